This design comes from an exercise in tuning for small area and a short achievable clock period on the open sky130 flow, not from production work.
RTL that was checked went through simulation tests only; none was proved equivalent to the original.
The runs stand in the order in which they began. Some may have run side by side, so a run need not build on the results above it, and the first need not be the original design.
Some runs may be left out. An edit can pass the tests and still lose a function that they never use.
Only the layout flow was run in runs 2, 3, 10, 11, 20, 21 and 23; the RTL was not checked for function there.
No activity file was given, so power comes from the tool's default toggle rates.

## flow/run.sh

```bash
#!/bin/bash
# synth_recipe.tcl (not shown) runs the flow's synth.tcl, then flattens the netlist and writes it again
# the make line also repeats each setting of config.mk as NAME=value (left out here)
make -C /OpenROAD-flow-scripts/flow DESIGN_CONFIG=/design/flow/config.mk WORK_HOME=/design/flow/orfs CLKGATE_MAP_FILE= SYNTH_SCRIPT=/design/flow/synth_recipe.tcl finish
```

## flow/config.mk

```make
export PLATFORM = sky130hd
export DESIGN_NAME = CPU
export DESIGN_NICKNAME = CPU
export VERILOG_FILES = /design/flow/design.v
export SDC_FILE = /design/flow/constraint.sdc
export NUM_CORES = 4
export LEC_CHECK = 0
export CAP_MARGIN = 20
export CORE_MARGIN = 2
export CORE_UTILIZATION = 40
export SLEW_MARGIN = 20
```

## flow/constraint.sdc

```tcl
create_clock -name core_clock -period 6.2 [get_ports {clock}]
set_input_delay 1.2400 -clock core_clock [delete_from_list [all_inputs] [get_ports {clock}]]
set_output_delay 1.2400 -clock core_clock [all_outputs]
set_load 0.01 [all_outputs]
```

## flow/design.v

```verilog
`timescale 1ns / 1ps
module Adder_8bit(
    input [7:0] inA,
    input [7:0] inB,
    output [7:0] total
    );
    wire [7:0] carry;
    wire carry_out;
    assign {carry[0], total[0]} = inA[0] + inB[0];
    assign {carry[1], total[1]} = inA[1] + inB[1] + carry[0];
    assign {carry[2], total[2]} = inA[2] + inB[2] + carry[1];
    assign {carry[3], total[3]} = inA[3] + inB[3] + carry[2];
    assign {carry[4], total[4]} = inA[4] + inB[4] + carry[3];
    assign {carry[5], total[5]} = inA[5] + inB[5] + carry[4];
    assign {carry[6], total[6]} = inA[6] + inB[6] + carry[5];
    assign {carry_out, total[7]} = inA[7] + inB[7] + carry[6];
endmodule
`timescale 1ns / 1ps
module ALU(
    input [7:0] inA,
    input [7:0] inB,
    input [2:0] alu_op,
    output [7:0] alu_out,
    output SKZ_cmp
    );
    reg [7:0] alu_result;
    reg SKZ_source;
    wire [7:0] adder_result;
    Adder_8bit ad8(inA, inB, adder_result);
    always @(*)
    begin
        case(alu_op)
        3'b110:  
            alu_result = inA;
        3'b101:  
            alu_result = inB;
        3'b011:  
            alu_result = inA & inB;
        3'b100:  
            alu_result = inA ^ inB;
        3'b010:  
            alu_result = adder_result;
        default:
            alu_result = inA;
        endcase
        case (alu_op)
            3'b000, 3'b001, 3'b110, 3'b111:  
                SKZ_source = ~(inA[7] | inA[6] | inA[5] | inA[4] |
                               inA[3] | inA[2] | inA[1] | inA[0]);
            default:  
                SKZ_source = ~(alu_result[7] | alu_result[6] | alu_result[5] | alu_result[4] |
                               alu_result[3] | alu_result[2] | alu_result[1] | alu_result[0]);
        endcase
    end
    assign alu_out = alu_result;
    assign SKZ_cmp = SKZ_source;
endmodule
`timescale 1ns / 1ps
module Accumulator(
    input clock,
    input reset,
    input en_acc_in,
    input [7:0] alu_result,
    output reg [7:0] acc_out
);
    always @(posedge clock or posedge reset) begin
        if (reset)
            acc_out <= 8'd0;
        else if (en_acc_in)
            acc_out <= alu_result;
    end
endmodule
`timescale 1ns / 1ps
module Controller(
    input clock,
    input reset,
    input Load_in,
    input [2:0] Opcode,
    output En_acc,
    output En_mem,
    output En_cpu,
    output reg [2:0] ALU_OP
    );
    reg En_run;
    reg En_write_reg;
    reg En_write_mem;
    wire write_reg_next;
    wire write_mem_next;
    assign write_mem_next = (Opcode == 3'b110);
    assign write_reg_next = (Opcode == 3'b010 || Opcode == 3'b011 || Opcode == 3'b100 || Opcode == 3'b101);
    assign En_acc = ~Load_in && En_write_reg && En_run;
    assign En_mem = ~Load_in && En_write_mem && En_run;
    assign En_cpu = ~Load_in && | Opcode;
    always @(posedge clock or posedge reset) begin
        if (reset) begin
            En_write_reg <= 1'b0;
            En_write_mem <= 1'b0;
            ALU_OP <= 3'b000;
        end else if (En_cpu) begin
            En_write_reg <= write_reg_next;
            En_write_mem <= write_mem_next;
            ALU_OP <= Opcode;
        end
    end
    always @(posedge clock, posedge reset) begin
        if(reset) En_run <= 1'b0;
        else En_run <= En_cpu;
   end
endmodule
`timescale 1ns / 1ps
module Data_Memory(
    input clock,
    input reset,
    input [7:0] Data_in,
    input En,
    input [4:0] Address,
    output [7:0] Data_out
);
    reg [7:0] memory [31:0];  
    integer i;
    assign Data_out = memory[Address];
    always @(posedge clock or posedge reset) begin
        if (reset) begin
            for (i = 0; i < 32; i = i + 1) begin
                if (i == 8'h1B) memory[i] <= 8'hFF;  
                else if (i == 8'h1C) memory[i] <= 8'hAA;  
                else memory[i] <= 8'h00;  
            end
        end else if (En) begin
            memory[Address] <= Data_in;
        end
    end
endmodule
`timescale 1ns / 1ps
module Instruction_Memory(
    input clock,
    input reset,
    input [7:0] mem_ins,
    output reg [2:0] Opcode_out,
    output reg [4:0] Address_out
    );
    reg [2:0] opcode_next;
    reg [4:0] address_next;
    always @(*) begin
        opcode_next = mem_ins[7:5];
        address_next = mem_ins[4:0];
    end
    always @(posedge clock or posedge reset) begin
        if (reset) begin
            Opcode_out <= 3'b0;      
            Address_out <= 5'b0;    
        end else begin
            Opcode_out <= opcode_next;
            Address_out <= address_next;
        end
    end
endmodule
`timescale 1ns / 1ps
module Program_Counter(
    input clock,
    input reset,
    input [4:0] addr,
    input [2:0] Opcode,
    input SKZ_cmp,
    input Load_in,
    input En_cpu_in,
    output reg [4:0] Program_counter,
    output reg [4:0] Address
);
    reg [4:0] pc_next;
    always @(*) begin
        if (Opcode == 3'b111) begin
            pc_next = addr;  
        end else if (Opcode == 3'b001 && SKZ_cmp) begin
            pc_next = Program_counter + 5'd2;  
        end else if (Opcode == 3'b000) begin
            pc_next = Program_counter;  
        end else begin
            pc_next = Program_counter + 5'd1;  
        end
    end
    always @(posedge clock or posedge reset) begin
        if (reset) begin
            Program_counter <= 5'd0;  
            Address <= 5'd0;          
        end else if (En_cpu_in) begin
            Program_counter <= pc_next;  
            Address <= addr;             
        end
    end
endmodule
`timescale 1ns / 1ps
module CPU(
    input clock,
    input Load,
    input reset,
    input [7:0] data_in,
    output [7:0] Instruction,
    output [7:0] Acc,
    output [7:0] Mem,
    output [4:0] Program_counter
    );
    reg [4:0] PC;
    wire [4:0] addr_wire;
    wire [4:0] Address;
    wire [7:0] Accumulator;
    wire [7:0] Data_out;
    wire En_mem_wire;
    wire En_acc_wire;
    wire En_cpu_wire;
    wire En_run_wire;
    wire [2:0] Opcode_wire;
    wire SKZ_cmp;
    wire [4:0] pc_jmp;
    wire [2:0] ALU_OP;
    wire [7:0] ALU_result;
    assign Instruction = {Opcode_wire, addr_wire};
    assign Acc = Accumulator;
    assign Mem = Data_out;
    Instruction_Memory im(
        .clock(clock),
        .reset(reset),
        .mem_ins(data_in),
        .Opcode_out(Opcode_wire),
        .Address_out(addr_wire)
        );
    Program_Counter pc(
        .clock(clock),
        .reset(reset),
        .addr(addr_wire),
        .Opcode(Opcode_wire),
        .SKZ_cmp(SKZ_cmp),
        .Load_in(Load),
        .En_cpu_in(En_cpu_wire),
        .Program_counter(Program_counter),
        .Address(Address)
       );
    Controller c(
        .clock(clock),
        .reset(reset),
        .Load_in(Load),
        .Opcode(Opcode_wire),
        .En_acc(En_acc_wire),
        .En_mem(En_mem_wire),
        .En_cpu(En_cpu_wire),
        .ALU_OP(ALU_OP)
        );
    Accumulator acc(
       .clock(clock),
       .reset(reset),
       .en_acc_in(En_acc_wire),
       .alu_result(ALU_result),
       .acc_out(Accumulator)
       );
    Data_Memory dm(
       .clock(clock),
       .reset(reset),
       .Data_in(ALU_result),
       .En(En_mem_wire),
       .Address(Address),
       .Data_out(Data_out)
       );
    ALU alu(
        .inA(Accumulator),
       .inB(Data_out),
       .alu_op(ALU_OP),
       .alu_out(ALU_result),
       .SKZ_cmp(SKZ_cmp)
       );
endmodule
```

==> run summary, run 1 <==
RR Startpoint=pc.Address[3]; vias=11,890; die area=36,810 µm²; ratio of cells with drive above 1 in the final layout=16.52%; status=finished clean; initial antenna violation count=1; Clock Path Buffers=3; fin nets=1,563; syn nets=1,507; row cnt=68; clock-pin slew on the worst setup and hold paths=0.06 ns; Combinational Power Share=21.6%; Top Registers=dm.memory x256, acc.acc_out x8; critical path's top delay family=adder cells; ant diodes=0; Synth Area per Inst=9.537 µm²; Placer Congestion=0.9532; period utilization=96.50%; Die Ht=191.9 µm; setup TNS=0 ns; PwrDens=331.5 nW/µm²; Post-synth ARST share=100.0%; switch share=31.51%; Hold Crit Class=register to register; Seq/Total Area, Yosys=51.17%; routed len/inst=24.53 µm; hold endpoint=dm.memory[5][1]; Final Power=5.516 mW; Cell Area, Placed=15,380 µm²; Iter 0 DRT Violations=1,243; H-tree depth=2; Int Power=3.778 mW; type of origin of the critical path=register; Achievable Freq=167.1 MHz; area share of the leading cell type in the synthesized netlist=48.93%; gr usage total=27.52%; fin util=48.05%; Critical Path RT=6.59 ns; largest net degree at the start of global routing=159; hold buffer count at CTS=0; DR DRC count=0; Netlist cell types=90; critical path class=register to register; final WL=49.47 mm; Seq cells post-synth=288; global route overflow=0; vias in the first global route=11,480; Die X=191.9 µm; critical path endpoint category=register; Worst R2R Path Depth=24; routed vias/inst=5.894; Psw=1.738 mW; Reg power frac=39.7%; clk sink count=288; final instance area=16,640 µm²; crit-path cells=buf_4 > and4b_1 > and3_1 > a2111oi_0 > nand4_1 > o22ai_1 > inv_1 > ha_1 > inv_1 > fa_1 > fa_1 > fa_1 > fa_1 > fa_1 > fa_1 > xor2_1 > nor3_1 > nor2_1 > mux2_4 > and2_4 > and3_1 > o311a_1 > o22ai_1 > a2bb2oi_2; first-pass GRT wire length=74.50 mm; maximum fanout along the worst path=14; drt first pass iters=5; synthesized instance count=1,480; number of synthesized flops with an enable pin=0; Slowest cell on crit path=dfrtp_2; final slew viol count=0; mapped cell area=14,110 µm²; max reg flops=256; Hold Vio Cnt, Final=0; CP dominant cell by count=fa_1; synth warn=7; antenna viol nets, final=0; Yosys top cell by area=dfrtp_1; Starting Density=40.76%; clock skew=0.01288 ns; FF-to-FF End=pc.Program_counter[4]; reg2reg setup slack=0.22 ns; CTS tree=done; Period minus WS final=5.983 ns; top_reg_cell synth=dfrtp_1; Slew @ Worst Pin=0.9862 ns; Biggest register=dm.memory; Synth area leaders=dfrtp_1 (49%), a21oi_1 (6.4%), nor2_1 (5.7%); Slew headroom=32.55%; Worst Path Arrival=6.38 ns; Root Buffer=clkbuf_16; Max Cap Violations=0; Ports=40; clock group share of total power=38.7%; endpoints failing setup=0; layout overhead on the synthesized area=17.87%; Port Buffers=39; worst path buffer plus inverter count=3; P_leak=7.516 nW; core footprint=34,630 µm²; worst ir drop on vdd=0.2736 mV; crit-path max cell delay=0.56 ns; Worst Hold Slack=0.4803 ns; Hold Startpoint=dm.memory[5][1]; RSZ-0062 raised after global routing=false; HPWL Detailed=34.43 mm; Hold Crit Depth=2; TritonCTS Buffers=34; worst skew pair latency=0.53 ns
## placed cells by master, fill, tap and decap left out, types with 10 or more instances in the layout
master           Yosys  layout
a21oi_1            180     180
a32oi_1             15      15
and3_1              43      43
buf_4                4      94
clkbuf_16            0      37
clkdlybuf4s50_1      0      39
dfrtp_1            276     272
dfstp_2             12      12
ha_1                10      10
inv_1               25      24
mux2_2              41      41
mux2i_1             25      25
nand2_1            123     123
nand3_1             47      47
nand4_1             20      20
nor2_1             214     212
nor2b_1             12      11
nor3_1              25      21
o21ai_0             91      91
## cell usage after synthesis (all sizes together), types with 8 or more instances
master and n:
a2111oi 15, a21oi 181, a31oi 8, a32o 8, a32oi 15, and2 10, and3 44, and3b 8
buf 42, clkbuf 80, dfrtp 276, dfstp 12, ha 10, inv 25, mux2 44, mux2i 25
nand2 123, nand3 47, nand3b 9, nand4 20, nor2 216, nor2b 12, nor3 26, nor3b 10
nor4 10, o21ai 92
## how the worst max path moves through the flow
| stage | startpoint | cells past startpoint | endpoint | slack, ns |
|---|---|---|---|---|
| 3_3_place_gp | pc.Address[2] | 22 | pc.Program_counter[4] | 0.22 |
| 6_report | pc.Address[3] | 24 | pc.Program_counter[4] | 0.22 |
| 3_5_place_dp | pc.Address[1] | 25 | pc.Program_counter[4] | 0.18 |
| 4_1_cts | pc.Address[1] | 25 | pc.Program_counter[4] | 0.18 |
| 5_1_grt | pc.Address[3] | 24 | pc.Program_counter[4] | 0.004 |
| 2_1_floorplan | pc.Address[2] | 26 | pc.Program_counter[4] | 0.40 |
## worst min-delay path: cells and delay by family (launching register included)
kind	cells	cell delay (ns)
flip-flops	1	0.34
AO/OA/AOI/OAI	1	0.06
AND/OR/NAND/NOR	1	0.05
## power by group through the flow
stage | Clock, mW | Combinational, mW | Sequential [mW]
3_5_place_dp | 0 | 1.17 | 2.22
4_1_cts | 2.17 | 1.18 | 2.19
3_3_place_gp | 0 | 1.16 | 2.22
6_report | 2.13 | 1.19 | 2.19
5_1_grt | 2.24 | 1.28 | 2.21
2_1_floorplan | 0 | 0.688 | 2.17
## area by class of cell
class / count / area [µm²]
clock inverter: 11 / 162.7
clock buffer: 51 / 1039
tap: 455 / 569.3
sequential: 288 / 7227
inverter: 25 / 97.59
multi-input combinational: 1045 / 6284
fill: 3220 / 17990
timing repair buffer: 142 / 1259
## logic make-up (layout without fill, tap and decap cells)
kind of cell             after synthesis  in the layout  share of synthesized area [%]
flip-flops                           288            288                          51.17
AND/OR/NAND/NOR                      570            570                          19.73
XOR/XNOR                               3              3                         0.1862
buffers and inverters                147            229                          4.663
AO/OA/AOI/OAI                        386            386                          17.05
multiplexers                          70             70                          5.469
adder cells (fa/ha/maj)               16             16                          1.737
## stage by stage
step	setup WS, ns	instances
after CTS	0.1786	2015
after global routing	0.003698	2017
after floorplan	0.3958	1480
after detailed placement	0.1821	1953
after global placement	0.2232	1953
final	0.2168	2017
## layer usage
metal | vias up | GRT usage [%] | wire, µm
li1 | 5370 | - | -
met1 | 5938 | 39.79 | 22310
met2 | 489 | 40.72 | 21670
met3 | 91 | 5.189 | 3671
met4 | 0 | 10.83 | 1820
met5 | - | 0 | 0
## what timing repair did
item / 4_1_cts / 5_1_grt
setup endpoints to repair: 0 / 3
setup buffers: 0 / 2
resized for setup: 0 / 9
==> inputs of run 2 (changes only) <==
==> flow/design.v (replaced) <==
`timescale 1ns / 1ps
module CPU(
    input clock,
    input Load,
    input reset,
    input [7:0] data_in,
    output [7:0] Instruction,
    output [7:0] Acc,
    output [7:0] Mem,
    output [4:0] Program_counter
    );
    reg [7:0] ir;        
    reg [4:0] pc;
    reg [4:0] mar;       
    reg [2:0] xop;       
    reg       run;
    reg [7:0] acc;
    reg [7:0] mdr;       
    reg [31:0] vld;      
    reg [255:0] mem;     
    wire [2:0] op = ir[7:5];
    wire [4:0] ad = ir[4:0];
    wire issue = ~Load & (|op);
    wire xalu = xop[2] ^ xop[1];             
    wire xsto = xop == 3'b110;
    wire acc_we = run & ~Load & xalu;
    wire mem_we = run & ~Load & xsto;
    wire [7:0] a = acc;
    wire [7:0] b = mdr;
    wire [7:0] p = a ^ b;
    wire [7:0] g = a & b;
    wire [7:0] o = a | b;
    wire [7:0] g1, p1, g2, p2, g3;
    genvar i;
    generate
        for (i = 0; i < 8; i = i + 1) begin : l1
            if (i % 2 == 1) begin : m
                assign g1[i] = g[i] | (p[i] & g[i-1]);
                assign p1[i] = p[i] & p[i-1];
            end else begin : k
                assign g1[i] = g[i];
                assign p1[i] = p[i];
            end
        end
        for (i = 0; i < 8; i = i + 1) begin : l2
            if (i % 4 >= 2) begin : m
                assign g2[i] = g1[i] | (p1[i] & g1[(i/4)*4+1]);
                assign p2[i] = p1[i] & p1[(i/4)*4+1];
            end else begin : k
                assign g2[i] = g1[i];
                assign p2[i] = p1[i];
            end
        end
        for (i = 0; i < 8; i = i + 1) begin : l3
            if (i >= 4) begin : m
                assign g3[i] = g2[i] | (p2[i] & g2[3]);
            end else begin : k
                assign g3[i] = g2[i];
            end
        end
    endgenerate
    wire [7:0] sum = p ^ {g3[6:0], 1'b0};
    reg [7:0] alu;
    always @(*) begin
        case ({xop[2], xop[0]})
            2'b00: alu = sum;    
            2'b01: alu = g;      
            2'b10: alu = p;      
            default: alu = b;    
        endcase
    end
    wire z_add = ~p[0] & (&(p[7:1] ~^ o[6:0]));
    reg zalu;
    always @(*) begin
        case ({xop[2], xop[0]})
            2'b00: zalu = z_add;
            2'b01: zalu = ~|g;
            2'b10: zalu = ~|p;
            default: zalu = ~|b;
        endcase
    end
    wire zero = xalu ? zalu : ~|a;
    reg [7:0] rdata;
    integer k;
    always @(*) begin
        rdata = 8'h00;
        for (k = 0; k < 32; k = k + 1)
            if (ad == k) begin
                if (vld[k])
                    rdata = mem[8*k +: 8];
                else if (k == 27)
                    rdata = 8'hFF;
                else if (k == 28)
                    rdata = 8'hAA;
            end
    end
    wire fwd = mem_we & (mar == ad);
    always @(posedge clock or posedge reset) begin
        if (reset) begin
            ir  <= 8'd0;
            pc  <= 5'd0;
            mar <= 5'd0;
            xop <= 3'd0;
            run <= 1'b0;
            acc <= 8'd0;
            mdr <= 8'd0;
            vld <= 32'd0;
        end else begin
            ir  <= data_in;
            run <= issue;
            if (issue) begin
                mar <= ad;
                xop <= op;
                if (op == 3'b111)
                    pc <= ad;
                else if (op == 3'b001 && zero)
                    pc <= pc + 5'd2;
                else
                    pc <= pc + 5'd1;
                mdr <= fwd ? acc : rdata;
            end else if (mem_we) begin
                mdr <= acc;
            end
            if (acc_we)
                acc <= alu;
            if (mem_we)
                vld[mar] <= 1'b1;
        end
    end
    always @(posedge clock) begin
        if (mem_we)
            mem[8*mar +: 8] <= acc;
    end
    assign Instruction = ir;
    assign Acc = acc;
    assign Mem = mdr;
    assign Program_counter = pc;
endmodule
==> run summary, run 2 <==
status=finished clean (unchanged); synth warn=1 (was 7); Iter 0 DRT Violations=1,531 (was 1,243); Biggest register=mem (was dm.memory); mapped cell area=16,920 µm² (was 14,110 µm²); critical path class=register to register (unchanged); Critical Path RT=6.58 ns (was 6.59 ns); Netlist cell types=80 (was 90); Yosys top cell by area=edfxtp_1 (was dfrtp_1); clk sink count=326 (was 288); Period minus WS final=3.713 ns (was 5.983 ns); Synth Area per Inst=11.27 µm² (was 9.537 µm²); H-tree depth=2 (unchanged); area share of the leading cell type in the synthesized netlist=45.42% (was 48.93%); Slew @ Worst Pin=1.177 ns (was 0.9862 ns); crit-path cells=nor3b_2 > and3_1 > or2_1 > o311a_1 > o311ai_1 > a31oi_1 > a21oi_1 (was buf_4 > and4b_1 > and3_1 > a2111oi_0 > nand4_1 > o22ai_1 > inv_1 > ha_1 > inv_1 > fa_1 > fa_1 > fa_1 > fa_1 > fa_1 > fa_1 > xor2_1 > nor3_1 > nor2_1 > mux2_4 > and2_4 > and3_1 > o311a_1 > o22ai_1 > a2bb2oi_2); Top Registers=mem x256, vld x32 (was dm.memory x256, acc.acc_out x8); Achievable Freq=269.3 MHz (was 167.1 MHz); first-pass GRT wire length=75.89 mm (was 74.50 mm); Port Buffers=39 (unchanged); final slew viol count=0 (unchanged); synthesized instance count=1,502 (was 1,480); Placer Congestion=0.8439 (was 0.9532); setup repair bufs after CTS=0 (unchanged); RR Startpoint=ir[2] (was pc.Address[3]); core footprint=41,850 µm² (was 34,630 µm²); Reg power frac=45.0% (was 39.7%); Hold Vio Cnt, Final=0 (unchanged); global route overflow=0 (unchanged); antenna viol nets, final=0 (unchanged); fin nets=1,529 (was 1,563); Clock Path Buffers=3 (unchanged); RSZ-0062 raised after global routing=false (unchanged); worst skew pair latency=0.54 ns (was 0.53 ns); clock skew=0.01967 ns (was 0.01288 ns); Starting Density=40.44% (was 40.76%); count leader, synth=edfxtp_1 (was dfrtp_1); type of origin of the critical path=register (unchanged); Ports=40 (unchanged); ratio of cells with drive above 1 in the final layout=14.07% (was 16.52%); Hold Startpoint=vld[19] (was dm.memory[5][1]); syn nets=1,535 (was 1,507); Seq/Total Area, Yosys=55.77% (was 51.17%); DP Cell Count=1,996 (was 1,953); crit-path max cell delay=0.86 ns (was 0.56 ns); Die X=209.7 µm (was 191.9 µm); routed len/inst=24.31 µm (was 24.53 µm); Root Buffer=clkbuf_16 (unchanged); Die Ht=209.7 µm (was 191.9 µm); vias in the first global route=12,050 (was 11,480); maximum fanout along the worst path=17 (was 14); hold buffer count at CTS=0 (unchanged); endpoints failing setup=0 (unchanged); routed vias/inst=6.083 (was 5.894); Post-synth ARST share=21.47% (was 100.0%); die area=43,970 µm² (was 36,810 µm²); Psw=1.969 mW (was 1.738 mW); period utilization=59.89% (was 96.50%); post_cts resized=0 (unchanged); P_leak=6.971 nW (was 7.516 nW); FF-to-FF End=mdr[5] (was pc.Program_counter[4]); DR DRC count=0 (unchanged); commonest non-fill, non-tap cell in the layout=edfxtp_1 (was dfrtp_1); Synth top cells by count=edfxtp_1 (256), nand2_1 (216), o21ai_0 (204) (was dfrtp_1 (276), nor2_1 (214), a21oi_1 (180)); clock-pin slew on the worst setup and hold paths=0.06 ns (about the same); Slowest cell on crit path=dfrtp_1 (was dfrtp_2); Hold Crit Class=register to register (unchanged); fillers=3,854 (was 3,220); top_reg_cell synth=edfxtp_1 (was dfrtp_1); critical path endpoint category=register (unchanged); row cnt=75 (was 68); vias=12,560 (was 11,890); switch share=31.76% (was 31.51%); Synth area leaders=edfxtp_1 (45%), dfrtp_1 (10%), mux2_2 (7.7%) (was dfrtp_1 (49%), a21oi_1 (6.4%), nor2_1 (5.7%)); Worst Hold Slack=0.4467 ns (was 0.4803 ns); clock group share of total power=35.1% (was 38.7%); Multi-input gate area=6958 µm² (was 6284 µm²); CTS tree=done (unchanged); Seq cells post-synth=326 (was 288); TritonCTS Buffers=37 (was 34); Worst Path Arrival=4.09 ns (was 6.38 ns); final worst setup slack=2.487 ns (was 0.2168 ns); Combinational Power Share=19.8% (was 21.6%); Worst R2R Path Depth=7 (was 24); final WL=50.17 mm (was 49.47 mm); PwrDens=328.0 nW/µm² (was 331.5 nW/µm²); drt first pass iters=5 (unchanged); max reg flops=256 (unchanged); initial antenna violation count=4 (was 1); largest net degree at the start of global routing=120 (was 159); HPWL Detailed=32.78 mm (was 34.43 mm); Hold Crit Depth=1 (was 2); hold endpoint=vld[19] (was dm.memory[5][1]); pre-CTS setup slack=2.078 ns (was 0.1821 ns); Slew headroom=21.51% (was 32.55%); Int Power=4.230 mW (was 3.778 mW); gr usage total=22.70% (was 27.52%); reg2reg setup slack=2.49 ns (was 0.22 ns); most frequent cells in the layout=edfxtp_1 (256), nand2_1 (216), o21ai_0 (204), mux2_2 (116), dfrtp_1 (70) (was dfrtp_1 (272), nor2_1 (212), a21oi_1 (180), nand2_1 (123), buf_4 (94)); number of synthesized flops with an enable pin=256 (was 0); Storage cell area=9439 µm² (was 7227 µm²); worst ir drop on vdd=0.2665 mV (was 0.2736 mV); Max Cap Violations=0 (unchanged); non-filler cells, final=2,064 (was 2,017); layout overhead on the synthesized area=11.65% (was 17.87%)
[run 2: final cells by class]
type	count	area share, %
antenna	4	0.05297
clock buffer	55	5.966
clock inverter	9	0.3509
inverter	26	0.5231
multi-input combinational	1050	36.82
sequential	326	49.95
tap	539	3.569
timing repair buffer	55	2.768
[run 2: routing by layer]
layer / global-route usage [%] / share of wire (%) / up-vias
li1: - / - / 5743
met1: 30.80 / 43 / 6207
met2: 35.09 / 45 / 498
met3: 5.162 / 8.0 / 105
met4: 9.636 / 3.9 / 2
met5: 0 / 0.036 / -
[run 2: worst max-delay path by stage]
stage | endpoint | start | cells after the start | slack, ns
5_1_grt | pc[3] | acc[6] | 10 | 2.41
4_1_cts | Acc[6] | acc[6] | 1 | 2.59
3_5_place_dp | vld[16] | Load | 6 | 2.08
3_3_place_gp | vld[16] | Load | 6 | 2.16
2_1_floorplan | mdr[2] | Load | 8 | -0.46
6_report | mdr[5] | ir[2] | 7 | 2.49
[run 2: cells by family after synthesis]
logic type / Yosys count / synth area share [%]
AO/OA/AOI/OAI: 468 / 18.25
flip-flops: 326 / 55.77
AND/OR/NAND/NOR: 417 / 11.64
adder cells (fa/ha/maj): 22 / 1.759
XOR/XNOR: 20 / 1.035
multiplexers: 123 / 8.354
buffers and inverters: 126 / 3.194
[run 2: per-stage QoR]
step	TNS [ns]	power (mW)	instance area (µm²)	util (%)
6_report	0	6.198	18900	45.15
3_3_place_gp	0	4.033	17690	42.28
5_1_grt	0	6.435	18890	45.13
2_1_floorplan	-3.457	3.422	16930	-
3_5_place_dp	0	4.055	17690	42.28
4_1_cts	0	6.220	18890	45.13
[run 2: power by group through the flow]
stage	clock (mW)	combinational (mW)	sequential, mW
2_1_floorplan	0	0.782	2.64
3_3_place_gp	0	1.21	2.82
3_5_place_dp	0	1.23	2.83
4_1_cts	2.21	1.23	2.78
5_1_grt	2.29	1.34	2.81
6_report	2.18	1.23	2.79
[run 2: worst max-delay path, delay by kind of cell (launching register included)]
kind	cells	cell delay [ns]
AND/OR/NAND/NOR	3	1.39
AO/OA/AOI/OAI	4	1.31
flip-flops	1	0.86
==> inputs of run 3 (changes only) <==
--- a/flow/config.mk
+++ b/flow/config.mk
@@ -7,5 +7,6 @@
 export LEC_CHECK = 0
 export CAP_MARGIN = 20
 export CORE_MARGIN = 2
-export CORE_UTILIZATION = 40
+export CORE_UTILIZATION = 60
+export SETUP_SLACK_MARGIN = 3.8
 export SLEW_MARGIN = 20
==> run summary, run 3 <==
Final Power=7.902 mW (was 6.198 mW); Biggest register=mem (unchanged); crit-path cells=buf_4 > and3_1 > and3_4 > a22oi_1 > o2111ai_1 > a31oi_4 > a21oi_1 (was nor3b_2 > and3_1 > or2_1 > o311a_1 > o311ai_1 > a31oi_1 > a21oi_1); clk sink count=326 (unchanged); routed len/inst=35.98 µm (was 24.31 µm); worst ir drop on vdd=0.2968 mV (was 0.2665 mV); vias in the first global route=14,500 (was 12,050); PwrDens=316.7 nW/µm² (was 328.0 nW/µm²); max reg flops=256 (unchanged); Slowest cell on crit path=a22oi_1 (was dfrtp_1); drt first pass iters=8 (was 5); crit-path max cell delay=1.08 ns (was 0.86 ns); Top Registers=mem x256, vld x32 (unchanged); Root Buffer=clkbuf_16 (unchanged); DR DRC count=0 (unchanged); Synth top cells by count=edfxtp_1 (256), nand2_1 (216), o21ai_0 (204) (unchanged); gr usage total=43.94% (was 22.70%); type of origin of the critical path=register (unchanged); Period minus WS final=3.492 ns (was 3.713 ns); Multi-input gate area=10,240 µm² (was 6958 µm²); Netlist cell types=80 (unchanged); Clock Path Buffers=3 (unchanged); worst skew pair latency=0.57 ns (was 0.54 ns); most frequent cells in the layout=edfxtp_1 (256), buf_4 (165), nand2_1 (119), o21ai_0 (92), mux2_4 (92) (was edfxtp_1 (256), nand2_1 (216), o21ai_0 (204), mux2_2 (116), dfrtp_1 (70)); die area=29,570 µm² (was 43,970 µm²); status=finished clean (unchanged); synthesized instance count=1,502 (unchanged); setup TNS=0 ns (unchanged); global route overflow=0 (unchanged); first-pass GRT wire length=94.05 mm (was 75.89 mm); Seq/Total Area, Yosys=55.77% (unchanged); ratio of cells with drive above 1 in the final layout=49.36% (was 14.07%); Synth area leaders=edfxtp_1 (45%), dfrtp_1 (10%), mux2_2 (7.7%) (unchanged); TritonCTS Buffers=37 (unchanged); period utilization=56.33% (was 59.89%); critical path endpoint category=register (unchanged); core footprint=27,780 µm² (was 41,850 µm²); Achievable Freq=286.3 MHz (was 269.3 MHz); H-tree depth=2 (unchanged); RSZ-0062 raised after global routing=true (was false); synth warn=1 (unchanged); fillers=1,042 (was 3,854); final WL=78.66 mm (was 50.17 mm); vias=16,880 (was 12,560); endpoints failing setup=0 (unchanged); top_reg_cell synth=edfxtp_1 (unchanged); mapped cell area=16,920 µm² (unchanged); crit path from=ir[0] (was ir[2]); Iter 0 DRT Violations=3,196 (was 1,531); Worst Path Arrival=3.90 ns (was 4.09 ns); largest net degree at the start of global routing=84 (was 120); Die X=172.0 µm (was 209.7 µm); clock skew=0.03638 ns (was 0.01967 ns); P_leak=9.450 nW (was 6.971 nW); Cell Area, Placed=17,670 µm² (was 17,690 µm²); RR Startpoint=ir[0] (was ir[2]); final instance area=24,950 µm² (was 18,900 µm²); Max Cap Violations=0 (unchanged); Seq cells post-synth=326 (unchanged); CTS tree=done (unchanged); Post-synth ARST share=21.47% (unchanged); Hold Crit Class=register to register (unchanged); layout overhead on the synthesized area=47.42% (was 11.65%); Critical Path RT=6.61 ns (was 6.58 ns); number of synthesized flops with an enable pin=256 (unchanged); routed vias/inst=7.723 (was 6.083); Ports=40 (unchanged); antenna viol nets, final=0 (unchanged); Hold Startpoint=vld[30] (was vld[19]); Storage cell area=9499 µm² (was 9439 µm²); Die Ht=172.0 µm (was 209.7 µm); count leader, synth=edfxtp_1 (unchanged); Synth Area per Inst=11.27 µm² (unchanged); HPWL Detailed=34.49 mm (was 32.78 mm); Hold Vio Cnt, Final=0 (unchanged); Starting Density=60.92% (was 40.44%); Slew headroom=6.938% (was 21.51%); fin nets=1,807 (was 1,529); Slew @ Worst Pin=1.396 ns (was 1.177 ns); row cnt=61 (was 75); commonest non-fill, non-tap cell in the layout=edfxtp_1 (unchanged); Placer Congestion=1.158 (was 0.8439); syn nets=1,535 (unchanged); critical path class=register to register (unchanged); clock-pin slew on the worst setup and hold paths=0.07 ns (was 0.06 ns); Yosys top cell by area=edfxtp_1 (unchanged); initial antenna violation count=10 (was 4); Port Buffers=39 (unchanged); final slew viol count=0 (unchanged); maximum fanout along the worst path=9 (was 17); area share of the leading cell type in the synthesized netlist=45.42% (unchanged)
[run 3: power by group]
part / total, mW / leakage, nW / internal (mW) / switching (mW)
logic: 3.08 / 5.72 / 1.24 / 1.84
clock network: 2.19 / 0.568 / 1.23 / 0.965
registers: 2.63 / 3.17 / 2.49 / 0.143
total: 7.90 / 9.45 / 4.95 / 2.95
[run 3: logic make-up (layout without fill, tap and decap cells)]
| group | after synthesis | after routing | synth area share, % |
|---|---|---|---|
| multiplexers | 123 | 123 | 8.354 |
| adder cells (fa/ha/maj) | 22 | 22 | 1.759 |
| other | 0 | 5 | 0 |
| XOR/XNOR | 20 | 20 | 1.035 |
| buffers and inverters | 126 | 410 | 3.194 |
| flip-flops | 326 | 326 | 55.77 |
| AND/OR/NAND/NOR | 417 | 433 | 11.64 |
| AO/OA/AOI/OAI | 468 | 469 | 18.25 |
[run 3: layer usage]
metal,vias up,GRT usage [%],routed length [µm]
met5,-,0,109
met4,12,34.86,8303
met3,661,12.66,13370
met2,1809,63.21,32660
met1,8032,55.69,24210
li1,6369,-,-
[run 3: area by class of cell]
class,count,area share (%)
Antenna cell,5,0.05015
Multi-Input combinational cell,1067,41.04
Clock inverter,14,0.3962
Timing Repair Buffer,316,13.85
Tap cell,378,1.896
Sequential cell,326,38.07
Inverter,26,0.4764
Clock buffer,54,4.217
[run 3: worst paths after layout]
path,end,slack [ns],cells past startpoint
max,mdr[5],2.71,7
min,vld[30],0.48,1
max reg2reg,mdr[5],2.71,7
min reg2reg,vld[30],0.48,1
max in group asynchronous,acc[5],4.25,3
min in group asynchronous,ir[2],0.98,2
[run 3: repair_timing]
item / in CTS / in global routing
hold buffers: 0 / 0
cloned: 16 / 12
setup buffers: 150 / 97
pin swaps: 100 / 109
gates resized for setup: 564 / 355
hold endpoints to repair: 0 / 0
setup endpoints to repair: 581 / 369
[run 3: stage by stage]
step                      hold WS, ns  worst slack, ns  utilization, %  std cells
after floorplan                0.4198          -0.4626               -       1502
after global placement         0.4312            2.211           63.59       1838
after detailed placement       0.4407            2.179           63.59       1838
after CTS                      0.4538            3.559           81.44       2072
after global routing           0.4895            2.933           89.76       2181
final                          0.4784            2.708           89.81       2186
[run 3: critical path: cells and delay by family, from the launching register on]
| family | cells | cell delay (ns) |
|---|---|---|
| flops | 1 | 0.52 |
| buf+inv | 1 | 0.18 |
| simple gates | 2 | 0.51 |
| compound gates | 4 | 2.15 |
==> inputs of run 4 (changes only) <==
--- a/flow/design.v
+++ b/flow/design.v
@@ -80,20 +80,25 @@
         endcase
     end
     wire zero = xalu ? zalu : ~|a;
-    reg [7:0] rdata;
-    integer k;
-    always @(*) begin
-        rdata = 8'h00;
-        for (k = 0; k < 32; k = k + 1)
-            if (ad == k) begin
-                if (vld[k])
-                    rdata = mem[8*k +: 8];
-                else if (k == 27)
-                    rdata = 8'hFF;
-                else if (k == 28)
-                    rdata = 8'hAA;
+    wire [3:0] rda = 4'b1 << ad[1:0];
+    wire [7:0] rdb = 8'b1 << ad[4:2];
+    wire [31:0] rsel;
+    wire [7:0] rdata;
+    generate
+        for (i = 0; i < 32; i = i + 1) begin : rs
+            assign rsel[i] = rda[i % 4] & rdb[i / 4] & vld[i];
+        end
+        for (i = 0; i < 8; i = i + 1) begin : rb
+            wire [31:0] t;
+            genvar j;
+            for (j = 0; j < 32; j = j + 1) begin : w
+                assign t[j] = rsel[j] & mem[8*j + i];
             end
-    end
+            wire r1b = rda[3] & rdb[6] & ~vld[27];
+            wire r1c = rda[0] & rdb[7] & ~vld[28];
+            assign rdata[i] = (|t) | r1b | ((i % 2 == 1) ? r1c : 1'b0);
+        end
+    endgenerate
     wire fwd = mem_we & (mar == ad);
     always @(posedge clock or posedge reset) begin
         if (reset) begin
@@ -123,14 +128,21 @@
             end
             if (acc_we)
                 acc <= alu;
-            if (mem_we)
-                vld[mar] <= 1'b1;
+            vld <= vld | wsel;
         end
     end
-    always @(posedge clock) begin
-        if (mem_we)
-            mem[8*mar +: 8] <= acc;
-    end
+    wire [3:0] wra = 4'b1 << mar[1:0];
+    wire [7:0] wrb = 8'b1 << mar[4:2];
+    wire [31:0] wsel;
+    generate
+        for (i = 0; i < 32; i = i + 1) begin : ws
+            assign wsel[i] = mem_we & wra[i % 4] & wrb[i / 4];
+            always @(posedge clock) begin
+                if (wsel[i])
+                    mem[8*i +: 8] <= acc;
+            end
+        end
+    endgenerate
     assign Instruction = ir;
     assign Acc = acc;
     assign Mem = mdr;
--- a/flow/config.mk
+++ b/flow/config.mk
@@ -7,6 +7,5 @@
 export LEC_CHECK = 0
 export CAP_MARGIN = 20
 export CORE_MARGIN = 2
-export CORE_UTILIZATION = 60
-export SETUP_SLACK_MARGIN = 3.8
+export CORE_UTILIZATION = 40
 export SLEW_MARGIN = 20
==> run summary, run 4 <==
final slew viol count=0 (unchanged); Starting Density=40.30% (was 60.92%); HPWL Detailed=29.55 mm (was 34.49 mm); Top Registers=mem x256, vld x32 (unchanged); Clock Path Buffers=3 (unchanged); synth warn=1 (unchanged); P_leak=5.799 nW (was 9.450 nW); die area=36,050 µm² (was 29,570 µm²); Seq/Total Area, Yosys=68.31% (was 55.77%); fin nets=1,098 (was 1,807); Synth Area per Inst=13.30 µm² (was 11.27 µm²); endpoints failing setup=0 (unchanged); CTS tree=done (unchanged); Achievable Freq=266.5 MHz (was 286.3 MHz); max reg flops=256 (unchanged); Multi-input gate area=3940 µm² (was 10,240 µm²); Max Cap Violations=0 (unchanged); RR Startpoint=ir[3] (was ir[0]); critical path class=register to output port (was register to register); critical path endpoint category=output port (was register); setup TNS=0 ns (unchanged); TritonCTS Buffers=36 (was 37); largest net degree at the start of global routing=44 (was 84); RSZ-0062 raised after global routing=false (was true); type of origin of the critical path=register (unchanged); Seq cells post-synth=326 (unchanged); setup repair bufs after CTS=0 (was 150); crit path from=acc[0] (was ir[0]); first-pass GRT wire length=64.87 mm (was 94.05 mm); count leader, synth=edfxtp_1 (unchanged); Hold Vio Cnt, Final=0 (unchanged); worst ir drop on vdd=0.2692 mV (was 0.2968 mV); top_reg_cell synth=edfxtp_1 (unchanged); Yosys top cell by area=edfxtp_1 (unchanged); area share of the leading cell type in the synthesized netlist=55.63% (was 45.42%); syn nets=1,070 (was 1,535); fin util=46.16% (was 89.81%); Port Buffers=39 (unchanged); number of synthesized flops with an enable pin=256 (unchanged); status=finished clean (unchanged); worst skew pair latency=0.53 ns (was 0.57 ns); Iter 0 DRT Violations=1,429 (was 3,196); drt first pass iters=6 (was 8); synthesized instance count=1,039 (was 1,502); Storage cell area=9440 µm² (was 9499 µm²); ratio of cells with drive above 1 in the final layout=11.78% (was 49.36%); vias=9,626 (was 16,880); global route overflow=0 (unchanged); Final Power=6.115 mW (was 7.902 mW); commonest non-fill, non-tap cell in the layout=edfxtp_1 (unchanged); Ports=40 (unchanged); Hold Startpoint=vld[2] (was vld[30]); Placer Congestion=0.9896 (was 1.158); DR DRC count=0 (unchanged); final WL=45.12 mm (was 78.66 mm); fillers=3,066 (was 1,042); maximum fanout along the worst path=20 (was 9); layout overhead on the synthesized area=14.55% (was 47.42%); initial antenna violation count=0 (was 10); Slew @ Worst Pin=1.058 ns (was 1.396 ns); most frequent cells in the layout=edfxtp_1 (256), nand3_1 (143), nand4_1 (96), dfrtp_1 (69), nand2_1 (57) (was edfxtp_1 (256), buf_4 (165), nand2_1 (119), o21ai_0 (92), mux2_4 (92)); Synth top cells by count=edfxtp_1 (256), nand3_1 (143), nand4_1 (96) (was edfxtp_1 (256), nand2_1 (216), o21ai_0 (204)); Critical Path RT=4.96 ns (was 6.61 ns); PwrDens=386.3 nW/µm² (was 316.7 nW/µm²); clock skew=0.01440 ns (was 0.03638 ns); pre-CTS setup slack=2.177 ns (was 2.179 ns); Hold Crit Class=register to register (unchanged); hold buffer count at CTS=0 (unchanged); antenna viol nets, final=0 (unchanged); clk sink count=326 (unchanged); Period minus WS final=3.753 ns (was 3.492 ns); post_cts resized=0 (was 564); core footprint=34,290 µm² (was 27,780 µm²); routed vias/inst=6.210 (was 7.723); final worst setup slack=2.447 ns (was 2.708 ns); Die Ht=189.9 µm (was 172.0 µm); Worst Hold Slack=0.4562 ns (was 0.4784 ns); vias in the first global route=9,151 (was 14,500); row cnt=68 (was 61); Worst Path Arrival=2.51 ns (was 3.90 ns); period utilization=60.53% (was 56.33%); Biggest register=mem (unchanged); mapped cell area=13,820 µm² (was 16,920 µm²); Synth area leaders=edfxtp_1 (56%), dfrtp_1 (13%), nand3_1 (5.2%) (was edfxtp_1 (45%), dfrtp_1 (10%), mux2_2 (7.7%)); routed len/inst=29.11 µm (was 35.98 µm); Netlist cell types=63 (was 80); reg2reg setup slack=2.99 ns (was 2.71 ns); clock-pin slew on the worst setup and hold paths=0.06 ns (was 0.07 ns); gr usage total=25.18% (was 43.94%); ant diodes=0 (was 5); Root Buffer=clkbuf_16 (unchanged); Slew headroom=29.44% (was 6.938%); Die X=189.9 µm (was 172.0 µm); Post-synth ARST share=21.47% (unchanged); H-tree depth=2 (unchanged)
## run 4: worst max-delay path: stages, from the launching register on
cell and delay (ns):
dfrtp_1 0.91, buf_4 0.45, clkdlybuf4s50_1 0.61
## run 4: path summary, 6_finish.rpt
check	depth (start not counted)	endpoint
max	2	Acc[0]
min	1	vld[2]
max reg2reg	6	mdr[4]
min reg2reg	1	vld[2]
max in group asynchronous	3	vld[28]
min in group asynchronous	2	vld[26]
## run 4: power by group
| group | leakage [nW] | internal (mW) | switching (mW) |
|---|---|---|---|
| logic | 1.95 | 0.331 | 0.720 |
| registers | 3.22 | 2.66 | 0.137 |
| clock network | 0.626 | 1.39 | 0.882 |
## run 4: layer usage
metal	GRT usage (%)	wire length, µm	up-vias
li1	-	-	4075
met1	35.80	17800	4813
met2	38.17	20160	630
met3	4.944	5235	108
met4	9.928	1918	0
met5	0	0	-
## run 4: final cells by class
type                       count  share of cell area, %
sequential                   326                  59.64
multi-input combinational    622                  24.89
clock buffer                  51                  6.553
tap                          455                  3.597
timing repair buffer          56                  3.272
clock inverter                15                  1.447
inverter                      25                 0.6007
## run 4: metrics by stage
stage | area, µm² | std cells
floorplan | 13820 | 1039
global placement | 14560 | 1484
detailed placement | 14560 | 1484
CTS | 15830 | 1550
global route | 15830 | 1550
finish | 15830 | 1550
## run 4: logic make-up after synthesis
group / synth area share (%)
compound gates: 4.989
xor+xnor: 0.8874
fa+ha+maj: 1.974
buf+inv: 3.350
flops: 68.31
mux: 0.9597
simple gates: 19.53
==> inputs of run 5 (changes only) <==
--- a/flow/config.mk
+++ b/flow/config.mk
@@ -7,5 +7,6 @@
 export LEC_CHECK = 0
 export CAP_MARGIN = 20
 export CORE_MARGIN = 2
-export CORE_UTILIZATION = 40
+export CORE_UTILIZATION = 65
+export CTS_BUF_LIST = sky130_fd_sc_hd__clkbuf_4 sky130_fd_sc_hd__clkbuf_8
 export SLEW_MARGIN = 20
==> run summary, run 5 <==
Storage cell area=9440 µm² (unchanged); vias in the first global route=9,035 (was 9,151); global route overflow=0 (unchanged); period utilization=61.09% (was 60.53%); clock-pin slew on the worst setup and hold paths=0.06 ns (about the same); Clock Path Buffers=3 (unchanged); Max Cap Violations=0 (unchanged); critical path endpoint category=output port (unchanged); simple-gate share of the synthesized area=19.53% (unchanged); Die X=149.8 µm (was 189.9 µm); core footprint=20,960 µm² (was 34,290 µm²); row cnt=53 (was 68); Seq cells post-synth=326 (unchanged); Port Buffers=39 (unchanged); Biggest register=mem (unchanged); Setup crit end=Acc[0] (unchanged); Hold Vio Cnt, Final=0 (unchanged); fin nets=1,113 (was 1,098); status=finished clean (unchanged); drt first pass iters=8 (was 6); setup repair bufs after CTS=0 (unchanged); ratio of cells with drive above 1 in the final layout=14.34% (was 11.78%); top_reg_cell synth=edfxtp_1 (unchanged); H-tree depth=2 (unchanged); worst skew pair latency=0.59 ns (was 0.53 ns); Period minus WS final=3.788 ns (was 3.753 ns); type of origin of the critical path=register (unchanged); maximum fanout along the worst path=20 (unchanged); setup TNS=0 ns (unchanged); count leader, synth=edfxtp_1 (unchanged); fin util=73.42% (was 46.16%); number of synthesized flops with an enable pin=256 (unchanged); Yosys top cell by area=edfxtp_1 (unchanged); Top Registers=mem x256, vld x32 (unchanged); Final Power=5.652 mW (was 6.115 mW); Worst R2R Path Depth=9 (was 6); Worst Path Arrival=2.55 ns (was 2.51 ns); Seq/Total Area, Yosys=68.31% (unchanged); antenna viol nets, final=0 (unchanged); Slew headroom=24.77% (was 29.44%); critical path class=register to output port (unchanged); Synth Area in Compound Gates=4.989% (unchanged); Cell Area, Placed=14,330 µm² (was 14,560 µm²); Placer Congestion=0.9744 (was 0.9896); Synth top cells by count=edfxtp_1 (256), nand3_1 (143), nand4_1 (96) (unchanged); largest net degree at the start of global routing=57 (was 44); Netlist cell types=63 (unchanged); die area=22,440 µm² (was 36,050 µm²); fillers=1,442 (was 3,066); final instance area=15,390 µm² (was 15,830 µm²); synthesized instance count=1,039 (unchanged); vias=9,842 (was 9,626); layout overhead on the synthesized area=11.35% (was 14.55%); P_leak=5.733 nW (was 5.799 nW); Slew @ Worst Pin=1.128 ns (was 1.058 ns); Adder-Cell Fraction of Synth Area=1.974% (unchanged); RSZ-0062 raised after global routing=false (unchanged); final WL=41.88 mm (was 45.12 mm); RR Startpoint=acc[0] (was ir[3]); Ports=40 (unchanged); reg2reg setup slack=2.60 ns (was 2.99 ns); final worst setup slack=2.412 ns (was 2.447 ns); Die Ht=149.8 µm (was 189.9 µm); syn nets=1,070 (unchanged); routed vias/inst=7.030 (was 6.210); first-pass GRT wire length=60.53 mm (was 64.87 mm); Starting Density=65.94% (was 40.30%); DR DRC count=0 (unchanged); initial antenna violation count=3 (was 0); clk sink count=326 (unchanged); crit path from=acc[0] (unchanged); TritonCTS Buffers=51 (was 36); endpoints failing setup=0 (unchanged); pre-CTS setup slack=2.342 ns (was 2.177 ns); CTS tree=done (unchanged); commonest non-fill, non-tap cell in the layout=edfxtp_1 (unchanged); Iter 0 DRT Violations=1,764 (was 1,429); Synth area leaders=edfxtp_1 (56%), dfrtp_1 (13%), nand3_1 (5.2%) (unchanged); most frequent cells in the layout=edfxtp_1 (256), nand3_1 (143), nand4_1 (96), dfrtp_1 (69), clkbuf_8 (58) (was edfxtp_1 (256), nand3_1 (143), nand4_1 (96), dfrtp_1 (69), nand2_1 (57)); Post-synth ARST share=21.47% (unchanged); routed len/inst=29.91 µm (was 29.11 µm); Achievable Freq=264.0 MHz (was 266.5 MHz); largest family of logic cells by synthesized area=simple AND/OR/NAND/NOR gates (unchanged); Synth Area per Inst=13.30 µm² (unchanged); max reg flops=256 (unchanged); worst ir drop on vdd=0.3049 mV (was 0.2692 mV); post_cts resized=0 (unchanged); mapped cell area=13,820 µm² (unchanged); Multi-input gate area=3933 µm² (was 3940 µm²); Post-Synth XOR/XNOR Area=0.8874% (unchanged); PwrDens=367.4 nW/µm² (was 386.3 nW/µm²); area share of the leading cell type in the synthesized netlist=55.63% (unchanged); FF-to-FF End=pc[4] (was mdr[4]); Hold Crit Class=register to register (unchanged); Critical Path RT=4.96 ns (about the same); post-synthesis mux area share=0.9598% (unchanged); gr usage total=38.31% (was 25.18%); hold buffer count at CTS=0 (unchanged); synth warn=1 (unchanged); final slew viol count=0 (unchanged); clock skew=0.01681 ns (was 0.01440 ns); HPWL Detailed=27.48 mm (was 29.55 mm); Root Buffer=clkbuf_8 (was clkbuf_16)
[run 5: cell counts after synthesis]
No cell type changed its count.
[run 5: power breakdown]
group	internal (mW)	total [mW]	switching (mW)
Sequential	2.66	2.80	0.142
Clock	1.00	1.84	0.836
Combinational	0.330	1.01	0.680
[run 5: logic make-up (layout without fill, tap and decap cells)]
logic type / count (synthesis) / in the layout
fa+ha+maj: 20 / 20
buf+inv: 91 / 175
compound gates: 95 / 95
simple gates: 484 / 484
other cells: 0 / 2
xor+xnor: 14 / 14
mux: 9 / 9
flops: 326 / 326
[run 5: metal layers]
layer	track usage [%]	vias up	routed length (µm)
met5	0	-	0
met4	14.86	0	1749
met3	9.390	121	5864
met2	56.67	826	18790
met1	55.82	4776	15470
li1	-	4119	-
[run 5: how the worst min path moves through the flow]
| stage | endpoint | startpoint | slack (ns) | cells after the start |
|---|---|---|---|---|
| finish | vld[20] | vld[20] | 0.46 | 1 |
| global route | vld[19] | vld[19] | 0.47 | 1 |
| CTS | vld[19] | vld[19] | 0.46 | 1 |
| detailed placement | vld[8] | vld[8] | 0.44 | 1 |
| global placement | vld[20] | vld[20] | 0.44 | 1 |
| floorplan | vld[16] | vld[16] | 0.43 | 1 |
[run 5: area by class of cell]
class / instances / share of cell area, %
inverter: 25 / 0.6180
timing repair buffer: 56 / 3.367
sequential: 326 / 61.36
tap: 275 / 2.236
antenna: 2 / 0.03253
clock inverter: 12 / 0.4717
clock buffer: 82 / 6.359
multi-input combinational: 622 / 25.56
[run 5: through the flow]
stage               hold WS [ns]  cells
floorplan                 0.4282   1039
global placement          0.4435   1304
detailed placement        0.4446   1304
CTS                       0.4589   1398
global route              0.4708   1398
finish                    0.4575   1400
[run 5: critical path, cell delays in order, from the launching register on]
cell	delay, ns
dfrtp_1	0.93
buf_4	0.43
clkdlybuf4s50_1	0.60
==> inputs of run 6 (changes only) <==
--- a/flow/config.mk
+++ b/flow/config.mk
@@ -7,6 +7,8 @@
 export LEC_CHECK = 0
 export CAP_MARGIN = 20
 export CORE_MARGIN = 2
-export CORE_UTILIZATION = 65
-export CTS_BUF_LIST = sky130_fd_sc_hd__clkbuf_4 sky130_fd_sc_hd__clkbuf_8
+export CORE_UTILIZATION = 55
+export CTS_CLUSTER_DIAMETER = 80
+export CTS_CLUSTER_SIZE = 30
+export SETUP_SLACK_MARGIN = 3.2
 export SLEW_MARGIN = 20
==> run summary, run 6 <==
status=finished clean (unchanged); Reg power frac=51.2% (was 49.6%); Synth top cells by count=edfxtp_1 (256), nand3_1 (143), nand4_1 (96) (unchanged); setup TNS=0 ns (unchanged); CTS tree=done (unchanged); worst skew pair latency=0.54 ns (was 0.59 ns); maximum fanout along the worst path=9 (was 20); non-filler cells, final=1,405 (was 1,400); Yosys top cell by area=edfxtp_1 (unchanged); clock group share of total power=23.4% (was 32.5%); core footprint=24,890 µm² (was 20,960 µm²); Port Buffers=39 (unchanged); Int Power=3.753 mW (was 3.994 mW); Top Registers=mem x256, vld x32 (unchanged); worst path buffer plus inverter count=1 (was 2); Worst Path Arrival=3.23 ns (was 2.55 ns); clk sink count=326 (unchanged); endpoints failing setup=0 (unchanged); Biggest register=mem (unchanged); Max Cap Violations=0 (unchanged); Period minus WS final=3.061 ns (was 3.788 ns); crit-path max cell delay=0.57 ns (was 0.93 ns); Achievable Freq=326.7 MHz (was 264.0 MHz); Die Ht=162.5 µm (was 149.8 µm); H-tree depth=1 (was 2); count leader, synth=edfxtp_1 (unchanged); switch share=30.63% (was 29.34%); gr usage total=34.82% (was 38.31%); ant diodes=0 (was 2); Post-synth ARST share=21.47% (unchanged); final WL=45.12 mm (was 41.88 mm); Synth Area per Inst=13.30 µm² (unchanged); Slew @ Worst Pin=1.025 ns (was 1.128 ns); type of origin of the critical path=input pin (was register); DR DRC count=0 (unchanged); HPWL Detailed=28.59 mm (was 27.48 mm); vias in the first global route=8,735 (was 9,035); PwrDens=348.9 nW/µm² (was 367.4 nW/µm²); most frequent cells in the layout=edfxtp_1 (256), nand3_1 (142), nand4_1 (96), dfrtp_1 (60), nand2_1 (57) (was edfxtp_1 (256), nand3_1 (143), nand4_1 (96), dfrtp_1 (69), clkbuf_8 (58)); critical path's top delay family=simple AND/OR/NAND/NOR gates (was buffers and inverters); Hold Crit Class=register to register (unchanged); ratio of cells with drive above 1 in the final layout=14.88% (was 14.34%); synthesized instance count=1,039 (unchanged); Placer Congestion=0.9332 (was 0.9744); vias=9,655 (was 9,842); syn nets=1,070 (unchanged); layout overhead on the synthesized area=12.21% (was 11.35%); top_reg_cell synth=edfxtp_1 (unchanged); Hold Vio Cnt, Final=0 (unchanged); routed len/inst=32.12 µm (was 29.91 µm); row cnt=58 (was 53); Seq/Total Area, Yosys=68.31% (unchanged); Ports=40 (unchanged); Slowest cell on crit path=nor2_2 (was dfrtp_1); final instance area=15,510 µm² (was 15,390 µm²); Die X=162.5 µm (was 149.8 µm); period utilization=49.38% (was 61.09%); max reg flops=256 (unchanged); crit-path cells=clkdlybuf4s50_1 > nor2b_1 > and2_1 > nand3_2 > nor2_2 (was buf_4 > clkdlybuf4s50_1); Final Power=5.410 mW (was 5.652 mW); final slew viol count=0 (unchanged); Slew headroom=31.68% (was 24.77%); RSZ-0062 raised after global routing=true (was false); fin nets=1,096 (was 1,113); Netlist cell types=63 (unchanged); Starting Density=55.51% (was 65.94%); Clock Path Buffers=3 (unchanged); Cell Area, Placed=14,410 µm² (was 14,330 µm²); worst ir drop on vdd=0.3070 mV (was 0.3049 mV); hold buffer count at CTS=0 (unchanged); global route overflow=0 (unchanged); Iter 0 DRT Violations=2,000 (was 1,764); commonest non-fill, non-tap cell in the layout=edfxtp_1 (unchanged); drt first pass iters=5 (was 8); pre-CTS setup slack=2.276 ns (was 2.342 ns); area share of the leading cell type in the synthesized netlist=55.63% (unchanged); routed vias/inst=6.872 (was 7.030); clock-pin slew on the worst setup and hold paths=0.10 ns (was 0.06 ns); Psw=1.657 mW (was 1.658 mW); mapped cell area=13,820 µm² (unchanged); antenna viol nets, final=0 (unchanged); first-pass GRT wire length=64.60 mm (was 60.53 mm); clock skew=0.02886 ns (was 0.01681 ns); Root Buffer=clkbuf_16 (was clkbuf_8); number of synthesized flops with an enable pin=256 (unchanged); Combinational Power Share=25.5% (was 17.9%); P_leak=5.601 nW (was 5.733 nW); fin util=62.30% (was 73.42%); critical path class=input pin to register (was register to output port); largest net degree at the start of global routing=42 (was 57); Worst Hold Slack=0.4716 ns (was 0.4575 ns); fillers=1,936 (was 1,442); synth warn=1 (unchanged); Synth area leaders=edfxtp_1 (56%), dfrtp_1 (13%), nand3_1 (5.2%) (unchanged); final worst setup slack=3.139 ns (was 2.412 ns); Critical Path RT=6.37 ns (was 4.96 ns); DP Cell Count=1,360 (was 1,304); initial antenna violation count=1 (was 3); critical path endpoint category=register (was output port); Seq cells post-synth=326 (unchanged); die area=26,410 µm² (was 22,440 µm²); TritonCTS Buffers=16 (was 51)
run 6: cell types whose count changed in the layout (fill, tap and decap cells not counted), sizes merged, moves of 2 or more:
| cell | previous run | this run |
|---|---|---|
| clkinvlp | 2 | 6 |
| clkbuf | 82 | 20 |
| clkinv | 10 | 1 |
| diode | 2 | 0 |
| bufbuf | 0 | 7 |
| buf | 17 | 28 |
run 6: cell families (layout without fill, tap and decap cells):
group	after synthesis	count (layout)	share of synthesized area, %
xor gates and xnor gates	14	14	0.8874
adders and majority gates	20	20	1.974
and+or+nand+nor	484	484	19.53
muxes	9	9	0.9597
AOI/OAI and AO/OA	95	95	4.989
buffers and inverters	91	127	3.350
DFF	326	326	68.31
run 6: timing repair:
action / in CTS / in global routing
cloned: 7 / 0
setup endpoints to repair: 282 / 258
buffers inserted: 7 / 3
pin swaps: 0 / 0
resized for setup: 57 / 26
run 6: path summary, 6_finish.rpt:
check                        start        to  slack [ns]  cells after the start
max                           Load  mem[221]        3.14                      5
min                        vld[11]   vld[11]        0.47                      1
max reg2reg                  ir[0]    mdr[3]        3.26                      7
min reg2reg                vld[11]   vld[11]        0.47                      1
max in group asynchronous    reset    acc[2]        3.84                      3
min in group asynchronous    reset     ir[6]        1.16                      2
run 6: layout make-up:
| class | instances | area (µm²) | area share [%] |
|---|---|---|---|
| clock buffer | 20 | 436.7 | 2.816 |
| multi-input combinational | 622 | 4093 | 26.39 |
| sequential | 326 | 9452 | 60.95 |
| inverter | 25 | 101.3 | 0.6536 |
| tap | 330 | 412.9 | 2.663 |
| timing repair buffer | 74 | 928.4 | 5.987 |
| clock inverter | 8 | 82.58 | 0.5326 |
run 6: routing by layer:
layer	global-route usage, %	wire, µm
met1	53.38	18480
met2	51.68	20290
met3	5.908	4784
met4	10.26	1553
met5	0	16
run 6: power groups by stage:
| stage | clock (mW) | combinational [mW] | sequential [mW] |
|---|---|---|---|
| final | 1.26 | 1.38 | 2.77 |
| after global routing | 1.33 | 1.44 | 2.78 |
| after CTS | 1.27 | 1.35 | 2.77 |
| after detailed placement | 0 | 1.07 | 2.79 |
| after global placement | 0 | 1.07 | 2.79 |
| after floorplan | 0 | 0.421 | 2.91 |
==> inputs of run 7 (changes only) <==
--- a/flow/config.mk
+++ b/flow/config.mk
@@ -10,5 +10,5 @@
 export CORE_UTILIZATION = 55
 export CTS_CLUSTER_DIAMETER = 80
 export CTS_CLUSTER_SIZE = 30
-export SETUP_SLACK_MARGIN = 3.2
+export SETUP_SLACK_MARGIN = 3.5
 export SLEW_MARGIN = 20
==> run summary, run 7 <==
critical path class=register to output port (was input pin to register); row cnt=58 (unchanged); die area=26,410 µm² (unchanged); Cell Area, Placed=14,430 µm² (was 14,410 µm²); pre-CTS setup slack=2.335 ns (was 2.276 ns); HPWL Detailed=29.34 mm (was 28.59 mm); Die X=162.5 µm (unchanged); Iter 0 DRT Violations=1,591 (was 2,000); largest net degree at the start of global routing=41 (was 42); Slew headroom=39.28% (was 31.68%); synthesized instance count=1,039 (unchanged); Yosys top cell by area=edfxtp_1 (unchanged); top_reg_cell synth=edfxtp_1 (unchanged); Achievable Freq=372.7 MHz (was 326.7 MHz); count leader, synth=edfxtp_1 (unchanged); DP Cell Count=1,362 (was 1,360); Top Registers=mem x256, vld x32 (unchanged); Ports=40 (unchanged); commonest non-fill, non-tap cell in the layout=edfxtp_1 (unchanged); Biggest register=mem (unchanged); Final Power=5.461 mW (was 5.410 mW); worst ir drop on vdd=0.2921 mV (was 0.3070 mV); clock group share of total power=23.4% (about the same); PwrDens=336.7 nW/µm² (was 348.9 nW/µm²); RSZ-0062 raised after global routing=true (unchanged); number of synthesized flops with an enable pin=256 (unchanged); Clock Path Buffers=3 (unchanged); Worst Path Arrival=1.44 ns (was 3.23 ns); endpoints failing setup=0 (unchanged); Max Cap Violations=0 (unchanged); H-tree depth=1 (unchanged); Critical Path RT=4.96 ns (was 6.37 ns); ratio of cells with drive above 1 in the final layout=21.36% (was 14.88%); non-filler cells, final=1,451 (was 1,405); Die Ht=162.5 µm (unchanged); final instance area=16,220 µm² (was 15,510 µm²); switch share=31.21% (was 30.63%); Hold Startpoint=vld[20] (was vld[11]); Period minus WS final=2.683 ns (was 3.061 ns); routed len/inst=31.93 µm (was 32.12 µm); critical path endpoint category=output port (was register); Seq cells post-synth=326 (unchanged); Hold Crit Depth=1 (unchanged); routed vias/inst=6.818 (was 6.872); mapped cell area=13,820 µm² (unchanged); Int Power=3.757 mW (was 3.753 mW); setup TNS=0 ns (unchanged); Starting Density=55.51% (unchanged); synth warn=1 (unchanged); crit path from=ir[1] (was Load); Post-synth ARST share=21.47% (unchanged); first-pass GRT wire length=65.33 mm (was 64.60 mm); Combinational Power Share=26.4% (was 25.5%); Psw=1.704 mW (was 1.657 mW); period utilization=43.28% (was 49.38%); status=finished clean (unchanged); drt first pass iters=5 (unchanged); Hold Crit Class=register to register (unchanged); layout overhead on the synthesized area=17.38% (was 12.21%); P_leak=5.947 nW (was 5.601 nW); Slew @ Worst Pin=0.9089 ns (was 1.025 ns); Placer Congestion=0.9979 (was 0.9332); vias in the first global route=9,020 (was 8,735); clock-pin slew on the worst setup and hold paths=0.11 ns (was 0.10 ns); Reg power frac=50.2% (was 51.2%); hold buffer count at CTS=0 (unchanged); Synth top cells by count=edfxtp_1 (256), nand3_1 (143), nand4_1 (96) (unchanged); TritonCTS Buffers=16 (unchanged); type of origin of the critical path=register (was input pin); maximum fanout along the worst path=15 (was 9); antenna viol nets, final=0 (unchanged); syn nets=1,070 (unchanged); CTS tree=done (unchanged); vias=9,893 (was 9,655); Synth area leaders=edfxtp_1 (56%), dfrtp_1 (13%), nand3_1 (5.2%) (unchanged); final WL=46.34 mm (was 45.12 mm); global route overflow=0 (unchanged); most frequent cells in the layout=edfxtp_1 (256), nand3_1 (138), nand4_1 (96), nand2_1 (56), dfrtp_1 (52) (was edfxtp_1 (256), nand3_1 (142), nand4_1 (96), dfrtp_1 (60), nand2_1 (57)); Worst R2R Path Depth=7 (unchanged); gr usage total=35.43% (was 34.82%); worst skew pair latency=0.54 ns (about the same); Seq/Total Area, Yosys=68.31% (unchanged); Port Buffers=39 (unchanged); final slew viol count=0 (unchanged); area share of the leading cell type in the synthesized netlist=55.63% (unchanged); max reg flops=256 (unchanged); DR DRC count=0 (unchanged); clk sink count=326 (unchanged); core footprint=24,890 µm² (unchanged); initial antenna violation count=2 (was 1); reg2reg setup slack=3.53 ns (was 3.26 ns); final worst setup slack=3.517 ns (was 3.139 ns); Hold Vio Cnt, Final=0 (unchanged); RR Startpoint=ir[4] (was ir[0]); Synth Area per Inst=13.30 µm² (unchanged); fin nets=1,140 (was 1,096); Root Buffer=clkbuf_16 (unchanged); clock skew=0.03262 ns (was 0.02886 ns); Netlist cell types=63 (unchanged)
[run 7: what timing repair did]
item	in CTS	in global routing
gates resized for setup	132	37
pin swaps	16	25
endpoints found under the setup margin	334	293
setup buffers	40	7
cloned	6	6
[run 7: metrics by stage]
step                      util [%]  hold WS (ns)
after global placement       57.98        0.4447
after CTS                    64.05        0.4721
after floorplan                  -        0.4282
after global routing         65.15        0.4862
after detailed placement     57.98        0.4461
final                        65.16        0.4683
[run 7: area by class of cell]
type                    instances  area (µm²)
multi-input cells             628        4405
clock inverters                 5       73.82
diodes                          2       5.005
fillers                      1873        8672
clock buffers                  23       457.9
well taps                     330       412.9
flip-flops and latches        326        9464
repair buffers                112        1295
inverters                      25       105.1
[run 7: logic make-up (layout without fill, tap and decap cells)]
logic type                 count (synthesis)  in the layout  synth area share [%]
and+or+nand+nor                          484            490                 19.53
DFF                                      326            326                 68.31
AOI/OAI and AO/OA                         95             95                 4.989
buffers and inverters                     91            165                 3.350
adders and majority gates                 20             20                 1.974
xor gates and xnor gates                  14             14                0.8874
muxes                                      9              9                0.9597
other                                      0              2                     0
[run 7: worst paths after layout]
check,endpoint
max,Instruction[1]
min,vld[20]
max reg2reg,mdr[0]
min reg2reg,vld[20]
max in group asynchronous,acc[3]
min in group asynchronous,mar[4]
[run 7: critical path, cell delays in order (launching register included)]
cell,delay (ns)
dfrtp_2,0.44
buf_12,0.17
dlygate4sd2_1,0.29
[run 7: routing by layer]
layer / vias up / wire length (µm) / track usage [%]
li1: 4185 / - / -
met2: 686 / 19900 / 51.53
met4: 0 / 2145 / 12.35
met5: - / 0 / 0
met3: 90 / 5985 / 7.818
met1: 4932 / 18310 / 53.23
[run 7: power groups by stage]
stage | clock [mW] | combinational [mW] | sequential [mW]
after CTS | 1.28 | 1.36 | 2.75
final | 1.28 | 1.44 | 2.74
after floorplan | 0 | 0.421 | 2.91
after global routing | 1.35 | 1.51 | 2.75
after detailed placement | 0 | 1.07 | 2.81
after global placement | 0 | 1.07 | 2.81
==> inputs of run 8 (changes only) <==
==> flow/flow/run.sh (new file) <==
#!/bin/bash
# Layout: the standard ORFS flow, with the port buffers made plain buffers
# (buf_4) instead of the cell buffer_ports picks by default (a delay cell).
set -euo pipefail
bash standard.sh BUFFER_PORTS_ARGS="-buffer_cell sky130_fd_sc_hd__buf_4" finish > flow_standard.log 2>&1
==> flow/standard.sh (new file) <==
#!/bin/bash
# synth_recipe.tcl (not shown) runs the flow's synth.tcl, then flattens the netlist and writes it again
# the make line also repeats each setting of config.mk as NAME=value (left out here)
make -C /OpenROAD-flow-scripts/flow DESIGN_CONFIG=/design/flow/config.mk WORK_HOME=/design/flow/orfs CLKGATE_MAP_FILE= SYNTH_SCRIPT=/design/flow/synth_recipe.tcl "${@:-finish}"
--- a/flow/config.mk
+++ b/flow/config.mk
@@ -9,6 +9,6 @@
 export CORE_MARGIN = 2
 export CORE_UTILIZATION = 55
 export CTS_CLUSTER_DIAMETER = 80
-export CTS_CLUSTER_SIZE = 30
-export SETUP_SLACK_MARGIN = 3.5
+export CTS_CLUSTER_SIZE = 24
+export SETUP_SLACK_MARGIN = 3.6
 export SLEW_MARGIN = 20
removed: flow/run.sh
==> run summary, run 8 <==
status=finished clean (unchanged); H-tree depth=1 (unchanged); layout overhead on the synthesized area=14.93% (was 17.38%); Die Ht=162.5 µm (unchanged); non-filler cells, final=1,422 (was 1,451); endpoints failing setup=0 (unchanged); Root Buffer=clkbuf_16 (unchanged); Netlist cell types=63 (unchanged); max reg flops=256 (unchanged); vias=9,823 (was 9,893); core footprint=24,890 µm² (unchanged); maximum fanout along the worst path=9 (was 15); Multi-input gate area=4369 µm² (was 4405 µm²); clk sink count=326 (unchanged); RSZ-0062 raised after global routing=true (unchanged); initial antenna violation count=2 (unchanged); routed vias/inst=6.908 (was 6.818); DR DRC count=0 (unchanged); Worst Path Arrival=2.82 ns (was 1.44 ns); Ports=40 (unchanged); drt first pass iters=5 (unchanged); mapped cell area=13,820 µm² (unchanged); antenna viol nets, final=0 (unchanged); Iter 0 DRT Violations=1,821 (was 1,591); TritonCTS Buffers=18 (was 16); Final Power=5.558 mW (was 5.461 mW); Post-synth ARST share=21.47% (unchanged); Period minus WS final=2.667 ns (was 2.683 ns); Placer Congestion=0.9455 (was 0.9979); Synth top cells by count=edfxtp_1 (256), nand3_1 (143), nand4_1 (96) (unchanged); HPWL Detailed=28.43 mm (was 29.34 mm); PwrDens=350.0 nW/µm² (was 336.7 nW/µm²); Clock Path Buffers=3 (unchanged); count leader, synth=edfxtp_1 (unchanged); DP Cell Count=1,359 (was 1,362); critical path class=input pin to register (was register to output port); reg2reg setup slack=3.53 ns (about the same); final instance area=15,880 µm² (was 16,220 µm²); Critical Path RT=6.36 ns (was 4.96 ns); area share of the leading cell type in the synthesized netlist=55.63% (unchanged); die area=26,410 µm² (unchanged); pre-CTS setup slack=2.718 ns (was 2.335 ns); vias in the first global route=8,731 (was 9,020); Seq cells post-synth=326 (unchanged); clock skew=0.02234 ns (was 0.03262 ns); final worst setup slack=3.533 ns (was 3.517 ns); worst ir drop on vdd=0.2806 mV (was 0.2921 mV); row cnt=58 (unchanged); Achievable Freq=375.0 MHz (was 372.7 MHz); Hold Crit Depth=1 (unchanged); number of synthesized flops with an enable pin=256 (unchanged); Seq/Total Area, Yosys=68.31% (unchanged); Starting Density=55.51% (unchanged); gr usage total=34.11% (was 35.43%); Synth Area per Inst=13.30 µm² (unchanged); Max Cap Violations=0 (unchanged); synthesized instance count=1,039 (unchanged); critical path endpoint category=register (was output port); period utilization=43.01% (was 43.28%); Die X=162.5 µm (unchanged); most frequent cells in the layout=edfxtp_1 (256), nand3_1 (137), nand4_1 (96), buf_4 (64), nand2_1 (56) (was edfxtp_1 (256), nand3_1 (138), nand4_1 (96), nand2_1 (56), dfrtp_1 (52)); final slew viol count=0 (unchanged); worst skew pair latency=0.53 ns (was 0.54 ns); syn nets=1,070 (unchanged); Yosys top cell by area=edfxtp_1 (unchanged); Storage cell area=9463 µm² (was 9464 µm²); Top Registers=mem x256, vld x32 (unchanged); top_reg_cell synth=edfxtp_1 (unchanged); Synth area leaders=edfxtp_1 (56%), dfrtp_1 (13%), nand3_1 (5.2%) (unchanged); clock-pin slew on the worst setup and hold paths=0.09 ns (was 0.11 ns); Hold Crit Class=register to register (unchanged); Hold Vio Cnt, Final=0 (unchanged); type of origin of the critical path=input pin (was register); Port Buffers=39 (unchanged); P_leak=5.747 nW (was 5.947 nW); final WL=46.22 mm (was 46.34 mm); first-pass GRT wire length=63.67 mm (was 65.33 mm); routed len/inst=32.51 µm (was 31.93 µm); Worst Hold Slack=0.4651 ns (was 0.4683 ns); setup TNS=0 ns (unchanged); Cell Area, Placed=14,380 µm² (was 14,430 µm²); ratio of cells with drive above 1 in the final layout=22.64% (was 21.36%); Worst R2R Path Depth=8 (was 7); Slew @ Worst Pin=0.9263 ns (was 0.9089 ns); Slew headroom=37.44% (was 39.28%); CTS tree=done (unchanged); fin nets=1,110 (was 1,140); commonest non-fill, non-tap cell in the layout=edfxtp_1 (unchanged); fillers=1,930 (was 1,873); Biggest register=mem (unchanged); synth warn=1 (unchanged); global route overflow=0 (unchanged); fin util=63.80% (was 65.16%); largest net degree at the start of global routing=42 (was 41)
## run 8: cell count changes in the layout (fill, tap and decap cells not counted), sizes merged
cell / delta
buf: +12
bufbuf: -4
clkbuf: +11
clkdlybuf4s15: -1
clkdlybuf4s50: -20
diode: -1
dlygate4sd2: -12
dlymetal6s2s: -6
inv: -2
nor2: -6
## run 8: logic make-up (layout without fill, tap and decap cells)
| kind of cell | count (synthesis) | in the layout | share of synthesized area, % |
|---|---|---|---|
| other | 0 | 1 | 0 |
| buffers and inverters | 91 | 143 | 3.350 |
| DFF | 326 | 326 | 68.31 |
| adders and majority gates | 20 | 20 | 1.974 |
| xor gates and xnor gates | 14 | 14 | 0.8874 |
| AOI/OAI and AO/OA | 95 | 95 | 4.989 |
| and+or+nand+nor | 484 | 484 | 19.53 |
| muxes | 9 | 9 | 0.9597 |
## run 8: worst paths after layout
| check | from | endpoint |
|---|---|---|
| max in group asynchronous | reset | acc[4] |
| hold / removal | vld[11] | vld[11] |
| setup / recovery | Load | mem[20] |
| min in group asynchronous | reset | ir[3] |
| setup reg to reg | ir[0] | mdr[7] |
| hold reg to reg | vld[11] | vld[11] |
## run 8: worst max-delay path, stage by stage
cell and delay [ns]:
buf_4 0.12, nor2b_1 0.25, nand2_1 0.12, nor2_1 0.10, nand2_1 0.37, nor2_2 0.62
## run 8: power breakdown
group	switching [mW]	internal [mW]
Combinational	0.895	0.586
Clock	0.719	0.589
Sequential	0.110	2.66
## run 8: repair_timing
| action | 4_1_cts | 5_1_grt |
|---|---|---|
| resized for setup | 81 | 39 |
| pin swaps | 1 | 9 |
| gates cloned | 2 | 5 |
| hold buffers | 0 | 0 |
| setup endpoints to repair | 313 | 158 |
| setup buffers | 9 | 14 |
## run 8: final cells by class
cell class	count	share of cell area [%]
inverter	25	0.6618
sequential	326	59.58
tap	330	2.600
clock buffer	29	3.230
antenna	1	0.01576
timing repair buffer	86	6.121
multi-input combinational	622	27.51
clock inverter	3	0.2757
## run 8: per-layer routing
layer	vias to the layer above	GRT usage [%]	share of wire, %	wire [µm]
met3	95	7.792	12	5420
met5	-	0	0	0
li1	4099	-	-	-
met2	669	48.90	44	20110
met4	0	9.976	4.0	1848
met1	4960	52.50	41	18840
==> inputs of run 9 (changes only) <==
--- a/flow/config.mk
+++ b/flow/config.mk
@@ -10,5 +10,5 @@
 export CORE_UTILIZATION = 55
 export CTS_CLUSTER_DIAMETER = 80
 export CTS_CLUSTER_SIZE = 24
-export SETUP_SLACK_MARGIN = 3.6
+export SETUP_SLACK_MARGIN = 3.8
 export SLEW_MARGIN = 20
==> run summary, run 9 <==
status=finished clean (unchanged); Post-synth ARST share=21.47% (unchanged); Max Cap Violations=0 (unchanged); crit path from=ir[4] (was Load); antenna viol nets, final=0 (unchanged); H-tree depth=1 (unchanged); count leader, synth=edfxtp_1 (unchanged); Die X=162.5 µm (unchanged); clock skew=0.01368 ns (was 0.02234 ns); setup TNS=0 ns (unchanged); commonest non-fill, non-tap cell in the layout=edfxtp_1 (unchanged); Slew headroom=47.85% (was 37.44%); Yosys top cell by area=edfxtp_1 (unchanged); HPWL Detailed=28.44 mm (was 28.43 mm); syn nets=1,070 (unchanged); Critical Path RT=4.96 ns (was 6.36 ns); area share of the leading cell type in the synthesized netlist=55.63% (unchanged); Worst R2R Path Depth=9 (was 8); Hold Crit Class=register to register (unchanged); Synth Area per Inst=13.30 µm² (unchanged); P_leak=6.044 nW (was 5.747 nW); critical path class=register to output port (was input pin to register); Netlist cell types=63 (unchanged); number of synthesized flops with an enable pin=256 (unchanged); final slew viol count=0 (unchanged); largest net degree at the start of global routing=45 (was 42); Starting Density=55.51% (unchanged); critical path endpoint category=output port (was register); most frequent cells in the layout=edfxtp_1 (256), nand3_1 (131), nand4_1 (96), buf_4 (78), nand2_1 (55) (was edfxtp_1 (256), nand3_1 (137), nand4_1 (96), buf_4 (64), nand2_1 (56)); Int Power=3.816 mW (was 3.834 mW); TritonCTS Buffers=17 (was 18); mapped cell area=13,820 µm² (unchanged); final worst setup slack=3.655 ns (was 3.533 ns); fin nets=1,167 (was 1,110); core footprint=24,890 µm² (unchanged); vias=10,200 (was 9,823); Synth area leaders=edfxtp_1 (56%), dfrtp_1 (13%), nand3_1 (5.2%) (unchanged); layout overhead on the synthesized area=20.40% (was 14.93%); Period minus WS final=2.545 ns (was 2.667 ns); first-pass GRT wire length=68.53 mm (was 63.67 mm); PwrDens=335.3 nW/µm² (was 350.0 nW/µm²); worst skew pair latency=0.52 ns (was 0.53 ns); maximum fanout along the worst path=3 (was 9); vias in the first global route=9,339 (was 8,731); Hold Vio Cnt, Final=0 (unchanged); RSZ-0062 raised after global routing=true (unchanged); global route overflow=0 (unchanged); Worst Path Arrival=1.31 ns (was 2.82 ns); Slew @ Worst Pin=0.7794 ns (was 0.9263 ns); pre-CTS setup slack=2.805 ns (was 2.718 ns); Achievable Freq=392.9 MHz (was 375.0 MHz); switch share=31.58% (was 31.01%); top_reg_cell synth=edfxtp_1 (unchanged); row cnt=58 (unchanged); fillers=1,840 (was 1,930); routed vias/inst=6.908 (about the same); final instance area=16,640 µm² (was 15,880 µm²); Biggest register=mem (unchanged); Placer Congestion=0.9473 (was 0.9455); Ports=40 (unchanged); routed len/inst=32.89 µm (was 32.51 µm); Psw=1.762 mW (was 1.724 mW); Setup crit end=Instruction[4] (was mem[20]); Iter 0 DRT Violations=1,698 (was 1,821); max reg flops=256 (unchanged); type of origin of the critical path=register (was input pin); Seq/Total Area, Yosys=68.31% (unchanged); reg2reg setup slack=3.67 ns (was 3.53 ns); RR Startpoint=acc[7] (was ir[0]); die area=26,410 µm² (unchanged); Clock Path Buffers=3 (unchanged); ratio of cells with drive above 1 in the final layout=30.45% (was 22.64%); Port Buffers=39 (unchanged); endpoints failing setup=0 (unchanged); clk sink count=326 (unchanged); Seq cells post-synth=326 (unchanged); drt first pass iters=7 (was 5); initial antenna violation count=1 (was 2); final WL=48.57 mm (was 46.22 mm); Combinational Power Share=28.5% (was 26.6%); FF-to-FF End=pc[0] (was mdr[7]); Reg power frac=50.0% (was 49.8%); Root Buffer=clkbuf_16 (unchanged); clock-pin slew on the worst setup and hold paths=0.09 ns (about the same); DR DRC count=0 (unchanged); CTS tree=done (unchanged); Cell Area, Placed=14,470 µm² (was 14,380 µm²); clock group share of total power=21.6% (was 23.5%); synth warn=1 (unchanged); Synth top cells by count=edfxtp_1 (256), nand3_1 (143), nand4_1 (96) (unchanged); synthesized instance count=1,039 (unchanged); period utilization=41.05% (was 43.01%); worst ir drop on vdd=0.4345 mV (was 0.2806 mV); Die Ht=162.5 µm (unchanged); gr usage total=37.00% (was 34.11%); Top Registers=mem x256, vld x32 (unchanged)
## run 9: cell counts after synthesis
Identical to the previous run, type by type.
## run 9: timing repair
action,CTS,global route
resized for setup,120,78
buffers inserted,73,12
gates cloned,3,3
endpoints found under the hold margin,0,0
pin swaps,25,52
setup endpoints to repair,263,161
hold buffers,0,0
## run 9: area by class of cell
type / instances / area [µm²] / area share [%]
Sequential cell: 326 / 9484 / 57.01
Multi-Input combinational cell: 623 / 4621 / 27.77
Timing Repair Buffer: 143 / 1540 / 9.258
Clock buffer: 27 / 462.9 / 2.783
Tap cell: 330 / 412.9 / 2.482
Inverter: 25 / 102.6 / 0.6167
Clock inverter: 2 / 11.26 / 0.06768
Antenna cell: 1 / 2.502 / 0.01504
## run 9: cell families after synthesis
| group | after synthesis | synth area share, % |
|---|---|---|
| AO/OA/AOI/OAI | 95 | 4.989 |
| adder cells (fa/ha/maj) | 20 | 1.974 |
| AND/OR/NAND/NOR | 484 | 19.53 |
| buffers and inverters | 91 | 3.350 |
| flip-flops | 326 | 68.31 |
| multiplexers | 9 | 0.9597 |
| XOR/XNOR | 14 | 0.8874 |
## run 9: how the worst min path moves through the flow
| stage | slack (ns) | endpoint | depth (start not counted) | from |
|---|---|---|---|---|
| 2_1_floorplan | 0.43 | vld[16] | 1 | vld[16] |
| 3_3_place_gp | 0.44 | vld[3] | 1 | vld[3] |
| 3_5_place_dp | 0.44 | vld[4] | 1 | vld[4] |
| 4_1_cts | 0.47 | vld[5] | 1 | vld[5] |
| 5_1_grt | 0.49 | vld[15] | 1 | vld[15] |
| 6_report | 0.47 | vld[15] | 1 | vld[15] |
## run 9: power by group through the flow
stage | clock, mW | sequential [mW] | combinational (mW)
after global routing | 1.28 | 2.80 | 1.66
final | 1.20 | 2.79 | 1.59
after detailed placement | 0 | 3.12 | 0.688
after global placement | 0 | 3.11 | 0.684
after CTS | 1.21 | 2.78 | 1.49
after floorplan | 0 | 2.92 | 0.430
## run 9: per-layer routing
metal | track usage (%) | part of all wire, % | wire [µm] | up-vias
met5 | 0 | 0 | 0 | -
met3 | 6.875 | 13 | 6130 | 113
li1 | - | - | - | 4213
met4 | 11.38 | 4.0 | 1943 | 0
met2 | 54.89 | 44 | 21410 | 720
met1 | 56.14 | 39 | 19090 | 5157
## run 9: per-stage QoR
| step | hold WS, ns | std cells | utilization (%) | total power, mW |
|---|---|---|---|---|
| floorplan | 0.4282 | 1039 | - | 3.350 |
| global placement | 0.4436 | 1356 | 58.12 | 3.797 |
| detailed placement | 0.4423 | 1356 | 58.12 | 3.803 |
| CTS | 0.4663 | 1461 | 64.91 | 5.483 |
| global route | 0.4852 | 1476 | 66.83 | 5.733 |
| finish | 0.4667 | 1477 | 66.84 | 5.578 |
## run 9: worst max-delay path, stage by stage (launching register included)
cell	delay, ns
dfrtp_2	0.44
buf_6	0.12
buf_6	0.11
buf_6	0.11
==> inputs of run 10 (changes only) <==
--- a/flow/design.v
+++ b/flow/design.v
@@ -18,6 +18,9 @@
     reg [7:0] mdr;       
     reg [31:0] vld;      
     reg [255:0] mem;     
+    reg       pv;        
+    reg [4:0] pa;        
+    reg [7:0] pd;        
     wire [2:0] op = ir[7:5];
     wire [4:0] ad = ir[4:0];
     wire issue = ~Load & (|op);
@@ -99,7 +102,8 @@
             assign rdata[i] = (|t) | r1b | ((i % 2 == 1) ? r1c : 1'b0);
         end
     endgenerate
-    wire fwd = mem_we & (mar == ad);
+    wire fwd = mem_we & (mar == ad);        
+    wire pfwd = pv & (pa == ad);            
     always @(posedge clock or posedge reset) begin
         if (reset) begin
             ir  <= 8'd0;
@@ -122,7 +126,7 @@
                     pc <= pc + 5'd2;
                 else
                     pc <= pc + 5'd1;
-                mdr <= fwd ? acc : rdata;
+                mdr <= fwd ? acc : pfwd ? pd : rdata;
             end else if (mem_we) begin
                 mdr <= acc;
             end
@@ -131,15 +135,25 @@
             vld <= vld | wsel;
         end
     end
-    wire [3:0] wra = 4'b1 << mar[1:0];
-    wire [7:0] wrb = 8'b1 << mar[4:2];
+    always @(posedge clock or posedge reset) begin
+        if (reset)
+            pv <= 1'b0;
+        else
+            pv <= mem_we;
+    end
+    always @(posedge clock) begin
+        pa <= mar;
+        pd <= acc;
+    end
+    wire [3:0] wra = 4'b1 << pa[1:0];
+    wire [7:0] wrb = 8'b1 << pa[4:2];
     wire [31:0] wsel;
     generate
         for (i = 0; i < 32; i = i + 1) begin : ws
-            assign wsel[i] = mem_we & wra[i % 4] & wrb[i / 4];
+            assign wsel[i] = pv & wra[i % 4] & wrb[i / 4];
             always @(posedge clock) begin
                 if (wsel[i])
-                    mem[8*i +: 8] <= acc;
+                    mem[8*i +: 8] <= pd;
             end
         end
     endgenerate
==> run summary, run 10 <==
grt met3 use=8.629% (was 6.875%); Combinational Power Share=18.1% (was 28.5%); vias in the first global route=8,759 (was 9,339); row cnt=57 (was 58); Port Buffers=39 (unchanged); setup TNS=0 ns (unchanged); final worst setup slack=3.678 ns (was 3.655 ns); Slew @ Worst Pin=1.211 ns (was 0.7794 ns); status=finished clean (unchanged); type of origin of the critical path=register (unchanged); synth warn=1 (unchanged); DR DRC count=0 (unchanged); maximum fanout along the worst path=8 (was 3); core footprint=24,320 µm² (was 24,890 µm²); Reg power frac=57.3% (was 50.0%); switch share=28.40% (was 31.58%); Synth Area per Inst=14.40 µm² (was 13.30 µm²); Seq cells post-synth=340 (was 326); Yosys top cell by area=edfxtp_1 (unchanged); HPWL Detailed=27.09 mm (was 28.44 mm); worst ir drop on vdd=0.3974 mV (was 0.4345 mV); drt first pass iters=6 (was 7); routed len/inst=30.85 µm (was 32.89 µm); period utilization=40.69% (was 41.05%); Clock Path Buffers=3 (unchanged); DP Cell Count=1,270 (was 1,356); Most Crowded Layer GR=met1 (unchanged); Netlist cell types=65 (was 63); Biggest register=mem (unchanged); ant diodes=0 (was 1); non-filler cells, final=1,355 (was 1,477); first-pass GRT wire length=59.60 mm (was 68.53 mm); gr usage total=32.33% (was 37.00%); H-tree depth=1 (unchanged); Synth top cells by count=edfxtp_1 (256), a22oi_1 (105), nand2_1 (77) (was edfxtp_1 (256), nand3_1 (143), nand4_1 (96)); PwrDens=335.2 nW/µm² (was 335.3 nW/µm²); commonest non-fill, non-tap cell in the layout=edfxtp_1 (unchanged); final WL=41.81 mm (was 48.57 mm); clock-pin slew on the worst setup and hold paths=0.09 ns (about the same); Starting Density=55.96% (was 55.51%); endpoints failing setup=0 (unchanged); most frequent cells in the layout=edfxtp_1 (256), a22oi_1 (94), buf_4 (90), nand2_1 (74), dfrtp_1 (46) (was edfxtp_1 (256), nand3_1 (131), nand4_1 (96), buf_4 (78), nand2_1 (55)); Worst Path Arrival=2.91 ns (was 1.31 ns); RSZ-0062 raised after global routing=true (unchanged); routed vias/inst=6.634 (was 6.908); critical path class=register to register (was register to output port); layout overhead on the synthesized area=15.39% (was 20.40%); count leader, synth=edfxtp_1 (unchanged); Critical Path RT=6.59 ns (was 4.96 ns); vias=8,989 (was 10,200); Iter 0 DRT Violations=1,586 (was 1,698); top_reg_cell synth=edfxtp_1 (unchanged); synthesized instance count=945 (was 1,039); area share of the leading cell type in the synthesized netlist=56.49% (was 55.63%); clk sink count=340 (was 326); largest net degree at the start of global routing=39 (was 45); clock skew=0.02781 ns (was 0.01368 ns); Synth area leaders=edfxtp_1 (56%), dfrtp_1 (13%), a22oi_1 (5.8%) (was edfxtp_1 (56%), dfrtp_1 (13%), nand3_1 (5.2%)); Ports=40 (unchanged); Int Power=3.769 mW (was 3.816 mW); Hold Vio Cnt, Final=0 (unchanged); worst skew pair latency=0.54 ns (was 0.52 ns); met1 usage=47.62% (was 56.14%); Post-synth ARST share=20.88% (was 21.47%); Max Cap Violations=0 (unchanged); fin nets=1,050 (was 1,167); CTS tree=done (unchanged); Root Buffer=clkbuf_16 (unchanged); die area=26,020 µm² (was 26,410 µm²); met2 Use GR=46.96% (was 54.89%); P_leak=5.854 nW (was 6.044 nW); Die X=161.3 µm (was 162.5 µm); final slew viol count=0 (unchanged); mapped cell area=13,610 µm² (was 13,820 µm²); Psw=1.495 mW (was 1.762 mW); TritonCTS Buffers=18 (was 17); Slew headroom=18.97% (was 47.85%); syn nets=976 (was 1,070); Placer Congestion=0.9358 (was 0.9473); Seq/Total Area, Yosys=71.46% (was 68.31%); pre-CTS setup slack=2.983 ns (was 2.805 ns); global route overflow=0 (unchanged); max reg flops=256 (unchanged); Achievable Freq=396.4 MHz (was 392.9 MHz); antenna viol nets, final=0 (unchanged); Die Ht=161.3 µm (was 162.5 µm); ratio of cells with drive above 1 in the final layout=29.00% (was 30.45%); clock group share of total power=24.6% (was 21.6%); critical path endpoint category=register (was output port); initial antenna violation count=0 (was 1); reg2reg setup slack=3.68 ns (was 3.67 ns); Period minus WS final=2.523 ns (was 2.545 ns); fin util=64.57% (was 66.84%); number of synthesized flops with an enable pin=256 (unchanged); Hold Crit Class=register to register (unchanged); Top Registers=mem x256, vld x32 (unchanged); Worst Hold Slack=0.4349 ns (was 0.4667 ns)
run 10: cell count changes after synthesis, moves of 13 or more:
cell and change:
nand4_1 -81, and3_1 +13, a22oi_1 +94, nand3_1 -130, dfxtp_1 +13, a32oi_1 -16
or4_1 -13, nand2_1 +20
run 10: power groups by stage:
stage	sequential, mW	clock [mW]	combinational, mW
floorplan	3.03	0	0.378
global placement	3.09	0	0.694
detailed placement	3.10	0	0.711
CTS	3.02	1.30	0.844
global route	3.04	1.38	1.02
finish	3.02	1.30	0.951
run 10: worst paths after layout:
check                      startpoint     end  cells after the start
hold reg to reg                mar[3]   pa[3]                      0
min in group asynchronous       reset  mar[0]                      2
setup / recovery                ir[1]  mdr[0]                      7
hold / removal                 mar[3]   pa[3]                      0
setup reg to reg                ir[1]  mdr[0]                      7
max in group asynchronous       reset   ir[1]                      3
run 10: per-layer routing:
metal,share of wire [%],wire (µm)
met1,39,16250
met2,44,18310
met3,13,5482
met4,4.2,1761
met5,0,0
run 10: layout make-up:
| class | instances | area, µm² |
|---|---|---|
| clock buffers | 29 | 513.0 |
| repair buffers | 107 | 845.8 |
| multi-input cells | 530 | 4048 |
| inverters | 22 | 98.84 |
| clock inverters | 3 | 26.28 |
| flip-flops and latches | 340 | 9766 |
| well taps | 324 | 405.4 |
| fillers | 1781 | 8617 |
run 10: logic make-up after synthesis:
| family | count (synthesis) | share of synthesized area [%] |
|---|---|---|
| compound gates | 178 | 9.783 |
| xor+xnor | 19 | 1.223 |
| fa+ha+maj | 20 | 2.004 |
| buf+inv | 75 | 2.528 |
| flops | 340 | 71.46 |
| mux | 9 | 1.048 |
| simple gates | 304 | 11.95 |
run 10: worst max-delay path, cell delays in order (launching register included):
cell,delay [ns]
dfrtp_4,0.54
clkbuf_2,0.18
nor2b_1,0.20
and3_2,0.32
a22oi_1,0.31
nand4_1,0.37
nor4_2,0.33
a211oi_1,0.13
run 10: repair_timing:
| item | CTS | global route |
|---|---|---|
| hold endpoints to repair | 0 | 0 |
| hold buffers | 0 | 0 |
| resized for setup | 74 | 72 |
| pin swaps | 3 | 18 |
| endpoints found under the setup margin | 38 | 28 |
| setup buffers | 41 | 11 |
run 10: metrics by stage:
stage / area, µm² / total power [mW]
2_1_floorplan: 13670 / 3.412
3_3_place_gp: 14210 / 3.784
3_5_place_dp: 14260 / 3.814
4_1_cts: 15320 / 5.170
5_1_grt: 15700 / 5.449
6_report: 15700 / 5.264
==> inputs of run 11 (changes only) <==
--- a/flow/config.mk
+++ b/flow/config.mk
@@ -10,5 +10,5 @@
 export CORE_UTILIZATION = 55
 export CTS_CLUSTER_DIAMETER = 80
 export CTS_CLUSTER_SIZE = 24
-export SETUP_SLACK_MARGIN = 3.8
+export SETUP_SLACK_MARGIN = 3.95
 export SLEW_MARGIN = 20
==> run summary, run 11 <==
status=finished clean (unchanged); clk sink count=340 (unchanged); Worst R2R Path Depth=8 (was 7); worst ir drop on vdd=0.2890 mV (was 0.3974 mV); largest net degree at the start of global routing=72 (was 39); Hold Vio Cnt, Final=0 (unchanged); Starting Density=55.96% (unchanged); max reg flops=256 (unchanged); routed len/inst=30.21 µm (was 30.85 µm); Die X=161.3 µm (unchanged); Yosys top cell by area=edfxtp_1 (unchanged); Post-synth ARST share=20.88% (unchanged); antenna viol nets, final=0 (unchanged); commonest non-fill, non-tap cell in the layout=edfxtp_1 (unchanged); Achievable Freq=399.2 MHz (was 396.4 MHz); type of origin of the critical path=register (unchanged); Worst Hold Slack=0.4251 ns (was 0.4349 ns); setup TNS=0 ns (unchanged); ratio of cells with drive above 1 in the final layout=35.43% (was 29.00%); Die Ht=161.3 µm (unchanged); initial antenna violation count=0 (unchanged); HPWL Detailed=26.85 mm (was 27.09 mm); Seq/Total Area, Yosys=71.46% (unchanged); Slew @ Worst Pin=1.122 ns (was 1.211 ns); DR DRC count=0 (unchanged); synthesized instance count=945 (unchanged); most frequent cells in the layout=edfxtp_1 (256), buf_4 (97), a22oi_1 (91), nand2_1 (74), dfrtp_1 (47) (was edfxtp_1 (256), a22oi_1 (94), buf_4 (90), nand2_1 (74), dfrtp_1 (46)); TritonCTS Buffers=18 (unchanged); vias in the first global route=8,920 (was 8,759); Port Buffers=39 (unchanged); RSZ-0062 raised after global routing=true (unchanged); P_leak=6.134 nW (was 5.854 nW); top_reg_cell synth=edfxtp_1 (unchanged); synth warn=1 (unchanged); vias=9,205 (was 8,989); Biggest register=mem (unchanged); CTS tree=done (unchanged); PwrDens=333.9 nW/µm² (was 335.2 nW/µm²); Iter 0 DRT Violations=1,324 (was 1,586); Critical Path RT=6.59 ns (about the same); Critical Path Stages=8 (was 7); count leader, synth=edfxtp_1 (unchanged); Seq cells post-synth=340 (unchanged); endpoints failing setup=0 (unchanged); global route overflow=0 (unchanged); final worst setup slack=3.695 ns (was 3.678 ns); Slew headroom=24.91% (was 18.97%); number of synthesized flops with an enable pin=256 (unchanged); pre-CTS setup slack=2.996 ns (was 2.983 ns); Ports=40 (unchanged); Hold Crit Depth=0 (unchanged); Root Buffer=clkbuf_16 (unchanged); syn nets=976 (unchanged); clock-pin slew on the worst setup and hold paths=0.09 ns (about the same); Placer Congestion=0.9345 (was 0.9358); crit-path cells=ha_4 > fa_2 > a21o_1 > a21o_1 > fa_2 > mux4_2 > nand2_1 > o21ai_1 (was clkbuf_2 > nor2b_1 > and3_2 > a22oi_1 > nand4_1 > nor4_2 > a211oi_1); mapped cell area=13,610 µm² (unchanged); Synth Area per Inst=14.40 µm² (unchanged); core footprint=24,320 µm² (unchanged); first-pass GRT wire length=60.90 mm (was 59.60 mm); drt first pass iters=6 (unchanged); period utilization=40.41% (was 40.69%); DP Cell Count=1,274 (was 1,270); non-filler cells, final=1,388 (was 1,355); worst path buffer plus inverter count=0 (was 1); row cnt=57 (unchanged); gr usage total=32.49% (was 32.33%); critical path class=register to register (unchanged); final slew viol count=0 (unchanged); layout overhead on the synthesized area=20.99% (was 15.39%); die area=26,020 µm² (unchanged); critical path's top delay family=adder cells (was simple AND/OR/NAND/NOR gates); clock skew=0.01442 ns (was 0.02781 ns); maximum fanout along the worst path=3 (was 8); Worst Path Arrival=2.89 ns (was 2.91 ns); Top Registers=mem x256, vld x32 (unchanged); crit-path max cell delay=0.47 ns (was 0.54 ns); Synth top cells by count=edfxtp_1 (256), a22oi_1 (105), nand2_1 (77) (unchanged); Period minus WS final=2.505 ns (was 2.523 ns); ant diodes=0 (unchanged); Max Cap Violations=0 (unchanged); Slowest cell on crit path=dfrtp_2 (was dfrtp_4); fin nets=1,083 (was 1,050); final WL=41.93 mm (was 41.81 mm); critical path endpoint category=register (unchanged); worst skew pair latency=0.53 ns (was 0.54 ns); H-tree depth=1 (unchanged); area share of the leading cell type in the synthesized netlist=56.49% (unchanged); Netlist cell types=65 (unchanged); routed vias/inst=6.632 (was 6.634); Hold Crit Class=register to register (unchanged); Clock Path Buffers=3 (unchanged); Synth area leaders=edfxtp_1 (56%), dfrtp_1 (13%), a22oi_1 (5.8%) (unchanged)
[run 11: cell count changes in the layout (fill, tap and decap cells not counted), moves of 4 or more]
cell and delta:
a211oi_1 -6, a211oi_2 +6, and3_1 -5, and3_2 -6, and3_4 +11, buf_4 +7
buf_6 +26, ha_1 -5, ha_4 +4, nand3_1 -4, nor2_1 -7, nor2_2 +7
nor4_4 +4
[run 11: per-stage QoR]
step / utilization [%] / power, mW / instance area [µm²]
global route: 67.70 / 5.667 / 16460
detailed placement: 58.72 / 3.816 / 14280
floorplan: - / 3.414 / 13680
CTS: 65.96 / 5.338 / 16040
global placement: 58.58 / 3.788 / 14250
finish: 67.70 / 5.498 / 16460
[run 11: kinds of logic (layout without fill, tap and decap cells)]
| logic type | count (synthesis) | in the layout | share of synthesized area, % |
|---|---|---|---|
| buf+inv | 75 | 194 | 2.528 |
| flops | 340 | 340 | 71.46 |
| xor+xnor | 19 | 19 | 1.223 |
| fa+ha+maj | 20 | 20 | 2.004 |
| simple gates | 304 | 304 | 11.95 |
| compound gates | 178 | 178 | 9.783 |
| mux | 9 | 9 | 1.048 |
[run 11: metal layers]
metal  vias to the layer above  global-route usage, %  part of all wire (%)
met4                         0                  10.11                   4.1
met5                         -                      0                     0
met1                      4686                  48.41                    39
li1                       3826                      -                     -
met3                        87                  5.136                    11
met2                       606                  50.04                    46
[run 11: worst paths after layout]
| kind | startpoint | endpoint | slack (ns) |
|---|---|---|---|
| max | mdr[0] | acc[4] | 3.69 |
| min | mar[4] | pa[4] | 0.43 |
| max reg2reg | mdr[0] | acc[4] | 3.69 |
| min reg2reg | mar[4] | pa[4] | 0.43 |
| max in group asynchronous | reset | acc[3] | 4.46 |
| min in group asynchronous | reset | mar[0] | 1.03 |
[run 11: power breakdown]
part           leakage (nW)  switching (mW)  internal (mW)
Sequential             3.33           0.164           2.78
Clock                 0.273           0.719          0.625
Combinational          2.53           0.689          0.522
[run 11: area by class of cell]
cell class	count	area, µm²
Timing Repair Buffer	140	1236
Tap cell	324	405.4
Multi-Input combinational cell	530	4394
Fill cell	1669	7855
Sequential cell	340	9762
Clock inverter	3	50.05
Clock buffer	29	514.2
Inverter	22	102.6
[run 11: timing repair]
item / 4_1_cts / 5_1_grt
setup buffers: 67 / 15
gates resized for setup: 181 / 69
pin swaps: 33 / 40
setup endpoints to repair: 61 / 69
hold buffers: 0 / 0
[run 11: worst register-to-register path, cell delays in order (launching register included)]
cell and delay, ns:
dfrtp_2 0.47, ha_4 0.20, fa_2 0.35, a21o_1 0.16, a21o_1 0.18, fa_2 0.41, mux4_2 0.46, nand2_1 0.09
o21ai_1 0.06
==> inputs of run 12 (changes only) <==
--- a/flow/design.v
+++ b/flow/design.v
@@ -10,6 +10,8 @@
     output [4:0] Program_counter
     );
     reg [7:0] ir;        
+    reg [3:0] rda;       
+    reg [7:0] rdb;       
     reg [4:0] pc;
     reg [4:0] mar;       
     reg [2:0] xop;       
@@ -83,8 +85,6 @@
         endcase
     end
     wire zero = xalu ? zalu : ~|a;
-    wire [3:0] rda = 4'b1 << ad[1:0];
-    wire [7:0] rdb = 8'b1 << ad[4:2];
     wire [31:0] rsel;
     wire [7:0] rdata;
     generate
@@ -107,6 +107,8 @@
     always @(posedge clock or posedge reset) begin
         if (reset) begin
             ir  <= 8'd0;
+            rda <= 4'b0001;
+            rdb <= 8'b00000001;
             pc  <= 5'd0;
             mar <= 5'd0;
             xop <= 3'd0;
@@ -116,6 +118,8 @@
             vld <= 32'd0;
         end else begin
             ir  <= data_in;
+            rda <= 4'b1 << data_in[1:0];
+            rdb <= 8'b1 << data_in[4:2];
             run <= issue;
             if (issue) begin
                 mar <= ad;
--- a/flow/config.mk
+++ b/flow/config.mk
@@ -10,5 +10,5 @@
 export CORE_UTILIZATION = 55
 export CTS_CLUSTER_DIAMETER = 80
 export CTS_CLUSTER_SIZE = 24
-export SETUP_SLACK_MARGIN = 3.95
+export SETUP_SLACK_MARGIN = 3.8
 export SLEW_MARGIN = 20
==> run summary, run 12 <==
most frequent cells in the layout=edfxtp_1 (256), buf_4 (91), a22o_1 (58), a221oi_1 (53), dfrtp_1 (53) (was edfxtp_1 (256), buf_4 (97), a22oi_1 (91), nand2_1 (74), dfrtp_1 (47)); final worst setup slack=3.701 ns (was 3.695 ns); Starting Density=56.24% (was 55.96%); area share of the leading cell type in the synthesized netlist=56.04% (was 56.49%); HPWL Detailed=26.43 mm (was 26.85 mm); largest net degree at the start of global routing=84 (was 72); Slew headroom=25.52% (was 24.91%); Reg power frac=57.6% (was 53.5%); first-pass GRT wire length=59.26 mm (was 60.90 mm); Port Buffers=39 (unchanged); Yosys top cell by area=edfxtp_1 (unchanged); maximum fanout along the worst path=5 (was 3); clock skew=0.01441 ns (was 0.01442 ns); antenna viol nets, final=0 (unchanged); Synth top cells by count=edfxtp_1 (256), dfrtp_1 (81), a221oi_1 (58), a22o_1 (58), nor2_1 (47) (was edfxtp_1 (256), a22oi_1 (105), nand2_1 (77)); count leader, synth=edfxtp_1 (unchanged); status=finished clean (unchanged); Synth area leaders=edfxtp_1 (56%), dfrtp_1 (15%), a221oi_1 (3.7%) (was edfxtp_1 (56%), dfrtp_1 (13%), a22oi_1 (5.8%)); clock group share of total power=24.1% (was 24.4%); final instance area=15,630 µm² (was 16,460 µm²); initial antenna violation count=0 (unchanged); Period minus WS final=2.499 ns (was 2.505 ns); Critical Path RT=4.96 ns (was 6.59 ns); ratio of cells with drive above 1 in the final layout=27.86% (was 35.43%); Ports=40 (unchanged); layout overhead on the synthesized area=13.92% (was 20.99%); final WL=41.36 mm (was 41.93 mm); final slew viol count=0 (unchanged); core footprint=24,390 µm² (was 24,320 µm²); hold buffer count at CTS=0 (unchanged); Post-synth ARST share=23.58% (was 20.88%); endpoints failing setup=0 (unchanged); top_reg_cell synth=edfxtp_1 (unchanged); DR DRC count=0 (unchanged); worst ir drop on vdd=0.2065 mV (was 0.2890 mV); Achievable Freq=400.2 MHz (was 399.2 MHz); type of origin of the critical path=register (unchanged); fin nets=1,006 (was 1,083); Slew @ Worst Pin=1.113 ns (was 1.122 ns); critical path class=register to output port (was register to register); clk sink count=352 (was 340); Top Registers=mem x256, vld x32 (unchanged); syn nets=930 (was 976); Biggest register=mem (unchanged); Combinational Power Share=18.3% (was 22.0%); Hold Vio Cnt, Final=0 (unchanged); DP Cell Count=1,240 (was 1,274); Cell Area, Placed=14,450 µm² (was 14,280 µm²); fillers=1,814 (was 1,669); switch share=27.93% (was 28.60%); Psw=1.499 mW (was 1.572 mW); Worst Path Arrival=1.26 ns (was 2.89 ns); row cnt=57 (unchanged); P_leak=5.707 nW (was 6.134 nW); Seq cells post-synth=352 (was 340); number of synthesized flops with an enable pin=256 (unchanged); clock-pin slew on the worst setup and hold paths=0.09 ns (about the same); Netlist cell types=64 (was 65); vias in the first global route=8,724 (was 8,920); Synth Area per Inst=15.26 µm² (was 14.40 µm²); routed len/inst=31.55 µm (was 30.21 µm); Seq/Total Area, Yosys=73.10% (was 71.46%); max reg flops=256 (unchanged); RSZ-0062 raised after global routing=true (unchanged); die area=26,220 µm² (was 26,020 µm²); Root Buffer=clkbuf_16 (unchanged); gr usage total=31.88% (was 32.49%); mapped cell area=13,720 µm² (was 13,610 µm²); TritonCTS Buffers=18 (unchanged); global route overflow=0 (unchanged); Iter 0 DRT Violations=1,219 (was 1,324); CTS tree=done (unchanged); period utilization=40.30% (was 40.41%); critical path endpoint category=output port (was register); synthesized instance count=899 (was 945); setup TNS=0 ns (unchanged); vias=8,825 (was 9,205); Clock Path Buffers=3 (unchanged); drt first pass iters=5 (was 6); PwrDens=343.6 nW/µm² (was 333.9 nW/µm²); worst skew pair latency=0.52 ns (was 0.53 ns); Hold Crit Class=register to register (unchanged); pre-CTS setup slack=3.304 ns (was 2.996 ns); Max Cap Violations=0 (unchanged); ant diodes=0 (unchanged); Die X=161.9 µm (was 161.3 µm); routed vias/inst=6.732 (was 6.632); Placer Congestion=0.9130 (was 0.9345); non-filler cells, final=1,311 (was 1,388); H-tree depth=1 (unchanged); Die Ht=161.9 µm (was 161.3 µm); commonest non-fill, non-tap cell in the layout=edfxtp_1 (unchanged); Int Power=3.869 mW (was 3.925 mW); synth warn=1 (unchanged)
## run 12: cell families after synthesis
kind of cell	share of synthesized area, %
adders and majority gates	1.988
AOI/OAI and AO/OA	11.89
muxes	0.7297
DFF	73.10
buffers and inverters	2.025
xor gates and xnor gates	1.350
and+or+nand+nor	8.921
## run 12: worst paths after layout
check / from / end / slack (ns) / cells past startpoint
max: mdr[3] / Mem[3] / 3.70 / 2
min: mar[0] / pa[0] / 0.42 / 0
max reg2reg: mdr[3] / pc[4] / 3.75 / 9
min reg2reg: mar[0] / pa[0] / 0.42 / 0
max in group asynchronous: reset / acc[2] / 4.68 / 3
min in group asynchronous: reset / vld[0] / 0.95 / 3
## run 12: final cells by class
cell class                      count  area [µm²]  share of cell area (%)
Clock inverter                      2       12.51                 0.08007
Sequential cell                   352       10060                   64.41
Clock buffer                       30       516.7                   3.307
Tap cell                          324       405.4                   2.594
Inverter                           24       97.59                  0.6246
Timing Repair Buffer              102       807.0                   5.165
Multi-Input combinational cell    477        3722                   23.82
## run 12: per-stage QoR
| step | utilization, % | power, mW | hold slack, ns |
|---|---|---|---|
| 2_1_floorplan | - | 3.528 | 0.3850 |
| 3_3_place_gp | 59.10 | 3.876 | 0.4013 |
| 3_5_place_dp | 59.22 | 3.927 | 0.3998 |
| 4_1_cts | 62.59 | 5.295 | 0.4234 |
| 5_1_grt | 64.07 | 5.567 | 0.4352 |
| 6_report | 64.07 | 5.369 | 0.4231 |
## run 12: routing by layer
metal / part of all wire, % / GRT usage (%) / vias up
li1: - / - / 3664
met1: 38 / 44.65 / 4474
met2: 47 / 50.66 / 590
met3: 10 / 5.439 / 97
met4: 4.6 / 12.51 / 0
met5: 0 / 0 / -
## run 12: critical path: stages, from the launching register on
cell and delay [ns]:
dfrtp_2 0.49, buf_6 0.15, buf_6 0.11
## run 12: power groups by stage
stage	sequential [mW]	combinational (mW)	clock (mW)
3_5_place_dp	3.16	0.763	0
2_1_floorplan	3.15	0.383	0
3_3_place_gp	3.15	0.725	0
6_report	3.09	0.984	1.29
4_1_cts	3.08	0.900	1.31
5_1_grt	3.11	1.07	1.39
## run 12: timing repair
item | CTS | global route
setup buffers | 21 | 18
gates resized for setup | 55 | 62
endpoints found under the setup margin | 38 | 39
pin swaps | 3 | 11
==> inputs of run 13 (changes only) <==
==> flow/flow/run.sh (replaced) <==
#!/bin/bash
# Layout: the standard ORFS flow, with the port buffers made plain buffers
# (buf_2) instead of the cell buffer_ports picks by default (a delay cell).
set -euo pipefail
bash standard.sh BUFFER_PORTS_ARGS="-buffer_cell sky130_fd_sc_hd__buf_2" finish > flow_standard.log 2>&1
==> run summary, run 13 <==
PwrDens=345.9 nW/µm² (was 343.6 nW/µm²); critical path class=register to output port (unchanged); Ports=40 (unchanged); switch share=28.21% (was 27.93%); Port Buffers=39 (unchanged); H-tree depth=1 (unchanged); Clock Path Buffers=3 (unchanged); global route overflow=0 (unchanged); clock skew=0.01591 ns (was 0.01441 ns); number of synthesized flops with an enable pin=256 (unchanged); ant diodes=0 (unchanged); commonest non-fill, non-tap cell in the layout=edfxtp_1 (unchanged); vias=8,966 (was 8,825); pre-CTS setup slack=3.280 ns (was 3.304 ns); drt first pass iters=5 (unchanged); routed vias/inst=6.844 (was 6.732); Seq cells post-synth=352 (unchanged); gr usage total=31.85% (was 31.88%); first-pass GRT wire length=59.86 mm (was 59.26 mm); ratio of cells with drive above 1 in the final layout=28.80% (was 27.86%); Post-synth ARST share=23.58% (unchanged); Die Ht=161.9 µm (unchanged); Period minus WS final=2.459 ns (was 2.499 ns); DP Cell Count=1,237 (was 1,240); clock-pin slew on the worst setup and hold paths=0.10 ns (was 0.09 ns); fin nets=1,005 (was 1,006); crit-path cells=buf_6 > buf_6 (unchanged); worst ir drop on vdd=0.2468 mV (was 0.2065 mV); Worst Hold Slack=0.4207 ns (was 0.4231 ns); Int Power=3.883 mW (was 3.869 mW); largest net degree at the start of global routing=84 (unchanged); die area=26,220 µm² (unchanged); Hold Vio Cnt, Final=0 (unchanged); clk sink count=352 (unchanged); syn nets=930 (unchanged); final WL=41.38 mm (was 41.36 mm); Placer Congestion=0.9133 (was 0.9130); core footprint=24,390 µm² (unchanged); Slowest cell on crit path=dfrtp_2 (unchanged); Psw=1.526 mW (was 1.499 mW); synthesized instance count=899 (unchanged); final instance area=15,640 µm² (was 15,630 µm²); Top Registers=mem x256, vld x32 (unchanged); P_leak=5.681 nW (was 5.707 nW); period utilization=39.66% (was 40.30%); count leader, synth=edfxtp_1 (unchanged); top_reg_cell synth=edfxtp_1 (unchanged); CTS tree=done (unchanged); Achievable Freq=406.7 MHz (was 400.2 MHz); Slew @ Worst Pin=1.158 ns (was 1.113 ns); Critical Path RT=4.96 ns (about the same); row cnt=57 (unchanged); non-filler cells, final=1,310 (was 1,311); final worst setup slack=3.741 ns (was 3.701 ns); crit-path max cell delay=0.45 ns (was 0.49 ns); DR DRC count=0 (unchanged); critical path endpoint category=output port (unchanged); setup TNS=0 ns (unchanged); Seq/Total Area, Yosys=73.10% (unchanged); Netlist cell types=64 (unchanged); Yosys top cell by area=edfxtp_1 (unchanged); most frequent cells in the layout=edfxtp_1 (256), a22o_1 (58), buf_4 (57), a221oi_1 (54), dfrtp_1 (50) (was edfxtp_1 (256), buf_4 (91), a22o_1 (58), a221oi_1 (53), dfrtp_1 (53)); antenna viol nets, final=0 (unchanged); Max Cap Violations=0 (unchanged); Die X=161.9 µm (unchanged); RSZ-0062 raised after global routing=true (unchanged); Synth area leaders=edfxtp_1 (56%), dfrtp_1 (15%), a221oi_1 (3.7%) (unchanged); endpoints failing setup=0 (unchanged); Slew headroom=22.70% (was 25.52%); synth warn=1 (unchanged); type of origin of the critical path=register (unchanged); final slew viol count=0 (unchanged); TritonCTS Buffers=18 (unchanged); maximum fanout along the worst path=5 (unchanged); Synth top cells by count=edfxtp_1 (256), dfrtp_1 (81), a221oi_1 (58), a22o_1 (58), nor2_1 (47) (unchanged); layout overhead on the synthesized area=14.00% (was 13.92%); Cell Area, Placed=14,320 µm² (was 14,450 µm²); vias in the first global route=8,920 (was 8,724); Combinational Power Share=18.0% (was 18.3%); status=finished clean (unchanged); Hold Crit Class=register to register (unchanged); Synth Area per Inst=15.26 µm² (unchanged); Root Buffer=clkbuf_16 (unchanged); Starting Density=56.24% (unchanged); Worst Path Arrival=1.22 ns (was 1.26 ns); Reg power frac=57.9% (was 57.6%); area share of the leading cell type in the synthesized netlist=56.04% (unchanged); worst skew pair latency=0.52 ns (about the same); max reg flops=256 (unchanged); routed len/inst=31.59 µm (was 31.55 µm); initial antenna violation count=1 (was 0); CP dominant cell by count=buf_6 (unchanged); Iter 0 DRT Violations=1,052 (was 1,219); Biggest register=mem (unchanged); hold buffer count at CTS=0 (unchanged); mapped cell area=13,720 µm² (unchanged); clock group share of total power=24.1% (about the same); HPWL Detailed=26.22 mm (was 26.43 mm)
run 13: changes by cell type in the layout (fill, tap and decap cells not counted), sizes merged:
cell,previous run,this run
inv,22,23
clkinvlp,2,1
buf,102,101
run 13: cell type report:
| cell class | instances | area [µm²] |
|---|---|---|
| flip-flops and latches | 352 | 10070 |
| fillers | 1785 | 8753 |
| multi-input cells | 477 | 3814 |
| repair buffers | 101 | 723.2 |
| clock buffers | 30 | 516.7 |
| well taps | 324 | 405.4 |
| inverters | 24 | 96.34 |
| clock inverters | 2 | 12.51 |
run 13: power groups by stage:
stage	Clock (mW)	Sequential (mW)	Combinational, mW
after floorplan	0	3.15	0.383
after global placement	0	3.18	0.658
after detailed placement	0	3.19	0.690
after CTS	1.31	3.12	0.856
after global routing	1.39	3.15	1.05
final	1.30	3.13	0.976
run 13: what timing repair did:
action                                 4_1_cts  5_1_grt
setup buffers                               22       18
pin swaps                                    7       15
gates resized for setup                     66       65
setup endpoints to repair                   37       28
endpoints found under the hold margin        0        0
run 13: metal layers:
metal	routed length [µm]	vias to the layer above	global-route usage, %
li1	-	3663	-
met1	16150	4660	45.06
met2	19900	536	52.53
met3	3638	107	3.371
met4	1696	0	10.74
met5	0	-	0
run 13: path summary, 6_finish.rpt:
check,start,endpoint,slack (ns),cells past startpoint
min in group asynchronous,reset,ir[3],0.97,3
max in group asynchronous,reset,acc[6],4.66,3
worst min register to register,mar[4],pa[4],0.42,0
worst max register to register,mdr[0],pc[4],3.79,10
worst max-delay path,mdr[0],Mem[0],3.74,2
worst min-delay path,mar[4],pa[4],0.42,0
run 13: critical path: cells and delay by family, from the launching register on:
kind / cells / cell delay (ns)
buf+inv: 2 / 0.25
flops: 1 / 0.45
run 13: per-stage QoR:
| step | utilization [%] | power, mW |
|---|---|---|
| final | 64.11 | 5.409 |
| after global routing | 64.11 | 5.592 |
| after CTS | 62.37 | 5.280 |
| after detailed placement | 58.70 | 3.881 |
| after global placement | 58.60 | 3.835 |
| after floorplan | - | 3.528 |
run 13: kinds of logic (layout without fill, tap and decap cells):
logic type,count (synthesis),count (layout),share of synthesized area [%]
xor+xnor,19,19,1.350
mux,8,8,0.7297
flops,352,352,73.10
simple gates,226,226,8.921
compound gates,204,204,11.89
buf+inv,70,157,2.025
fa+ha+maj,20,20,1.988
==> inputs of run 14 (changes only) <==
--- a/flow/config.mk
+++ b/flow/config.mk
@@ -5,6 +5,7 @@
 export SDC_FILE = /design/flow/constraint.sdc
 export NUM_CORES = 4
 export LEC_CHECK = 0
+export ABC_CLOCK_PERIOD_IN_PS = 2500
 export CAP_MARGIN = 20
 export CORE_MARGIN = 2
 export CORE_UTILIZATION = 55
==> run summary, run 14 <==
row cnt=57 (unchanged); Max Cap Violations=0 (unchanged); DR DRC count=0 (unchanged); synth warn=1 (unchanged); Hold Crit Class=register to register (unchanged); Starting Density=56.24% (unchanged); crit-path max cell delay=0.45 ns (about the same); mapped cell area=13,720 µm² (unchanged); core footprint=24,390 µm² (unchanged); antenna viol nets, final=0 (unchanged); count leader, synth=edfxtp_1 (unchanged); worst path buffer plus inverter count=2 (unchanged); clock-pin slew on the worst setup and hold paths=0.10 ns (about the same); max reg flops=256 (unchanged); vias=8,966 (unchanged); final WL=41.38 mm (unchanged); gr usage total=31.85% (unchanged); Slew headroom=22.70% (unchanged); CTS tree=done (unchanged); most frequent cells in the layout=edfxtp_1 (256), a22o_1 (58), buf_4 (57), a221oi_1 (54), dfrtp_1 (50) (unchanged); largest net degree at the start of global routing=84 (unchanged); Period minus WS final=2.459 ns (unchanged); TritonCTS Buffers=18 (unchanged); maximum fanout along the worst path=5 (unchanged); Yosys top cell by area=edfxtp_1 (unchanged); Seq cells post-synth=352 (unchanged); type of origin of the critical path=register (unchanged); layout overhead on the synthesized area=14.00% (unchanged); crit-path cells=buf_6 > buf_6 (unchanged); Slew @ Worst Pin=1.158 ns (unchanged); area share of the leading cell type in the synthesized netlist=56.04% (unchanged); critical path endpoint category=output port (unchanged); ant diodes=0 (unchanged); HPWL Detailed=26.22 mm (unchanged); Synth top cells by count=edfxtp_1 (256), dfrtp_1 (81), a221oi_1 (58), a22o_1 (58), nor2_1 (47) (unchanged); routed vias/inst=6.844 (unchanged); RSZ-0062 raised after global routing=true (unchanged); DP Cell Count=1,237 (unchanged); CP dominant cell by count=buf_6 (unchanged); syn nets=930 (unchanged); number of synthesized flops with an enable pin=256 (unchanged); period utilization=39.66% (unchanged); final slew viol count=0 (unchanged); Worst Path Arrival=1.22 ns (about the same); commonest non-fill, non-tap cell in the layout=edfxtp_1 (unchanged); Hold Vio Cnt, Final=0 (unchanged); H-tree depth=1 (unchanged); critical path class=register to output port (unchanged); routed len/inst=31.59 µm (unchanged); ratio of cells with drive above 1 in the final layout=28.80% (unchanged); Worst Hold Slack=0.4207 ns (unchanged); Biggest register=mem (unchanged); Critical Path RT=4.96 ns (about the same); Die X=161.9 µm (unchanged); Seq/Total Area, Yosys=73.10% (unchanged); PwrDens=345.9 nW/µm² (unchanged); Iter 0 DRT Violations=1,052 (unchanged); global route overflow=0 (unchanged); drt first pass iters=5 (unchanged); Clock Path Buffers=3 (unchanged); Root Buffer=clkbuf_16 (unchanged); Achievable Freq=406.7 MHz (unchanged); Placer Congestion=0.9133 (unchanged); non-filler cells, final=1,310 (unchanged); die area=26,220 µm² (unchanged); endpoints failing setup=0 (unchanged); initial antenna violation count=1 (unchanged); vias in the first global route=8,920 (unchanged); Port Buffers=39 (unchanged); worst ir drop on vdd=0.2468 mV (unchanged); fin nets=1,005 (unchanged); clock skew=0.01591 ns (unchanged); critical path's top delay family=flip-flops (unchanged); Top Registers=mem x256, vld x32 (unchanged); setup TNS=0 ns (unchanged); Ports=40 (unchanged); P_leak=5.681 nW (unchanged); Netlist cell types=64 (unchanged); top_reg_cell synth=edfxtp_1 (unchanged); Post-synth ARST share=23.58% (unchanged); worst skew pair latency=0.52 ns (about the same); fillers=1,785 (unchanged); synthesized instance count=899 (unchanged); clk sink count=352 (unchanged); Die Ht=161.9 µm (unchanged); Synth area leaders=edfxtp_1 (56%), dfrtp_1 (15%), a221oi_1 (3.7%) (unchanged); status=finished clean (unchanged); Slowest cell on crit path=dfrtp_2 (unchanged); Synth Area per Inst=15.26 µm² (unchanged); Final Power=5.409 mW (unchanged); first-pass GRT wire length=59.86 mm (unchanged)
-- run 14: path summary, 6_finish.rpt --
| check | from | end | slack [ns] | depth (start not counted) |
|---|---|---|---|---|
| worst max-delay path | mdr[0] | Mem[0] | 3.74 | 2 |
| worst min register to register | mar[4] | pa[4] | 0.42 | 0 |
| max in group asynchronous | reset | acc[6] | 4.66 | 3 |
| worst max register to register | mdr[0] | pc[4] | 3.79 | 10 |
| worst min-delay path | mar[4] | pa[4] | 0.42 | 0 |
| min in group asynchronous | reset | ir[3] | 0.97 | 3 |
-- run 14: kinds of logic after synthesis --
kind of cell             Yosys count  share of synthesized area, %
adder cells (fa/ha/maj)           20                         1.988
buffers and inverters             70                         2.025
flip-flops                       352                         73.10
AO/OA/AOI/OAI                    204                         11.89
AND/OR/NAND/NOR                  226                         8.921
multiplexers                       8                        0.7297
XOR/XNOR                          19                         1.350
-- run 14: metrics by stage --
step,worst slack [ns],utilization [%],instance area (µm²)
final,3.741,64.11,15640
after global routing,3.711,64.11,15640
after CTS,3.695,62.37,15210
after detailed placement,3.280,58.70,14320
after global placement,3.328,58.60,14290
after floorplan,3.821,-,13730
-- run 14: routing by layer --
layer | global-route usage (%) | share of wire [%]
met2 | 52.53 | 48
met1 | 45.06 | 39
met5 | 0 | 0
met3 | 3.371 | 8.8
met4 | 10.74 | 4.1
-- run 14: timing repair --
item / in CTS / in global routing
setup endpoints to repair: 37 / 28
setup buffers: 22 / 18
hold buffers: 0 / 0
gates resized for setup: 66 / 65
pin swaps: 7 / 15
-- run 14: worst reg2reg max path, stage by stage (launching register included) --
cell	delay [ns]
dfrtp_2	0.45
buf_6	0.14
inv_1	0.10
ha_4	0.21
nor2_4	0.12
nand3b_1	0.15
nor4_4	0.40
o31ai_4	0.13
mux2_4	0.36
o22ai_2	0.16
a2bb2oi_2	0.08
-- run 14: layout make-up --
class | count | area, µm² | area share (%)
Clock buffer | 30 | 516.7 | 3.305
Clock inverter | 2 | 12.51 | 0.08001
Inverter | 24 | 96.34 | 0.6161
Multi-Input combinational cell | 477 | 3814 | 24.39
Sequential cell | 352 | 10070 | 64.39
Tap cell | 324 | 405.4 | 2.592
Timing Repair Buffer | 101 | 723.2 | 4.625
-- run 14: power breakdown --
| part | internal [mW] | switching (mW) | total (mW) |
|---|---|---|---|
| Clock | 0.580 | 0.722 | 1.30 |
| Sequential | 2.88 | 0.247 | 3.13 |
| Combinational | 0.419 | 0.557 | 0.976 |
| Total | 3.88 | 1.53 | 5.41 |
==> inputs of run 15 (changes only) <==
==> flow/config.mk (replaced) <==
export PLATFORM = sky130hd
export DESIGN_NAME = CPU
export DESIGN_NICKNAME = CPU
export VERILOG_FILES = /design/flow/design.v
export SDC_FILE = /design/flow/constraint.sdc
export NUM_CORES = 4
export LEC_CHECK = 0
export CAP_MARGIN = 20
export CORE_MARGIN = 2
export CORE_UTILIZATION = 55
export CTS_CLUSTER_DIAMETER = 80
export CTS_CLUSTER_SIZE = 24
export SETUP_SLACK_MARGIN = 3.9
export SLEW_MARGIN = 20
==> run summary, run 15 <==
status=finished clean (unchanged); Achievable Freq=402.6 MHz (was 406.7 MHz); Die X=161.9 µm (unchanged); setup TNS=0 ns (unchanged); Hold Vio Cnt, Final=0 (unchanged); Netlist cell types=64 (unchanged); synthesized instance count=899 (unchanged); Slowest cell on crit path=dfrtp_2 (unchanged); area share of the leading cell type in the synthesized netlist=56.04% (unchanged); first-pass GRT wire length=59.81 mm (was 59.86 mm); Biggest register=mem (unchanged); number of synthesized flops with an enable pin=256 (unchanged); post-synthesis mux area share=0.7297% (unchanged); CP dominant cell by count=buf_6 (unchanged); Post-synth ARST share=23.58% (unchanged); Starting Density=56.24% (unchanged); P_leak=5.769 nW (was 5.681 nW); syn nets=930 (unchanged); Ports=40 (unchanged); ratio of cells with drive above 1 in the final layout=31.39% (was 28.80%); Reg power frac=56.2% (was 57.9%); DR DRC count=0 (unchanged); Max Cap Violations=0 (unchanged); type of origin of the critical path=register (unchanged); row cnt=57 (unchanged); Placer Congestion=0.9664 (was 0.9133); synth warn=1 (unchanged); drt first pass iters=5 (unchanged); fin nets=1,012 (was 1,005); hold buffer count at CTS=0 (unchanged); Hold Crit Class=register to register (unchanged); crit-path max cell delay=0.48 ns (was 0.45 ns); worst ir drop on vdd=0.3410 mV (was 0.2468 mV); Iter 0 DRT Violations=1,185 (was 1,052); Slew headroom=15.54% (was 22.70%); initial antenna violation count=1 (unchanged); simple-gate share of the synthesized area=8.921% (unchanged); worst skew pair latency=0.54 ns (was 0.52 ns); period utilization=40.07% (was 39.66%); Cell Area, Placed=14,360 µm² (was 14,320 µm²); Worst R2R Path Depth=12 (was 10); Synth Area per Inst=15.26 µm² (unchanged); final slew viol count=0 (unchanged); Port Buffers=39 (unchanged); count leader, synth=edfxtp_1 (unchanged); Combinational Power Share=19.4% (was 18.0%); gr usage total=32.16% (was 31.85%); commonest non-fill, non-tap cell in the layout=edfxtp_1 (unchanged); largest net degree at the start of global routing=84 (unchanged); TritonCTS Buffers=19 (was 18); critical path endpoint category=output port (unchanged); top_reg_cell synth=edfxtp_1 (unchanged); Die Ht=161.9 µm (unchanged); Hold Startpoint=mar[2] (was mar[4]); clock group share of total power=24.5% (was 24.1%); CTS tree=done (unchanged); most frequent cells in the layout=edfxtp_1 (256), buf_4 (63), a22o_1 (58), dfrtp_1 (50), a221oi_1 (45) (was edfxtp_1 (256), a22o_1 (58), buf_4 (57), a221oi_1 (54), dfrtp_1 (50)); Psw=1.561 mW (was 1.526 mW); Seq/Total Area, Yosys=73.10% (unchanged); Int Power=3.937 mW (was 3.883 mW); Post-Synth XOR/XNOR Area=1.350% (unchanged); vias=8,833 (was 8,966); clk sink count=352 (unchanged); clock-pin slew on the worst setup and hold paths=0.10 ns (about the same); critical path class=register to output port (unchanged); switch share=28.39% (was 28.21%); final WL=41.67 mm (was 41.38 mm); RR Startpoint=mdr[0] (unchanged); Slew @ Worst Pin=1.262 ns (was 1.158 ns); Period minus WS final=2.484 ns (was 2.459 ns); largest family of logic cells by synthesized area=compound AO/OA/AOI/OAI gates (unchanged); Adder-Cell Fraction of Synth Area=1.989% (unchanged); Seq cells post-synth=352 (unchanged); hold endpoint=pa[2] (was pa[4]); crit-path cells=buf_6 > buf_6 (unchanged); core footprint=24,390 µm² (unchanged); ant diodes=0 (unchanged); die area=26,220 µm² (unchanged); reg2reg setup slack=3.82 ns (was 3.79 ns); endpoints failing setup=0 (unchanged); Worst Path Arrival=1.24 ns (was 1.22 ns); maximum fanout along the worst path=4 (was 5); critical path's top delay family=flip-flops (unchanged); PwrDens=344.9 nW/µm² (was 345.9 nW/µm²); routed vias/inst=6.702 (was 6.844); routed len/inst=31.61 µm (was 31.59 µm); Worst Hold Slack=0.4208 ns (was 0.4207 ns); max reg flops=256 (unchanged); final instance area=15,940 µm² (was 15,640 µm²); vias in the first global route=8,853 (was 8,920); layout overhead on the synthesized area=16.20% (was 14.00%); FF-to-FF End=acc[5] (was pc[4]); Synth top cells by count=edfxtp_1 (256), dfrtp_1 (81), a221oi_1 (58), a22o_1 (58), nor2_1 (47) (unchanged); Root Buffer=clkbuf_16 (unchanged); Clock Path Buffers=3 (unchanged); RSZ-0062 raised after global routing=true (unchanged); Top Registers=mem x256, vld x32 (unchanged); Yosys top cell by area=edfxtp_1 (unchanged); H-tree depth=1 (unchanged); Hold Crit Depth=0 (unchanged); mapped cell area=13,720 µm² (unchanged); antenna viol nets, final=0 (unchanged); Critical Path RT=4.96 ns (about the same); Synth area leaders=edfxtp_1 (56%), dfrtp_1 (15%), a221oi_1 (3.7%) (unchanged); Synth Area in Compound Gates=11.89% (unchanged); HPWL Detailed=26.27 mm (was 26.22 mm); worst path buffer plus inverter count=2 (unchanged); clock skew=0.02999 ns (was 0.01591 ns); global route overflow=0 (unchanged)
-- run 15: power groups by stage --
stage,clock network (mW),registers [mW],logic [mW]
floorplan,0,3.15,0.386
global placement,0,3.15,0.711
detailed placement,0,3.16,0.738
CTS,1.35,3.08,0.969
global route,1.44,3.11,1.14
finish,1.35,3.09,1.06
-- run 15: worst reg2reg max path, delay by kind of cell (launching register included) --
kind	cells	cell delay, ns
flops	1	0.46
fa+ha+maj	3	0.91
simple gates	4	0.47
buf+inv	1	0.04
compound gates	4	0.42
-- run 15: cell type report --
| cell class | instances | area, µm² |
|---|---|---|
| flip-flops and latches | 352 | 10070 |
| fillers | 1776 | 8452 |
| multi-input cells | 477 | 3895 |
| repair buffers | 107 | 889.6 |
| clock buffers | 31 | 520.5 |
| well taps | 324 | 405.4 |
| inverters | 24 | 103.9 |
| clock inverters | 3 | 55.05 |
-- run 15: metal layers --
metal / routed length [µm] / global-route usage [%] / part of all wire (%) / vias up
met5: 0 / 0 / 0 / -
met4: 1769 / 11.06 / 4.2 / 0
met3: 4088 / 6.384 / 9.8 / 102
met2: 20070 / 52.53 / 48 / 510
met1: 15740 / 43.74 / 38 / 4539
li1: - / - / - / 3682
-- run 15: logic make-up (layout without fill, tap and decap cells) --
family | after synthesis | in the layout
and+or+nand+nor | 226 | 226
adders and majority gates | 20 | 20
buffers and inverters | 70 | 165
DFF | 352 | 352
xor gates and xnor gates | 19 | 19
muxes | 8 | 8
AOI/OAI and AO/OA | 204 | 204
-- run 15: how the worst max path moves through the flow --
stage	from	to	cells past startpoint	slack (ns)
finish	mdr[0]	Mem[0]	2	3.72
detailed placement	Load	mdr[3]	4	3.39
global route	mdr[0]	acc[5]	12	3.69
global placement	Load	mdr[3]	4	3.42
floorplan	acc[0]	acc[5]	10	3.90
CTS	rdb[1]	mdr[0]	6	3.80
-- run 15: stage by stage --
step	setup WS [ns]	cells	power, mW	util, %
floorplan	3.903	899	3.534	-
global placement	3.423	1236	3.857	58.75
detailed placement	3.387	1236	3.896	58.85
CTS	3.800	1303	5.402	63.97
global route	3.691	1318	5.694	65.35
finish	3.716	1318	5.498	65.35
-- run 15: timing repair --
item,in CTS,in global routing
pin swaps,8,16
gates cloned,0,0
endpoints found under the setup margin,53,44
buffers inserted,33,15
gates resized for setup,120,48
==> inputs of run 16 (changes only) <==
--- a/flow/config.mk
+++ b/flow/config.mk
@@ -7,8 +7,8 @@
 export LEC_CHECK = 0
 export CAP_MARGIN = 20
 export CORE_MARGIN = 2
-export CORE_UTILIZATION = 55
+export CORE_UTILIZATION = 80
 export CTS_CLUSTER_DIAMETER = 80
 export CTS_CLUSTER_SIZE = 24
-export SETUP_SLACK_MARGIN = 3.9
+export SETUP_SLACK_MARGIN = 3.8
 export SLEW_MARGIN = 20
==> run summary, run 16 <==
Placer Congestion=0.9957 (was 0.9664); Synth top cells by count=edfxtp_1 (256), dfrtp_1 (81), a221oi_1 (58), a22o_1 (58), nor2_1 (47) (unchanged); Post-synth ARST share=23.58% (unchanged); Netlist cell types=64 (unchanged); row cnt=47 (was 57); Clock Path Buffers=3 (unchanged); H-tree depth=1 (unchanged); Starting Density=82.13% (was 56.24%); mapped cell area=13,720 µm² (unchanged); Synth area leaders=edfxtp_1 (56%), dfrtp_1 (15%), a221oi_1 (3.7%) (unchanged); synth warn=1 (unchanged); GR repair worst EP=pc[2]$_DFFE_PP0P_/D; global route overflow=753; Seq cells post-synth=352 (unchanged); Root Buffer=clkbuf_16 (unchanged); Seq/Total Area, Yosys=73.10% (unchanged); Synth Area per Inst=15.26 µm² (unchanged); synthesized instance count=899 (unchanged); Cell Area, Placed=14,090 µm² (was 14,360 µm²); TritonCTS Buffers=18 (was 19); Yosys top cell by area=edfxtp_1 (unchanged); HPWL Detailed=25.60 mm (was 26.27 mm); Die X=134.9 µm (was 161.9 µm); syn nets=930 (unchanged); top_reg_cell synth=edfxtp_1 (unchanged); Die Ht=134.9 µm (was 161.9 µm); count leader, synth=edfxtp_1 (unchanged); Stop stage=global routing (5_1_grt); gr usage total=97.84%; clk sink count=352 (unchanged); Error=[ERROR GRT-0232] Routing congestion too high. Check the congestion heatmap in the GUI.; worst_ep kind=register input; Port Buffers=39 (unchanged); status=stopped before the end (was finished clean); Ports=40 (unchanged); area share of the leading cell type in the synthesized netlist=56.04% (unchanged); number of synthesized flops with an enable pin=256 (unchanged); largest net degree at the start of global routing=84
run 16: how the worst min path moves through the flow:
stage             to  startpoint  slack, ns
2_1_floorplan  pa[1]      mar[1]       0.39
3_3_place_gp   pa[1]      mar[1]       0.40
3_5_place_dp   pa[3]      mar[3]       0.41
4_1_cts        pa[3]      mar[3]       0.43
run 16: power by group through the flow:
stage,sequential [mW],combinational [mW],clock (mW)
floorplan,3.15,0.383,0
global placement,3.19,0.613,0
detailed placement,3.21,0.648,0
CTS,3.15,0.870,1.29
run 16: kinds of logic after synthesis:
group / Yosys count / synth area share, %
flip-flops: 352 / 73.10
AND/OR/NAND/NOR: 226 / 8.921
AO/OA/AOI/OAI: 204 / 11.89
buffers and inverters: 70 / 2.025
adder cells (fa/ha/maj): 20 / 1.988
XOR/XNOR: 19 / 1.350
multiplexers: 8 / 0.7297
run 16: timing repair:
item                       CTS
hold buffers                 0
cloned                       0
resized for setup          104
pin swaps                   10
hold endpoints to repair     0
setup endpoints to repair   46
buffers inserted            24
run 16: stage by stage:
stage,worst slack (ns),hold slack [ns],cells,power [mW],utilization (%)
after CTS,3.759,0.4300,1177,5.318,90.65
after detailed placement,3.330,0.4089,1121,3.861,84.36
after global placement,3.343,0.4013,1120,3.800,84.27
after floorplan,3.821,0.3850,899,3.528,-
run 16: metal layers:
layer	track usage, %	overflow
met5	75.28	11
met4	104.7	250
met3	88.59	53
met2	108.3	402
met1	93.18	37
==> inputs of run 17 (changes only) <==
==> flow/flow/run.sh (replaced) <==
#!/bin/bash
# Layout: the standard ORFS flow, with the port buffers made plain buffers
# (buf_2) instead of the cell buffer_ports picks by default (a delay cell),
# and clock tree synthesis without dummy balancing loads.
set -euo pipefail
bash standard.sh BUFFER_PORTS_ARGS="-buffer_cell sky130_fd_sc_hd__buf_2" \
  CTS_ARGS="-sink_clustering_enable -repair_clock_nets -sink_clustering_size 24 -sink_clustering_max_diameter 80 -dont_use_dummy_load" \
  finish > flow_standard.log 2>&1
--- a/flow/config.mk
+++ b/flow/config.mk
@@ -7,7 +7,7 @@
 export LEC_CHECK = 0
 export CAP_MARGIN = 20
 export CORE_MARGIN = 2
-export CORE_UTILIZATION = 80
+export CORE_UTILIZATION = 70
 export CTS_CLUSTER_DIAMETER = 80
 export CTS_CLUSTER_SIZE = 24
 export SETUP_SLACK_MARGIN = 3.8
==> run summary, run 17 <==
Top Registers=mem x256, vld x32; RSZ-0062 raised after global routing=true; Critical Path RT=6.57 ns; Placer Congestion=0.9439 (was 0.9957); largest net degree at the start of global routing=45; gr usage total=37.37%; Synth area leaders=edfxtp_1 (56%), dfrtp_1 (15%), a221oi_1 (3.7%) (unchanged); DR DRC count=0; routed vias/inst=7.314; synth warn=1 (unchanged); Period minus WS final=2.476 ns; Final Power=5.254 mW; Starting Density=70.94% (was 82.13%); vias=8,879; Die X=144.0 µm (was 134.9 µm); row cnt=51 (was 47); crit path from=rda[2]; global route overflow=0; Hold Startpoint=mar[3]; antenna viol nets, final=0; critical path class=register to register; critical path endpoint category=register; RR Startpoint=rda[2]; endpoints failing setup=0; Iter 0 DRT Violations=1,253; Worst Path Arrival=2.85 ns; final slew viol count=0; count leader, synth=edfxtp_1 (unchanged); Hold Vio Cnt, Final=0; period utilization=39.94%; Synth Area per Inst=15.26 µm² (unchanged); worst ir drop on vdd=0.2646 mV; CTS tree=done; most frequent cells in the layout=edfxtp_1 (256), a22o_1 (58), a221oi_1 (56), dfrtp_1 (54), nand2_1 (42); TritonCTS Buffers=19 (was 18); core footprint=19,330 µm²; P_leak=5.511 nW; Die Ht=144.0 µm (was 134.9 µm); clock-pin slew on the worst setup and hold paths=0.10 ns; top_reg_cell synth=edfxtp_1 (unchanged); die area=20,730 µm²; Netlist cell types=64 (unchanged); fin nets=982; Max Cap Violations=0; Hold Crit Class=register to register; final WL=38.29 mm; Root Buffer=clkbuf_16 (unchanged); Biggest register=mem; type of origin of the critical path=register; worst skew pair latency=0.51 ns; clock skew=0.04991 ns; Ports=40 (unchanged); Yosys top cell by area=edfxtp_1 (unchanged); drt first pass iters=6; number of synthesized flops with an enable pin=256 (unchanged); Post-synth ARST share=23.58% (unchanged); Slew @ Worst Pin=1.311 ns; Seq/Total Area, Yosys=73.10% (unchanged); area share of the leading cell type in the synthesized netlist=56.04% (unchanged); vias in the first global route=8,588; Achievable Freq=403.9 MHz; syn nets=930 (unchanged); clk sink count=352 (unchanged); maximum fanout along the worst path=8; PwrDens=345.0 nW/µm²; Seq cells post-synth=352 (unchanged); status=finished clean (was stopped before the end); setup TNS=0 ns; HPWL Detailed=24.24 mm (was 25.60 mm); commonest non-fill, non-tap cell in the layout=edfxtp_1; mapped cell area=13,720 µm² (unchanged); DP Cell Count=1,165 (was 1,121); routed len/inst=31.54 µm; max reg flops=256; H-tree depth=1 (unchanged); Port Buffers=39 (unchanged); Slew headroom=12.28%; synthesized instance count=899 (unchanged); Synth top cells by count=edfxtp_1 (256), dfrtp_1 (81), a221oi_1 (58), a22o_1 (58), nor2_1 (47) (unchanged); layout overhead on the synthesized area=11.01%; non-filler cells, final=1,214; fillers=1,106; ratio of cells with drive above 1 in the final layout=26.45%; initial antenna violation count=0; Clock Path Buffers=3 (unchanged); ant diodes=0; first-pass GRT wire length=54.49 mm
==> run 17: cell counts after synthesis <==
Identical to the previous run, type by type.
==> run 17: final timing paths <==
kind / cells past startpoint / end / slack, ns
min in group asynchronous: 2 / ir[0] / 0.88
hold reg to reg: 0 / pa[3] / 0.38
max in group asynchronous: 3 / vld[17] / 4.24
setup / recovery: 6 / mdr[0] / 3.72
hold / removal: 0 / pa[3] / 0.38
setup reg to reg: 6 / mdr[0] / 3.72
==> run 17: repair_timing <==
action	CTS	global route
pin swaps	7	13
hold buffers	0	0
endpoints found under the hold margin	0	0
endpoints found under the setup margin	26	29
buffers inserted	14	16
resized for setup	66	47
==> run 17: critical path: stages, from the launching register on <==
cell and delay, ns:
dfrtp_2 0.50, and3_2 0.30, a22o_1 0.28, a221oi_1 0.46, nand4_1 0.23, o32ai_2 0.44
a21oi_1 0.13
==> run 17: cells by family (layout without fill, tap and decap cells) <==
family	count (synthesis)	count (layout)	share of synthesized area, %
flip-flops	352	352	73.10
multiplexers	8	8	0.7297
AND/OR/NAND/NOR	226	226	8.921
buffers and inverters	70	120	2.025
AO/OA/AOI/OAI	204	204	11.89
adder cells (fa/ha/maj)	20	20	1.988
XOR/XNOR	19	19	1.350
==> run 17: where the power goes <==
group          switching, mW  internal [mW]
Combinational          0.468          0.368
Sequential             0.305           2.89
Clock                  0.678          0.549
Total                   1.45           3.80
==> run 17: routing by layer <==
layer	global-route usage (%)	wire, µm	vias to the layer above
li1	-	-	3600
met1	51.27	13390	4376
met2	58.17	17520	741
met3	8.477	5138	162
met4	17.34	2243	0
met5	0	0	-
==> run 17: area by class of cell <==
type	count	area [µm²]	area share (%)
repair buffers	77	500.5	3.287
clock buffers	19	475.5	3.122
flip-flops and latches	352	10070	66.11
inverters	24	95.09	0.6245
well taps	265	331.6	2.177
multi-input cells	477	3757	24.68
==> run 17: stage by stage <==
stage | hold WS [ns] | utilization (%) | instance area (µm²) | setup slack, ns
global route | 0.3821 | 78.75 | 15230 | 3.717
finish | 0.3751 | 78.75 | 15230 | 3.724
global placement | 0.3976 | 73.08 | 14130 | 3.317
CTS | 0.3757 | 77.11 | 14910 | 3.746
floorplan | 0.3850 | - | 13730 | 3.821
detailed placement | 0.4021 | 73.16 | 14140 | 3.321
==> inputs of run 18 (changes only) <==
==> flow/flow/run.sh (replaced) <==
#!/bin/bash
# Layout: the standard ORFS flow, with the port buffers made plain buffers
# (buf_2) instead of the cell buffer_ports picks by default (a delay cell).
set -euo pipefail
bash standard.sh BUFFER_PORTS_ARGS="-buffer_cell sky130_fd_sc_hd__buf_2" finish > flow_standard.log 2>&1
==> run summary, run 18 <==
status=finished clean (unchanged); core footprint=19,330 µm² (unchanged); vias in the first global route=8,579 (was 8,588); HPWL Detailed=24.24 mm (unchanged); Hold Crit Class=register to register (unchanged); Die Ht=144.0 µm (unchanged); Hold Vio Cnt, Final=0 (unchanged); final worst setup slack=3.739 ns (was 3.724 ns); Combinational Power Share=15.8% (was 15.9%); Clock Path Buffers=3 (unchanged); worst skew pair latency=0.52 ns (was 0.51 ns); RR Startpoint=rda[3] (was rda[2]); Hold Startpoint=mar[3] (unchanged); Seq/Total Area, Yosys=73.10% (unchanged); type of origin of the critical path=register (unchanged); ant diodes=0 (unchanged); final slew viol count=0 (unchanged); ratio of cells with drive above 1 in the final layout=26.92% (was 26.45%); antenna viol nets, final=0 (unchanged); syn nets=930 (unchanged); reg2reg setup slack=3.80 ns (was 3.72 ns); critical path class=register to output port (was register to register); Top Registers=mem x256, vld x32 (unchanged); Root Buffer=clkbuf_16 (unchanged); Seq cells post-synth=352 (unchanged); clock skew=0.02569 ns (was 0.04991 ns); fin util=79.33% (was 78.75%); most frequent cells in the layout=edfxtp_1 (256), a22o_1 (58), a221oi_1 (54), dfrtp_1 (50), nand2_1 (42) (was edfxtp_1 (256), a22o_1 (58), a221oi_1 (56), dfrtp_1 (54), nand2_1 (42)); Ports=40 (unchanged); CP dominant cell by count=buf_6; Placer Congestion=0.9439 (unchanged); drt first pass iters=5 (was 6); worst ir drop on vdd=0.3264 mV (was 0.2646 mV); fillers=1,097 (was 1,106); gr usage total=37.47% (was 37.37%); pre-CTS setup slack=3.321 ns (unchanged); H-tree depth=1 (unchanged); synthesized instance count=899 (unchanged); clock group share of total power=24.6% (was 23.4%); Slew headroom=13.18% (was 12.28%); endpoints failing setup=0 (unchanged); global route overflow=0 (unchanged); P_leak=5.562 nW (was 5.511 nW); final WL=38.36 mm (was 38.29 mm); critical path endpoint category=output port (was register); Post-synth ARST share=23.58% (unchanged); Worst Path Arrival=1.22 ns (was 2.85 ns); switch share=27.95% (was 27.61%); Biggest register=mem (unchanged); die area=20,730 µm² (unchanged); DP Cell Count=1,165 (unchanged); Int Power=3.854 mW (was 3.803 mW); layout overhead on the synthesized area=11.82% (was 11.01%); setup TNS=0 ns (unchanged); area share of the leading cell type in the synthesized netlist=56.04% (unchanged); period utilization=39.70% (was 39.94%); Iter 0 DRT Violations=1,350 (was 1,253); TritonCTS Buffers=19 (unchanged); Period minus WS final=2.461 ns (was 2.476 ns); Die X=144.0 µm (unchanged); CTS tree=done (unchanged); fin nets=985 (was 982); first-pass GRT wire length=54.57 mm (was 54.49 mm); Synth Area per Inst=15.26 µm² (unchanged); clock-pin slew on the worst setup and hold paths=0.10 ns (about the same); Yosys top cell by area=edfxtp_1 (unchanged); Final Power=5.350 mW (was 5.254 mW); Starting Density=70.94% (unchanged); routed vias/inst=7.293 (was 7.314); Reg power frac=59.6% (was 60.7%); routed len/inst=31.16 µm (was 31.54 µm); Slowest cell on crit path=dfrtp_2 (unchanged); mapped cell area=13,720 µm² (unchanged); crit-path max cell delay=0.45 ns (was 0.50 ns); Psw=1.495 mW (was 1.451 mW); vias=8,978 (was 8,879); crit-path cells=buf_6 > buf_6 (was and3_2 > a22o_1 > a221oi_1 > nand4_1 > o32ai_2 > a21oi_1); Achievable Freq=406.3 MHz (was 403.9 MHz); number of synthesized flops with an enable pin=256 (unchanged); largest net degree at the start of global routing=45 (unchanged); DR DRC count=0 (unchanged); Critical Path RT=4.96 ns (was 6.57 ns); non-filler cells, final=1,231 (was 1,214); hold buffer count at CTS=0 (unchanged); Synth top cells by count=edfxtp_1 (256), dfrtp_1 (81), a221oi_1 (58), a22o_1 (58), nor2_1 (47) (unchanged); max reg flops=256 (unchanged); crit path from=mdr[0] (was rda[2]); count leader, synth=edfxtp_1 (unchanged); clk sink count=352 (unchanged); commonest non-fill, non-tap cell in the layout=edfxtp_1 (unchanged); top_reg_cell synth=edfxtp_1 (unchanged); RSZ-0062 raised after global routing=true (unchanged); maximum fanout along the worst path=4 (was 8); initial antenna violation count=0 (unchanged); Port Buffers=39 (unchanged); PwrDens=348.8 nW/µm² (was 345.0 nW/µm²); Synth area leaders=edfxtp_1 (56%), dfrtp_1 (15%), a221oi_1 (3.7%) (unchanged); row cnt=51 (unchanged); Max Cap Violations=0 (unchanged); Slew @ Worst Pin=1.298 ns (was 1.311 ns); Netlist cell types=64 (unchanged); synth warn=1 (unchanged)
[run 18: cell counts after synthesis]
Identical to the previous run, type by type.
[run 18: through the flow]
step                area [µm²]  hold WS [ns]
floorplan                13730        0.3850
global placement         14130        0.3976
detailed placement       14140        0.4021
CTS                      15000        0.4173
global route             15340        0.4239
finish                   15340        0.4173
[run 18: area by class of cell]
type                            count  area, µm²  area share, %
Tap cell                          265      331.6          2.162
Clock inverter                      2      36.28         0.2366
Sequential cell                   352      10070          65.67
Multi-Input combinational cell    477       3747          24.43
Clock buffer                       31      520.5          3.393
Timing Repair Buffer               80      535.5          3.491
Inverter                           24      95.09         0.6200
[run 18: logic make-up after synthesis]
family | count (synthesis) | synth area share [%]
xor+xnor | 19 | 1.350
compound gates | 204 | 11.89
mux | 8 | 0.7297
simple gates | 226 | 8.921
flops | 352 | 73.10
buf+inv | 70 | 2.025
fa+ha+maj | 20 | 1.988
[run 18: power groups by stage]
stage                     combinational (mW)  clock [mW]  sequential (mW)
after floorplan                        0.383           0             3.15
after global placement                 0.594           0             3.23
after detailed placement               0.612           0             3.24
after CTS                              0.721        1.32             3.17
after global routing                   0.910        1.39             3.21
final                                  0.844        1.32             3.19
[run 18: path summary, 6_finish.rpt]
path,endpoint,depth (start not counted)
setup / recovery,Mem[0],2
max in group asynchronous,rda[3],3
hold reg to reg,pa[3],0
min in group asynchronous,ir[0],2
hold / removal,pa[3],0
setup reg to reg,mdr[0],6
[run 18: repair_timing]
| action | in CTS | in global routing |
|---|---|---|
| pin swaps | 7 | 11 |
| resized for setup | 67 | 50 |
| buffers inserted | 15 | 18 |
| setup endpoints to repair | 27 | 34 |
[run 18: critical path: cells and delay by family, from the launching register on]
family | cells | cell delay, ns
buf+inv | 2 | 0.25
flops | 1 | 0.45
[run 18: routing by layer]
metal | GRT usage, % | part of all wire [%] | vias to the layer above
met3 | 8.974 | 14 | 170
li1 | - | - | 3623
met5 | 2.005 | 0.14 | -
met2 | 57.99 | 46 | 760
met1 | 51.62 | 35 | 4423
met4 | 16.46 | 5.8 | 2
==> inputs of run 19 (changes only) <==
--- a/flow/config.mk
+++ b/flow/config.mk
@@ -10,5 +10,5 @@
 export CORE_UTILIZATION = 70
 export CTS_CLUSTER_DIAMETER = 80
 export CTS_CLUSTER_SIZE = 24
-export SETUP_SLACK_MARGIN = 3.8
+export SETUP_SLACK_MARGIN = 3.7
 export SLEW_MARGIN = 20
==> run summary, run 19 <==
final instance area=14,970 µm² (was 15,340 µm²); CTS tree=done (unchanged); Hold Vio Cnt, Final=0 (unchanged); critical path endpoint category=register (was output port); clk sink count=352 (unchanged); Slew headroom=11.19% (was 13.18%); Yosys top cell by area=edfxtp_1 (unchanged); endpoints failing setup=0 (unchanged); RSZ-0062 raised after global routing=true (unchanged); Die X=144.0 µm (unchanged); Port Buffers=39 (unchanged); Slew @ Worst Pin=1.327 ns (was 1.298 ns); die area=20,730 µm² (unchanged); commonest non-fill, non-tap cell in the layout=edfxtp_1 (unchanged); Top Registers=mem x256, vld x32 (unchanged); status=finished clean (unchanged); Hold Crit Class=register to register (unchanged); Final Power=5.183 mW (was 5.350 mW); fillers=1,136 (was 1,097); routed vias/inst=7.240 (was 7.293); Seq cells post-synth=352 (unchanged); Synth area leaders=edfxtp_1 (56%), dfrtp_1 (15%), a221oi_1 (3.7%) (unchanged); Ports=40 (unchanged); Multi-input gate area=3582 µm² (was 3747 µm²); largest net degree at the start of global routing=84 (was 45); row cnt=51 (unchanged); maximum fanout along the worst path=8 (was 4); number of synthesized flops with an enable pin=256 (unchanged); Clock Path Buffers=3 (unchanged); top_reg_cell synth=edfxtp_1 (unchanged); antenna viol nets, final=0 (unchanged); Worst Path Arrival=2.93 ns (was 1.22 ns); RR Startpoint=rdb[2] (was rda[3]); core footprint=19,330 µm² (unchanged); Starting Density=70.94% (unchanged); vias=8,782 (was 8,978); Iter 0 DRT Violations=1,278 (was 1,350); Max Cap Violations=0 (unchanged); layout overhead on the synthesized area=9.158% (was 11.82%); Die Ht=144.0 µm (unchanged); drt first pass iters=6 (was 5); crit path from=rdb[2] (was mdr[0]); H-tree depth=1 (unchanged); Storage cell area=10,050 µm² (was 10,070 µm²); gr usage total=37.02% (was 37.47%); TritonCTS Buffers=18 (was 19); Root Buffer=clkbuf_16 (unchanged); Period minus WS final=2.548 ns (was 2.461 ns); setup TNS=0 ns (unchanged); fin nets=967 (was 985); vias in the first global route=8,377 (was 8,579); synth warn=1 (unchanged); crit-path max cell delay=0.48 ns (was 0.45 ns); Placer Congestion=0.9787 (was 0.9439); worst ir drop on vdd=0.2885 mV (was 0.3264 mV); Achievable Freq=392.5 MHz (was 406.3 MHz); ratio of cells with drive above 1 in the final layout=20.36% (was 26.92%); area share of the leading cell type in the synthesized netlist=56.04% (unchanged); type of origin of the critical path=register (unchanged); global route overflow=0 (unchanged); Post-synth ARST share=23.58% (unchanged); count leader, synth=edfxtp_1 (unchanged); most frequent cells in the layout=edfxtp_1 (256), dfrtp_1 (69), a22o_1 (58), a221oi_1 (56), nand2_1 (42) (was edfxtp_1 (256), a22o_1 (58), a221oi_1 (54), dfrtp_1 (50), nand2_1 (42)); final slew viol count=0 (unchanged); HPWL Detailed=24.01 mm (was 24.24 mm); Synth Area per Inst=15.26 µm² (unchanged); PwrDens=346.1 nW/µm² (was 348.8 nW/µm²); hold buffer count at CTS=0 (unchanged); Netlist cell types=64 (unchanged); clock skew=0.01918 ns (was 0.02569 ns); Critical Path RT=6.59 ns (was 4.96 ns); worst skew pair latency=0.52 ns (about the same); syn nets=930 (unchanged); mapped cell area=13,720 µm² (unchanged); ant diodes=0 (unchanged); synthesized instance count=899 (unchanged); Slowest cell on crit path=dfrtp_1 (was dfrtp_2); final worst setup slack=3.652 ns (was 3.739 ns); Synth top cells by count=edfxtp_1 (256), dfrtp_1 (81), a221oi_1 (58), a22o_1 (58), nor2_1 (47) (unchanged); P_leak=5.491 nW (was 5.562 nW); first-pass GRT wire length=53.88 mm (was 54.57 mm); initial antenna violation count=0 (unchanged); Biggest register=mem (unchanged); routed len/inst=31.13 µm (was 31.16 µm); Seq/Total Area, Yosys=73.10% (unchanged); worst path buffer plus inverter count=0 (was 2); Cell Area, Placed=14,190 µm² (was 14,140 µm²); final WL=37.76 mm (was 38.36 mm); pre-CTS setup slack=3.252 ns (was 3.321 ns); Hold Startpoint=mar[4] (was mar[3]); period utilization=41.09% (was 39.70%); DR DRC count=0 (unchanged); critical path's top delay family=compound AO/OA/AOI/OAI gates (was flip-flops); crit-path cells=and3_1 > a22o_1 > a221oi_1 > nand4_1 > o32ai_1 > a21oi_1 (was buf_6 > buf_6); clock-pin slew on the worst setup and hold paths=0.10 ns (about the same); critical path class=register to register (was register to output port); max reg flops=256 (unchanged)
[run 19: changes by cell type in the layout (fill, tap and decap cells not counted), moves of 3 or more]
cell and change:
and3_1 +12, buf_2 +4, dfrtp_1 +19, dfrtp_2 -19, buf_4 -18, ha_1 +4, and3_4 -11, buf_6 -3
ha_4 -5
[run 19: what timing repair did]
item / CTS / global route
pin swaps: 1 / 3
gates cloned: 0 / 0
buffers inserted: 6 / 3
endpoints found under the setup margin: 11 / 17
resized for setup: 23 / 28
[run 19: cell families (layout without fill, tap and decap cells)]
logic type,count (synthesis),count (layout),share of synthesized area (%)
compound gates,204,204,11.89
xor+xnor,19,19,1.350
fa+ha+maj,20,20,1.988
buf+inv,70,119,2.025
flops,352,352,73.10
mux,8,8,0.7297
simple gates,226,226,8.921
[run 19: report_power, final]
part / switching, mW / total [mW] / internal (mW)
Clock: 0.707 / 1.29 / 0.582
Combinational: 0.469 / 0.762 / 0.294
Sequential: 0.253 / 3.13 / 2.88
Total: 1.43 / 5.18 / 3.75
[run 19: final timing paths]
| kind | end | slack [ns] | cells past startpoint |
|---|---|---|---|
| max | mdr[5] | 3.65 | 6 |
| min | pa[4] | 0.42 | 0 |
| max reg2reg | mdr[5] | 3.65 | 6 |
| min reg2reg | pa[4] | 0.42 | 0 |
| max in group asynchronous | acc[5] | 4.66 | 3 |
| min in group asynchronous | pc[4] | 0.93 | 3 |
[run 19: cell type report]
class / instances / share of cell area (%)
clock buffer: 31 / 3.476
clock inverter: 1 / 0.05849
inverter: 24 / 0.6518
multi-input combinational: 477 / 23.92
sequential: 352 / 67.09
tap: 265 / 2.214
timing repair buffer: 63 / 2.582
[run 19: per-stage QoR]
stage               hold slack, ns  std cells  util (%)
floorplan                   0.3850        899         -
global placement            0.4097       1169     73.18
detailed placement          0.4144       1172     73.40
CTS                         0.4191       1210     76.69
global route                0.4256       1213     77.44
finish                      0.4170       1213     77.44
[run 19: per-layer routing]
layer	share of wire [%]	vias to the layer above	wire length (µm)	track usage [%]
li1	-	3585	-	-
met4	6.0	0	2259	18.01
met3	14	144	5263	8.940
met1	35	4322	13060	50.86
met2	45	731	17180	56.72
met5	0	-	0	0
==> inputs of run 20 (changes only) <==
--- a/flow/design.v
+++ b/flow/design.v
@@ -22,7 +22,6 @@
     reg [255:0] mem;     
     reg       pv;        
     reg [4:0] pa;        
-    reg [7:0] pd;        
     wire [2:0] op = ir[7:5];
     wire [4:0] ad = ir[4:0];
     wire issue = ~Load & (|op);
@@ -130,7 +129,7 @@
                     pc <= pc + 5'd2;
                 else
                     pc <= pc + 5'd1;
-                mdr <= fwd ? acc : pfwd ? pd : rdata;
+                mdr <= (fwd | pfwd) ? acc : rdata;
             end else if (mem_we) begin
                 mdr <= acc;
             end
@@ -147,7 +146,6 @@
     end
     always @(posedge clock) begin
         pa <= mar;
-        pd <= acc;
     end
     wire [3:0] wra = 4'b1 << pa[1:0];
     wire [7:0] wrb = 8'b1 << pa[4:2];
@@ -157,7 +155,7 @@
             assign wsel[i] = pv & wra[i % 4] & wrb[i / 4];
             always @(posedge clock) begin
                 if (wsel[i])
-                    mem[8*i +: 8] <= pd;
+                    mem[8*i +: 8] <= acc;
             end
         end
     endgenerate
--- a/flow/config.mk
+++ b/flow/config.mk
@@ -10,5 +10,5 @@
 export CORE_UTILIZATION = 70
 export CTS_CLUSTER_DIAMETER = 80
 export CTS_CLUSTER_SIZE = 24
-export SETUP_SLACK_MARGIN = 3.7
+export SETUP_SLACK_MARGIN = 3.8
 export SLEW_MARGIN = 20
==> run summary, run 20 <==
status=finished clean (unchanged); CTS tree=done (unchanged); Worst R2R Path Depth=9 (was 6); Hold Crit Depth=0 (unchanged); final slew viol count=0 (unchanged); number of synthesized flops with an enable pin=256 (unchanged); type of origin of the critical path=register (unchanged); count leader, synth=edfxtp_1 (unchanged); PwrDens=363.9 nW/µm² (was 346.1 nW/µm²); Synth Area per Inst=14.95 µm² (was 15.26 µm²); endpoints failing setup=0 (unchanged); final WL=40.90 mm (was 37.76 mm); Slew headroom=15.76% (was 11.19%); vias=9,205 (was 8,782); drt first pass iters=8 (was 6); Critical Path RT=6.62 ns (was 6.59 ns); setup TNS=0 ns (unchanged); Hold Vio Cnt, Final=0 (unchanged); Max Cap Violations=0 (unchanged); Worst Path Arrival=2.97 ns (was 2.93 ns); fin nets=1,013 (was 967); Top Registers=mem x256, vld x32 (unchanged); Ports=40 (unchanged); die area=20,480 µm² (was 20,730 µm²); worst ir drop on vdd=0.3426 mV (was 0.2885 mV); HPWL Detailed=23.86 mm (was 24.01 mm); Die X=143.1 µm (was 144.0 µm); ratio of cells with drive above 1 in the final layout=28.47% (was 20.36%); period utilization=41.18% (was 41.09%); area share of the leading cell type in the synthesized netlist=56.75% (was 56.04%); Worst Hold Slack=0.4206 ns (was 0.4170 ns); Iter 0 DRT Violations=1,521 (was 1,278); routed len/inst=32.62 µm (was 31.13 µm); critical path endpoint category=register (unchanged); commonest non-fill, non-tap cell in the layout=edfxtp_1 (unchanged); core footprint=18,830 µm² (was 19,330 µm²); largest net degree at the start of global routing=45 (was 84); Slew @ Worst Pin=1.259 ns (was 1.327 ns); vias in the first global route=8,931 (was 8,377); Placer Congestion=0.9335 (was 0.9787); Cell Area, Placed=14,090 µm² (was 14,190 µm²); Netlist cell types=60 (was 64); antenna viol nets, final=0 (unchanged); clk sink count=344 (was 352); Biggest register=mem (unchanged); Yosys top cell by area=edfxtp_1 (unchanged); synth warn=1 (unchanged); initial antenna violation count=1 (was 0); Starting Density=71.93% (was 70.94%); maximum fanout along the worst path=6 (was 8); first-pass GRT wire length=58.07 mm (was 53.88 mm); RSZ-0062 raised after global routing=true (unchanged); H-tree depth=1 (unchanged); Die Ht=143.1 µm (was 144.0 µm); routed vias/inst=7.341 (was 7.240); global route overflow=0 (unchanged); DR DRC count=0 (unchanged); top_reg_cell synth=edfxtp_1 (unchanged); Post-synth ARST share=24.13% (was 23.58%); synthesized instance count=906 (was 899); P_leak=5.710 nW (was 5.491 nW); critical path class=register to register (unchanged); syn nets=937 (was 930); worst skew pair latency=0.52 ns (about the same); clock-pin slew on the worst setup and hold paths=0.09 ns (was 0.10 ns); Synth area leaders=edfxtp_1 (57%), dfrtp_1 (15%), a22o_1 (3.0%) (was edfxtp_1 (56%), dfrtp_1 (15%), a221oi_1 (3.7%)); mapped cell area=13,550 µm² (was 13,720 µm²); hold buffer count at CTS=0 (unchanged); Port Buffers=39 (unchanged); Synth top cells by count=edfxtp_1 (256), dfrtp_1 (81), nor2_1 (54) (was edfxtp_1 (256), dfrtp_1 (81), a221oi_1 (58), a22o_1 (58), nor2_1 (47)); Seq cells post-synth=344 (was 352); clock skew=0.02350 ns (was 0.01918 ns); Period minus WS final=2.553 ns (was 2.548 ns); TritonCTS Buffers=18 (unchanged); Root Buffer=clkbuf_16 (unchanged); most frequent cells in the layout=edfxtp_1 (256), dfrtp_1 (52), buf_4 (49), nand2_1 (47), a22o_1 (47) (was edfxtp_1 (256), dfrtp_1 (69), a22o_1 (58), a221oi_1 (56), nand2_1 (42)); Achievable Freq=391.7 MHz (was 392.5 MHz); ant diodes=0 (unchanged); Seq/Total Area, Yosys=72.84% (was 73.10%); final instance area=15,500 µm² (was 14,970 µm²); row cnt=50 (was 51); Hold Crit Class=register to register (unchanged); max reg flops=256 (unchanged); layout overhead on the synthesized area=14.43% (was 9.158%); gr usage total=40.56% (was 37.02%); Clock Path Buffers=3 (unchanged)
[run 20: cell types whose count changed in the layout (fill, tap and decap cells not counted), sizes merged, moves of 4 or more]
cell / before / now
a21oi: 20 / 14
nor2: 47 / 54
dfxtp: 13 / 5
a211o: 0 / 4
nor3: 6 / 11
buf: 63 / 103
a221oi: 59 / 45
o22ai: 12 / 2
a22oi: 10 / 38
o32ai: 7 / 3
a22o: 58 / 47
nor2b: 3 / 8
nand2: 42 / 49
[run 20: layout make-up]
class,count,area [µm²]
flip-flops and latches,344,9923
clock inverters,1,16.27
multi-input cells,491,3781
fillers,957,3331
clock buffers,31,520.5
inverters,24,100.1
repair buffers,103,833.3
well taps,260,325.3
[run 20: path summary, 6_finish.rpt]
| check | from | end | slack (ns) |
|---|---|---|---|
| hold reg to reg | mar[1] | pa[1] | 0.42 |
| min in group asynchronous | reset | rda[3] | 0.88 |
| hold / removal | mar[1] | pa[1] | 0.42 |
| setup reg to reg | acc[0] | acc[4] | 3.65 |
| setup / recovery | acc[0] | acc[4] | 3.65 |
| max in group asynchronous | reset | acc[5] | 4.17 |
[run 20: power by group]
| group | total, mW | switching, mW | internal (mW) |
|---|---|---|---|
| combinational | 1.37 | 0.796 | 0.579 |
| clock | 1.30 | 0.717 | 0.586 |
| sequential | 2.96 | 0.153 | 2.81 |
[run 20: through the flow]
stage / cells / utilization [%] / setup slack [ns] / total power, mW
2_1_floorplan: 906 / - / 3.674 / 3.559
3_3_place_gp: 1164 / 74.70 / 3.308 / 3.847
3_5_place_dp: 1164 / 74.82 / 3.150 / 3.905
4_1_cts: 1228 / 79.96 / 3.713 / 5.429
5_1_grt: 1254 / 82.31 / 3.588 / 5.796
6_report: 1254 / 82.31 / 3.647 / 5.641
[run 20: timing repair]
| action | CTS | global route |
|---|---|---|
| endpoints found under the hold margin | 0 | 0 |
| resized for setup | 52 | 57 |
| endpoints found under the setup margin | 38 | 41 |
| buffers inserted | 32 | 24 |
| pin swaps | 2 | 10 |
[run 20: critical path, cell delays in order (launching register included)]
cell	delay, ns
dfrtp_4	0.47
ha_4	0.16
inv_2	0.04
fa_2	0.33
nor2b_1	0.17
o21a_1	0.19
nor2_1	0.06
fa_2	0.41
mux4_2	0.47
o21ai_2	0.17
[run 20: cell families after synthesis]
logic type | count (synthesis) | synth area share (%)
multiplexers | 10 | 0.9975
AND/OR/NAND/NOR | 253 | 9.884
buffers and inverters | 71 | 2.032
adder cells (fa/ha/maj) | 20 | 2.014
AO/OA/AOI/OAI | 189 | 11.00
XOR/XNOR | 19 | 1.229
flip-flops | 344 | 72.84
[run 20: metal layers]
metal	GRT usage (%)	up-vias	routed length [µm]
li1	-	3654	-
met1	55.02	4564	13690
met2	62.98	805	18530
met3	11.80	182	6332
met4	16.26	0	2340
met5	0	-	0
==> inputs of run 21 (changes only) <==
--- a/flow/config.mk
+++ b/flow/config.mk
@@ -10,5 +10,6 @@
 export CORE_UTILIZATION = 70
 export CTS_CLUSTER_DIAMETER = 80
 export CTS_CLUSTER_SIZE = 24
+export PLACE_DENSITY = 0.8
 export SETUP_SLACK_MARGIN = 3.8
 export SLEW_MARGIN = 20
==> run summary, run 21 <==
ant diodes=0 (unchanged); endpoints failing setup=0 (unchanged); Max Cap Violations=0 (unchanged); status=finished clean (unchanged); layout overhead on the synthesized area=13.84% (was 14.43%); TritonCTS Buffers=18 (unchanged); critical path endpoint category=register (unchanged); crit-path max cell delay=0.47 ns (about the same); routed len/inst=32.15 µm (was 32.62 µm); H-tree depth=1 (unchanged); final instance area=15,420 µm² (was 15,500 µm²); Synth Area per Inst=14.95 µm² (unchanged); clock skew=0.01405 ns (was 0.02350 ns); Die X=143.1 µm (unchanged); core footprint=18,830 µm² (unchanged); clock group share of total power=22.7% (was 23.1%); row cnt=50 (unchanged); Seq/Total Area, Yosys=72.84% (unchanged); type of origin of the critical path=register (unchanged); ratio of cells with drive above 1 in the final layout=26.51% (was 28.47%); maximum fanout along the worst path=5 (was 6); Starting Density=71.93% (unchanged); clock-pin slew on the worst setup and hold paths=0.09 ns (about the same); Yosys top cell by area=edfxtp_1 (unchanged); Int Power=3.990 mW (was 3.976 mW); Die Ht=143.1 µm (unchanged); Synth area leaders=edfxtp_1 (57%), dfrtp_1 (15%), a22o_1 (3.0%) (unchanged); non-filler cells, final=1,252 (was 1,254); Post-synth ARST share=24.13% (unchanged); vias in the first global route=8,749 (was 8,931); Worst Path Arrival=3.03 ns (was 2.97 ns); setup TNS=0 ns (unchanged); critical path's top delay family=compound AO/OA/AOI/OAI gates (was adder cells); Placer Congestion=0.9793 (was 0.9335); Reg power frac=52.1% (was 52.5%); Seq cells post-synth=344 (unchanged); die area=20,480 µm² (unchanged); synthesized instance count=906 (unchanged); synth warn=1 (unchanged); period utilization=43.03% (was 41.18%); Port Buffers=39 (unchanged); crit-path cells=ha_4 > inv_2 > fa_2 > nor2b_1 > o21a_1 > o21ai_0 > a21oi_1 > mux2_2 > a311oi_1 > o21ai_0 (was ha_4 > inv_2 > fa_2 > nor2b_1 > o21a_1 > nor2_1 > fa_2 > mux4_2 > o21ai_2); gr usage total=40.59% (was 40.56%); first-pass GRT wire length=58.07 mm (unchanged); RSZ-0062 raised after global routing=true (unchanged); final WL=40.25 mm (was 40.90 mm); clk sink count=344 (unchanged); switch share=29.64% (was 29.53%); CTS tree=done (unchanged); Top Registers=mem x256, vld x32 (unchanged); Root Buffer=clkbuf_16 (unchanged); Iter 0 DRT Violations=1,564 (was 1,521); mapped cell area=13,550 µm² (unchanged); Hold Vio Cnt, Final=0 (unchanged); Achievable Freq=374.8 MHz (was 391.7 MHz); DR DRC count=0 (unchanged); Ports=40 (unchanged); Netlist cell types=60 (unchanged); worst skew pair latency=0.51 ns (was 0.52 ns); Hold Crit Class=register to register (unchanged); number of synthesized flops with an enable pin=256 (unchanged); routed vias/inst=7.283 (was 7.341); Period minus WS final=2.668 ns (was 2.553 ns); final slew viol count=0 (unchanged); Critical Path RT=6.56 ns (was 6.62 ns); count leader, synth=edfxtp_1 (unchanged); Combinational Power Share=25.2% (was 24.4%); vias=9,118 (was 9,205); syn nets=937 (unchanged); largest net degree at the start of global routing=44 (was 45); global route overflow=0 (unchanged); antenna viol nets, final=0 (unchanged); area share of the leading cell type in the synthesized netlist=56.75% (unchanged); Slew @ Worst Pin=1.285 ns (was 1.259 ns); worst path buffer plus inverter count=1 (unchanged); PwrDens=367.8 nW/µm² (was 363.9 nW/µm²); Slowest cell on crit path=dfrtp_4 (unchanged); Synth top cells by count=edfxtp_1 (256), dfrtp_1 (81), nor2_1 (54) (unchanged); fillers=951 (was 957); max reg flops=256 (unchanged); initial antenna violation count=0 (was 1); HPWL Detailed=23.56 mm (was 23.86 mm); worst ir drop on vdd=0.4619 mV (was 0.3426 mV); commonest non-fill, non-tap cell in the layout=edfxtp_1 (unchanged); Slew headroom=14.04% (was 15.76%); most frequent cells in the layout=edfxtp_1 (256), dfrtp_1 (55), nand2_1 (49), buf_4 (49) (was edfxtp_1 (256), dfrtp_1 (52), buf_4 (49), nand2_1 (47), a22o_1 (47)); critical path class=register to register (unchanged); fin nets=1,011 (was 1,013); Final Power=5.671 mW (was 5.641 mW); drt first pass iters=7 (was 8); Psw=1.681 mW (was 1.666 mW); Clock Path Buffers=3 (unchanged); top_reg_cell synth=edfxtp_1 (unchanged); DP Cell Count=1,167 (was 1,164); P_leak=5.708 nW (was 5.710 nW); Biggest register=mem (unchanged); Cell Area, Placed=14,100 µm² (was 14,090 µm²); CP dominant cell by count=o21ai_0 (was fa_2)
[run 21: repair_timing]
action / CTS / global route
hold buffers: 0 / 0
endpoints found under the setup margin: 38 / 33
buffers inserted: 39 / 13
gates cloned: 1 / 0
pin swaps: 4 / 8
gates resized for setup: 49 / 37
[run 21: cell type report]
cell class | instances | area (µm²) | area share, %
clock inverters | 2 | 23.77 | 0.1542
repair buffers | 101 | 822.0 | 5.331
well taps | 260 | 325.3 | 2.110
multi-input cells | 491 | 3716 | 24.10
inverters | 24 | 98.84 | 0.6410
clock buffers | 30 | 516.7 | 3.351
flip-flops and latches | 344 | 9917 | 64.31
[run 21: worst register-to-register path, cell delays in order, from the launching register on]
cell	delay (ns)
dfrtp_4	0.47
ha_4	0.15
inv_2	0.04
fa_2	0.35
nor2b_1	0.13
o21a_1	0.16
o21ai_0	0.14
a21oi_1	0.22
mux2_2	0.37
a311oi_1	0.33
o21ai_0	0.17
[run 21: path summary, 6_finish.rpt]
path / start / cells after the start / slack, ns / endpoint
setup / recovery: acc[0] / 10 / 3.53 / acc[7]
hold / removal: mar[4] / 0 / 0.43 / pa[4]
setup reg to reg: acc[0] / 10 / 3.53 / acc[7]
hold reg to reg: mar[4] / 0 / 0.43 / pa[4]
max in group asynchronous: reset / 3 / 4.21 / acc[0]
min in group asynchronous: reset / 2 / 0.89 / rdb[4]
[run 21: power by group through the flow]
| stage | Combinational [mW] | Sequential (mW) | Clock, mW |
|---|---|---|---|
| 3_3_place_gp | 0.664 | 3.19 | 0 |
| 6_report | 1.43 | 2.96 | 1.29 |
| 5_1_grt | 1.51 | 2.96 | 1.35 |
| 2_1_floorplan | 0.478 | 3.08 | 0 |
| 4_1_cts | 1.27 | 2.96 | 1.28 |
| 3_5_place_dp | 0.698 | 3.21 | 0 |
[run 21: metal layers]
layer	global-route usage, %	up-vias	part of all wire, %
met2	61.40	824	45
li1	-	3650	-
met5	0	-	0
met4	19.96	0	6.1
met3	11.17	187	15
met1	55.48	4457	33
[run 21: cells by family (layout without fill, tap and decap cells)]
family                     Yosys count  in the layout  share of synthesized area, %
buffers and inverters               71            157                         2.032
DFF                                344            344                         72.84
xor gates and xnor gates            19             19                         1.229
and+or+nand+nor                    253            253                         9.884
AOI/OAI and AO/OA                  189            189                         11.00
adders and majority gates           20             20                         2.014
muxes                               10             10                        0.9975
[run 21: through the flow]
stage	hold slack [ns]	worst slack, ns	utilization, %
final	0.4289	3.532	81.89
after global routing	0.4412	3.354	81.89
after CTS	0.4284	3.677	80.63
after detailed placement	0.4074	3.171	74.88
after global placement	0.3929	3.358	74.66
after floorplan	0.3850	3.674	-
==> inputs of run 22 (changes only) <==
--- a/flow/design.v
+++ b/flow/design.v
@@ -22,6 +22,7 @@
     reg [255:0] mem;     
     reg       pv;        
     reg [4:0] pa;        
+    reg [7:0] pd;        
     wire [2:0] op = ir[7:5];
     wire [4:0] ad = ir[4:0];
     wire issue = ~Load & (|op);
@@ -129,7 +130,7 @@
                     pc <= pc + 5'd2;
                 else
                     pc <= pc + 5'd1;
-                mdr <= (fwd | pfwd) ? acc : rdata;
+                mdr <= fwd ? acc : pfwd ? pd : rdata;
             end else if (mem_we) begin
                 mdr <= acc;
             end
@@ -146,6 +147,7 @@
     end
     always @(posedge clock) begin
         pa <= mar;
+        pd <= acc;
     end
     wire [3:0] wra = 4'b1 << pa[1:0];
     wire [7:0] wrb = 8'b1 << pa[4:2];
@@ -155,7 +157,7 @@
             assign wsel[i] = pv & wra[i % 4] & wrb[i / 4];
             always @(posedge clock) begin
                 if (wsel[i])
-                    mem[8*i +: 8] <= acc;
+                    mem[8*i +: 8] <= pd;
             end
         end
     endgenerate
--- a/flow/config.mk
+++ b/flow/config.mk
@@ -8,8 +8,7 @@
 export CAP_MARGIN = 20
 export CORE_MARGIN = 2
 export CORE_UTILIZATION = 70
-export CTS_CLUSTER_DIAMETER = 80
-export CTS_CLUSTER_SIZE = 24
-export PLACE_DENSITY = 0.8
+export CTS_CLUSTER_DIAMETER = 90
+export CTS_CLUSTER_SIZE = 27
 export SETUP_SLACK_MARGIN = 3.8
 export SLEW_MARGIN = 20
==> run summary, run 22 <==
core footprint=19,330 µm² (was 18,830 µm²); Hold Crit Class=register to register (unchanged); Combinational Power Share=16.5% (was 25.2%); Critical Path RT=4.96 ns (was 6.56 ns); antenna viol nets, final=0 (unchanged); clock-pin slew on the worst setup and hold paths=0.10 ns (was 0.09 ns); gr usage total=37.41% (was 40.59%); global route overflow=0 (unchanged); Top Registers=mem x256, vld x32 (unchanged); RSZ-0062 raised after global routing=true (unchanged); Post-synth ARST share=23.58% (was 24.13%); PwrDens=345.5 nW/µm² (was 367.8 nW/µm²); P_leak=5.535 nW (was 5.708 nW); vias in the first global route=8,483 (was 8,749); Worst Path Arrival=1.22 ns (was 3.03 ns); Die X=144.0 µm (was 143.1 µm); Starting Density=70.94% (was 71.93%); drt first pass iters=6 (was 7); number of synthesized flops with an enable pin=256 (unchanged); final slew viol count=0 (unchanged); Yosys top cell by area=edfxtp_1 (unchanged); type of origin of the critical path=register (unchanged); Slew headroom=17.34% (was 14.04%); Int Power=3.807 mW (was 3.990 mW); first-pass GRT wire length=54.34 mm (was 58.07 mm); mapped cell area=13,720 µm² (was 13,550 µm²); worst ir drop on vdd=0.2507 mV (was 0.4619 mV); Die Ht=144.0 µm (was 143.1 µm); Period minus WS final=2.457 ns (was 2.668 ns); endpoints failing setup=0 (unchanged); Port Buffers=39 (unchanged); fillers=1,088 (was 951); Seq/Total Area, Yosys=73.10% (was 72.84%); Netlist cell types=64 (was 60); critical path class=register to output port (was register to register); fin nets=984 (was 1,011); Final Power=5.289 mW (was 5.671 mW); Max Cap Violations=0 (unchanged); area share of the leading cell type in the synthesized netlist=56.04% (was 56.75%); max reg flops=256 (unchanged); Biggest register=mem (unchanged); Hold Vio Cnt, Final=0 (unchanged); final WL=38.52 mm (was 40.25 mm); Iter 0 DRT Violations=1,257 (was 1,564); Achievable Freq=406.9 MHz (was 374.8 MHz); Slew @ Worst Pin=1.235 ns (was 1.285 ns); switch share=28.03% (was 29.64%); Synth top cells by count=edfxtp_1 (256), dfrtp_1 (81), a221oi_1 (58), a22o_1 (58), nor2_1 (47) (was edfxtp_1 (256), dfrtp_1 (81), nor2_1 (54)); ant diodes=0 (unchanged); DR DRC count=0 (unchanged); period utilization=39.64% (was 43.03%); CTS tree=done (unchanged); routed len/inst=31.36 µm (was 32.15 µm); Clock Path Buffers=3 (unchanged); clock skew=0.04019 ns (was 0.01405 ns); row cnt=51 (was 50); Worst Hold Slack=0.4258 ns (was 0.4289 ns); top_reg_cell synth=edfxtp_1 (unchanged); most frequent cells in the layout=edfxtp_1 (256), a22o_1 (58), a221oi_1 (56), dfrtp_1 (50), nand2_1 (42) (was edfxtp_1 (256), dfrtp_1 (55), nand2_1 (49), buf_4 (49)); die area=20,730 µm² (was 20,480 µm²); clk sink count=352 (was 344); ratio of cells with drive above 1 in the final layout=27.21% (was 26.51%); commonest non-fill, non-tap cell in the layout=edfxtp_1 (unchanged); routed vias/inst=7.245 (was 7.283); Ports=40 (unchanged); critical path endpoint category=output port (was register); count leader, synth=edfxtp_1 (unchanged); status=finished clean (unchanged); Reg power frac=60.3% (was 52.1%); Root Buffer=clkbuf_16 (unchanged); worst skew pair latency=0.52 ns (was 0.51 ns); initial antenna violation count=1 (was 0); Seq cells post-synth=352 (was 344); HPWL Detailed=24.24 mm (was 23.56 mm); TritonCTS Buffers=17 (was 18); layout overhead on the synthesized area=11.61% (was 13.84%); Placer Congestion=0.9439 (was 0.9793); H-tree depth=1 (unchanged); setup TNS=0 ns (unchanged); vias=8,897 (was 9,118); synthesized instance count=899 (was 906); largest net degree at the start of global routing=45 (was 44); Psw=1.482 mW (was 1.681 mW); synth warn=1 (unchanged); Synth Area per Inst=15.26 µm² (was 14.95 µm²); Synth area leaders=edfxtp_1 (56%), dfrtp_1 (15%), a221oi_1 (3.7%) (was edfxtp_1 (57%), dfrtp_1 (15%), a22o_1 (3.0%)); hold buffer count at CTS=0 (unchanged); syn nets=930 (was 937); clock group share of total power=23.2% (was 22.7%); maximum fanout along the worst path=4 (was 5)
==> run 22: worst paths after layout <==
kind / start / endpoint / slack [ns] / cells after the start
setup reg to reg: mdr[6] / pc[4] / 3.78 / 9
setup / recovery: acc[5] / Acc[5] / 3.74 / 2
hold reg to reg: mar[2] / pa[2] / 0.43 / 0
min in group asynchronous: reset / mdr[2] / 0.89 / 2
max in group asynchronous: reset / rda[3] / 4.24 / 3
hold / removal: mar[2] / pa[2] / 0.43 / 0
==> run 22: metal layers <==
layer | up-vias | part of all wire [%] | GRT usage (%)
li1 | 3619 | - | -
met1 | 4346 | 35 | 50.75
met2 | 763 | 45 | 57.69
met3 | 165 | 14 | 9.238
met4 | 4 | 6.1 | 18.16
met5 | - | 0.14 | 1.504
==> run 22: layout make-up <==
| cell class | count | area, µm² | area share, % |
|---|---|---|---|
| clock inverters | 2 | 32.53 | 0.2125 |
| well taps | 265 | 331.6 | 2.166 |
| repair buffers | 81 | 563.0 | 3.678 |
| inverters | 24 | 101.3 | 0.6620 |
| flip-flops and latches | 352 | 10070 | 65.78 |
| clock buffers | 27 | 462.9 | 3.024 |
| multi-input cells | 477 | 3747 | 24.48 |
==> run 22: power groups by stage <==
stage	Combinational (mW)	Sequential, mW	Clock (mW)
finish	0.872	3.19	1.23
global route	0.935	3.21	1.30
CTS	0.727	3.17	1.22
detailed placement	0.612	3.24	0
global placement	0.594	3.23	0
floorplan	0.383	3.15	0
==> run 22: critical path: stages (launching register included) <==
cell     delay (ns)
dfrtp_2        0.45
buf_6          0.14
buf_6          0.11
==> run 22: kinds of logic (layout without fill, tap and decap cells) <==
| logic type | Yosys count | in the layout | share of synthesized area (%) |
|---|---|---|---|
| AO/OA/AOI/OAI | 204 | 204 | 11.89 |
| adder cells (fa/ha/maj) | 20 | 20 | 1.988 |
| XOR/XNOR | 19 | 19 | 1.350 |
| flip-flops | 352 | 352 | 73.10 |
| multiplexers | 8 | 8 | 0.7297 |
| buffers and inverters | 70 | 134 | 2.025 |
| AND/OR/NAND/NOR | 226 | 226 | 8.921 |
==> run 22: timing repair <==
item	CTS	global route
cloned	0	0
gates resized for setup	61	66
setup endpoints to repair	25	32
pin swaps	8	15
buffers inserted	15	18
==> run 22: through the flow <==
step           instance area (µm²)  instances  setup WS (ns)  utilization, %
2_1_floorplan                13730        899          3.821               -
3_3_place_gp                 14130       1165          3.317           73.08
3_5_place_dp                 14140       1165          3.321           73.16
4_1_cts                      14920       1209          3.747           77.18
5_1_grt                      15310       1228          3.723           79.18
6_report                     15310       1228          3.743           79.18
==> inputs of run 23 (changes only) <==
--- a/flow/design.v
+++ b/flow/design.v
@@ -65,15 +65,24 @@
         end
     endgenerate
     wire [7:0] sum = p ^ {g3[6:0], 1'b0};
-    reg [7:0] alu;
+    wire [7:0] cin = {g3[6:0], 1'b0};
+    wire xadd = xop[2:0] == 3'b010;
+    reg [7:0] lop;       
     always @(*) begin
         case ({xop[2], xop[0]})
-            2'b00: alu = sum;    
-            2'b01: alu = g;      
-            2'b10: alu = p;      
-            default: alu = b;    
+            2'b01: lop = g;      
+            2'b10: lop = p;      
+            default: lop = b;    
         endcase
     end
+    wire [7:0] acc_c0 = ~acc_we ? acc : xadd ? p : lop;
+    wire [7:0] acc_c1 = ~acc_we ? acc : xadd ? ~p : lop;
+    wire [7:0] acc_d;
+    generate
+        for (i = 0; i < 8; i = i + 1) begin : ad_
+            assign acc_d[i] = cin[i] ? acc_c1[i] : acc_c0[i];
+        end
+    endgenerate
     wire z_add = ~p[0] & (&(p[7:1] ~^ o[6:0]));
     reg zalu;
     always @(*) begin
@@ -104,6 +113,15 @@
     endgenerate
     wire fwd = mem_we & (mar == ad);        
     wire pfwd = pv & (pa == ad);            
+    wire use_rd = issue & ~fwd & ~pfwd;
+    wire [7:0] mdr_o = (issue & fwd) ? acc : (issue & pfwd) ? pd :
+                       (~issue & mem_we) ? acc : mdr;
+    wire [7:0] mdr_d = use_rd ? rdata : mdr_o;
+    wire [4:0] pc1 = pc + 5'd1;
+    wire [4:0] pc2 = pc + 5'd2;
+    wire [4:0] pc_z0 = ~issue ? pc : (op == 3'b111) ? ad : pc1;
+    wire [4:0] pc_z1 = ~issue ? pc : (op == 3'b111) ? ad : (op == 3'b001) ? pc2 : pc1;
+    wire [4:0] pc_d = zero ? pc_z1 : pc_z0;
     always @(posedge clock or posedge reset) begin
         if (reset) begin
             ir  <= 8'd0;
@@ -121,21 +139,13 @@
             rda <= 4'b1 << data_in[1:0];
             rdb <= 8'b1 << data_in[4:2];
             run <= issue;
+            pc  <= pc_d;
+            mdr <= mdr_d;
             if (issue) begin
                 mar <= ad;
                 xop <= op;
-                if (op == 3'b111)
-                    pc <= ad;
-                else if (op == 3'b001 && zero)
-                    pc <= pc + 5'd2;
-                else
-                    pc <= pc + 5'd1;
-                mdr <= fwd ? acc : pfwd ? pd : rdata;
-            end else if (mem_we) begin
-                mdr <= acc;
             end
-            if (acc_we)
-                acc <= alu;
+            acc <= acc_d;
             vld <= vld | wsel;
         end
     end
--- a/flow/config.mk
+++ b/flow/config.mk
@@ -8,7 +8,7 @@
 export CAP_MARGIN = 20
 export CORE_MARGIN = 2
 export CORE_UTILIZATION = 70
-export CTS_CLUSTER_DIAMETER = 90
-export CTS_CLUSTER_SIZE = 27
+export CTS_CLUSTER_DIAMETER = 80
+export CTS_CLUSTER_SIZE = 24
 export SETUP_SLACK_MARGIN = 3.8
 export SLEW_MARGIN = 20
==> run summary, run 23 <==
status=finished clean (unchanged); Root Buffer=clkbuf_16 (unchanged); synthesized instance count=941 (was 899); final instance area=15,620 µm² (was 15,310 µm²); worst skew pair latency=0.53 ns (was 0.52 ns); count leader, synth=edfxtp_1 (unchanged); Post-synth ARST share=23.58% (unchanged); number of synthesized flops with an enable pin=256 (unchanged); Critical Path RT=4.96 ns (about the same); max reg flops=256 (unchanged); Netlist cell types=62 (was 64); clk sink count=352 (unchanged); final WL=38.62 mm (was 38.52 mm); ant diodes=0 (unchanged); core footprint=19,400 µm² (was 19,330 µm²); period utilization=40.23% (was 39.64%); worst path buffer plus inverter count=2 (unchanged); Synth Area in Compound Gates=10.66% (was 11.89%); RSZ-0062 raised after global routing=true (unchanged); maximum fanout along the worst path=3 (was 4); worst ir drop on vdd=0.2671 mV (was 0.2507 mV); critical path's top delay family=flip-flops (unchanged); crit-path max cell delay=0.45 ns (about the same); largest family of logic cells by synthesized area=compound AO/OA/AOI/OAI gates (unchanged); Adder-Cell Fraction of Synth Area=1.903% (was 1.989%); PwrDens=357.4 nW/µm² (was 345.5 nW/µm²); Slew headroom=20.58% (was 17.34%); initial antenna violation count=0 (was 1); DR DRC count=0 (unchanged); top_reg_cell synth=edfxtp_1 (unchanged); H-tree depth=1 (unchanged); synth warn=1 (unchanged); Synth Area per Inst=14.67 µm² (was 15.26 µm²); drt first pass iters=5 (was 6); Max Cap Violations=0 (unchanged); fin nets=1,028 (was 984); Cell Area, Placed=14,250 µm² (was 14,140 µm²); Placer Congestion=0.9718 (was 0.9439); Synth area leaders=edfxtp_1 (56%), dfrtp_1 (15%), a22oi_1 (4.0%) (was edfxtp_1 (56%), dfrtp_1 (15%), a221oi_1 (3.7%)); Seq cells post-synth=352 (unchanged); row cnt=51 (unchanged); hold buffer count at CTS=0 (unchanged); simple-gate share of the synthesized area=10.52% (was 8.921%); area share of the leading cell type in the synthesized netlist=55.68% (was 56.04%); antenna viol nets, final=0 (unchanged); first-pass GRT wire length=55.10 mm (was 54.34 mm); Clock Path Buffers=3 (unchanged); largest net degree at the start of global routing=84 (was 45); mapped cell area=13,810 µm² (was 13,720 µm²); Worst Path Arrival=1.25 ns (was 1.22 ns); HPWL Detailed=24.32 mm (was 24.24 mm); Slowest cell on crit path=dfrtp_2 (unchanged); most frequent cells in the layout=edfxtp_1 (256), a22oi_1 (70), dfrtp_1 (58), nand2_1 (55), nor2_1 (54) (was edfxtp_1 (256), a22o_1 (58), a221oi_1 (56), dfrtp_1 (50), nand2_1 (42)); Seq/Total Area, Yosys=72.63% (was 73.10%); fillers=1,070 (was 1,088); Port Buffers=39 (unchanged); gr usage total=37.52% (was 37.41%); vias=9,108 (was 8,897); ratio of cells with drive above 1 in the final layout=25.60% (was 27.21%); crit-path cells=buf_4 > buf_2 (was buf_6 > buf_6); Die Ht=144.4 µm (was 144.0 µm); Ports=40 (unchanged); critical path class=register to output port (unchanged); Synth top cells by count=edfxtp_1 (256), dfrtp_1 (81), a22oi_1 (73) (was edfxtp_1 (256), dfrtp_1 (81), a221oi_1 (58), a22o_1 (58), nor2_1 (47)); Top Registers=mem x256, vld x32 (unchanged); endpoints failing setup=0 (unchanged); final slew viol count=0 (unchanged); die area=20,860 µm² (was 20,730 µm²); routed len/inst=30.34 µm (was 31.36 µm); Die X=144.4 µm (was 144.0 µm); routed vias/inst=7.155 (was 7.245); commonest non-fill, non-tap cell in the layout=edfxtp_1 (unchanged); type of origin of the critical path=register (unchanged); critical path endpoint category=output port (unchanged); clock-pin slew on the worst setup and hold paths=0.10 ns (about the same); Period minus WS final=2.494 ns (was 2.457 ns); Achievable Freq=400.9 MHz (was 406.9 MHz); P_leak=5.765 nW (was 5.535 nW); Slew @ Worst Pin=1.187 ns (was 1.235 ns); Yosys top cell by area=edfxtp_1 (unchanged); Starting Density=71.17% (was 70.94%); Iter 0 DRT Violations=1,498 (was 1,257); post-synthesis mux area share=0.7794% (was 0.7297%); TritonCTS Buffers=18 (was 17); Hold Vio Cnt, Final=0 (unchanged); Hold Crit Class=register to register (unchanged); setup TNS=0 ns (unchanged); Post-Synth XOR/XNOR Area=1.523% (was 1.350%); syn nets=973 (was 930); layout overhead on the synthesized area=13.12% (was 11.61%); vias in the first global route=8,530 (was 8,483); CTS tree=done (unchanged); clock skew=0.02896 ns (was 0.04019 ns); Biggest register=mem (unchanged); global route overflow=0 (unchanged)
-- run 23: per-stage QoR --
stage          util, %  power, mW  hold WS [ns]  setup WS [ns]  instances
4_1_cts          78.41      5.388        0.4198          3.773       1254
3_5_place_dp     73.47      4.065        0.4022          2.758       1204
5_1_grt          80.51      5.747        0.4331          3.694       1273
2_1_floorplan        -      3.649        0.3850          3.542        941
3_3_place_gp     73.45      4.013        0.3976          2.832       1204
6_report         80.51      5.581        0.4166          3.706       1273
-- run 23: routing by layer --
metal  wire length [µm]  up-vias  GRT usage (%)  share of wire, %
li1                   -     3725              -                 -
met1              14350     4564          56.05                37
met2              17530      700          54.73                45
met3               5194      119          9.868                13
met4               1547        0          12.98               4.0
met5                  0        -              0                 0
-- run 23: kinds of logic (layout without fill, tap and decap cells) --
family | count (synthesis) | after routing
buf+inv | 72 | 139
simple gates | 276 | 276
mux | 10 | 10
xor+xnor | 24 | 24
fa+ha+maj | 21 | 21
flops | 352 | 352
compound gates | 186 | 186
-- run 23: worst paths after layout --
check | startpoint | to | slack (ns) | depth (start not counted)
worst max-delay path | mdr[1] | Mem[1] | 3.71 | 2
worst min-delay path | mar[3] | pa[3] | 0.42 | 0
worst max register to register | rda[3] | mdr[1] | 3.76 | 7
worst min register to register | mar[3] | pa[3] | 0.42 | 0
max in group asynchronous | reset | acc[1] | 4.67 | 3
min in group asynchronous | reset | pc[0] | 0.95 | 3
-- run 23: timing repair --
action | 4_1_cts | 5_1_grt
resized for setup | 83 | 60
pin swaps | 8 | 18
setup buffers | 18 | 16
setup endpoints to repair | 27 | 33
-- run 23: report_power, final --
group | total [mW] | leakage [nW] | switching, mW | internal, mW
logic | 1.16 | 2.07 | 0.686 | 0.477
clock network | 1.28 | 0.247 | 0.722 | 0.560
registers | 3.14 | 3.45 | 0.235 | 2.90
-- run 23: worst register-to-register path: cells and delay by family, from the launching register on --
| family | cells | cell delay (ns) |
|---|---|---|
| compound gates | 4 | 1.00 |
| simple gates | 3 | 0.83 |
| flops | 1 | 0.50 |
-- run 23: final cells by class --
type	count	area (µm²)	area share [%]
clock buffers	30	495.5	3.173
flip-flops and latches	352	10060	64.41
well taps	265	331.6	2.123
inverters	21	87.58	0.5608
repair buffers	86	614.3	3.934
multi-input cells	517	4004	25.64
clock inverters	2	25.02	0.1602
==> inputs of run 24 (changes only) <==
--- a/flow/design.v
+++ b/flow/design.v
@@ -65,24 +65,15 @@
         end
     endgenerate
     wire [7:0] sum = p ^ {g3[6:0], 1'b0};
-    wire [7:0] cin = {g3[6:0], 1'b0};
-    wire xadd = xop[2:0] == 3'b010;
-    reg [7:0] lop;       
+    reg [7:0] alu;
     always @(*) begin
         case ({xop[2], xop[0]})
-            2'b01: lop = g;      
-            2'b10: lop = p;      
-            default: lop = b;    
+            2'b00: alu = sum;    
+            2'b01: alu = g;      
+            2'b10: alu = p;      
+            default: alu = b;    
         endcase
     end
-    wire [7:0] acc_c0 = ~acc_we ? acc : xadd ? p : lop;
-    wire [7:0] acc_c1 = ~acc_we ? acc : xadd ? ~p : lop;
-    wire [7:0] acc_d;
-    generate
-        for (i = 0; i < 8; i = i + 1) begin : ad_
-            assign acc_d[i] = cin[i] ? acc_c1[i] : acc_c0[i];
-        end
-    endgenerate
     wire z_add = ~p[0] & (&(p[7:1] ~^ o[6:0]));
     reg zalu;
     always @(*) begin
@@ -113,15 +104,6 @@
     endgenerate
     wire fwd = mem_we & (mar == ad);        
     wire pfwd = pv & (pa == ad);            
-    wire use_rd = issue & ~fwd & ~pfwd;
-    wire [7:0] mdr_o = (issue & fwd) ? acc : (issue & pfwd) ? pd :
-                       (~issue & mem_we) ? acc : mdr;
-    wire [7:0] mdr_d = use_rd ? rdata : mdr_o;
-    wire [4:0] pc1 = pc + 5'd1;
-    wire [4:0] pc2 = pc + 5'd2;
-    wire [4:0] pc_z0 = ~issue ? pc : (op == 3'b111) ? ad : pc1;
-    wire [4:0] pc_z1 = ~issue ? pc : (op == 3'b111) ? ad : (op == 3'b001) ? pc2 : pc1;
-    wire [4:0] pc_d = zero ? pc_z1 : pc_z0;
     always @(posedge clock or posedge reset) begin
         if (reset) begin
             ir  <= 8'd0;
@@ -139,13 +121,21 @@
             rda <= 4'b1 << data_in[1:0];
             rdb <= 8'b1 << data_in[4:2];
             run <= issue;
-            pc  <= pc_d;
-            mdr <= mdr_d;
             if (issue) begin
                 mar <= ad;
                 xop <= op;
+                if (op == 3'b111)
+                    pc <= ad;
+                else if (op == 3'b001 && zero)
+                    pc <= pc + 5'd2;
+                else
+                    pc <= pc + 5'd1;
+                mdr <= fwd ? acc : pfwd ? pd : rdata;
+            end else if (mem_we) begin
+                mdr <= acc;
             end
-            acc <= acc_d;
+            if (acc_we)
+                acc <= alu;
             vld <= vld | wsel;
         end
     end
--- a/flow/config.mk
+++ b/flow/config.mk
@@ -10,5 +10,6 @@
 export CORE_UTILIZATION = 70
 export CTS_CLUSTER_DIAMETER = 80
 export CTS_CLUSTER_SIZE = 24
+export PLACE_DENSITY = 0.75
 export SETUP_SLACK_MARGIN = 3.8
 export SLEW_MARGIN = 20
==> run summary, run 24 <==
worst skew pair latency=0.52 ns (was 0.53 ns); Post-Synth XOR/XNOR Area=1.350% (was 1.523%); Slew @ Worst Pin=1.298 ns (was 1.187 ns); setup TNS=0 ns (unchanged); Psw=1.495 mW (was 1.643 mW); largest family of logic cells by synthesized area=compound AO/OA/AOI/OAI gates (unchanged); Slowest cell on crit path=dfrtp_2 (unchanged); HPWL Detailed=24.24 mm (was 24.32 mm); count leader, synth=edfxtp_1 (unchanged); PwrDens=348.8 nW/µm² (was 357.4 nW/µm²); Clock Path Buffers=3 (unchanged); Iter 0 DRT Violations=1,350 (was 1,498); crit-path cells=buf_6 > buf_6 (was buf_4 > buf_2); vias in the first global route=8,579 (was 8,530); final instance area=15,340 µm² (was 15,620 µm²); RSZ-0062 raised after global routing=true (unchanged); core footprint=19,330 µm² (was 19,400 µm²); TritonCTS Buffers=19 (was 18); Int Power=3.854 mW (was 3.939 mW); reg2reg setup slack=3.80 ns (was 3.76 ns); Worst R2R Path Depth=6 (was 7); Combinational Power Share=15.8% (was 20.8%); pre-CTS setup slack=3.321 ns (was 2.758 ns); final WL=38.36 mm (was 38.62 mm); Final Power=5.350 mW (was 5.581 mW); Die X=144.0 µm (was 144.4 µm); Cell Area, Placed=14,140 µm² (was 14,250 µm²); clock group share of total power=24.6% (was 23.0%); period utilization=39.70% (was 40.23%); Root Buffer=clkbuf_16 (unchanged); commonest non-fill, non-tap cell in the layout=edfxtp_1 (unchanged); Placer Congestion=0.9439 (was 0.9718); synthesized instance count=899 (was 941); P_leak=5.562 nW (was 5.765 nW); gr usage total=37.47% (was 37.52%); Hold Startpoint=mar[3] (unchanged); Hold Vio Cnt, Final=0 (unchanged); Netlist cell types=64 (was 62); Synth Area in Compound Gates=11.89% (was 10.66%); number of synthesized flops with an enable pin=256 (unchanged); layout overhead on the synthesized area=11.82% (was 13.12%); top_reg_cell synth=edfxtp_1 (unchanged); Adder-Cell Fraction of Synth Area=1.989% (was 1.903%); largest net degree at the start of global routing=45 (was 84); Reg power frac=59.6% (was 56.2%); type of origin of the critical path=register (unchanged); critical path class=register to output port (unchanged); fin nets=985 (was 1,028); most frequent cells in the layout=edfxtp_1 (256), a22o_1 (58), a221oi_1 (54), dfrtp_1 (50), nand2_1 (42) (was edfxtp_1 (256), a22oi_1 (70), dfrtp_1 (58), nand2_1 (55), nor2_1 (54)); Top Registers=mem x256, vld x32 (unchanged); critical path endpoint category=output port (unchanged); status=finished clean (unchanged); Ports=40 (unchanged); Period minus WS final=2.461 ns (was 2.494 ns); area share of the leading cell type in the synthesized netlist=56.04% (was 55.68%); syn nets=930 (was 973); row cnt=51 (unchanged); first-pass GRT wire length=54.57 mm (was 55.10 mm); Hold Crit Depth=0 (unchanged); final slew viol count=0 (unchanged); crit-path max cell delay=0.45 ns (about the same); DR DRC count=0 (unchanged); synth warn=1 (unchanged); FF-to-FF End=mdr[0] (was mdr[1]); Biggest register=mem (unchanged); Critical Path RT=4.96 ns (about the same); Seq cells post-synth=352 (unchanged); endpoints failing setup=0 (unchanged); Synth area leaders=edfxtp_1 (56%), dfrtp_1 (15%), a221oi_1 (3.7%) (was edfxtp_1 (56%), dfrtp_1 (15%), a22oi_1 (4.0%)); post-synthesis mux area share=0.7297% (was 0.7794%); vias=8,978 (was 9,108); Synth top cells by count=edfxtp_1 (256), dfrtp_1 (81), a221oi_1 (58), a22o_1 (58), nor2_1 (47) (was edfxtp_1 (256), dfrtp_1 (81), a22oi_1 (73)); antenna viol nets, final=0 (unchanged); routed vias/inst=7.293 (was 7.155); ant diodes=0 (unchanged); Max Cap Violations=0 (unchanged); initial antenna violation count=0 (unchanged); die area=20,730 µm² (was 20,860 µm²); max reg flops=256 (unchanged); CTS tree=done (unchanged); fin util=79.33% (was 80.51%); Seq/Total Area, Yosys=73.10% (was 72.63%); clk sink count=352 (unchanged); Hold Crit Class=register to register (unchanged); final worst setup slack=3.739 ns (was 3.706 ns); Port Buffers=39 (unchanged); clock-pin slew on the worst setup and hold paths=0.10 ns (about the same); RR Startpoint=rda[3] (unchanged); Yosys top cell by area=edfxtp_1 (unchanged); DP Cell Count=1,165 (was 1,204); Worst Hold Slack=0.4173 ns (was 0.4166 ns); clock skew=0.02569 ns (was 0.02896 ns); Worst Path Arrival=1.22 ns (was 1.25 ns); Synth Area per Inst=15.26 µm² (was 14.67 µm²); Die Ht=144.0 µm (was 144.4 µm); hold buffer count at CTS=0 (unchanged); maximum fanout along the worst path=4 (was 3); Slew headroom=13.18% (was 20.58%); routed len/inst=31.16 µm (was 30.34 µm); CP dominant cell by count=buf_6; Achievable Freq=406.3 MHz (was 400.9 MHz); non-filler cells, final=1,231 (was 1,273); switch share=27.95% (was 29.43%); global route overflow=0 (unchanged); H-tree depth=1 (unchanged); simple-gate share of the synthesized area=8.921% (was 10.52%); drt first pass iters=5 (unchanged); mapped cell area=13,720 µm² (was 13,810 µm²); Starting Density=70.94% (was 71.17%); hold endpoint=pa[3] (unchanged); ratio of cells with drive above 1 in the final layout=26.92% (was 25.60%); Post-synth ARST share=23.58% (unchanged); worst ir drop on vdd=0.3264 mV (was 0.2671 mV)
run 24: what timing repair did:
action	in CTS	in global routing
endpoints found under the setup margin	27	34
setup buffers	15	18
resized for setup	67	50
hold endpoints to repair	0	0
pin swaps	7	11
run 24: cell families (layout without fill, tap and decap cells):
family	Yosys count	count (layout)
muxes	8	8
buffers and inverters	70	137
AOI/OAI and AO/OA	204	204
adders and majority gates	20	20
and+or+nand+nor	226	226
xor gates and xnor gates	19	19
DFF	352	352
run 24: power groups by stage:
stage,Combinational [mW],Clock (mW),Sequential [mW]
final,0.844,1.32,3.19
after global routing,0.910,1.39,3.21
after CTS,0.721,1.32,3.17
after detailed placement,0.612,0,3.24
after global placement,0.594,0,3.23
after floorplan,0.383,0,3.15
run 24: critical path, delay by kind of cell (launching register included):
family | cells | cell delay (ns)
DFF | 1 | 0.45
buffers and inverters | 2 | 0.25
run 24: area by class of cell:
cell class	instances	area [µm²]
inverters	24	95.09
fillers	1097	3996
flip-flops and latches	352	10070
multi-input cells	477	3747
well taps	265	331.6
clock buffers	31	520.5
clock inverters	2	36.28
repair buffers	80	535.5
run 24: metal layers:
metal,up-vias,wire (µm),global-route usage [%]
met5,-,53,2.005
met1,4423,13310,51.62
met2,760,17550,57.99
met3,170,5207,8.974
met4,2,2237,16.46
li1,3623,-,-
run 24: worst max-delay path by stage:
stage	startpoint	endpoint	depth (start not counted)
3_3_place_gp	Load	acc[6]	4
6_report	mdr[0]	Mem[0]	2
4_1_cts	mdr[0]	Mem[0]	2
5_1_grt	mdr[0]	Mem[0]	2
2_1_floorplan	mdr[0]	acc[5]	10
3_5_place_dp	Load	acc[6]	4
==> inputs of run 25 (changes only) <==
==> flow/flow/run.sh (replaced) <==
#!/bin/bash
# Layout: the standard ORFS flow, with the port buffers made plain buffers
# (buf_2) instead of the cell buffer_ports picks by default (a delay cell),
# and clock tree synthesis without dummy balancing loads.
set -euo pipefail
bash standard.sh BUFFER_PORTS_ARGS="-buffer_cell sky130_fd_sc_hd__buf_2" \
  CTS_ARGS="-sink_clustering_enable -repair_clock_nets -sink_clustering_size 27 -sink_clustering_max_diameter 90 -dont_use_dummy_load" \
  finish > flow_standard.log 2>&1
--- a/flow/config.mk
+++ b/flow/config.mk
@@ -10,6 +10,5 @@
 export CORE_UTILIZATION = 70
 export CTS_CLUSTER_DIAMETER = 80
 export CTS_CLUSTER_SIZE = 24
-export PLACE_DENSITY = 0.75
 export SETUP_SLACK_MARGIN = 3.8
 export SLEW_MARGIN = 20
==> run summary, run 25 <==
crit-path cells=buf_6 > buf_6 (unchanged); final slew viol count=0 (unchanged); Root Buffer=clkbuf_16 (unchanged); Cell Area, Placed=14,140 µm² (unchanged); endpoints failing setup=0 (unchanged); status=finished clean (unchanged); TritonCTS Buffers=17 (was 19); largest net degree at the start of global routing=45 (unchanged); Starting Density=70.94% (unchanged); fin nets=988 (was 985); synth warn=1 (unchanged); critical path's top delay family=flip-flops (unchanged); Yosys top cell by area=edfxtp_1 (unchanged); Die X=144.0 µm (unchanged); final worst setup slack=3.741 ns (was 3.739 ns); clock-pin slew on the worst setup and hold paths=0.10 ns (about the same); Critical Path Stages=2 (unchanged); worst skew pair latency=0.52 ns (about the same); type of origin of the critical path=register (unchanged); Clock Path Buffers=3 (unchanged); clk sink count=352 (unchanged); period utilization=39.66% (was 39.70%); H-tree depth=1 (unchanged); crit-path max cell delay=0.45 ns (about the same); Achievable Freq=406.7 MHz (was 406.3 MHz); DP Cell Count=1,165 (unchanged); Slew @ Worst Pin=1.303 ns (was 1.298 ns); setup TNS=0 ns (unchanged); PwrDens=342.6 nW/µm² (was 348.8 nW/µm²); area share of the leading cell type in the synthesized netlist=56.04% (unchanged); Worst Path Arrival=1.22 ns (about the same); Setup crit end=Mem[0] (unchanged); Critical Path RT=4.96 ns (about the same); DR DRC count=0 (unchanged); Port Buffers=39 (unchanged); row cnt=51 (unchanged); Storage cell area=10,070 µm² (about the same); Multi-input gate area=3736 µm² (was 3747 µm²); global route overflow=0 (unchanged); count leader, synth=edfxtp_1 (unchanged); routed len/inst=31.52 µm (was 31.16 µm); syn nets=930 (unchanged); Die Ht=144.0 µm (unchanged); Synth top cells by count=edfxtp_1 (256), dfrtp_1 (81), a221oi_1 (58), a22o_1 (58), nor2_1 (47) (unchanged); critical path endpoint category=output port (unchanged); worst path buffer plus inverter count=2 (unchanged); M1 wire length=13.66 mm (was 13.31 mm); Seq cells post-synth=352 (unchanged); maximum fanout along the worst path=4 (unchanged); die area=20,730 µm² (unchanged); reg2reg setup slack=3.75 ns (was 3.80 ns); Biggest register=mem (unchanged); Hold Crit Class=register to register (unchanged); Top Registers=mem x256, vld x32 (unchanged); Synth Area per Inst=15.26 µm² (unchanged); met2 wire length=17.78 mm (was 17.55 mm); ratio of cells with drive above 1 in the final layout=27.64% (was 26.92%); vias in the first global route=8,541 (was 8,579); synthesized instance count=899 (unchanged); Seq/Total Area, Yosys=73.10% (unchanged); drt first pass iters=5 (unchanged); RSZ-0062 raised after global routing=true (unchanged); Slew headroom=12.79% (was 13.18%); Worst R2R Path Depth=10 (was 6); fillers=1,104 (was 1,097); Max Cap Violations=0 (unchanged); crit path from=mdr[0] (unchanged); CTS tree=done (unchanged); routed vias/inst=7.277 (was 7.293); critical path class=register to output port (unchanged); number of synthesized flops with an enable pin=256 (unchanged); Iter 0 DRT Violations=1,316 (was 1,350); Slowest cell on crit path=dfrtp_2 (unchanged); wire length on met3=5.050 mm (was 5.207 mm); first-pass GRT wire length=54.51 mm (was 54.57 mm); initial antenna violation count=0 (unchanged); pre-CTS setup slack=3.321 ns (unchanged); layout overhead on the synthesized area=11.13% (was 11.82%); CP dominant cell by count=buf_6 (unchanged); gr usage total=37.44% (was 37.47%); FF-to-FF End=pc[2] (was mdr[0]); Netlist cell types=64 (unchanged); Synth area leaders=edfxtp_1 (56%), dfrtp_1 (15%), a221oi_1 (3.7%) (unchanged); Hold Vio Cnt, Final=0 (unchanged); Worst Hold Slack=0.4158 ns (was 0.4173 ns); Post-synth ARST share=23.58% (unchanged); Top Metal Used=met4 (was met5); most frequent cells in the layout=edfxtp_1 (256), a22o_1 (58), a221oi_1 (56), dfrtp_1 (53), buf_4 (43) (was edfxtp_1 (256), a22o_1 (58), a221oi_1 (54), dfrtp_1 (50), nand2_1 (42)); Final Power=5.222 mW (was 5.350 mW); RR Startpoint=mdr[3] (was rda[3]); clock skew=0.04411 ns (was 0.02569 ns); fin util=78.84% (was 79.33%); hold buffer count at CTS=0 (unchanged); antenna viol nets, final=0 (unchanged); Period minus WS final=2.459 ns (was 2.461 ns); top_reg_cell synth=edfxtp_1 (unchanged); final instance area=15,240 µm² (was 15,340 µm²); mapped cell area=13,720 µm² (unchanged); P_leak=5.539 nW (was 5.562 nW); core footprint=19,330 µm² (unchanged); Placer Congestion=0.9439 (unchanged); Ports=40 (unchanged); max reg flops=256 (unchanged); commonest non-fill, non-tap cell in the layout=edfxtp_1 (unchanged); HPWL Detailed=24.24 mm (unchanged); vias=8,885 (was 8,978); worst ir drop on vdd=0.2412 mV (was 0.3264 mV); non-filler cells, final=1,221 (was 1,231); final WL=38.49 mm (was 38.36 mm)
run 25: changes by cell type in the layout (fill, tap and decap cells not counted), moves of 3 or more:
cell	change
and3_2	+3
and3_4	-3
buf_4	+4
clkbuf_1	-12
dfrtp_1	+3
dfrtp_2	-3
inv_1	-4
inv_2	+3
run 25: worst reg2reg max path, cell delays in order (launching register included):
cell,delay [ns]
dfrtp_2,0.45
inv_2,0.07
ha_4,0.28
xor2_1,0.18
nand4_1,0.17
nor4_4,0.38
o31ai_4,0.12
buf_4,0.19
nand2_1,0.06
o21ai_0,0.09
o311ai_0,0.33
run 25: metal layers:
layer,GRT usage [%],up-vias
met2,57.82,739
met5,0,-
met1,51.15,4385
met4,17.18,0
met3,9.536,147
li1,-,3614
run 25: area by class of cell:
| cell class | count | area share (%) |
|---|---|---|
| flip-flops and latches | 352 | 66.04 |
| repair buffers | 85 | 3.825 |
| well taps | 265 | 2.175 |
| inverters | 24 | 0.6402 |
| multi-input cells | 477 | 24.51 |
| diodes | 1 | 0.01642 |
| clock buffers | 17 | 2.791 |
run 25: worst min-delay path by stage:
stage / to / from / slack, ns / depth (start not counted)
after global routing: pa[4] / mar[4] / 0.44 / 0
final: pa[2] / mar[2] / 0.42 / 0
after floorplan: pa[1] / mar[1] / 0.39 / 0
after CTS: pa[2] / mar[2] / 0.42 / 0
after global placement: pa[1] / mar[1] / 0.40 / 0
after detailed placement: pa[2] / mar[2] / 0.40 / 0
run 25: repair_timing:
action                                  in CTS  in global routing
pin swaps                                    8                 16
resized for setup                           59                 60
endpoints found under the setup margin      25                 30
gates cloned                                 0                  0
setup buffers                               13                 24
run 25: logic make-up (layout without fill, tap and decap cells):
logic type	after synthesis	in the layout	share of synthesized area (%)
muxes	8	8	0.7297
AOI/OAI and AO/OA	204	204	11.89
and+or+nand+nor	226	226	8.921
buffers and inverters	70	126	2.025
adders and majority gates	20	20	1.988
xor gates and xnor gates	19	19	1.350
other	0	1	0
DFF	352	352	73.10
run 25: power by group:
group          switching, mW  internal (mW)  total [mW]
sequential             0.300           2.89        3.19
clock                  0.664          0.494        1.16
combinational          0.478          0.400       0.879
==> inputs of run 26 (changes only) <==
==> flow/flow/run.sh (replaced) <==
#!/bin/bash
set -euo pipefail
bash standard.sh BUFFER_PORTS_ARGS="-buffer_cell sky130_fd_sc_hd__buf_2" \
  CTS_ARGS="-sink_clustering_enable -repair_clock_nets -sink_clustering_size 24 -sink_clustering_max_diameter 80 -sink_clustering_levels 2" \
  finish > flow_standard.log 2>&1
==> run summary, run 26 <==
status=finished clean (unchanged); Synth top cells by count=edfxtp_1 (256), dfrtp_1 (81), a221oi_1 (58), a22o_1 (58), nor2_1 (47) (unchanged); Psw=1.495 mW (was 1.442 mW); antenna viol nets, final=0 (unchanged); Slew headroom=13.18% (was 12.79%); mapped cell area=13,720 µm² (unchanged); DR DRC count=0 (unchanged); type of origin of the critical path=register (unchanged); Placer Congestion=0.9439 (unchanged); ant diodes=0 (was 1); FF-to-FF End=mdr[0] (was pc[2]); hold endpoint=pa[3] (was pa[2]); syn nets=930 (unchanged); Slew @ Worst Pin=1.298 ns (was 1.303 ns); Post-Synth XOR/XNOR Area=1.350% (unchanged); Int Power=3.854 mW (was 3.780 mW); routed vias/inst=7.293 (was 7.277); synthesized instance count=899 (unchanged); Root Buffer=clkbuf_16 (unchanged); vias=8,978 (was 8,885); period utilization=39.70% (was 39.66%); Top Registers=mem x256, vld x32 (unchanged); Seq cells post-synth=352 (unchanged); Worst Hold Slack=0.4173 ns (was 0.4158 ns); simple-gate share of the synthesized area=8.921% (unchanged); post-synthesis mux area share=0.7297% (unchanged); Hold Startpoint=mar[3] (was mar[2]); TritonCTS Buffers=19 (was 17); clock group share of total power=24.6% (was 22.2%); clock skew=0.02569 ns (was 0.04411 ns); drt first pass iters=5 (unchanged); area share of the leading cell type in the synthesized netlist=56.04% (unchanged); Port Buffers=39 (unchanged); Biggest register=mem (unchanged); number of synthesized flops with an enable pin=256 (unchanged); count leader, synth=edfxtp_1 (unchanged); RSZ-0062 raised after global routing=true (unchanged); Hold Crit Depth=0 (unchanged); Achievable Freq=406.3 MHz (was 406.7 MHz); max reg flops=256 (unchanged); H-tree depth=1 (unchanged); endpoints failing setup=0 (unchanged); initial antenna violation count=0 (unchanged); PwrDens=348.8 nW/µm² (was 342.6 nW/µm²); switch share=27.95% (was 27.61%); Starting Density=70.94% (unchanged); synth warn=1 (unchanged); Synth area leaders=edfxtp_1 (56%), dfrtp_1 (15%), a221oi_1 (3.7%) (unchanged); Adder-Cell Fraction of Synth Area=1.989% (unchanged); core footprint=19,330 µm² (unchanged); HPWL Detailed=24.24 mm (unchanged); Synth Area in Compound Gates=11.89% (unchanged); Die Ht=144.0 µm (unchanged); Synth Area per Inst=15.26 µm² (unchanged); commonest non-fill, non-tap cell in the layout=edfxtp_1 (unchanged); most frequent cells in the layout=edfxtp_1 (256), a22o_1 (58), a221oi_1 (54), dfrtp_1 (50), nand2_1 (42) (was edfxtp_1 (256), a22o_1 (58), a221oi_1 (56), dfrtp_1 (53), buf_4 (43)); clk sink count=352 (unchanged); Reg power frac=59.6% (was 61.0%); Yosys top cell by area=edfxtp_1 (unchanged); Max Cap Violations=0 (unchanged); routed len/inst=31.16 µm (was 31.52 µm); critical path class=register to output port (unchanged); worst ir drop on vdd=0.3264 mV (was 0.2412 mV); Clock Path Buffers=3 (unchanged); final WL=38.36 mm (was 38.49 mm); Iter 0 DRT Violations=1,350 (was 1,316); maximum fanout along the worst path=4 (unchanged); Worst Path Arrival=1.22 ns (about the same); Seq/Total Area, Yosys=73.10% (unchanged); vias in the first global route=8,579 (was 8,541); Hold Vio Cnt, Final=0 (unchanged); Netlist cell types=64 (unchanged); Ports=40 (unchanged); Period minus WS final=2.461 ns (was 2.459 ns); final slew viol count=0 (unchanged); P_leak=5.562 nW (was 5.539 nW); fin nets=985 (was 988); worst skew pair latency=0.52 ns (about the same); Combinational Power Share=15.8% (was 16.8%); top_reg_cell synth=edfxtp_1 (unchanged); reg2reg setup slack=3.80 ns (was 3.75 ns); ratio of cells with drive above 1 in the final layout=26.92% (was 27.64%); die area=20,730 µm² (unchanged); hold buffer count at CTS=0 (unchanged); largest family of logic cells by synthesized area=compound AO/OA/AOI/OAI gates (unchanged); gr usage total=37.47% (was 37.44%); setup TNS=0 ns (unchanged); Post-synth ARST share=23.58% (unchanged); Critical Path RT=4.96 ns (about the same); global route overflow=0 (unchanged); Hold Crit Class=register to register (unchanged); row cnt=51 (unchanged); clock-pin slew on the worst setup and hold paths=0.10 ns (about the same); RR Startpoint=rda[3] (was mdr[3]); CTS tree=done (unchanged); first-pass GRT wire length=54.57 mm (was 54.51 mm); Final Power=5.350 mW (was 5.222 mW); layout overhead on the synthesized area=11.82% (was 11.13%); critical path endpoint category=output port (unchanged); Worst R2R Path Depth=6 (was 10); largest net degree at the start of global routing=45 (unchanged); Die X=144.0 µm (unchanged)
[run 26: changes by cell type in the layout (fill, tap and decap cells not counted), sizes merged]
cell,change
clkbuf,+14
buf,-5
clkinv,+1
diode,-1
inv,+1
[run 26: layout make-up]
class                           instances  area, µm²
Inverter                               24      95.09
Fill cell                            1097       3996
Clock buffer                           31      520.5
Multi-Input combinational cell        477       3747
Timing Repair Buffer                   80      535.5
Clock inverter                          2      36.28
Sequential cell                       352      10070
Tap cell                              265      331.6
[run 26: worst max-delay path by stage]
stage            from     end  slack [ns]  cells past startpoint
5_1_grt        mdr[0]  Mem[0]        3.72                      2
3_3_place_gp     Load  acc[6]        3.32                      4
2_1_floorplan  mdr[0]  acc[5]        3.82                     10
3_5_place_dp     Load  acc[6]        3.32                      4
4_1_cts        mdr[0]  Mem[0]        3.74                      2
6_report       mdr[0]  Mem[0]        3.74                      2
[run 26: critical path, cell delays in order (launching register included)]
cell     delay (ns)
dfrtp_2        0.45
buf_6          0.14
buf_6          0.11
[run 26: per-layer routing]
| metal | global-route usage, % | wire (µm) | vias up |
|---|---|---|---|
| met4 | 16.46 | 2237 | 2 |
| met2 | 57.99 | 17550 | 760 |
| met1 | 51.62 | 13310 | 4423 |
| met3 | 8.974 | 5207 | 170 |
| li1 | - | - | 3623 |
| met5 | 2.005 | 53 | - |
[run 26: stage by stage]
step	setup WS [ns]	instances	utilization [%]	area [µm²]
after floorplan	3.821	899	-	13730
after global placement	3.317	1165	73.08	14130
after detailed placement	3.321	1165	73.16	14140
after CTS	3.739	1213	77.56	15000
after global routing	3.721	1231	79.33	15340
final	3.739	1231	79.33	15340
[run 26: repair_timing]
item | in CTS | in global routing
gates cloned | 0 | 0
pin swaps | 7 | 11
resized for setup | 67 | 50
setup endpoints to repair | 27 | 34
buffers inserted | 15 | 18
[run 26: kinds of logic after synthesis]
family                     after synthesis
DFF                                    352
muxes                                    8
adders and majority gates               20
xor gates and xnor gates                19
buffers and inverters                   70
AOI/OAI and AO/OA                      204
and+or+nand+nor                        226
[run 26: power by group through the flow]
stage | combinational (mW) | clock [mW] | sequential (mW)
finish | 0.844 | 1.32 | 3.19
global route | 0.910 | 1.39 | 3.21
CTS | 0.721 | 1.32 | 3.17
detailed placement | 0.612 | 0 | 3.24
global placement | 0.594 | 0 | 3.23
floorplan | 0.383 | 0 | 3.15
==> inputs of run 27 (changes only) <==
==> flow/flow/run.sh (replaced) <==
#!/bin/bash
set -euo pipefail
bash standard.sh BUFFER_PORTS_ARGS="-buffer_cell sky130_fd_sc_hd__buf_2" \
  CTS_ARGS="-sink_clustering_enable -repair_clock_nets -sink_clustering_size 24 -sink_clustering_max_diameter 80 -num_static_layers 1" \
  finish > flow_standard.log 2>&1
==> run summary, run 27 <==
synthesized instance count=899 (unchanged); Combinational Power Share=16.1% (was 15.8%); commonest non-fill, non-tap cell in the layout=edfxtp_1 (unchanged); Final Power=5.343 mW (was 5.350 mW); global route overflow=0 (unchanged); Biggest register=mem (unchanged); top_reg_cell synth=edfxtp_1 (unchanged); ant diodes=0 (unchanged); fin util=79.23% (was 79.33%); clock skew=0.02657 ns (was 0.02569 ns); max reg flops=256 (unchanged); clk sink count=352 (unchanged); setup TNS=0 ns (unchanged); type of origin of the critical path=register (unchanged); ratio of cells with drive above 1 in the final layout=26.76% (was 26.92%); non-filler cells, final=1,233 (was 1,231); Slew @ Worst Pin=1.271 ns (was 1.298 ns); Die X=144.0 µm (unchanged); Post-synth ARST share=23.58% (unchanged); maximum fanout along the worst path=8 (was 4); layout overhead on the synthesized area=11.68% (was 11.82%); final slew viol count=0 (unchanged); antenna viol nets, final=0 (unchanged); die area=20,730 µm² (unchanged); vias=8,909 (was 8,978); RSZ-0062 raised after global routing=true (unchanged); Hold Crit Class=register to register (unchanged); clock group share of total power=24.6% (about the same); Worst Path Arrival=2.86 ns (was 1.22 ns); Hold Crit Depth=0 (unchanged); initial antenna violation count=1 (was 0); endpoints failing setup=0 (unchanged); routed vias/inst=7.225 (was 7.293); worst ir drop on vdd=0.3417 mV (was 0.3264 mV); first-pass GRT wire length=54.55 mm (was 54.57 mm); Ports=40 (unchanged); Critical Path Stages=6 (was 2); CTS tree=done (unchanged); gr usage total=37.43% (was 37.47%); vias in the first global route=8,590 (was 8,579); H-tree depth=1 (unchanged); Int Power=3.853 mW (was 3.854 mW); Clock Path Buffers=3 (unchanged); Psw=1.490 mW (was 1.495 mW); final instance area=15,320 µm² (was 15,340 µm²); crit-path cells=and3_1 > a22o_1 > a221oi_1 > nand4_1 > o32ai_2 > a21oi_1 (was buf_6 > buf_6); Hold Vio Cnt, Final=0 (unchanged); Reg power frac=59.3% (was 59.6%); Critical Path RT=6.57 ns (was 4.96 ns); TritonCTS Buffers=19 (unchanged); HPWL Detailed=24.24 mm (unchanged); Max Cap Violations=0 (unchanged); number of synthesized flops with an enable pin=256 (unchanged); DR DRC count=0 (unchanged); row cnt=51 (unchanged); drt first pass iters=6 (was 5); Seq cells post-synth=352 (unchanged); critical path's top delay family=compound AO/OA/AOI/OAI gates (was flip-flops); count leader, synth=edfxtp_1 (unchanged); Slew headroom=14.98% (was 13.18%); Period minus WS final=2.484 ns (was 2.461 ns); largest net degree at the start of global routing=45 (unchanged); Iter 0 DRT Violations=1,304 (was 1,350); synth warn=1 (unchanged); routed len/inst=31.23 µm (was 31.16 µm); Port Buffers=39 (unchanged); hold buffer count at CTS=0 (unchanged); period utilization=40.06% (was 39.70%); mapped cell area=13,720 µm² (unchanged); clock-pin slew on the worst setup and hold paths=0.10 ns (about the same); worst path buffer plus inverter count=0 (was 2); Starting Density=70.94% (unchanged); switch share=27.89% (was 27.95%); Synth Area per Inst=15.26 µm² (unchanged); Placer Congestion=0.9439 (unchanged); Root Buffer=clkbuf_16 (unchanged); final WL=38.50 mm (was 38.36 mm); Netlist cell types=64 (unchanged); crit-path max cell delay=0.45 ns (about the same); Slowest cell on crit path=a221oi_1 (was dfrtp_2); status=finished clean (unchanged); DP Cell Count=1,165 (unchanged); syn nets=930 (unchanged); core footprint=19,330 µm² (unchanged); Worst R2R Path Depth=6 (unchanged); fin nets=987 (was 985); Yosys top cell by area=edfxtp_1 (unchanged); Achievable Freq=402.6 MHz (was 406.3 MHz); most frequent cells in the layout=edfxtp_1 (256), a22o_1 (58), a221oi_1 (55), dfrtp_1 (51), nand2_1 (42) (was edfxtp_1 (256), a22o_1 (58), a221oi_1 (54), dfrtp_1 (50), nand2_1 (42)); critical path endpoint category=register (was output port); critical path class=register to register (was register to output port); P_leak=5.562 nW (about the same); Die Ht=144.0 µm (unchanged); Synth top cells by count=edfxtp_1 (256), dfrtp_1 (81), a221oi_1 (58), a22o_1 (58), nor2_1 (47) (unchanged); Synth area leaders=edfxtp_1 (56%), dfrtp_1 (15%), a221oi_1 (3.7%) (unchanged); worst skew pair latency=0.52 ns (about the same); Cell Area, Placed=14,140 µm² (unchanged); Seq/Total Area, Yosys=73.10% (unchanged); PwrDens=348.8 nW/µm² (about the same); Top Registers=mem x256, vld x32 (unchanged); area share of the leading cell type in the synthesized netlist=56.04% (unchanged)
==> run 27: cell counts after synthesis <==
Identical to the previous run, type by type.
==> run 27: kinds of logic after synthesis <==
logic type	synth area share [%]
flip-flops	73.10
AND/OR/NAND/NOR	8.921
AO/OA/AOI/OAI	11.89
buffers and inverters	2.025
adder cells (fa/ha/maj)	1.988
XOR/XNOR	1.350
multiplexers	0.7297
==> run 27: per-layer routing <==
| layer | part of all wire [%] | routed length [µm] | vias to the layer above | track usage (%) |
|---|---|---|---|---|
| met2 | 46 | 17690 | 765 | 58.40 |
| met5 | 0.029 | 11 | - | 0 |
| met4 | 5.7 | 2178 | 2 | 16.62 |
| li1 | - | - | 3618 | - |
| met1 | 35 | 13500 | 4360 | 51.32 |
| met3 | 13 | 5124 | 164 | 8.841 |
==> run 27: metrics by stage <==
stage	setup WS (ns)	hold WS (ns)
after floorplan	3.821	0.3850
after global placement	3.317	0.3976
after detailed placement	3.321	0.4021
after CTS	3.742	0.4172
after global routing	3.686	0.4235
final	3.716	0.4171
==> run 27: worst register-to-register path: stages (launching register included) <==
cell and delay (ns):
dfrtp_1 0.44, and3_1 0.39, a22o_1 0.28, a221oi_1 0.46
nand4_1 0.23, o32ai_2 0.44, a21oi_1 0.12
==> run 27: what timing repair did <==
item                       in CTS  in global routing
buffers inserted               15                 19
pin swaps                       7                 14
resized for setup              66                 46
setup endpoints to repair      26                 31
==> run 27: cell type report <==
type,instances,area [µm²]
clock buffer,31,520.5
clock inverter,2,36.28
fill,1115,4016
inverter,24,95.09
multi-input combinational,477,3710
sequential,352,10070
tap,265,331.6
timing repair buffer,82,555.5
==> run 27: path summary, 6_finish.rpt <==
path | from | to | slack (ns)
setup / recovery | rdb[3] | mdr[0] | 3.72
hold / removal | mar[3] | pa[3] | 0.42
setup reg to reg | rdb[3] | mdr[0] | 3.72
hold reg to reg | mar[3] | pa[3] | 0.42
max in group asynchronous | reset | rda[3] | 4.25
min in group asynchronous | reset | ir[0] | 0.89
==> run 27: power groups by stage <==
stage          logic, mW  clock network (mW)  registers, mW
2_1_floorplan      0.383                   0           3.15
3_3_place_gp       0.594                   0           3.23
3_5_place_dp       0.612                   0           3.24
4_1_cts            0.721                1.31           3.17
5_1_grt            0.927                1.39           3.19
6_report           0.860                1.32           3.17

## afterwards: timing with drivers on the ports
In the flow no input, the clock included, has a driving cell. The finished layouts below were timed again as built, in two steps. Step 1 assumes that a clkbuf_16 drives the clock port and a buf_2 every other input. Step 2, shift: input delay + t, output delay - t, t = (earliest + latest rising clock arrival at the registers) / 2. This alone moves slack from input paths to output paths. Slacks: ideal ports / drivers / drivers and shift; pairs: ideal ports / drivers.
run	shift t [ns]	setup slack, ns	latest minus earliest clock arrival (ns)	pins driven straight from the clock port
run 1	0.573	0.217 / 0.217 / 0.217	0.012 / 0.013	1
run 2	0.578	2.487 / 2.487 / 2.031	0.025 / 0.024	1
run 3	0.599	2.708 / 2.708 / 2.708	0.036 / 0.037	1
run 4	0.573	2.447 / 2.397 / 2.126	0.016 / 0.016	1
run 5	0.629	2.412 / 2.363 / 2.145	0.018 / 0.019	1
run 6	0.571	3.139 / 3.167 / 2.597	0.029 / 0.029	1
run 7	0.576	3.517 / 3.463 / 3.000	0.034 / 0.034	1
run 8	0.565	3.533 / 3.509 / 2.995	0.023 / 0.022	1
run 9	0.566	3.655 / 3.600 / 3.294	0.019 / 0.019	1
run 10	0.571	3.678 / 3.678 / 3.326	0.029 / 0.030	1
run 11	0.571	3.695 / 3.661 / 3.281	0.015 / 0.015	1
run 12	0.564	3.701 / 3.650 / 3.386	0.014 / 0.014	1
run 13	0.559	3.741 / 3.691 / 3.313	0.019 / 0.018	1
run 14	0.559	3.741 / 3.691 / 3.313	0.019 / 0.018	1
run 15	0.562	3.716 / 3.670 / 3.518	0.045 / 0.045	1
run 17	0.537	3.724 / 3.699 / 3.437	0.051 / 0.051	1
run 18	0.557	3.739 / 3.687 / 3.420	0.027 / 0.027	1
run 19	0.558	3.652 / 3.652 / 3.371	0.020 / 0.019	1
run 20	0.554	3.647 / 3.628 / 3.389	0.024 / 0.024	1
run 21	0.550	3.532 / 3.532 / 3.395	0.018 / 0.017	1
run 22	0.549	3.743 / 3.694 / 3.378	0.040 / 0.040	1
run 23	0.568	3.706 / 3.658 / 3.320	0.031 / 0.031	1
run 24	0.557	3.739 / 3.687 / 3.420	0.027 / 0.027	1
run 25	0.542	3.741 / 3.693 / 3.416	0.044 / 0.044	1
run 26	0.557	3.739 / 3.687 / 3.420	0.027 / 0.027	1
run 27	0.556	3.716 / 3.701 / 3.410	0.029 / 0.029	1
After both steps every run listed still meets setup and hold. The setup slack of run 6, which loses most, moves by +0.028 ns with the drivers and by -0.542 ns with both steps.
